Source: an optimization exercise on an open RTL-to-GDS flow (aim: small area). Production flows keep margins and buffers that such runs may drop. Where RTL was checked, it was by simulation tests only, not by an equivalence proof against the original. The runs stand in the order in which they began. Some may have run side by side, so a run need not build on the results above it, and the first need not be the original design. Some runs may be left out. An edit can pass the tests and still lose a function that they never use. No functional check of the RTL was part of run 1. Power is estimated from default activity; no workload was simulated.

## design/flow/design.v

```verilog
`timescale 1ns / 1ps
module clockdivider #(parameter n=5000)(rst,inputclk,outputclk,tick);
input inputclk,rst;
output reg outputclk;
output tick;
assign tick=(count==n-1)&&(outputclk==1'b0);
reg[31:0] count;
always @(posedge(inputclk),posedge(rst)) begin
if(rst==1'b1)
count<=32'b0;
else if(count==n-1)
count<=32'b0;
else
count<=count+1;
end
always @(posedge(inputclk),posedge(rst))begin
if(rst==1'b1)
outputclk<=1'b0;
else if(count==n-1)
outputclk<=~outputclk;
else
outputclk<=outputclk;
end
endmodule
`timescale 1ns / 1ps
module count_refresh(input clk, input rst, input en, output reg [1:0] refresh_counter);
always @(posedge clk, posedge rst)
if(rst)
refresh_counter<=2'b00;
else if(en)
refresh_counter<=refresh_counter+1;
endmodule
`timescale 1ns / 1ps
module counter(input clk, en, reset,in, output reg [3:0]count);
reg pushing, pushing_sync, pushing_fn;
wire pushing_edge;
always @(posedge clk) if(en) begin
pushing<=in;
pushing_sync<=pushing;
end
always @(posedge clk) begin
    if(reset) begin
    pushing_fn<=1'b0;
    end 
    else if(en) begin
    pushing_fn<=pushing_sync;
    end
end
assign pushing_edge=pushing_sync&~pushing_fn;
always @(posedge clk, posedge reset) begin
 if (reset)
 count <= 4'b0000;  
 else if(en) begin
 if(pushing_edge) begin
 if(in) begin
 count <= count + 1;  
 end
 if(count>=4'b1001) begin
 count<=4'b0000;
 end
 end
end
end
endmodule
`timescale 1ns / 1ps
module anode_control(input [1:0]LED_activating_counter,  output reg [3:0] Anode_Activate);
always @(LED_activating_counter)
begin
    case(LED_activating_counter)
    2'b00: begin
        Anode_Activate = 4'b0111; 
         end
    2'b01: begin
        Anode_Activate = 4'b1011; 
            end
    2'b10: begin
        Anode_Activate = 4'b1101; 
          end
      2'b11: begin
        Anode_Activate = 4'b1110; 
        end
    endcase
end
endmodule
`timescale 1ns / 1ps
module adjust(input [3:0] a,input [3:0] b,input [3:0] c,input [3:0] d,output[7:0] num1,num2);
wire [7:0] temp1,temp2;
assign temp1=a*10;
assign num1=temp1+b;
assign temp2=c*10;
assign num2=temp2+d;
endmodule
`timescale 1ns / 1ps
module addition(input [3:0] a,input [3:0] b,input [3:0] c,input [3:0] d,output[13:0] result);
wire [7:0] num1,num2;
adjust adj (a,b,c,d,num1,num2);
assign result=num1+num2;
endmodule
`timescale 1ns / 1ps
module multiply(input [3:0] a,input [3:0] b,input [3:0] c,input [3:0] d,output[13:0] result);
wire [7:0] num1,num2;
adjust adj (a,b,c,d,num1,num2);
assign result=num1*num2;
endmodule
`timescale 1ns / 1ps
module divide(input[3:0] D1,D2,D3,D4, output reg [13:0]res);
wire[7:0] num1,num2;
reg r;
adjust adj (D1,D2,D3,D4,num1,num2);
 always @(*) begin
  if(num2==8'd0) begin
   r = 1'b0;
   res = 14'd0;
  end
  else begin
 r = num1%num2;
 res = num1/num2;
  if(r*2 >= num2)begin
     res = res+1;
  end
  end
  end
endmodule
`timescale 1ns / 1ps
module subtractor(input[3:0] i1,i2,i3,i4, output reg[3:0]D1,D2,D3,D4, output reg isNegative);
wire [7:0] num1,num2;
reg signed [13:0] res;
	adjust adj (i1,i2,i3,i4,num1,num2);
	always@(*) begin 
	   if(num2 > num1)begin
	       res = num2 - num1;
	       isNegative = 1;
	   end
	   else begin
	       res =  num1 - num2;
	        isNegative = 0;
       end
        if (res<0) begin
          D1 = 4'b1111;
            res = -1*res;
            D4 = res%10;
            res = res/10;
            D3 = res%10;
            res = res/10;
            D2 = res%10;
        end
      else begin
        D4 = res%10;
        res = res/10;
        D3 = res%10;
        res = res/10;
        D2 = res%10;
        res = res/10;
        D1 = res%10;
      end
    end 
endmodule
`timescale 1ns / 1ps
module converter(input[13:0] result_temp, output  [3:0]out0, out1, out2, out3);
    assign out0=result_temp / 1000;
    assign out1=((result_temp % 1000)/100);
   assign out2=(result_temp % 100)/10;
   assign out3=result_temp % 10;
endmodule
`timescale 1ns / 1ps
module bcd_control(input [1:0] refreshcounter, input [3:0] out0,out1,out2,out3, output reg [3:0]digit,output reg second);
always@(*)
begin
case(refreshcounter)
2'd0:begin
digit=out0;
second=0;
end
2'd1:begin
digit=out1;
second=1;
end
2'd2:begin
digit=out2;
second=0;
end
2'd3:begin
digit=out3;
second=0;
end
endcase
end
endmodule
`timescale 1ns / 1ps
module sdcc (operations,second,x, enable , y);
input [3:0] x;
input operations,second;
input enable ;
output reg [7:0] y;
 always @(*) begin
 if( enable )begin
 if(second==1&&operations==0) begin
 case (x)
4'b0000 : y = 8'b00000_001 ;
4'b0001 : y = 8'b01001_111 ;
4'b0010 : y = 8'b00010_010 ;
4'b0011 : y = 8'b00000_110 ;
4'b0100 : y = 8'b01001_100 ;
4'b0101 : y = 8'b00100_100 ;
4'b0110 : y = 8'b00100_000 ;
4'b0111 : y = 8'b00001_111 ;
4'b1000 : y = 8'b00000_000 ;
4'b1001 : y = 8'b00000_100 ;
4'b1111 : y=  8'b01111_110 ;
default : y=  8'b01111_111 ;
endcase
end
else begin
 case (x)
4'b0000 : y = 8'b10000_001 ;
4'b0001 : y = 8'b11001_111 ;
4'b0010 : y = 8'b10010_010 ;
4'b0011 : y = 8'b10000_110 ;
4'b0100 : y = 8'b11001_100 ;
4'b0101 : y = 8'b10100_100 ;
4'b0110 : y = 8'b10100_000 ;
4'b0111 : y = 8'b10001_111 ;
4'b1000 : y = 8'b10000_000 ;
4'b1001 : y = 8'b10000_100 ;
4'b1111 : y=  8'b11111_110 ;
default : y=  8'b11111_111 ;
endcase
end
end
else
y = 8'b1111_1111 ;
end
endmodule
`timescale 1ns / 1ps
module countertest(input clk,original, input [3:0] in, input rstn, input[3:0] operations, output [7:0] y, output [3:0] Anode_Activate);
wire [3:0] out[3:0];
wire [3:0] out2[3:0];
wire [3:0] out3[3:0];
wire [3:0] out4[3:0];
wire [3:0] out5[3:0];
reg [3:0] temp[3:0];
wire clkout;
wire isNegative;
wire second_number;
wire [13:0]result, result2,result3,result4;
reg [6:0] y1,y2;
wire tick;
clockdivider #(5) div(rstn,clk,clkout,tick);
reg operation;
wire [1:0] refreshcounter;
wire [3:0] digit, digit1;
wire debout,debout2;
wire [3:0] temp1;
genvar j;
genvar i;
count_refresh dev(clk, rstn, tick, refreshcounter);
generate for (i = 0; i < 4; i = i + 1) begin: block1
        counter c(clk, tick, rstn, in[i], out[i]);
    end endgenerate
anode_control inst(refreshcounter, Anode_Activate);
addition inst2 (out[0],out[1],out[2],out[3],result);
multiply inst3 (out[0],out[1],out[2],out[3],result2);
divide inst4 (out[0],out[1],out[2],out[3],result3);
subtractor inst5(out[0],out[1],out[2],out[3],out5[0],out5[1],out5[2],out5[3], isNegative);
converter conv1 (result, out2[0], out2[1], out2[2], out2[3]);
 converter conv2 (result2, out3[0], out3[1], out3[2], out3[3]);
 converter conv3 (result3, out4[0], out4[1], out4[2], out4[3]);
 always @(posedge clk) if (tick) begin
temp[0]=out[0];
temp[1]=out[1];
temp[2]=out[2];
temp[3]=out[3];
if(operations==4'b0000)begin
operation=0;
end
    if (original ==1) begin 
    temp[0]=out[0];
    temp[1]=out[1];
    temp[2]=out[2];
    temp[3]=out[3];
   operation=0;
    end
    else begin
  if(operations[0]==1) begin
    temp[0]=out2[0];
    temp[1]=out2[1];
    temp[2]=out2[2];
    temp[3]=out2[3];
    operation=1;
end
else if(operations[1]==1) begin
    temp[0]=out3[0];
    temp[1]=out3[1];
    temp[2]=out3[2];
    temp[3]=out3[3];
    operation=1;
end
else
if(operations[2]==1) begin
    temp[0]=out4[0];
    temp[1]=out4[1];
    temp[2]=out4[2];
    temp[3]=out4[3];
    operation=1;
end
else
if(operations[3]==1) begin
    temp[0]=out5[0];
    temp[1]=out5[1];
    temp[2]=out5[2];
    temp[3]=out5[3];
    operation=1;
end
end
end
 bcd_control bcd (refreshcounter, (isNegative && operations[3]&&original==0)? 4'b1111 : temp[0], temp[1], temp[2], temp[3], digit,second_number);
 sdcc sd (operation,second_number,digit, 1'b1, y);
endmodule
```

## design/flow/constraint.sdc

```tcl
create_clock -name core_clock -period 250.0 [get_ports {clk}]
set_input_delay 50.0000 -clock core_clock [delete_from_list [all_inputs] [get_ports {clk}]]
set_output_delay 50.0000 -clock core_clock [all_outputs]
set_load 0.01 [all_outputs]
```

## design/flow/run.sh

```bash
#!/bin/bash
# synth_recipe.tcl (not shown) runs the flow's synth.tcl, then flattens the netlist and writes it again
# the make line also repeats each setting of config.mk as NAME=value (left out here)
make -C /OpenROAD-flow-scripts/flow DESIGN_CONFIG=/design/flow/config.mk WORK_HOME=/design/flow/orfs CLKGATE_MAP_FILE= SYNTH_SCRIPT=/design/flow/synth_recipe.tcl finish
```

## design/flow/config.mk

```make
export PLATFORM = sky130hd
export DESIGN_NAME = countertest
export DESIGN_NICKNAME = countertest
export VERILOG_FILES = /design/flow/design.v
export SDC_FILE = /design/flow/constraint.sdc
export NUM_CORES = 4
export LEC_CHECK = 0
export CAP_MARGIN = 20
export CORE_MARGIN = 2
export CORE_UTILIZATION = 40
export SLEW_MARGIN = 20
```

==> flow_metrics.py, run 1 <==
metrics = {
    "setup_path": {
        "cp_max_fo": 26,
        "rrSetupSlack_ns": 209.67,
        "r2r-start": "block1[2].c.count[3]",
        "startpoint_type": "primary input",
        "crit_arrival_ns": 53.20,
        "cp-end-kind": "primary output",
        "crit_start": "operations[3]",
        "crit_required_ns": 200.00,
        "path_class": "primary input to primary output",
    },
    "placed_design": {
        "dp_hpwl_mm": 91.5,
        "io_buffers": 22,
        "gp_congestion": 0.951,
    },
    "global_route": {
        "grt_use_total": 0.232,
        "grt_max_degree": 57,
        "grt_pass1_wl_mm": 187,
        "grt_antenna_before_repair": 3,
        "overflow": 0,
        "grt_pass1_vias": 35400,
    },
    "cts": {
        "cts-root-buf": "clkbuf_16",
        "cts_hold_buf": 0,
        "cts_tree": "yes",
        "clock_sinks": 80,
        "cts_buffers": 9,
        "cts_max_level": 3,
        "path_clk_slew_ns": 0.06,
        "post_cts_resized": 0,
        "cts_setup_buffers": 0,
        "cts_max_path_buffers": 2,
        "clk_latency_ns": 0.36,
    },
    "sta": {
        "fmax_mhz": 9.69,
        "setup_viol": 0,
        "hold_viol_final": 0,
        "maxSlewViolCount": 0,
        "period_share": 0.413,
        "fin_crit_ns": 103.21,
        "rsz0062_at_grt": "no",
        "clock_skew_ns": 0.0148,
        "relSlewSlack": 0.239,
        "tns_ns": 0,
        "worst_pin_slew_ns": 1.13,
    },
    "route": {
        "ant_nets": 0,
        "wire_per_inst_um": 17.8,
        "wl_mm": 117,
        "vias": 40200,
        "drc": 0,
        "drtIter0Drc": 4084,
        "detail_route.vias_per_cell": 6.15,
        "drtPass1Iterations": 9,
    },
    "synthesis": {
        "ys_seq_elements": 80,
        "synthMuxAreaShare": 0.0429,
        "synth_compound_area_frac": 0.335,
        "yosysSeqAreaShare": 0.0565,
        "synth_simple_gate_area_frac": 0.273,
        "async_flop_share": 0.638,
        "synth_top_family_by_area": "compound AO/OA/AOI/OAI gates",
        "yosysUniqueCellTypes": 160,
        "netlist_area_sq_um": 37300,
        "syn_inst": 5407,
        "synthFlopType": "dfrtp_1",
        "synthAdderAreaFrac": 0.122,
        "avgSynthCellArea_sq_um": 6.89,
        "yosys_warnings": 11,
        "synth-edff-count": 25,
        "synth-xor-area-share": 0.113,
    },
    "floorplanning": {
        "io-pin-count": 23,
        "core_sq_um": 92100,
        "dieWidth_um": 309,
        "die_area_sq_um": 95700,
        "die_height_um": 309,
        "rows": 111,
        "start_util": 0.405,
    },
    "run": {
        "maxCapViolCount": 0,
    },
    "cells_and_area": {
        "area_growth_pct": 4.27,
        "final_common_cell": "nor2_1",
        "multiInputGateArea_sq_um": 33100,
        "final_util": 0.422,
        "final_net_count": 5607,
        "final_cell_mix": "nor2_1, nand2_1, a21oi_1",
        "seq_area_sq_um": 2110,
        "drive_gt1_frac": 0.0721,
        "diodes": 0,
        "fillers": 9664,
    },
    "worst_hold_path": {
        "hp-class": "register to register",
        "hp-start": "block1[2].c.pushing",
    },
    "status": {
        "outcome": "finished clean",
    },
}
==> Yosys cell counts, types with 26 or more instances <==
master | number | area [sq um]
nor2_1 | 564 | 2120
nand2_1 | 523 | 1960
a21oi_1 | 401 | 2010
xnor2_1 | 373 | 3270
o21ai_0 | 357 | 1790
ha_1 | 258 | 3230
inv_1 | 220 | 826
nor3_1 | 192 | 961
nand3_1 | 187 | 936
clkbuf_1 | 140 | 526
xor2_1 | 103 | 902
mux2i_1 | 94 | 941
a211oi_1 | 86 | 646
a31oi_1 | 82 | 513
and3_1 | 81 | 507
o21a_1 | 81 | 608
nand2b_1 | 78 | 488
and2_1 | 72 | 450
o211ai_1 | 69 | 518
o31ai_1 | 62 | 465
nor2b_1 | 58 | 363
mux2_2 | 52 | 586
dfrtp_1 | 51 | 1280
o22ai_1 | 51 | 319
nor4_1 | 48 | 300
a21o_1 | 47 | 353
or2_2 | 47 | 294
or3_1 | 47 | 294
maj3_1 | 44 | 440
nand4_1 | 43 | 269
fa_1 | 42 | 841
a211o_1 | 39 | 342
buf_2 | 33 | 165
o21ai_1 | 31 | 155
buf_6 | 26 | 293
o21bai_1 | 26 | 195
==> area by class of cell <==
| type | instances | share of cell area |
|---|---|---|
| multi-input cells | 4859 | 0.853 |
| flip-flops and latches | 80 | 0.0542 |
| well taps | 1243 | 0.0400 |
| repair buffers | 112 | 0.0230 |
| inverters | 234 | 0.0227 |
| clock buffers | 10 | 0.00589 |
| clock inverters | 6 | 0.00151 |
==> worst paths after layout <==
kind | end | cells after the start
max | y[1] | 10
min | block1[2].c.pushing_sync | 0
max reg2reg | temp[2][0] | 167
min reg2reg | block1[2].c.pushing_sync | 0
max in group asynchronous | div.count[1] | 3
min in group asynchronous | block1[0].c.count[1] | 2
==> registers in the layout, summed over array words and instances (netlist names) <==
register               flops
block1.c.count            16
block1.c.pushing           4
block1.c.pushing_fn        4
block1.c.pushing_sync      4
dev.refresh_counter        2
div.count                 32
div.outputclk              1
operation                  1
temp                      16
==> critical path: stages <==
cell and delay (ns):
clkdlybuf4s50_1 0.46, buf_4 0.28, inv_1 0.17, o31ai_1 0.63
o21ai_0 0.39, inv_1 0.23, ha_1 0.20, o21ai_0 0.10
a21oi_1 0.18, clkdlybuf4s50_1 0.55
==> kinds of logic after synthesis <==
logic type	after synthesis
simple gates	2082
compound gates	1795
xor+xnor	479
buf+inv	473
fa+ha+maj	347
mux	150
flops	80
other cells	1
==> per-stage QoR <==
step	hold WS [ns]	instance area [sq um]	std cells	worst slack (ns)
CTS	0.425	38800	6544	146.91
finish	0.423	38900	6544	146.80
global route	0.428	38900	6544	146.62
detailed placement	0.405	38600	6528	146.93
global placement	0.402	38600	6528	147.00
floorplan	0.400	37300	5412	148.52
==> routing by layer <==
| layer | track usage | share of wire |
|---|---|---|
| met1 | 0.346 | 0.49 |
| met2 | 0.368 | 0.43 |
| met3 | 0.0180 | 0.063 |
| met4 | 0.0392 | 0.015 |
| met5 | 0 | 0.00023 |
Power of run 1 is left out: the tool's default activity adds up to more than one toggle a clock period on the data nets, which glitch-free logic cannot reach.
==> run 2, diff against run 1 <==
==> design/flow/design.v (replaced) <==
module countertest(input clk, original, input [3:0] in, input rstn,
                   input [3:0] operations, output [7:0] y,
                   output [3:0] Anode_Activate);
  reg [3:0] cnt;                        
  wire tick = (cnt == 4'd9);
  always @(posedge clk or posedge rstn)
    if (rstn) cnt <= 4'd5;
    else      cnt <= tick ? 4'd0 : cnt + 4'd1;
  reg [1:0] rc;
  always @(posedge clk or posedge rstn)
    if (rstn) rc <= 2'd0;
    else if (tick) rc <= rc + 2'd1;
  reg [3:0] p1, ps, pf;
  reg [3:0] D0, D1, D2, D3;
  always @(posedge clk) if (tick) begin
    p1 <= in;
    ps <= p1;
    pf <= ps;
  end
  wire [3:0] pe = ps & ~pf;
  function [3:0] step(input [3:0] d, input e, input i);
    step = !e ? d : (d >= 4'd9) ? 4'd0 : i ? d + 4'd1 : d;
  endfunction
  always @(posedge clk or posedge rstn)
    if (rstn) begin
      D0 <= 4'd0; D1 <= 4'd0; D2 <= 4'd0; D3 <= 4'd0;
    end else if (tick) begin
      D0 <= step(D0, pe[0], in[0]);
      D1 <= step(D1, pe[1], in[1]);
      D2 <= step(D2, pe[2], in[2]);
      D3 <= step(D3, pe[3], in[3]);
    end
  wire [3:0] a = D0, b = D1, c = D2, d = D3;
  wire [1:0] k = rc + 2'd1;             
  wire [4:0] s0 = b + d;
  wire       c0 = s0 >= 5'd10;
  wire [3:0] add1 = c0 ? s0 - 5'd10 : s0;
  wire [4:0] s1 = a + c + c0;
  wire       c1 = s1 >= 5'd10;
  wire [3:0] add10 = c1 ? s1 - 5'd10 : s1;
  wire neg = {c, d} > {a, b};
  wire [3:0] x1 = neg ? c : a, x0 = neg ? d : b;
  wire [3:0] y1 = neg ? a : c, y0 = neg ? b : d;
  wire       bw = x0 < y0;
  wire [3:0] sub1 = bw ? x0 + 4'd10 - y0 : x0 - y0;
  wire [3:0] sub10 = x1 - y1 - bw;
  reg  [7:0] S;
  wire [4:0] S10 = S / 10;
  reg  [1:0] asel;                      
  reg        xsel;                      
  reg  [1:0] ysel;                      
  always @* begin
    asel = 2'd1; xsel = 1'b0; ysel = 2'd0;
    case (cnt)
      4'd0: begin asel = 2'd0; xsel = 1'b0; ysel = 2'd1; end
      4'd1: if (k != 2'd3) begin asel = 2'd2; xsel = 1'b1; ysel = 2'd1; end
      4'd2: if (k != 2'd3) begin asel = 2'd1; xsel = 1'b0; ysel = 2'd2; end
      4'd3: if (k[1] == 1'b0) begin asel = 2'd2; xsel = 1'b1; ysel = 2'd2; end
      4'd4: if (k == 2'd0) begin asel = 2'd2; ysel = 2'd0; end
      default: ;
    endcase
  end
  wire [3:0] mx = xsel ? a : b;
  wire [3:0] my = ysel == 2'd1 ? d : ysel == 2'd2 ? c : 4'd0;
  wire [7:0] mA = asel == 2'd0 ? 8'd0 : asel == 2'd1 ? S : {3'd0, S10};
  always @(posedge clk) S <= mA + mx * my;
  wire [3:0] mulD = S % 10;
  wire [6:0] n1 = a * 4'd10 + b;
  wire [6:0] n2 = c * 4'd10 + d;
  wire       two = (c == 4'd0) && (d == 4'd2);
  wire [6:0] N  = n1 + two;             
  reg  [6:0] R;
  reg  [7:0] Q;
  wire       first = (cnt == 4'd0);
  wire       run = (cnt <= 4'd6);
  wire [7:0] Tr = {first ? 7'd0 : R, N[3'd6 - cnt[2:0]]};
  wire       ge = Tr >= {1'b0, n2};
  wire [7:0] Rn = ge ? Tr - {1'b0, n2} : Tr;
  wire [7:0] Qo = first ? 8'd0 : Q;
  wire [3:0] qh = Qo[7:4] >= 4'd5 ? Qo[7:4] + 4'd3 : Qo[7:4];
  wire [3:0] ql = Qo[3:0] >= 4'd5 ? Qo[3:0] + 4'd3 : Qo[3:0];
  always @(posedge clk) if (run) begin
    R <= Rn[6:0];
    Q <= {qh[2:0], ql, ge};
  end
  wire dz = (c == 4'd0) && (d == 4'd0);
  wire [3:0] divD = dz ? 4'd0 : k == 2'd2 ? Q[7:4] : Q[3:0];
  reg [3:0] T;
  reg       op;
  reg [3:0] nd;
  reg       nop;
  wire zero = ~|{a, b, c, d};
  always @* begin
    nop = 1'b1;
    if (original || operations == 4'd0) begin
      nop = 1'b0;
      case (k) 2'd0: nd = a; 2'd1: nd = b; 2'd2: nd = c; default: nd = d; endcase
    end else if (operations[0])
      nd = k == 2'd0 ? 4'd0 : k == 2'd1 ? {3'd0, c1} : k == 2'd2 ? add10 : add1;
    else if (operations[1])
      nd = zero ? 4'd0 : mulD;
    else if (operations[2])
      nd = k[1] ? divD : 4'd0;
    else
      nd = k[1] ? (k[0] ? sub1 : sub10) : 4'd0;
  end
  always @(posedge clk) if (tick) begin
    T  <= nd;
    op <= nop;
  end
  assign Anode_Activate = ~(4'b1000 >> rc);
  wire [3:0] dig = (rc == 2'd0 && neg && operations[3] && !original) ? 4'hf : T;
  reg  [6:0] seg;
  always @* case (dig)
    4'd0: seg = 7'b0000001;  4'd1: seg = 7'b1001111;
    4'd2: seg = 7'b0010010;  4'd3: seg = 7'b0000110;
    4'd4: seg = 7'b1001100;  4'd5: seg = 7'b0100100;
    4'd6: seg = 7'b0100000;  4'd7: seg = 7'b0001111;
    4'd8: seg = 7'b0000000;  4'd9: seg = 7'b0000100;
    4'd15: seg = 7'b1111110;
    default: seg = 7'b1111111;
  endcase
  assign y = {~(rc == 2'd1 && !op), seg};
endmodule
--- a/design/flow/config.mk
+++ b/design/flow/config.mk
@@ -7,2 +7,3 @@
 export LEC_CHECK = 0
+export ABC_AREA = 1
 export CAP_MARGIN = 20
==> flow_metrics.py, run 2 <==
metrics = {
    "status": {
        "outcome": "finished clean",
    },
    "setup_path": {
        "cp_max_fo": 6,
        "r2r-start": "cnt[3]",
        "crit_start": "original",
        "cp-end-kind": "primary output",
        "crit_end": "y[0]",
        "crit_arrival_ns": 51.97,
        "crit_required_ns": 200.00,
        "reg2reg_to": "S[7]",
        "critPathSlowestCell": "clkdlybuf4s50_1",
        "startpoint_type": "primary input",
        "crit_chain": "clkdlybuf4s50_1 > inv_1 > nand3_1 > nand2_1 > o21ai_0 > a21oi_1 > o21bai_1 > clkdlybuf4s50_1",
        "rrSetupSlack_ns": 244.45,
        "crit_path_frequent_cell": "clkdlybuf4s50_1",
        "path_class": "primary input to primary output",
        "rr_worst_depth": 20,
        "max_stage_delay_ns": 0.48,
    },
    "sta": {
        "tns_ns": 0,
        "setup_viol": 0,
        "hold_viol_final": 0,
        "fin_crit_ns": 101.97,
        "hold_slack_ns": 0.420,
        "period_share": 0.408,
        "relSlewSlack": 0.362,
        "fmax_mhz": 9.81,
        "rsz0062_at_grt": "no",
        "maxSlewViolCount": 0,
        "clock_skew_ns": 0.00677,
        "worst_pin_slew_ns": 0.945,
    },
    "route": {
        "ant_nets": 0,
        "drtPass1Iterations": 4,
        "wl_mm": 16.2,
        "detail_route.vias_per_cell": 5.07,
        "drtIter0Drc": 281,
        "wire_per_inst_um": 13.8,
        "vias": 5946,
        "drc": 0,
    },
    "cts": {
        "post_cts_resized": 0,
        "cts_tree": "yes",
        "cts_buffers": 9,
        "path_clk_slew_ns": 0.05,
        "clock_sinks": 62,
        "cts_setup_buffers": 0,
        "cts_max_level": 3,
        "cts_hold_buf": 0,
        "clk_latency_ns": 0.35,
        "cts-root-buf": "clkbuf_16",
        "cts_max_path_buffers": 2,
    },
    "synthesis": {
        "yosys.area.top_type_share": 0.172,
        "yosysUniqueCellTypes": 57,
        "synth_most_common_cell": "nand2_1",
        "netlist_area_sq_um": 6910,
        "synthTopCellsByCount": "nand2_1, inv_1, ha_1",
        "ys_seq_elements": 62,
        "avgSynthCellArea_sq_um": 7.51,
        "yosysSeqAreaShare": 0.242,
        "syn_inst": 920,
        "yosys_warnings": 1,
        "async_flop_share": 0.355,
        "yosys-top-cells-area": "ha_1, edfxtp_1, nand2_1",
        "yosys.area.top_type": "ha_1",
        "synthFlopType": "edfxtp_1",
        "synth-edff-count": 32,
    },
    "placed_design": {
        "dp.cells": 1157,
        "gp_congestion": 0.889,
        "io_buffers": 22,
        "placed_cell_area_sq_um": 7380,
        "dp_hpwl_mm": 12.9,
    },
    "global_route": {
        "grt_max_degree": 24,
        "overflow": 0,
        "grt_use_total": 0.187,
        "grt_pass1_vias": 5543,
        "grt_antenna_before_repair": 0,
        "grt_pass1_wl_mm": 27.1,
    },
    "cells_and_area": {
        "stdcell_area_sq_um": 7720,
        "drive_gt1_frac": 0.0696,
        "final_common_cell": "nand2_1",
        "final_net_count": 1069,
        "final_cell_mix": "nand2_1, inv_1, ha_1",
        "area_growth_pct": 11.7,
        "seq_area_sq_um": 1670,
        "multiInputGateArea_sq_um": 4540,
        "diodes": 0,
        "final_cells": 1173,
        "fillers": 1763,
    },
    "floorplanning": {
        "die_height_um": 135,
        "dieWidth_um": 135,
        "core_sq_um": 17100,
        "io-pin-count": 23,
        "rows": 48,
        "die_area_sq_um": 18300,
        "start_util": 0.404,
    },
    "pwr": {
        "leakagePower_nw": 3.86,
        "ir_drop_mv": 0.00334,
        "powerDensity_nw_per_um2": 5.00,
    },
    "worst_hold_path": {
        "hp-class": "register to register",
    },
    "run": {
        "maxCapViolCount": 0,
    },
}
## run 2: cell types whose count changed after synthesis, moves of 185 or more
cell,delta
a21oi_1,-351
xnor2_1,-363
nor2_1,-501
o21ai_0,-278
nand2_1,-351
nor3_1,-185
## run 2: where the power goes
group / total (mW) / internal (mW) / switching, mW
logic: 0.0124 / 0.00457 / 0.00778
registers: 0.0116 / 0.0111 / 0.000486
clock network: 0.0146 / 0.00973 / 0.00491
## run 2: routing by layer
layer | up-vias | GRT usage | part of all wire
met5 | - | 0 | 0
met4 | 0 | 0.0694 | 0.018
met3 | 20 | 0.0269 | 0.041
met2 | 116 | 0.294 | 0.44
met1 | 2729 | 0.262 | 0.50
li1 | 3081 | - | -
## run 2: how the worst min path moves through the flow
stage               slack [ns]  start    end  depth (start not counted)
floorplan                 0.40  p1[0]  ps[0]                          0
global placement          0.40  p1[3]  ps[3]                          0
detailed placement        0.41  p1[3]  ps[3]                          0
CTS                       0.42  p1[2]  ps[2]                          0
global route              0.43  p1[2]  ps[2]                          0
finish                    0.42  p1[3]  ps[3]                          0
## run 2: critical path, delay by kind of cell
| family | cells | cell delay, ns |
|---|---|---|
| compound gates | 3 | 0.70 |
| simple gates | 2 | 0.30 |
| buf+inv | 3 | 0.98 |
## run 2: layout make-up
type	instances	area share
multi-input combinational	673	0.588
sequential	62	0.217
inverter	173	0.0844
tap	225	0.0365
timing repair buffer	24	0.0305
clock buffer	10	0.0297
clock inverter	6	0.0141
## run 2: logic make-up after synthesis
kind of cell    after synthesis  share of synthesized area
simple gates                342                      0.231
buf+inv                     185                      0.102
compound gates              180                      0.150
fa+ha+maj                   115                      0.230
flops                        62                      0.242
xor+xnor                     36                     0.0456
## run 2: stage by stage
stage                util  total power, mW  worst slack, ns
finish              0.451           0.0386           148.03
global route        0.451           0.0413           147.74
CTS                 0.451           0.0389           148.01
detailed placement  0.431           0.0242           148.02
global placement    0.431           0.0241           148.04
floorplan               -           0.0220           148.99
==> run 3, diff against run 2 <==
==> design/flow/design.v (replaced) <==
module radd #(parameter W = 4) (input [W-1:0] a, b, input ci,
                                output [W-1:0] s, output co);
  wire [W:0] c;
  assign c[0] = ci;
  genvar i;
  generate for (i = 0; i < W; i = i + 1) begin : g
    assign s[i] = a[i] ^ b[i] ^ c[i];
    assign c[i+1] = (a[i] & b[i]) | (c[i] & (a[i] ^ b[i]));
  end endgenerate
  assign co = c[W];
endmodule
module bcdadd (input [3:0] x, y, input ci, output [3:0] r, output dc);
  wire [3:0] s;
  wire s4;
  radd #(4) u (x, y, ci, s, s4);
  assign dc = s4 | (s[3] & (s[2] | s[1]));
  assign r = {s[3] ^ (dc & (s[2] | s[1])), s[2] ^ (dc & ~s[1]), s[1] ^ dc, s[0]};
endmodule
module countertest(input clk, original, input [3:0] in, input rstn,
                   input [3:0] operations, output [7:0] y,
                   output [3:0] Anode_Activate);
  function [3:0] nc(input [3:0] v);
    nc = {~(v[3] | v[2] | v[1]), v[2] ^ v[1], v[1], ~v[0]};
  endfunction
  function [3:0] add3(input [3:0] v);
    add3 = (v[3] | (v[2] & (v[1] | v[0]))) ? v + 4'd3 : v;
  endfunction
  reg [3:0] cnt;                        
  wire tick = cnt[3] & cnt[0];
  always @(posedge clk or posedge rstn)
    if (rstn) cnt <= 4'd5;
    else      cnt <= tick ? 4'd0 : cnt + 4'd1;
  reg [1:0] rc;
  always @(posedge clk or posedge rstn)
    if (rstn) rc <= 2'd0;
    else if (tick) rc <= rc + 2'd1;
  reg [3:0] p1, ps, pf;
  reg [3:0] D0, D1, D2, D3;
  always @(posedge clk) if (tick) begin
    p1 <= in;
    ps <= p1;
    pf <= ps;
  end
  wire [3:0] pe = ps & ~pf;
  function [3:0] step(input [3:0] d, input e, input i);
    step = !e ? d : (d[3] & d[0]) ? 4'd0 :
           i ? {d[3] | (d[2] & d[1] & d[0]), d[2] ^ (d[1] & d[0]), d[1] ^ d[0], ~d[0]} : d;
  endfunction
  always @(posedge clk or posedge rstn)
    if (rstn) begin
      D0 <= 4'd0; D1 <= 4'd0; D2 <= 4'd0; D3 <= 4'd0;
    end else if (tick) begin
      D0 <= step(D0, pe[0], in[0]);
      D1 <= step(D1, pe[1], in[1]);
      D2 <= step(D2, pe[2], in[2]);
      D3 <= step(D3, pe[3], in[3]);
    end
  wire [3:0] a = D0, b = D1, c = D2, d = D3;
  wire [1:0] k = rc + 2'd1;             
  wire two = ~|c & (d == 4'd2);         
  wire dz  = ~|c & ~|d;                 
  wire [3:0] u1s; wire u1c;
  radd #(4) ad1 (a, {1'b0, b[3:1]}, 1'b0, u1s, u1c);               
  wire [5:0] m1 = {u1c, u1s, b[0]};                                 
  wire [5:0] m1p; wire m1c;
  radd #(6) ad1c (m1, 6'd0, two, m1p, m1c);
  wire [3:0] N63; wire Nc;
  radd #(4) ad1d (a, {1'b0, m1p[5:3]}, 1'b0, N63, Nc);
  wire [6:0] N = {N63, m1p[2:0]};
  wire [3:0] v1s; wire v1c;
  radd #(4) ad2 (c, {1'b0, d[3:1]}, 1'b0, v1s, v1c);
  wire [5:0] m2 = {v1c, v1s, d[0]};
  wire [3:0] n263; wire n2c;
  radd #(4) ad2d (c, {1'b0, m2[5:3]}, 1'b0, n263, n2c);
  wire [6:0] n2 = {n263, m2[2:0]};
  reg nb, mb;
  always @* case (cnt)
    4'd2: begin nb = N[6]; mb = n2[6]; end
    4'd3: begin nb = N[5]; mb = n2[5]; end
    4'd4: begin nb = N[4]; mb = n2[4]; end
    4'd5: begin nb = N[3]; mb = n2[3]; end
    4'd6: begin nb = N[2]; mb = n2[2]; end
    4'd7: begin nb = N[1]; mb = n2[1]; end
    default: begin nb = N[0]; mb = n2[0]; end
  endcase
  wire first = (cnt == 4'd2);
  reg [3:0] P0, P1, P2, P3;
  wire [3:0] z0 = P0 & {4{~first}}, z1 = P1 & {4{~first}};
  wire [3:0] z2 = P2 & {4{~first}}, z3 = P3 & {4{~first}};
  wire [3:0] h0 = add3(z0), h1 = add3(z1), h2 = add3(z2);
  wire [3:0] d0 = {h0[2:0], 1'b0};
  wire [3:0] d1 = {h1[2:0], h0[3]};
  wire [3:0] d2 = {h2[2:0], h1[3]};
  wire [3:0] d3 = {z3[2:0], h2[3]};
  wire sub = ~operations[0];
  wire neg = {c, d} > {a, b};
  wire [3:0] A0 = tick ? (sub ? nc(d) : d) : d0;
  wire [3:0] A1 = tick ? (sub ? nc(c) : c) : d1;
  wire g = tick | mb;
  wire [3:0] r0, r1;
  wire c1, c2;
  bcdadd ua0 (A0, b & {4{g}}, tick & sub & ~neg, r0, c1);
  bcdadd ua1 (A1, a & {4{g}}, c1, r1, c2);
  wire c3 = c2 & d2[3] & d2[0];
  wire [3:0] r2 = c3 ? 4'd0 : d2 + c2;
  wire [3:0] r3 = d3 + c3;
  always @(posedge clk) begin
    P0 <= r0; P1 <= r1; P2 <= r2; P3 <= r3;
  end
  wire [3:0] s0 = (sub & neg) ? nc(r0) : r0;
  wire [3:0] s1 = (sub & neg) ? nc(r1) : r1;
  reg  [6:0] R;
  reg  [7:0] Q;
  wire [7:0] Tr = {R & {7{~first}}, nb};
  wire [7:0] df;
  wire ge;
  radd #(8) sb (Tr, ~{1'b0, n2}, 1'b1, df, ge);
  wire [7:0] Qo = Q & {8{~first}};
  wire [3:0] qh = add3(Qo[7:4]), ql = add3(Qo[3:0]);
  always @(posedge clk) begin
    R <= ge ? df[6:0] : Tr[6:0];
    Q <= {qh[2:0], ql, ge};
  end
  reg [3:0] T;
  reg       op;
  reg [3:0] nd;
  reg       nop;
  always @* begin
    nop = 1'b1;
    if (original || operations == 4'd0) begin
      nop = 1'b0;
      case (k) 2'd0: nd = a; 2'd1: nd = b; 2'd2: nd = c; default: nd = d; endcase
    end else if (operations[0])
      nd = k == 2'd0 ? 4'd0 : k == 2'd1 ? {3'd0, c2} : k == 2'd2 ? r1 : r0;
    else if (operations[1]) begin
      if (dz) nd = 4'd0;
      else case (k) 2'd0: nd = P3; 2'd1: nd = P2; 2'd2: nd = P1; default: nd = P0; endcase
    end else if (operations[2])
      nd = (dz | ~k[1]) ? 4'd0 : k[0] ? Q[3:0] : Q[7:4];
    else
      nd = k[1] ? (k[0] ? s0 : s1) : 4'd0;
  end
  always @(posedge clk) if (tick) begin
    T  <= nd;
    op <= nop;
  end
  assign Anode_Activate = ~(4'b1000 >> rc);
  wire [3:0] dig = (rc == 2'd0 && neg && operations[3] && !original) ? 4'hf : T;
  reg  [6:0] seg;
  always @* case (dig)
    4'd0: seg = 7'b0000001;  4'd1: seg = 7'b1001111;
    4'd2: seg = 7'b0010010;  4'd3: seg = 7'b0000110;
    4'd4: seg = 7'b1001100;  4'd5: seg = 7'b0100100;
    4'd6: seg = 7'b0100000;  4'd7: seg = 7'b0001111;
    4'd8: seg = 7'b0000000;  4'd9: seg = 7'b0000100;
    4'd15: seg = 7'b1111110;
    default: seg = 7'b1111111;
  endcase
  assign y = {~(rc == 2'd1 && !op), seg};
endmodule
==> flow_metrics.py, run 3 <==
metrics = {
    "synthesis": {
        "synth_simple_gate_area_frac": 0.210,
        "avgSynthCellArea_sq_um": 7.89,
        "synth-xor-area-share": 0.0368,
        "yosys-top-cells-area": "ha_1, dfxtp_1, nand2_1",
        "netlist_area_sq_um": 5480,
        "yosysUniqueCellTypes": 50,
        "yosysSeqAreaShare": 0.307,
        "synthTopCellsByCount": "nand2_1, inv_1, ha_1",
        "synth_top_family_by_area": "adder cells",
        "yosys.area.top_type_share": 0.137,
        "yosys_warnings": 1,
        "synth-edff-count": 17,
        "synthMuxAreaShare": 0,
        "synthFlopType": "dfxtp_1",
        "yosys.area.top_type": "ha_1",
        "syn_inst": 695,
        "synthAdderAreaFrac": 0.221,
        "ys_seq_elements": 70,
        "async_flop_share": 0.314,
        "synth_most_common_cell": "nand2_1",
        "synth_compound_area_frac": 0.123,
    },
    "floorplanning": {
        "rows": 42,
        "die_area_sq_um": 14700,
        "die_height_um": 121,
        "start_util": 0.412,
        "io-pin-count": 23,
        "core_sq_um": 13300,
        "dieWidth_um": 121,
    },
    "global_route": {
        "grt_max_degree": 28,
        "grt_pass1_wl_mm": 22.5,
        "grt_use_total": 0.200,
        "grt_antenna_before_repair": 0,
        "grt_pass1_vias": 4611,
        "overflow": 0,
    },
    "cells_and_area": {
        "largest_reg_flops": 8,
        "drive_gt1_frac": 0.0676,
        "diodes": 0,
        "final_net_count": 814,
        "area_growth_pct": 12.8,
        "final_common_cell": "nand2_1",
        "final_cell_mix": "nand2_1, inv_1, ha_1",
        "largest-register": "Q",
    },
    "pwr": {
        "pwr-share-comb": 0.392,
        "leakagePower_nw": 3.03,
        "ir_drop_mv": 0.00452,
        "intPower_mw": 0.0293,
        "powerDensity_nw_per_um2": 7.57,
        "clockPowerShare": 0.276,
        "p_sw_frac": 0.374,
        "pwr-share-seq": 0.332,
        "switchingPower_mw": 0.0175,
    },
    "cts": {
        "post_cts_resized": 0,
        "path_clk_slew_ns": 0.06,
        "clock_sinks": 70,
        "cts_max_level": 3,
        "cts_setup_buffers": 0,
        "cts-root-buf": "clkbuf_16",
        "cts_hold_buf": 0,
        "cts_buffers": 9,
        "cts_tree": "yes",
        "clk_latency_ns": 0.34,
        "cts_max_path_buffers": 2,
    },
    "route": {
        "detail_route.vias_per_cell": 5.08,
        "wire_per_inst_um": 15.2,
        "drtIter0Drc": 389,
        "drtPass1Iterations": 6,
        "vias": 4577,
        "wl_mm": 13.7,
        "ant_nets": 0,
        "drc": 0,
    },
    "setup_path": {
        "rrSetupSlack_ns": 241.44,
        "cp_max_fo": 4,
        "crit_chain": "clkdlybuf4s50_1 > nor2_1 > nand4_2 > nand2_1 > inv_1 > ha_1 > nor2_1 > o21ai_0 > clkdlybuf4s50_1",
        "path_class": "primary input to primary output",
        "max_stage_delay_ns": 0.56,
        "cp_top_family": "buffers and inverters",
        "cp-end-kind": "primary output",
        "startpoint_type": "primary input",
        "crit_required_ns": 200.00,
        "crit_arrival_ns": 52.16,
        "critPathSlowestCell": "clkdlybuf4s50_1",
        "path_buf_inv": 3,
    },
    "sta": {
        "clock_skew_ns": 0.00642,
        "rsz0062_at_grt": "no",
        "setup_viol": 0,
        "tns_ns": 0,
        "hold_viol_final": 0,
        "maxSlewViolCount": 0,
        "hold_slack_ns": 0.425,
        "fmax_mhz": 9.79,
        "period_share": 0.409,
        "worst_pin_slew_ns": 0.970,
        "relSlewSlack": 0.353,
        "fin_crit_ns": 102.16,
    },
    "run": {
        "maxCapViolCount": 0,
    },
    "placed_design": {
        "io_buffers": 22,
        "gp_congestion": 0.881,
        "dp_hpwl_mm": 10.7,
    },
    "worst_hold_path": {
        "hp-class": "register to register",
    },
    "status": {
        "outcome": "finished clean",
    },
}
-- run 3: cell count changes after synthesis, sizes merged, moves of 5 or more --
cell,before,now
a31oi,7,2
xor2,26,17
nand4,19,7
inv,173,134
o21ai,82,49
nor2,68,62
a21oi,54,39
nand2,183,150
ha,95,60
o211ai,10,3
nand3,50,23
edfxtp,32,17
dfxtp,8,31
-- run 3: layout make-up --
class,instances,area [sq um]
clock buffers,10,239
clock inverters,6,61.3
fillers,1308,7110
inverters,135,509
multi-input cells,480,3230
flip-flops and latches,70,1680
well taps,176,220
repair buffers,24,235
-- run 3: logic make-up (layout without fill, tap and decap cells) --
family,after synthesis,count (layout)
buf+inv,145,175
simple gates,259,259
xor+xnor,23,23
flops,70,70
fa+ha+maj,83,83
compound gates,115,115
-- run 3: per-stage QoR --
step | std cells | setup slack [ns] | instance area (sq um) | power (mW) | util
2_1_floorplan | 695 | 148.91 | 5480 | 0.0298 | -
3_3_place_gp | 885 | 147.90 | 5880 | 0.0333 | 0.443
3_5_place_dp | 885 | 147.84 | 5880 | 0.0342 | 0.443
4_1_cts | 901 | 147.82 | 6180 | 0.0474 | 0.465
5_1_grt | 901 | 147.66 | 6180 | 0.0510 | 0.465
6_report | 901 | 147.84 | 6180 | 0.0468 | 0.465
-- run 3: path summary, 6_finish.rpt --
path,start,end,depth (start not counted)
setup / recovery,original,y[3],9
hold / removal,p1[2],ps[2],0
setup reg to reg,D2[1],T[3],38
hold reg to reg,p1[2],ps[2],0
max in group asynchronous,rstn,D1[0],2
min in group asynchronous,rstn,D0[1],2
-- run 3: power groups by stage --
stage               Combinational, mW  Clock (mW)  Sequential [mW]
floorplan                      0.0145           0           0.0153
global placement               0.0176           0           0.0157
detailed placement             0.0184           0           0.0158
CTS                            0.0185      0.0133           0.0156
global route                   0.0214      0.0138           0.0158
finish                         0.0184      0.0129           0.0155
-- run 3: layer usage --
layer / vias to the layer above / routed length (um) / track usage
met5: - / 0 / 0
met4: 0 / 290 / 0.0727
met3: 21 / 695 / 0.0404
met2: 116 / 6720 / 0.345
met1: 2159 / 5980 / 0.246
li1: 2281 / - / -
==> run 4, diff against run 3 <==
--- a/design/flow/config.mk
+++ b/design/flow/config.mk
@@ -11,2 +11,5 @@
 export CORE_UTILIZATION = 40
+export CTS_BUF_LIST = sky130_fd_sc_hd__clkbuf_4
+export CTS_CLUSTER_DIAMETER = 100
+export CTS_CLUSTER_SIZE = 30
 export SLEW_MARGIN = 20
==> flow_metrics.py, run 4 <==
metrics = {
    "global_route": {
        "grt_pass1_wl_mm": 22.4,
        "grt_pass1_vias": 4595,
        "grt_use_total": 0.199,
        "grt_max_degree": 28,
        "grt_antenna_before_repair": 1,
        "overflow": 0,
    },
    "cts": {
        "cts_max_level": 3,
        "cts-root-buf": "clkbuf_4",
        "clk_latency_ns": 0.46,
        "post_cts_resized": 0,
        "cts_max_path_buffers": 2,
        "cts_buffers": 9,
        "clock_sinks": 70,
        "cts_tree": "yes",
        "path_clk_slew_ns": 0.12,
        "cts_setup_buffers": 0,
        "cts_hold_buf": 0,
    },
    "synthesis": {
        "avgSynthCellArea_sq_um": 7.89,
        "yosys-top-cells-area": "ha_1, dfxtp_1, nand2_1",
        "yosys_warnings": 1,
        "yosys.area.top_type": "ha_1",
        "synth_most_common_cell": "nand2_1",
        "yosysSeqAreaShare": 0.307,
        "yosysUniqueCellTypes": 50,
        "synthTopCellsByCount": "nand2_1, inv_1, ha_1",
        "ys_seq_elements": 70,
        "yosys.area.top_type_share": 0.137,
        "syn_inst": 695,
        "netlist_area_sq_um": 5480,
        "synthFlopType": "dfxtp_1",
        "async_flop_share": 0.314,
        "synth-edff-count": 17,
    },
    "pwr": {
        "powerDensity_nw_per_um2": 6.84,
        "ir_drop_mv": 0.00282,
        "p_sw_frac": 0.410,
        "leakagePower_nw": 2.95,
        "clockPowerShare": 0.178,
        "intPower_mw": 0.0243,
        "finalPower_mw": 0.0412,
        "pwr-share-seq": 0.376,
        "pwr-share-comb": 0.446,
        "switchingPower_mw": 0.0169,
    },
    "setup_path": {
        "crit_required_ns": 200.00,
        "cp_max_fo": 4,
        "path_class": "primary input to primary output",
        "reg2reg_to": "T[3]",
        "r2r-start": "D2[1]",
        "crit_arrival_ns": 52.17,
        "cp-end-kind": "primary output",
        "rr_worst_depth": 38,
        "rrSetupSlack_ns": 241.42,
        "crit_start": "original",
        "crit_end": "y[3]",
        "startpoint_type": "primary input",
    },
    "floorplanning": {
        "rows": 42,
        "dieWidth_um": 121,
        "core_sq_um": 13300,
        "io-pin-count": 23,
        "die_area_sq_um": 14700,
        "die_height_um": 121,
        "start_util": 0.412,
    },
    "placed_design": {
        "io_buffers": 22,
        "gp_congestion": 0.881,
        "placed_cell_area_sq_um": 5880,
        "dp_hpwl_mm": 10.7,
    },
    "sta": {
        "rsz0062_at_grt": "no",
        "maxSlewViolCount": 0,
        "relSlewSlack": 0.364,
        "clock_skew_ns": 0.0194,
        "fin_crit_ns": 102.17,
        "fmax_mhz": 9.79,
        "tns_ns": 0,
        "period_share": 0.409,
        "hold_viol_final": 0,
        "setup_viol": 0,
        "worst_pin_slew_ns": 0.953,
    },
    "route": {
        "wl_mm": 13.6,
        "route.top_layer_used": "met4",
        "routed-wl-met2_mm": 6.74,
        "wl_met3_um": 722,
        "drtIter0Drc": 352,
        "vias": 4574,
        "drtPass1Iterations": 7,
        "ant_nets": 0,
        "detail_route.vias_per_cell": 5.07,
        "drc": 0,
        "routedLengthMet1_mm": 5.93,
        "wire_per_inst_um": 15.0,
    },
    "cells_and_area": {
        "final_net_count": 814,
        "final_cell_mix": "nand2_1, inv_1, ha_1",
        "final_common_cell": "nand2_1",
        "stdcell_area_sq_um": 6020,
        "area_growth_pct": 9.82,
        "drive_gt1_frac": 0.0662,
        "largest_reg_flops": 8,
        "largest-register": "Q",
    },
    "run": {
        "maxCapViolCount": 0,
    },
    "status": {
        "outcome": "finished clean",
    },
    "worst_hold_path": {
        "hp-start": "p1[2]",
        "hp-class": "register to register",
    },
}
[run 4: cell types whose count changed in the layout (fill, tap and decap cells not counted), sizes merged]
cell / before / now
diode: 0 / 1
clkbuf: 10 / 9
clkinv: 4 / 5
[run 4: cells by family after synthesis]
group           after synthesis  synth area share
compound gates              115             0.123
buf+inv                     145             0.103
simple gates                259             0.210
xor+xnor                     23            0.0368
flops                        70             0.307
fa+ha+maj                    83             0.221
[run 4: area by class of cell]
cell class,count,area [sq um]
diodes,1,2.50
clock buffers,9,67.6
clock inverters,7,65.1
flip-flops and latches,70,1680
multi-input cells,480,3230
inverters,135,509
well taps,176,220
fillers,1320,7280
repair buffers,24,235
[run 4: worst max-delay path, stage by stage]
cell,delay (ns)
clkdlybuf4s50_1,0.44
nor2_1,0.14
nand4_2,0.18
nand2_1,0.20
inv_1,0.12
ha_1,0.32
nor2_1,0.05
o21ai_0,0.16
clkdlybuf4s50_1,0.56
[run 4: per-stage QoR]
stage          std cells  hold slack [ns]  setup WS, ns  utilization
2_1_floorplan        695            0.400        148.91            -
3_3_place_gp         885            0.403        147.90        0.443
3_5_place_dp         885            0.406        147.84        0.443
4_1_cts              901            0.441        147.82        0.452
5_1_grt              902            0.449        147.66        0.453
6_report             902            0.441        147.83        0.453
[run 4: worst min-delay path by stage]
stage | end | slack (ns) | depth (start not counted)
floorplan | ps[0] | 0.40 | 0
detailed placement | ps[1] | 0.41 | 0
CTS | ps[2] | 0.44 | 0
finish | ps[2] | 0.44 | 0
global placement | ps[1] | 0.40 | 0
global route | ps[2] | 0.45 | 0
[run 4: power groups by stage]
| stage | clock network (mW) | logic (mW) | registers [mW] |
|---|---|---|---|
| 2_1_floorplan | 0 | 0.0145 | 0.0153 |
| 3_3_place_gp | 0 | 0.0176 | 0.0157 |
| 3_5_place_dp | 0 | 0.0184 | 0.0158 |
| 4_1_cts | 0.00763 | 0.0185 | 0.0155 |
| 5_1_grt | 0.00815 | 0.0214 | 0.0158 |
| 6_report | 0.00733 | 0.0184 | 0.0155 |
[run 4: routing by layer]
| layer | GRT usage | vias to the layer above |
|---|---|---|
| met1 | 0.246 | 2181 |
| li1 | - | 2283 |
| met4 | 0.0531 | 0 |
| met2 | 0.344 | 96 |
| met5 | 0 | - |
| met3 | 0.0517 | 14 |
==> run 5, diff against run 4 <==
==> design/flow/flow/run.sh (new file) <==
#!/bin/bash
# Layout flow: the standard ORFS flow (standard.sh) with these changes,
# all made through ORFS variables and a copy of ORFS's synth.tcl:
#  - synthesis maps the combinational logic with flow/area.abc instead of the
#    ORFS ABC script, and leaves adders to ABC (no extract_fa adder cells, no
#    Kogge-Stone carry lookahead); flip-flops are mapped by the same
#    dfflibmap step, so the registers are those of the standard synthesis;
#  - every port still gets a buffer, a buf_1 cell;
#  - CTS builds the clock tree from small clock buffers, without dummy loads.
# Each tool's output goes to a log file in this folder (flow_*.log) and to
# ORFS's own logs under orfs/logs.
set -uo pipefail
W=$(pwd)
F=$W/flow
sed -e "s|^\(\s*\)log_cmd abc {\*}\$abc_args|\1set abc_args [lreplace \$abc_args 1 1 $F/area.abc]; log_cmd abc {*}\$abc_args|" \
    -e 's|"-extra-map $::env(FLOW_HOME)/platforms/common/lcu_kogge_stone.v"|""|' \
    "$FLOW_HOME/scripts/synth.tcl" > "$W/own_orfs_synth.tcl"
grep -q "area.abc" "$W/own_orfs_synth.tcl" || { echo "synth.tcl patch failed"; exit 1; }
sed -e "s|source \$::env(SCRIPTS_DIR)/synth.tcl|source $W/own_orfs_synth.tcl|" \
    "$W/synth_recipe.tcl" > "$W/own_synth.tcl"
grep -q "own_orfs_synth" "$W/own_synth.tcl" || { echo "synth_recipe.tcl patch failed"; exit 1; }
CTS="-sink_clustering_enable -repair_clock_nets -dont_use_dummy_load -root_buf sky130_fd_sc_hd__clkbuf_8 -buf_list sky130_fd_sc_hd__clkbuf_4"
sed -e "s|SYNTH_SCRIPT=[^ ]*|SYNTH_SCRIPT=$W/own_synth.tcl ADDER_MAP_FILE= 'BUFFER_PORTS_ARGS=-buffer_cell sky130_fd_sc_hd__buf_1' 'CTS_ARGS=$CTS'|" \
    "$W/standard.sh" > "$W/own_standard.sh"
grep -q "own_synth.tcl" "$W/own_standard.sh" || { echo "standard.sh patch failed"; exit 1; }
bash "$W/own_standard.sh" finish > "$W/flow_make.log" 2>&1
rc=$?
tail -n 30 "$W/flow_make.log"
exit $rc
==> design/flow/flow/area.abc (new file) <==
strash
&get -n
&deepsyn -T 20
&dch -f
&nf -a
&put
topo
==> design/flow/standard.sh (new file) <==
#!/bin/bash
# synth_recipe.tcl (not shown) runs the flow's synth.tcl, then flattens the netlist and writes it again
# the make line also repeats each setting of config.mk as NAME=value (left out here)
make -C /OpenROAD-flow-scripts/flow DESIGN_CONFIG=/design/flow/config.mk WORK_HOME=/design/flow/orfs CLKGATE_MAP_FILE= SYNTH_SCRIPT=/design/flow/synth_recipe.tcl "${@:-finish}"
--- a/design/flow/config.mk
+++ b/design/flow/config.mk
@@ -7,3 +7,2 @@
 export LEC_CHECK = 0
-export ABC_AREA = 1
 export CAP_MARGIN = 20
@@ -11,5 +10,2 @@
 export CORE_UTILIZATION = 40
-export CTS_BUF_LIST = sky130_fd_sc_hd__clkbuf_4
-export CTS_CLUSTER_DIAMETER = 100
-export CTS_CLUSTER_SIZE = 30
 export SLEW_MARGIN = 20
removed: design/flow/run.sh
==> flow_metrics.py, run 5 <==
metrics = {
    "worst_hold_path": {
        "hp-class": "register to register",
        "min_path_cells": 0,
        "hp-start": "p1[2]",
    },
    "cts": {
        "cts_hold_buf": 0,
        "cts_max_level": 3,
        "cts_tree": "yes",
        "post_cts_resized": 0,
        "path_clk_slew_ns": 0.06,
        "cts_buffers": 9,
        "clock_sinks": 70,
        "cts-root-buf": "clkbuf_8",
        "cts_setup_buffers": 0,
        "clk_latency_ns": 0.35,
        "cts_max_path_buffers": 2,
    },
    "global_route": {
        "grt_pass1_vias": 4127,
        "grt_max_degree": 23,
        "grt_pass1_wl_mm": 20.8,
        "overflow": 0,
        "grt_antenna_before_repair": 0,
        "grt_use_total": 0.210,
    },
    "synthesis": {
        "synth_most_common_cell": "nand2_1",
        "yosys.area.top_type": "dfxtp_1",
        "avgSynthCellArea_sq_um": 8.22,
        "netlist_area_sq_um": 4550,
        "async_flop_share": 0.314,
        "yosysUniqueCellTypes": 59,
        "synth-edff-count": 17,
        "yosys.area.top_type_share": 0.136,
        "yosys-top-cells-area": "dfxtp_1, edfxtp_1, dfrtp_1",
        "synthTopCellsByCount": "nand2_1, nor2_1, a21oi_1",
        "syn_inst": 554,
        "yosysSeqAreaShare": 0.370,
        "yosys_warnings": 1,
        "ys_seq_elements": 70,
        "synthFlopType": "dfxtp_1",
    },
    "floorplanning": {
        "dieWidth_um": 111,
        "die_area_sq_um": 12300,
        "start_util": 0.415,
        "rows": 38,
        "core_sq_um": 11000,
        "io-pin-count": 23,
        "die_height_um": 111,
    },
    "placed_design": {
        "dp.cells": 718,
        "dp_slack_ns": 148.67,
        "io_buffers": 22,
        "dp_hpwl_mm": 9.30,
        "gp_congestion": 0.919,
    },
    "sta": {
        "tns_ns": 0,
        "setup_slack_ns": 148.63,
        "fmax_mhz": 9.87,
        "setup_viol": 0,
        "hold_viol_final": 0,
        "maxSlewViolCount": 0,
        "clock_skew_ns": 0.0134,
        "hold_slack_ns": 0.429,
        "rsz0062_at_grt": "no",
        "period_share": 0.405,
        "fin_crit_ns": 101.37,
        "relSlewSlack": 0.445,
        "worst_pin_slew_ns": 0.827,
    },
    "setup_path": {
        "startpoint_type": "primary input",
        "crit_chain": "buf_1 > clkinv_1 > and4_1 > nor3_1 > a22oi_1 > or2_0 > buf_1",
        "path_buf_inv": 3,
        "path_depth": 7,
        "cp_max_fo": 4,
        "crit_required_ns": 200.00,
        "critPathSlowestCell": "nor3_1",
        "path_class": "primary input to primary output",
        "cp-end-kind": "primary output",
        "crit_start": "original",
        "cp_top_family": "simple AND/OR/NAND/NOR gates",
        "r2r-start": "D3[0]",
        "rr_worst_depth": 21,
        "crit_arrival_ns": 51.37,
        "crit_path_frequent_cell": "buf_1",
        "max_stage_delay_ns": 0.40,
    },
    "route": {
        "wl_mm": 12.5,
        "ant_nets": 0,
        "drtIter0Drc": 320,
        "wire_per_inst_um": 17.2,
        "vias": 4321,
        "drc": 0,
        "detail_route.vias_per_cell": 5.94,
        "drtPass1Iterations": 7,
    },
    "status": {
        "outcome": "finished clean",
    },
    "cells_and_area": {
        "largest-register": "Q",
        "area_growth_pct": 8.71,
        "drive_gt1_frac": 0.0221,
        "final_cells": 727,
        "final_net_count": 600,
        "final_cell_mix": "nand2_1, nor2_1, a21oi_1",
        "diodes": 0,
        "final_common_cell": "nand2_1",
        "largest_reg_flops": 8,
    },
    "pwr": {
        "leakagePower_nw": 1.90,
        "powerDensity_nw_per_um2": 6.23,
        "ir_drop_mv": 0.00376,
    },
    "run": {
        "maxCapViolCount": 0,
    },
}
-- run 5: path summary, 6_finish.rpt --
check	endpoint	slack, ns
worst min register to register	ps[2]	0.43
min in group asynchronous	D1[0]	49.68
worst min-delay path	ps[2]	0.43
worst max register to register	T[2]	243.45
max in group asynchronous	D2[3]	199.91
worst max-delay path	y[2]	148.63
-- run 5: cell type report --
cell class / count / area (sq um)
sequential: 70 / 1680
clock buffer: 9 / 124
multi-input combinational: 448 / 2740
fill: 1091 / 6030
tap: 140 / 175
inverter: 36 / 135
timing repair buffer: 24 / 97.6
-- run 5: metrics by stage --
step / total power, mW / util / area, sq um
2_1_floorplan: 0.0217 / - / 4550
3_3_place_gp: 0.0234 / 0.440 / 4830
3_5_place_dp: 0.0238 / 0.440 / 4830
4_1_cts: 0.0310 / 0.451 / 4950
5_1_grt: 0.0329 / 0.451 / 4950
6_report: 0.0308 / 0.451 / 4950
-- run 5: report_power, final --
| group | switching [mW] | total [mW] | internal, mW |
|---|---|---|---|
| Sequential | 0.00216 | 0.0159 | 0.0137 |
| Combinational | 0.00450 | 0.00784 | 0.00334 |
| Clock | 0.00393 | 0.00714 | 0.00321 |
-- run 5: cell families after synthesis --
| group | share of synthesized area |
|---|---|
| flip-flops | 0.370 |
| XOR/XNOR | 0.103 |
| AND/OR/NAND/NOR | 0.236 |
| multiplexers | 0.00494 |
| adder cells (fa/ha/maj) | 0.0154 |
| AO/OA/AOI/OAI | 0.241 |
| buffers and inverters | 0.0297 |
-- run 5: metal layers --
metal | wire length [um] | vias up | part of all wire | global-route usage
li1 | - | 2097 | - | -
met1 | 5660 | 2045 | 0.45 | 0.272
met2 | 5620 | 142 | 0.45 | 0.338
met3 | 611 | 37 | 0.049 | 0.0295
met4 | 579 | 0 | 0.046 | 0.113
met5 | 0 | - | 0 | 0
==> run 6, diff against run 5 <==
--- a/design/flow/design.v
+++ b/design/flow/design.v
@@ -96,8 +96,11 @@
   wire neg = {c, d} > {a, b};
-  wire [3:0] A0 = tick ? (sub ? nc(d) : d) : d0;
-  wire [3:0] A1 = tick ? (sub ? nc(c) : c) : d1;
-  wire g = tick | mb;
+  wire dm = original | ~|operations;
+  wire az = dm & ~k[1];                 
+  wire bz = dm & k[1];                  
+  wire [3:0] A0 = tick ? ((sub & ~dm ? nc(d) : d) & {4{~az}}) : d0;
+  wire [3:0] A1 = tick ? ((sub & ~dm ? nc(c) : c) & {4{~az}}) : d1;
+  wire g = tick ? ~bz : mb;
   wire [3:0] r0, r1;
   wire c1, c2;
-  bcdadd ua0 (A0, b & {4{g}}, tick & sub & ~neg, r0, c1);
+  bcdadd ua0 (A0, b & {4{g}}, tick & sub & ~dm & ~neg, r0, c1);
   bcdadd ua1 (A1, a & {4{g}}, c1, r1, c2);
@@ -109,4 +112,5 @@
   end
-  wire [3:0] s0 = (sub & neg) ? nc(r0) : r0;
-  wire [3:0] s1 = (sub & neg) ? nc(r1) : r1;
+  wire cn = sub & ~dm & neg;            
+  wire [3:0] s0 = cn ? nc(r0) : r0;
+  wire [3:0] s1 = cn ? nc(r1) : r1;
   reg  [6:0] R;
@@ -129,7 +133,6 @@
     nop = 1'b1;
-    if (original || operations == 4'd0) begin
-      nop = 1'b0;
-      case (k) 2'd0: nd = a; 2'd1: nd = b; 2'd2: nd = c; default: nd = d; endcase
-    end else if (operations[0])
-      nd = k == 2'd0 ? 4'd0 : k == 2'd1 ? {3'd0, c2} : k == 2'd2 ? r1 : r0;
+    if (dm | operations[0] | ~(operations[1] | operations[2])) begin
+      nop = ~dm;
+      nd = (dm | k[1]) ? (k[0] ? s0 : s1) : {3'd0, k[0] & c2 & ~sub};
+    end
     else if (operations[1]) begin
@@ -137,6 +140,4 @@
       else case (k) 2'd0: nd = P3; 2'd1: nd = P2; 2'd2: nd = P1; default: nd = P0; endcase
-    end else if (operations[2])
+    end else
       nd = (dz | ~k[1]) ? 4'd0 : k[0] ? Q[3:0] : Q[7:4];
-    else
-      nd = k[1] ? (k[0] ? s0 : s1) : 4'd0;
   end
--- a/design/flow/flow/run.sh
+++ b/design/flow/flow/run.sh
@@ -21,3 +21,3 @@
 grep -q "own_orfs_synth" "$W/own_synth.tcl" || { echo "synth_recipe.tcl patch failed"; exit 1; }
-CTS="-sink_clustering_enable -repair_clock_nets -dont_use_dummy_load -root_buf sky130_fd_sc_hd__clkbuf_8 -buf_list sky130_fd_sc_hd__clkbuf_4"
+CTS="-repair_clock_nets -dont_use_dummy_load -root_buf sky130_fd_sc_hd__clkbuf_16 -buf_list sky130_fd_sc_hd__clkbuf_16"
 sed -e "s|SYNTH_SCRIPT=[^ ]*|SYNTH_SCRIPT=$W/own_synth.tcl ADDER_MAP_FILE= 'BUFFER_PORTS_ARGS=-buffer_cell sky130_fd_sc_hd__buf_1' 'CTS_ARGS=$CTS'|" \
==> flow_metrics.py, run 6 <==
metrics = {
    "synthesis": {
        "yosys-top-cells-area": "dfxtp_1, edfxtp_1, dfrtp_1",
        "yosysSeqAreaShare": 0.385,
        "async_flop_share": 0.314,
        "syn_inst": 521,
        "netlist_area_sq_um": 4380,
        "ys_seq_elements": 70,
        "yosys.area.top_type_share": 0.142,
        "avgSynthCellArea_sq_um": 8.41,
        "synthFlopType": "dfxtp_1",
        "yosys_warnings": 1,
        "synth-edff-count": 17,
        "synthTopCellsByCount": "nand2_1, nor2_1, a21oi_1",
        "yosys.area.top_type": "dfxtp_1",
        "synth_most_common_cell": "nand2_1",
        "yosysUniqueCellTypes": 60,
    },
    "sta": {
        "fmax_mhz": 9.89,
        "rsz0062_at_grt": "no",
        "setup_slack_ns": 148.90,
        "period_share": 0.404,
        "setup_viol": 0,
        "maxSlewViolCount": 0,
        "clock_skew_ns": 0.0111,
        "tns_ns": 0,
        "worst_pin_slew_ns": 0.878,
        "relSlewSlack": 0.411,
        "fin_crit_ns": 101.10,
        "hold_viol_final": 0,
    },
    "route": {
        "drtPass1Iterations": 4,
        "ant_nets": 0,
        "wire_per_inst_um": 16.1,
        "vias": 4031,
        "drc": 0,
        "detail_route.vias_per_cell": 5.81,
        "drtIter0Drc": 275,
        "wl_mm": 11.2,
    },
    "placed_design": {
        "placed_cell_area_sq_um": 4650,
        "gp_congestion": 0.878,
        "dp_hpwl_mm": 8.38,
        "io_buffers": 22,
        "dp_slack_ns": 148.92,
    },
    "cts": {
        "cts_buffers": 9,
        "post_cts_resized": 0,
        "cts_max_level": 3,
        "clock_sinks": 70,
        "cts_tree": "yes",
        "cts_setup_buffers": 0,
        "cts_hold_buf": 0,
        "cts-root-buf": "clkbuf_16",
        "cts_max_path_buffers": 2,
        "clk_latency_ns": 0.34,
        "path_clk_slew_ns": 0.05,
    },
    "cells_and_area": {
        "largest_reg_flops": 8,
        "final_cell_mix": "nand2_1, nor2_1, a21oi_1",
        "area_growth_pct": 11.4,
        "diodes": 0,
        "drive_gt1_frac": 0.0271,
        "fillers": 1097,
        "final_common_cell": "nand2_1",
        "stdcell_area_sq_um": 4880,
        "final_net_count": 567,
        "largest-register": "Q",
    },
    "floorplanning": {
        "rows": 38,
        "die_area_sq_um": 11800,
        "die_height_um": 109,
        "core_sq_um": 10700,
        "start_util": 0.408,
        "io-pin-count": 23,
        "dieWidth_um": 109,
    },
    "setup_path": {
        "cp_max_fo": 7,
        "crit_required_ns": 200.00,
        "crit_arrival_ns": 51.10,
        "startpoint_type": "primary input",
        "path_class": "primary input to primary output",
        "cp-end-kind": "primary output",
    },
    "global_route": {
        "grt_pass1_wl_mm": 18.4,
        "grt_pass1_vias": 3744,
        "grt_antenna_before_repair": 0,
        "grt_use_total": 0.204,
        "overflow": 0,
        "grt_max_degree": 27,
    },
    "status": {
        "outcome": "finished clean",
    },
    "pwr": {
        "leakagePower_nw": 1.86,
        "powerDensity_nw_per_um2": 7.69,
        "finalPower_mw": 0.0375,
        "ir_drop_mv": 0.00539,
    },
    "worst_hold_path": {
        "hp-class": "register to register",
    },
    "run": {
        "maxCapViolCount": 0,
    },
}
-- run 6: cell types whose count changed after synthesis, sizes merged, moves of 4 or more --
cell,previous run,this run
a222oi,7,2
a211oi,9,3
or2,5,10
xor2,19,13
nor3,21,17
clkinv,36,24
and3,11,7
nand2,66,73
nor2,64,51
-- run 6: metal layers --
layer | global-route usage | vias to the layer above | part of all wire
met3 | 0.0538 | 13 | 0.047
met4 | 0.0705 | 0 | 0.015
li1 | - | 1986 | -
met1 | 0.254 | 1920 | 0.46
met2 | 0.344 | 112 | 0.48
met5 | 0 | - | 0
-- run 6: area by class of cell --
type,count,area [sq um],share of cell area
inverters,24,90.1,0.0185
repair buffers,24,97.6,0.0200
multi-input cells,427,2610,0.534
clock buffers,9,225,0.0462
well taps,140,175,0.0359
flip-flops and latches,70,1680,0.345
-- run 6: kinds of logic (layout without fill, tap and decap cells) --
logic type | count (synthesis) | after routing | share of synthesized area
simple gates | 219 | 219 | 0.239
xor+xnor | 38 | 38 | 0.0857
flops | 70 | 70 | 0.385
compound gates | 157 | 157 | 0.235
fa+ha+maj | 8 | 8 | 0.0183
buf+inv | 24 | 57 | 0.0206
mux | 5 | 5 | 0.0171
-- run 6: worst max-delay path, stage by stage --
cell,delay [ns]
buf_1,0.23
nor3_1,0.12
a21oi_1,0.32
o31ai_1,0.14
nand2b_1,0.16
buf_1,0.12
-- run 6: worst paths after layout --
check,start,end,slack (ns),depth (start not counted)
setup / recovery,original,y[3],148.90,6
hold / removal,p1[3],ps[3],0.41,0
setup reg to reg,D3[1],P3[3],242.96,21
hold reg to reg,p1[3],ps[3],0.41,0
max in group asynchronous,rstn,D2[3],199.87,2
min in group asynchronous,rstn,D0[3],49.71,2
-- run 6: power by group --
group / switching, mW / internal, mW
Combinational: 0.00579 / 0.00466
Clock: 0.00423 / 0.00629
Sequential: 0.00259 / 0.0140
Total: 0.0126 / 0.0249
-- run 6: stage by stage --
| step | std cells | hold WS (ns) | utilization |
|---|---|---|---|
| floorplan | 521 | 0.400 | - |
| global placement | 685 | 0.401 | 0.433 |
| detailed placement | 685 | 0.407 | 0.433 |
| CTS | 694 | 0.413 | 0.454 |
| global route | 694 | 0.414 | 0.454 |
| finish | 694 | 0.412 | 0.454 |
==> run 7, diff against run 6 <==
--- a/design/flow/flow/run.sh
+++ b/design/flow/flow/run.sh
@@ -21,3 +21,3 @@
 grep -q "own_orfs_synth" "$W/own_synth.tcl" || { echo "synth_recipe.tcl patch failed"; exit 1; }
-CTS="-repair_clock_nets -dont_use_dummy_load -root_buf sky130_fd_sc_hd__clkbuf_16 -buf_list sky130_fd_sc_hd__clkbuf_16"
+CTS="-sink_clustering_enable -sink_clustering_size 40 -sink_clustering_max_diameter 200 -repair_clock_nets -dont_use_dummy_load -root_buf sky130_fd_sc_hd__clkbuf_8 -buf_list sky130_fd_sc_hd__clkbuf_8"
 sed -e "s|SYNTH_SCRIPT=[^ ]*|SYNTH_SCRIPT=$W/own_synth.tcl ADDER_MAP_FILE= 'BUFFER_PORTS_ARGS=-buffer_cell sky130_fd_sc_hd__buf_1' 'CTS_ARGS=$CTS'|" \
==> flow_metrics.py, run 7 <==
metrics = {
    "status": {
        "outcome": "finished clean",
    },
    "synthesis": {
        "yosysUniqueCellTypes": 60,
        "synth-edff-count": 17,
        "yosys.area.top_type": "dfxtp_1",
        "syn_inst": 521,
        "yosys.area.top_type_share": 0.142,
        "netlist_area_sq_um": 4380,
        "synth_most_common_cell": "nand2_1",
        "yosys_warnings": 1,
        "yosysSeqAreaShare": 0.385,
        "synthFlopType": "dfxtp_1",
        "yosys-top-cells-area": "dfxtp_1, edfxtp_1, dfrtp_1",
        "avgSynthCellArea_sq_um": 8.41,
        "ys_seq_elements": 70,
        "synthTopCellsByCount": "nand2_1, nor2_1, a21oi_1",
        "async_flop_share": 0.314,
    },
    "floorplanning": {
        "dieWidth_um": 109,
        "io-pin-count": 23,
        "rows": 38,
        "core_sq_um": 10700,
        "die_height_um": 109,
        "die_area_sq_um": 11800,
        "start_util": 0.408,
    },
    "sta": {
        "fmax_mhz": 9.89,
        "hold_viol_final": 0,
        "period_share": 0.404,
        "maxSlewViolCount": 0,
        "hold_slack_ns": 0.412,
        "fin_crit_ns": 101.08,
        "relSlewSlack": 0.406,
        "setup_viol": 0,
        "worst_pin_slew_ns": 0.885,
        "rsz0062_at_grt": "no",
        "clock_skew_ns": 0.0181,
        "tns_ns": 0,
    },
    "route": {
        "wire_per_inst_um": 16.1,
        "wl_mm": 11.2,
        "drtIter0Drc": 290,
        "detail_route.vias_per_cell": 5.82,
        "vias": 4038,
        "ant_nets": 0,
        "drc": 0,
        "drtPass1Iterations": 6,
    },
    "cells_and_area": {
        "largest_reg_flops": 8,
        "final_cells": 694,
        "fillers": 1104,
        "seq_area_sq_um": 1680,
        "largest-register": "Q",
        "stdcell_area_sq_um": 4780,
        "final_cell_mix": "nand2_1, nor2_1, a21oi_1",
        "final_net_count": 567,
        "diodes": 0,
        "multiInputGateArea_sq_um": 2610,
        "final_common_cell": "nand2_1",
        "drive_gt1_frac": 0.0271,
        "area_growth_pct": 9.06,
    },
    "pwr": {
        "intPower_mw": 0.0218,
        "leakagePower_nw": 1.81,
        "finalPower_mw": 0.0340,
        "pwr-share-comb": 0.308,
        "switchingPower_mw": 0.0122,
        "clockPowerShare": 0.205,
        "ir_drop_mv": 0.00478,
        "p_sw_frac": 0.359,
        "pwr-share-seq": 0.487,
        "powerDensity_nw_per_um2": 7.12,
    },
    "cts": {
        "cts_tree": "yes",
        "cts_buffers": 9,
        "cts_max_path_buffers": 2,
        "post_cts_resized": 0,
        "cts_hold_buf": 0,
        "cts_setup_buffers": 0,
        "clock_sinks": 70,
        "cts_max_level": 3,
        "cts-root-buf": "clkbuf_8",
        "clk_latency_ns": 0.36,
        "path_clk_slew_ns": 0.07,
    },
    "setup_path": {
        "max_stage_delay_ns": 0.32,
        "crit_path_frequent_cell": "buf_1",
        "crit_arrival_ns": 51.08,
        "cp_max_fo": 7,
        "critPathSlowestCell": "a21oi_1",
        "cp-end-kind": "primary output",
        "path_class": "primary input to primary output",
        "crit_chain": "buf_1 > nor3_1 > a21oi_1 > o31ai_1 > nand2b_1 > buf_1",
        "path_buf_inv": 2,
        "rrSetupSlack_ns": 242.99,
        "crit_required_ns": 200.00,
        "cp_top_family": "compound AO/OA/AOI/OAI gates",
        "startpoint_type": "primary input",
    },
    "placed_design": {
        "io_buffers": 22,
        "dp_hpwl_mm": 8.38,
        "gp_congestion": 0.878,
        "dp.cells": 685,
        "placed_cell_area_sq_um": 4650,
    },
    "global_route": {
        "grt_pass1_wl_mm": 18.4,
        "grt_pass1_vias": 3751,
        "grt_max_degree": 27,
        "grt_antenna_before_repair": 0,
        "grt_use_total": 0.204,
        "overflow": 0,
    },
    "run": {
        "maxCapViolCount": 0,
    },
    "worst_hold_path": {
        "hp-class": "register to register",
    },
}
[run 7: cell counts after synthesis]
Identical to the previous run, type by type.
[run 7: cells by family (layout without fill, tap and decap cells)]
logic type / after synthesis / in the layout / share of synthesized area
and+or+nand+nor: 219 / 219 / 0.239
AOI/OAI and AO/OA: 157 / 157 / 0.235
DFF: 70 / 70 / 0.385
xor gates and xnor gates: 38 / 38 / 0.0857
buffers and inverters: 24 / 57 / 0.0206
adders and majority gates: 8 / 8 / 0.0183
muxes: 5 / 5 / 0.0171
[run 7: power by group through the flow]
| stage | Combinational [mW] | Clock [mW] | Sequential (mW) |
|---|---|---|---|
| floorplan | 0.00850 | 0 | 0.0158 |
| global placement | 0.00993 | 0 | 0.0167 |
| detailed placement | 0.0103 | 0 | 0.0167 |
| CTS | 0.0104 | 0.00727 | 0.0165 |
| global route | 0.0118 | 0.00766 | 0.0169 |
| finish | 0.0105 | 0.00698 | 0.0165 |
[run 7: layer usage]
layer | up-vias | wire (um) | track usage
li1 | 1987 | - | -
met1 | 1903 | 5130 | 0.255
met2 | 129 | 5310 | 0.344
met3 | 19 | 542 | 0.0556
met4 | 0 | 184 | 0.0595
met5 | - | 0 | 0
[run 7: layout make-up]
class,count,area share
Clock buffer,9,0.0259
Inverter,24,0.0189
Multi-Input combinational cell,427,0.545
Sequential cell,70,0.353
Tap cell,140,0.0367
Timing Repair Buffer,24,0.0204
[run 7: stage by stage]
step / setup WS, ns / util
floorplan: 149.24 / -
detailed placement: 148.92 / 0.433
global route: 148.76 / 0.444
global placement: 149.01 / 0.433
finish: 148.92 / 0.444
CTS: 148.92 / 0.444
[run 7: final timing paths]
check	start	end	cells after the start
min reg2reg	p1[3]	ps[3]	0
max	original	y[3]	6
min	p1[3]	ps[3]	0
max in group asynchronous	rstn	D2[3]	2
min in group asynchronous	rstn	rc[0]	2
max reg2reg	D3[1]	P3[3]	21
==> run 8, diff against run 7 <==
--- a/design/flow/flow/run.sh
+++ b/design/flow/flow/run.sh
@@ -21,3 +21,3 @@
 grep -q "own_orfs_synth" "$W/own_synth.tcl" || { echo "synth_recipe.tcl patch failed"; exit 1; }
-CTS="-sink_clustering_enable -sink_clustering_size 40 -sink_clustering_max_diameter 200 -repair_clock_nets -dont_use_dummy_load -root_buf sky130_fd_sc_hd__clkbuf_8 -buf_list sky130_fd_sc_hd__clkbuf_8"
+CTS="-sink_clustering_enable -repair_clock_nets -dont_use_dummy_load -root_buf sky130_fd_sc_hd__clkbuf_4 -buf_list sky130_fd_sc_hd__clkbuf_4"
 sed -e "s|SYNTH_SCRIPT=[^ ]*|SYNTH_SCRIPT=$W/own_synth.tcl ADDER_MAP_FILE= 'BUFFER_PORTS_ARGS=-buffer_cell sky130_fd_sc_hd__buf_1' 'CTS_ARGS=$CTS'|" \
==> flow_metrics.py, run 8 <==
metrics = {
    "status": {
        "outcome": "finished clean",
    },
    "route": {
        "wire_per_inst_um": 16.1,
        "drc": 0,
        "detail_route.vias_per_cell": 5.78,
        "drtPass1Iterations": 5,
        "vias": 4014,
        "ant_nets": 0,
        "wl_mm": 11.1,
        "drtIter0Drc": 277,
    },
    "synthesis": {
        "yosys-top-cells-area": "dfxtp_1, edfxtp_1, dfrtp_1",
        "synth_most_common_cell": "nand2_1",
        "synth-edff-count": 17,
        "yosys.area.top_type": "dfxtp_1",
        "netlist_area_sq_um": 4380,
        "yosys_warnings": 1,
        "avgSynthCellArea_sq_um": 8.41,
        "async_flop_share": 0.314,
        "yosysSeqAreaShare": 0.385,
        "syn_inst": 521,
        "synthTopCellsByCount": "nand2_1, nor2_1, a21oi_1",
        "yosys.area.top_type_share": 0.142,
        "ys_seq_elements": 70,
        "synthFlopType": "dfxtp_1",
        "yosysUniqueCellTypes": 60,
    },
    "sta": {
        "tns_ns": 0,
        "setup_viol": 0,
        "maxSlewViolCount": 0,
        "fmax_mhz": 9.89,
        "setup_slack_ns": 148.90,
        "hold_viol_final": 0,
        "fin_crit_ns": 101.10,
        "relSlewSlack": 0.401,
        "rsz0062_at_grt": "no",
        "worst_pin_slew_ns": 0.893,
        "hold_slack_ns": 0.413,
        "period_share": 0.404,
        "clock_skew_ns": 0.0269,
    },
    "cells_and_area": {
        "drive_gt1_frac": 0.0271,
        "stdcell_area_sq_um": 4720,
        "final_util": 0.439,
        "area_growth_pct": 7.77,
        "final_net_count": 567,
        "final_common_cell": "nand2_1",
        "largest_reg_flops": 8,
        "diodes": 0,
        "final_cells": 694,
        "largest-register": "Q",
        "final_cell_mix": "nand2_1, nor2_1, a21oi_1",
    },
    "placed_design": {
        "dp.cells": 685,
        "io_buffers": 22,
        "gp_congestion": 0.878,
        "dp_hpwl_mm": 8.38,
        "dp_slack_ns": 148.92,
        "placed_cell_area_sq_um": 4650,
    },
    "pwr": {
        "intPower_mw": 0.0203,
        "pwr-share-comb": 0.325,
        "finalPower_mw": 0.0322,
        "ir_drop_mv": 0.00438,
        "switchingPower_mw": 0.0119,
        "pwr-share-seq": 0.514,
        "leakagePower_nw": 1.79,
        "p_sw_frac": 0.371,
        "clockPowerShare": 0.161,
        "powerDensity_nw_per_um2": 6.82,
    },
    "floorplanning": {
        "rows": 38,
        "die_height_um": 109,
        "io-pin-count": 23,
        "core_sq_um": 10700,
        "dieWidth_um": 109,
        "start_util": 0.408,
        "die_area_sq_um": 11800,
    },
    "setup_path": {
        "rr_worst_depth": 21,
        "crit_arrival_ns": 51.10,
        "cp-end-kind": "primary output",
        "crit_required_ns": 200.00,
        "cp_max_fo": 7,
        "startpoint_type": "primary input",
        "path_class": "primary input to primary output",
    },
    "global_route": {
        "grt_use_total": 0.203,
        "grt_pass1_wl_mm": 18.4,
        "grt_pass1_vias": 3766,
        "grt_antenna_before_repair": 0,
        "overflow": 0,
        "grt_max_degree": 27,
    },
    "cts": {
        "cts_buffers": 9,
        "cts_tree": "yes",
        "clock_sinks": 70,
        "post_cts_resized": 0,
        "cts-root-buf": "clkbuf_4",
        "path_clk_slew_ns": 0.10,
        "cts_setup_buffers": 0,
        "cts_hold_buf": 0,
        "cts_max_path_buffers": 2,
        "cts_max_level": 3,
        "clk_latency_ns": 0.43,
    },
    "worst_hold_path": {
        "hp-class": "register to register",
        "min_path_cells": 0,
    },
    "run": {
        "maxCapViolCount": 0,
    },
}
-- run 8: path summary, 6_finish.rpt --
path                                from     to  slack (ns)
worst min-delay path               p1[3]  ps[3]        0.41
worst max register to register     D3[1]  P3[3]      242.99
worst min register to register     p1[3]  ps[3]        0.41
min in group asynchronous           rstn  rc[0]       49.61
worst max-delay path            original   y[3]      148.90
max in group asynchronous           rstn  D2[3]      199.95
-- run 8: kinds of logic (layout without fill, tap and decap cells) --
logic type | count (synthesis) | after routing | share of synthesized area
flops | 70 | 70 | 0.385
simple gates | 219 | 219 | 0.239
mux | 5 | 5 | 0.0171
compound gates | 157 | 157 | 0.235
xor+xnor | 38 | 38 | 0.0857
fa+ha+maj | 8 | 8 | 0.0183
buf+inv | 24 | 57 | 0.0206
-- run 8: layout make-up --
| type | instances | area (sq um) |
|---|---|---|
| Sequential cell | 70 | 1680 |
| Inverter | 24 | 90.1 |
| Clock buffer | 9 | 67.6 |
| Fill cell | 1112 | 6030 |
| Tap cell | 140 | 175 |
| Multi-Input combinational cell | 427 | 2610 |
| Timing Repair Buffer | 24 | 97.6 |
-- run 8: power by group through the flow --
stage	combinational [mW]	sequential [mW]	clock, mW
after floorplan	0.00850	0.0158	0
after global placement	0.00993	0.0167	0
after detailed placement	0.0103	0.0167	0
after CTS	0.0104	0.0165	0.00551
after global routing	0.0119	0.0169	0.00584
final	0.0105	0.0165	0.00517
-- run 8: routing by layer --
layer	track usage	vias to the layer above	wire length, um
met5	0	-	0
met4	0.0595	0	167
met3	0.0514	21	479
met2	0.343	96	5310
met1	0.256	1910	5190
li1	-	1987	-
-- run 8: critical path, cell delays in order --
cell	delay [ns]
buf_1	0.23
nor3_1	0.12
a21oi_1	0.32
o31ai_1	0.14
nand2b_1	0.16
buf_1	0.12
==> run 9, diff against run 8 <==
--- a/design/flow/config.mk
+++ b/design/flow/config.mk
@@ -9,3 +9,4 @@
 export CORE_MARGIN = 2
-export CORE_UTILIZATION = 40
+export CORE_UTILIZATION = 70
+export GPL_TIMING_DRIVEN = 0
 export SLEW_MARGIN = 20
==> flow_metrics.py, run 9 <==
metrics = {
    "status": {
        "outcome": "finished clean",
    },
    "pwr": {
        "leakagePower_nw": 1.78,
        "pwr-share-seq": 0.511,
        "clockPowerShare": 0.162,
        "switchingPower_mw": 0.0118,
        "ir_drop_mv": 0.00683,
        "finalPower_mw": 0.0320,
        "powerDensity_nw_per_um2": 6.93,
        "pwr-share-comb": 0.328,
        "p_sw_frac": 0.368,
        "intPower_mw": 0.0203,
    },
    "synthesis": {
        "syn_inst": 521,
        "netlist_area_sq_um": 4380,
        "synthFlopType": "dfxtp_1",
        "synth-edff-count": 17,
        "yosys.area.top_type": "dfxtp_1",
        "synth_most_common_cell": "nand2_1",
        "yosys_warnings": 1,
        "async_flop_share": 0.314,
        "yosysSeqAreaShare": 0.385,
        "avgSynthCellArea_sq_um": 8.41,
        "yosysUniqueCellTypes": 60,
        "yosys.area.top_type_share": 0.142,
        "synthTopCellsByCount": "nand2_1, nor2_1, a21oi_1",
        "ys_seq_elements": 70,
        "yosys-top-cells-area": "dfxtp_1, edfxtp_1, dfrtp_1",
    },
    "placed_design": {
        "io_buffers": 22,
        "gp_congestion": 1.01,
        "dp_hpwl_mm": 7.83,
    },
    "global_route": {
        "grt_antenna_before_repair": 0,
        "met1_usage": 0.397,
        "grt_pass1_vias": 3933,
        "grt_use_total": 0.317,
        "use_met3": 0.0567,
        "grtUsageMet2": 0.529,
        "grt_pass1_wl_mm": 17.8,
        "grt_busiest_layer": "met2",
        "grt_max_degree": 28,
        "overflow": 0,
    },
    "cts": {
        "cts_max_path_buffers": 2,
        "cts_setup_buffers": 0,
        "clock_sinks": 70,
        "post_cts_resized": 0,
        "cts_max_level": 3,
        "cts_buffers": 9,
        "cts_tree": "yes",
        "clk_latency_ns": 0.43,
        "cts_hold_buf": 0,
        "path_clk_slew_ns": 0.10,
        "cts-root-buf": "clkbuf_4",
    },
    "setup_path": {
        "reg2reg_to": "P3[3]",
        "crit_chain": "buf_1 > nor3_1 > a21oi_1 > o31ai_1 > nand2b_1 > buf_1",
        "crit_path_frequent_cell": "buf_1",
        "r2r-start": "D3[1]",
        "cp_top_family": "compound AO/OA/AOI/OAI gates",
        "path_class": "primary input to primary output",
        "cp-end-kind": "primary output",
        "startpoint_type": "primary input",
        "crit_required_ns": 200.00,
        "path_buf_inv": 2,
        "cp_max_fo": 7,
        "crit_arrival_ns": 51.12,
        "max_stage_delay_ns": 0.32,
        "critPathSlowestCell": "a21oi_1",
        "rr_worst_depth": 21,
        "rrSetupSlack_ns": 243.12,
    },
    "sta": {
        "period_share": 0.404,
        "rsz0062_at_grt": "no",
        "hold_slack_ns": 0.430,
        "maxSlewViolCount": 0,
        "tns_ns": 0,
        "relSlewSlack": 0.333,
        "fmax_mhz": 9.89,
        "setup_viol": 0,
        "worst_pin_slew_ns": 0.995,
        "hold_viol_final": 0,
        "fin_crit_ns": 101.12,
        "clock_skew_ns": 0.0257,
    },
    "floorplanning": {
        "start_util": 0.731,
        "rows": 28,
        "die_height_um": 83.1,
        "io-pin-count": 23,
        "dieWidth_um": 83.1,
        "die_area_sq_um": 6900,
        "core_sq_um": 5990,
    },
    "run": {
        "maxCapViolCount": 0,
    },
    "cells_and_area": {
        "fillers": 440,
        "final_net_count": 565,
        "diodes": 0,
        "drive_gt1_frac": 0.0236,
        "final_common_cell": "nand2_1",
        "final_cell_mix": "nand2_1, nor2_1, a21oi_1",
        "largest-register": "Q",
        "largest_reg_flops": 8,
        "area_growth_pct": 5.57,
    },
    "route": {
        "wl_mm": 10.6,
        "detail_route.vias_per_cell": 6.57,
        "ant_nets": 0,
        "vias": 4119,
        "drc": 0,
        "drtPass1Iterations": 7,
        "drtIter0Drc": 328,
        "wire_per_inst_um": 16.9,
    },
    "worst_hold_path": {
        "hp-class": "register to register",
        "holdPathEnd": "ps[0]",
        "min_path_cells": 0,
        "hp-start": "p1[0]",
    },
}
==> run 9: layer usage <==
| metal | vias up | share of wire |
|---|---|---|
| met3 | 32 | 0.071 |
| met5 | - | 0 |
| met1 | 1914 | 0.42 |
| li1 | 1989 | - |
| met4 | 0 | 0.032 |
| met2 | 184 | 0.48 |
==> run 9: worst register-to-register path: stages (launching register included) <==
cell and delay, ns:
dfrtp_1 0.68, clkinv_1 0.24, a211oi_1 0.38, nand2_1 0.16, o211a_1 0.19, or2_0 0.28
a221oi_1 0.30, o21ai_0 0.26, a31oi_1 0.27, o21ai_0 0.17, maj3_1 0.40, maj3_1 0.39
o21a_1 0.24, o21ai_0 0.33, maj3_1 0.28, maj3_1 0.21, xor3_1 0.49, a21oi_1 0.26
o22ai_1 0.26, nor4b_1 0.59, nand4_1 0.20, xor2_1 0.19
==> run 9: final cells by class <==
type | count | area, sq um | share of cell area
well taps | 75 | 93.8 | 0.0203
multi-input cells | 427 | 2610 | 0.563
inverters | 24 | 90.1 | 0.0195
repair buffers | 22 | 82.6 | 0.0179
flip-flops and latches | 70 | 1680 | 0.364
clock buffers | 9 | 67.6 | 0.0146
==> run 9: power groups by stage <==
| stage | Combinational (mW) | Clock [mW] | Sequential [mW] |
|---|---|---|---|
| 6_report | 0.0105 | 0.00518 | 0.0164 |
| 2_1_floorplan | 0.00850 | 0 | 0.0158 |
| 4_1_cts | 0.0103 | 0.00517 | 0.0163 |
| 3_5_place_dp | 0.0102 | 0 | 0.0166 |
| 3_3_place_gp | 0.00977 | 0 | 0.0164 |
| 5_1_grt | 0.0119 | 0.00569 | 0.0167 |
==> run 9: worst max path at each step <==
stage	from	endpoint	slack [ns]	depth (start not counted)
floorplan	operations[3]	y[3]	149.24	5
global placement	original	y[3]	148.98	6
detailed placement	original	y[3]	148.87	6
CTS	original	y[3]	148.87	6
global route	original	y[3]	148.73	6
finish	original	y[3]	148.88	6
==> run 9: through the flow <==
step / util / cell area [sq um] / cells / setup slack, ns
finish: 0.772 / 4620 / 627 / 148.88
global route: 0.772 / 4620 / 627 / 148.73
global placement: 0.760 / 4560 / 618 / 148.98
floorplan: - / 4380 / 521 / 149.24
CTS: 0.772 / 4620 / 627 / 148.87
detailed placement: 0.760 / 4560 / 618 / 148.87
==> run 9: logic make-up (layout without fill, tap and decap cells) <==
family	Yosys count	count (layout)	synth area share
buffers and inverters	24	55	0.0206
and+or+nand+nor	219	219	0.239
adders and majority gates	8	8	0.0183
DFF	70	70	0.385
AOI/OAI and AO/OA	157	157	0.235
muxes	5	5	0.0171
xor gates and xnor gates	38	38	0.0857
==> run 10, diff against run 9 <==
--- a/design/flow/flow/run.sh
+++ b/design/flow/flow/run.sh
@@ -8,3 +8,5 @@
 #  - every port still gets a buffer, a buf_1 cell;
-#  - CTS builds the clock tree from small clock buffers, without dummy loads.
+#  - CTS builds the clock tree from clkbuf_4 cells without dummy loads; if a
+#    flip-flop clock pin of the finished layout then has a slew above
+#    110 ps, CTS and the later steps are run again with clkbuf_8 cells.
 # Each tool's output goes to a log file in this folder (flow_*.log) and to
@@ -21,9 +23,31 @@
 grep -q "own_orfs_synth" "$W/own_synth.tcl" || { echo "synth_recipe.tcl patch failed"; exit 1; }
-CTS="-sink_clustering_enable -repair_clock_nets -dont_use_dummy_load -root_buf sky130_fd_sc_hd__clkbuf_4 -buf_list sky130_fd_sc_hd__clkbuf_4"
-sed -e "s|SYNTH_SCRIPT=[^ ]*|SYNTH_SCRIPT=$W/own_synth.tcl ADDER_MAP_FILE= 'BUFFER_PORTS_ARGS=-buffer_cell sky130_fd_sc_hd__buf_1' 'CTS_ARGS=$CTS'|" \
-    "$W/standard.sh" > "$W/own_standard.sh"
-grep -q "own_synth.tcl" "$W/own_standard.sh" || { echo "standard.sh patch failed"; exit 1; }
+
+mkscript () {   # $1: clock buffer cell, $2: script name
+  local cts="-sink_clustering_enable -repair_clock_nets -dont_use_dummy_load -root_buf $1 -buf_list $1"
+  sed -e "s|SYNTH_SCRIPT=[^ ]*|SYNTH_SCRIPT=$W/own_synth.tcl ADDER_MAP_FILE= 'BUFFER_PORTS_ARGS=-buffer_cell sky130_fd_sc_hd__buf_1' 'CTS_ARGS=$cts'|" \
+      "$W/standard.sh" > "$W/$2"
+  grep -q "own_synth.tcl" "$W/$2" || { echo "standard.sh patch failed"; exit 1; }
+}
+mkscript sky130_fd_sc_hd__clkbuf_4 own_standard.sh
+mkscript sky130_fd_sc_hd__clkbuf_8 own_standard8.sh
+
 bash "$W/own_standard.sh" finish > "$W/flow_make.log" 2>&1
 rc=$?
-tail -n 30 "$W/flow_make.log"
-exit $rc
+tail -n 20 "$W/flow_make.log"
+[ $rc -eq 0 ] || exit $rc
+
+RES=$(ls -d "$W"/orfs/results/*/countertest/base)
+LIB_FILE=$(ls "$FLOW_HOME"/platforms/sky130hd/lib/sky130_fd_sc_hd__tt_025C_1v80.lib) RES=$RES \
+  openroad -no_init -exit "$F/clkslew.tcl" > "$W/flow_slew.log" 2>&1
+slew=$(sed -n 's/^MAXCLKSLEW //p' "$W/flow_slew.log")
+echo "clock pin slew with clkbuf_4: ${slew:-unknown} ns"
+if [ -z "$slew" ] || python3 -c "import sys; sys.exit(0 if float('$slew') > 0.110 else 1)"; then
+  echo "rebuilding the clock tree with clkbuf_8"
+  rm -f "$W/out/final.def"
+  bash "$W/own_standard8.sh" clean_cts clean_route clean_finish > "$W/flow_clean.log" 2>&1
+  bash "$W/own_standard8.sh" finish > "$W/flow_make8.log" 2>&1
+  rc=$?
+  tail -n 20 "$W/flow_make8.log"
+  exit $rc
+fi
+exit 0
==> design/flow/flow/clkslew.tcl (new file) <==
# Largest slew at a flip-flop clock pin of the final layout, with its
# extracted parasitics. Prints "MAXCLKSLEW <ns>".
read_liberty $::env(LIB_FILE)
read_db $::env(RES)/6_final.odb
read_sdc $::env(RES)/6_final.sdc
read_spef $::env(RES)/6_final.spef
set mx 0
foreach p [get_pins -hierarchical */CLK] {
  foreach prop {slew_max_rise slew_max_fall} {
    set s [get_property $p $prop]
    if {$s > $mx} { set mx $s }
  }
}
puts "MAXCLKSLEW $mx"
==> flow_metrics.py, run 10 <==
metrics = {
    "setup_path": {
        "crit_required_ns": 200.00,
        "crit_path_frequent_cell": "buf_1",
        "path_buf_inv": 2,
        "max_stage_delay_ns": 0.32,
        "path_class": "primary input to primary output",
        "crit_chain": "buf_1 > nor3_1 > a21oi_1 > o31ai_1 > nand2b_1 > buf_1",
        "crit_arrival_ns": 51.12,
        "cp_top_family": "compound AO/OA/AOI/OAI gates",
        "startpoint_type": "primary input",
        "cp-end-kind": "primary output",
        "cp_max_fo": 7,
        "critPathSlowestCell": "a21oi_1",
    },
    "sta": {
        "fmax_mhz": 9.89,
        "fin_crit_ns": 101.12,
        "clock_skew_ns": 0.0170,
        "maxSlewViolCount": 0,
        "rsz0062_at_grt": "no",
        "period_share": 0.404,
        "setup_viol": 0,
        "relSlewSlack": 0.335,
        "tns_ns": 0,
        "worst_pin_slew_ns": 0.992,
        "hold_viol_final": 0,
    },
    "cells_and_area": {
        "largest-register": "Q",
        "final_util": 0.781,
        "diodes": 0,
        "drive_gt1_frac": 0.0236,
        "area_growth_pct": 6.86,
        "final_cell_mix": "nand2_1, nor2_1, a21oi_1",
        "final_common_cell": "nand2_1",
        "final_net_count": 565,
        "largest_reg_flops": 8,
    },
    "status": {
        "outcome": "finished clean",
    },
    "pwr": {
        "leakagePower_nw": 1.80,
        "ir_drop_mv": 0.00756,
        "finalPower_mw": 0.0338,
        "powerDensity_nw_per_um2": 7.23,
    },
    "cts": {
        "cts_buffers": 9,
        "cts_max_level": 3,
        "cts-root-buf": "clkbuf_8",
        "cts_hold_buf": 0,
        "post_cts_resized": 0,
        "clk_latency_ns": 0.36,
        "path_clk_slew_ns": 0.07,
        "cts_setup_buffers": 0,
        "cts_max_path_buffers": 2,
        "cts_tree": "yes",
        "clock_sinks": 70,
    },
    "synthesis": {
        "avgSynthCellArea_sq_um": 8.41,
        "synth_most_common_cell": "nand2_1",
        "yosys.area.top_type_share": 0.142,
        "netlist_area_sq_um": 4380,
        "yosys-top-cells-area": "dfxtp_1, edfxtp_1, dfrtp_1",
        "synthFlopType": "dfxtp_1",
        "yosys.area.top_type": "dfxtp_1",
        "yosysUniqueCellTypes": 60,
        "yosys_warnings": 1,
        "ys_seq_elements": 70,
        "synthTopCellsByCount": "nand2_1, nor2_1, a21oi_1",
        "syn_inst": 521,
        "synth-edff-count": 17,
        "yosysSeqAreaShare": 0.385,
        "async_flop_share": 0.314,
    },
    "global_route": {
        "overflow": 0,
        "grt_pass1_vias": 3922,
        "grt_pass1_wl_mm": 17.8,
        "grt_use_total": 0.316,
        "grt_max_degree": 28,
        "grt_antenna_before_repair": 0,
    },
    "worst_hold_path": {
        "hp-class": "register to register",
    },
    "floorplanning": {
        "die_area_sq_um": 6900,
        "rows": 28,
        "die_height_um": 83.1,
        "dieWidth_um": 83.1,
        "io-pin-count": 23,
        "start_util": 0.731,
        "core_sq_um": 5990,
    },
    "route": {
        "drc": 0,
        "detail_route.vias_per_cell": 6.66,
        "wl_mm": 10.6,
        "vias": 4174,
        "ant_nets": 0,
        "wire_per_inst_um": 16.9,
        "drtIter0Drc": 307,
        "drtPass1Iterations": 6,
    },
    "run": {
        "maxCapViolCount": 0,
    },
    "placed_design": {
        "io_buffers": 22,
        "gp_congestion": 1.01,
        "dp_hpwl_mm": 7.83,
    },
}
[run 10: path summary, 6_finish.rpt]
kind                           from  endpoint  slack [ns]  depth (start not counted)
hold / removal                p1[0]     ps[0]        0.42                          0
setup reg to reg              D3[1]     P3[3]      243.13                         21
hold reg to reg               p1[0]     ps[0]        0.42                          0
max in group asynchronous      rstn     D3[0]      199.91                          2
setup / recovery           original      y[3]      148.88                          6
min in group asynchronous      rstn     D1[1]       49.69                          2
[run 10: cell families (layout without fill, tap and decap cells)]
logic type | Yosys count | in the layout | share of synthesized area
AOI/OAI and AO/OA | 157 | 157 | 0.235
xor gates and xnor gates | 38 | 38 | 0.0857
adders and majority gates | 8 | 8 | 0.0183
buffers and inverters | 24 | 55 | 0.0206
DFF | 70 | 70 | 0.385
muxes | 5 | 5 | 0.0171
and+or+nand+nor | 219 | 219 | 0.239
[run 10: where the power goes]
group	total [mW]	switching [mW]	internal [mW]
clock	0.00692	0.00372	0.00320
sequential	0.0164	0.00243	0.0139
combinational	0.0105	0.00588	0.00466
total	0.0338	0.0120	0.0218
[run 10: layer usage]
metal,up-vias,GRT usage,wire length (um),share of wire
met2,190,0.523,5000,0.47
met3,43,0.0606,748,0.071
met5,-,0,0,0
met4,0,0.151,386,0.036
met1,1942,0.400,4470,0.42
li1,1999,-,-,-
[run 10: metrics by stage]
step           worst slack, ns  std cells  hold slack [ns]  instance area [sq um]
2_1_floorplan           149.24        521            0.400                   4380
3_3_place_gp            148.98        618            0.404                   4560
3_5_place_dp            148.87        618            0.415                   4560
4_1_cts                 148.87        627            0.424                   4680
5_1_grt                 148.73        627            0.444                   4680
6_report                148.88        627            0.422                   4680
[run 10: cell type report]
class | instances | area [sq um]
Sequential cell | 70 | 1680
Fill cell | 429 | 1310
Tap cell | 75 | 93.8
Multi-Input combinational cell | 427 | 2610
Timing Repair Buffer | 22 | 82.6
Inverter | 24 | 90.1
Clock buffer | 9 | 124
==> run 11, diff against run 10 <==
--- a/design/flow/flow/run.sh
+++ b/design/flow/flow/run.sh
@@ -43,3 +43,3 @@
 echo "clock pin slew with clkbuf_4: ${slew:-unknown} ns"
-if [ -z "$slew" ] || python3 -c "import sys; sys.exit(0 if float('$slew') > 0.110 else 1)"; then
+if [ -z "$slew" ] || python3 -c "import sys; sys.exit(0 if float('$slew') > 0.050 else 1)"; then
   echo "rebuilding the clock tree with clkbuf_8"
==> flow_metrics.py, run 11 <==
metrics = {
    "synthesis": {
        "async_flop_share": 0.314,
        "ys_seq_elements": 70,
        "synthTopCellsByCount": "nand2_1, nor2_1, a21oi_1",
        "yosys.area.top_type_share": 0.142,
        "avgSynthCellArea_sq_um": 8.41,
        "yosysUniqueCellTypes": 60,
        "synth_top_family_by_area": "simple AND/OR/NAND/NOR gates",
        "synthFlopType": "dfxtp_1",
        "yosys-top-cells-area": "dfxtp_1, edfxtp_1, dfrtp_1",
        "synth-xor-area-share": 0.0857,
        "netlist_area_sq_um": 4380,
        "synth_simple_gate_area_frac": 0.239,
        "synth_most_common_cell": "nand2_1",
        "synthAdderAreaFrac": 0.0183,
        "yosysSeqAreaShare": 0.385,
        "yosys_warnings": 1,
        "synthMuxAreaShare": 0.0171,
        "synth-edff-count": 17,
        "yosys.area.top_type": "dfxtp_1",
        "synth_compound_area_frac": 0.235,
        "syn_inst": 521,
    },
    "route": {
        "drtPass1Iterations": 6,
        "vias": 4174,
        "routed-wl-met2_mm": 5.00,
        "wl_met3_um": 748,
        "wire_per_inst_um": 16.9,
        "routedLengthMet1_mm": 4.47,
        "detail_route.vias_per_cell": 6.66,
        "ant_nets": 0,
        "route.top_layer_used": "met4",
        "drc": 0,
        "wl_mm": 10.6,
        "drtIter0Drc": 307,
    },
    "cells_and_area": {
        "seq_area_sq_um": 1680,
        "fillers": 429,
        "largest_reg_flops": 8,
        "final_cells": 627,
        "largest-register": "Q",
        "area_growth_pct": 6.86,
        "final_net_count": 565,
        "final_cell_mix": "nand2_1, nor2_1, a21oi_1",
        "multiInputGateArea_sq_um": 2610,
        "final_common_cell": "nand2_1",
        "diodes": 0,
        "drive_gt1_frac": 0.0236,
    },
    "sta": {
        "period_share": 0.404,
        "clock_skew_ns": 0.0170,
        "worst_pin_slew_ns": 0.992,
        "setup_viol": 0,
        "fmax_mhz": 9.89,
        "hold_viol_final": 0,
        "tns_ns": 0,
        "relSlewSlack": 0.335,
        "maxSlewViolCount": 0,
        "rsz0062_at_grt": "no",
        "fin_crit_ns": 101.12,
        "setup_slack_ns": 148.88,
    },
    "setup_path": {
        "crit_arrival_ns": 51.12,
        "r2r-start": "D3[1]",
        "crit_required_ns": 200.00,
        "path_class": "primary input to primary output",
        "cp-end-kind": "primary output",
        "rrSetupSlack_ns": 243.13,
        "reg2reg_to": "P3[3]",
        "rr_worst_depth": 21,
        "startpoint_type": "primary input",
        "cp_max_fo": 7,
    },
    "floorplanning": {
        "start_util": 0.731,
        "io-pin-count": 23,
        "die_height_um": 83.1,
        "rows": 28,
        "die_area_sq_um": 6900,
        "core_sq_um": 5990,
        "dieWidth_um": 83.1,
    },
    "cts": {
        "post_cts_resized": 0,
        "cts_max_path_buffers": 2,
        "cts_buffers": 9,
        "path_clk_slew_ns": 0.07,
        "cts-root-buf": "clkbuf_8",
        "cts_max_level": 3,
        "cts_setup_buffers": 0,
        "clk_latency_ns": 0.36,
        "cts_tree": "yes",
        "clock_sinks": 70,
        "cts_hold_buf": 0,
    },
    "global_route": {
        "grt_antenna_before_repair": 0,
        "grt_pass1_wl_mm": 17.8,
        "grt_max_degree": 28,
        "grt_use_total": 0.316,
        "overflow": 0,
        "grt_pass1_vias": 3922,
    },
    "status": {
        "outcome": "finished clean",
    },
    "pwr": {
        "finalPower_mw": 0.0338,
        "leakagePower_nw": 1.80,
        "powerDensity_nw_per_um2": 7.23,
        "ir_drop_mv": 0.00756,
    },
    "placed_design": {
        "gp_congestion": 1.01,
        "dp_slack_ns": 148.87,
        "io_buffers": 22,
        "dp_hpwl_mm": 7.83,
        "dp.cells": 618,
    },
    "worst_hold_path": {
        "min_path_cells": 0,
        "holdPathEnd": "ps[0]",
        "hp-class": "register to register",
        "hp-start": "p1[0]",
    },
    "run": {
        "maxCapViolCount": 0,
    },
}
[run 11: how the worst max path moves through the flow]
stage                     slack [ns]    to           from
after floorplan               149.24  y[3]  operations[3]
after global placement        148.98  y[3]       original
after detailed placement      148.87  y[3]       original
after CTS                     148.87  y[3]       original
after global routing          148.73  y[3]       original
final                         148.88  y[3]       original
[run 11: cells by family (layout without fill, tap and decap cells)]
logic type,after synthesis,after routing
xor gates and xnor gates,38,38
AOI/OAI and AO/OA,157,157
buffers and inverters,24,55
DFF,70,70
muxes,5,5
adders and majority gates,8,8
and+or+nand+nor,219,219
[run 11: power by group]
group | internal [mW] | switching, mW | total [mW]
Sequential | 0.0139 | 0.00243 | 0.0164
Combinational | 0.00466 | 0.00588 | 0.0105
Clock | 0.00320 | 0.00372 | 0.00692
Total | 0.0218 | 0.0120 | 0.0338
[run 11: layout make-up]
| type | instances | area share |
|---|---|---|
| inverter | 24 | 0.0193 |
| tap | 75 | 0.0201 |
| clock buffer | 9 | 0.0265 |
| timing repair buffer | 22 | 0.0176 |
| sequential | 70 | 0.360 |
| multi-input combinational | 427 | 0.557 |
[run 11: per-stage QoR]
step                      hold slack (ns)   util  instance area [sq um]
after floorplan                     0.400      -                   4380
after global routing                0.444  0.781                   4680
after global placement              0.404  0.760                   4560
after CTS                           0.424  0.781                   4680
after detailed placement            0.415  0.760                   4560
final                               0.422  0.781                   4680
[run 11: critical path: stages]
cell,delay [ns]
buf_1,0.23
nor3_1,0.13
a21oi_1,0.32
o31ai_1,0.16
nand2b_1,0.16
buf_1,0.12
[run 11: per-layer routing]
| metal | up-vias | global-route usage |
|---|---|---|
| met5 | - | 0 |
| met4 | 0 | 0.151 |
| met3 | 43 | 0.0606 |
| met2 | 190 | 0.523 |
| met1 | 1942 | 0.400 |
| li1 | 1999 | - |
==> run 12, diff against run 11 <==
--- a/design/flow/flow/run.sh
+++ b/design/flow/flow/run.sh
@@ -4,5 +4,7 @@
 #  - synthesis maps the combinational logic with flow/area.abc instead of the
-#    ORFS ABC script, and leaves adders to ABC (no extract_fa adder cells, no
-#    Kogge-Stone carry lookahead); flip-flops are mapped by the same
-#    dfflibmap step, so the registers are those of the standard synthesis;
+#    ORFS ABC script, run with six &deepsyn seeds, keeping the smallest
+#    result (flow/abc_multi.tcl), and leaves adders to ABC (no extract_fa
+#    adder cells, no Kogge-Stone carry lookahead); flip-flops are mapped by
+#    the same dfflibmap step, so the registers are those of the standard
+#    synthesis;
 #  - every port still gets a buffer, a buf_1 cell;
@@ -10,3 +12,3 @@
 #    flip-flop clock pin of the finished layout then has a slew above
-#    110 ps, CTS and the later steps are run again with clkbuf_8 cells.
+#    118 ps, CTS and the later steps are run again with clkbuf_8 cells.
 # Each tool's output goes to a log file in this folder (flow_*.log) and to
@@ -16,6 +18,13 @@
 F=$W/flow
-sed -e "s|^\(\s*\)log_cmd abc {\*}\$abc_args|\1set abc_args [lreplace \$abc_args 1 1 $F/area.abc]; log_cmd abc {*}\$abc_args|" \
+# one ABC script per &deepsyn seed; abc_multi.tcl keeps the smallest result
+scripts=""
+for sd in 0 1 2 3 4 5; do
+  sed "s/&deepsyn -T 20/\&deepsyn -T 20 -S $sd/" "$F/area.abc" > "$W/own_area_$sd.abc"
+  scripts="$scripts $W/own_area_$sd.abc"
+done
+{ echo "set own_abc_scripts {$scripts}"; cat "$F/abc_multi.tcl"; } > "$W/own_abc_multi.tcl"
+sed -e "s|^\(\s*\)log_cmd abc {\*}\$abc_args|\1source $W/own_abc_multi.tcl|" \
     -e 's|"-extra-map $::env(FLOW_HOME)/platforms/common/lcu_kogge_stone.v"|""|' \
     "$FLOW_HOME/scripts/synth.tcl" > "$W/own_orfs_synth.tcl"
-grep -q "area.abc" "$W/own_orfs_synth.tcl" || { echo "synth.tcl patch failed"; exit 1; }
+grep -q "own_abc_multi.tcl" "$W/own_orfs_synth.tcl" || { echo "synth.tcl patch failed"; exit 1; }
 sed -e "s|source \$::env(SCRIPTS_DIR)/synth.tcl|source $W/own_orfs_synth.tcl|" \
@@ -43,3 +52,3 @@
 echo "clock pin slew with clkbuf_4: ${slew:-unknown} ns"
-if [ -z "$slew" ] || python3 -c "import sys; sys.exit(0 if float('$slew') > 0.050 else 1)"; then
+if [ -z "$slew" ] || python3 -c "import sys; sys.exit(0 if float('$slew') > 0.118 else 1)"; then
   echo "rebuilding the clock tree with clkbuf_8"
==> design/flow/flow/abc_multi.tcl (new file) <==
# Included in place of synth.tcl's ABC call. Maps the logic with ABC once per
# script in own_abc_scripts (the same script with different &deepsyn seeds)
# and keeps the result with the smallest standard-cell area.
design -save own_pre_abc
set own_best -1
foreach own_script $own_abc_scripts {
  design -load own_pre_abc
  log_cmd abc {*}[lreplace $abc_args 1 1 $own_script]
  set own_txt [tee -q -s result.string stat {*}$lib_args]
  set own_area -1
  regexp {Chip area for module[^:]*:\s*([0-9.]+)} $own_txt -> own_area
  puts "own flow: ABC script $own_script gives area $own_area"
  if { $own_area > 0 && ($own_best < 0 || $own_area < $own_best) } {
    set own_best $own_area
    design -save own_best_abc
  }
}
design -load own_best_abc
puts "own flow: kept area $own_best"
==> flow_metrics.py, run 12 <==
metrics = {
    "pwr": {
        "leakagePower_nw": 1.68,
        "ir_drop_mv": 0.00646,
        "pwr-share-comb": 0.286,
        "intPower_mw": 0.0189,
        "clockPowerShare": 0.179,
        "pwr-share-seq": 0.534,
        "powerDensity_nw_per_um2": 6.39,
        "switchingPower_mw": 0.0104,
        "finalPower_mw": 0.0293,
        "p_sw_frac": 0.354,
    },
    "synthesis": {
        "yosysSeqAreaShare": 0.389,
        "yosys_warnings": 1,
        "netlist_area_sq_um": 4330,
        "yosys.area.top_type": "dfxtp_1",
        "synth_simple_gate_area_frac": 0.252,
        "avgSynthCellArea_sq_um": 8.32,
        "synthMuxAreaShare": 0.00521,
        "synthTopCellsByCount": "nand2_1, nor2_1, o21ai_0",
        "synthAdderAreaFrac": 0.0162,
        "syn_inst": 520,
        "synth_most_common_cell": "nand2_1",
        "yosys-top-cells-area": "dfxtp_1, edfxtp_1, dfrtp_1",
        "yosysUniqueCellTypes": 52,
        "ys_seq_elements": 70,
        "synthFlopType": "dfxtp_1",
        "synth-edff-count": 17,
        "yosys.area.top_type_share": 0.143,
        "synth_compound_area_frac": 0.232,
        "synth-xor-area-share": 0.0911,
        "synth_top_family_by_area": "simple AND/OR/NAND/NOR gates",
        "async_flop_share": 0.314,
    },
    "setup_path": {
        "cp_max_fo": 4,
        "cp-end-kind": "primary output",
        "crit_arrival_ns": 51.02,
        "startpoint_type": "primary input",
        "path_class": "primary input to primary output",
        "crit_required_ns": 200.00,
    },
    "placed_design": {
        "placed_cell_area_sq_um": 4510,
        "io_buffers": 22,
        "dp_hpwl_mm": 8.02,
        "gp_congestion": 0.920,
        "dp.cells": 618,
    },
    "cts": {
        "cts-root-buf": "clkbuf_4",
        "cts_tree": "yes",
        "post_cts_resized": 0,
        "cts_buffers": 9,
        "clock_sinks": 70,
        "cts_hold_buf": 0,
        "cts_max_path_buffers": 2,
        "path_clk_slew_ns": 0.10,
        "cts_max_level": 3,
        "clk_latency_ns": 0.43,
        "cts_setup_buffers": 0,
    },
    "cells_and_area": {
        "drive_gt1_frac": 0.0254,
        "diodes": 0,
        "final_common_cell": "nand2_1",
        "area_growth_pct": 6.05,
        "final_net_count": 565,
        "largest_reg_flops": 8,
        "final_cells": 627,
        "largest-register": "Q",
        "stdcell_area_sq_um": 4590,
        "final_cell_mix": "nand2_1, nor2_1, o21ai_0",
    },
    "floorplanning": {
        "dieWidth_um": 82.6,
        "start_util": 0.726,
        "io-pin-count": 23,
        "core_sq_um": 5960,
        "die_height_um": 82.6,
        "rows": 28,
        "die_area_sq_um": 6820,
    },
    "sta": {
        "maxSlewViolCount": 0,
        "tns_ns": 0,
        "fmax_mhz": 9.90,
        "clock_skew_ns": 0.0361,
        "hold_slack_ns": 0.435,
        "setup_viol": 0,
        "fin_crit_ns": 101.02,
        "worst_pin_slew_ns": 0.990,
        "period_share": 0.404,
        "hold_viol_final": 0,
        "rsz0062_at_grt": "no",
        "relSlewSlack": 0.323,
    },
    "status": {
        "outcome": "finished clean",
    },
    "route": {
        "wl_mm": 11.0,
        "ant_nets": 0,
        "drtIter0Drc": 381,
        "detail_route.vias_per_cell": 6.73,
        "drtPass1Iterations": 5,
        "drc": 0,
        "vias": 4218,
        "wire_per_inst_um": 17.5,
    },
    "global_route": {
        "grt_max_degree": 23,
        "grt_pass1_vias": 3936,
        "grt_antenna_before_repair": 0,
        "overflow": 0,
        "grt_use_total": 0.337,
        "grt_pass1_wl_mm": 17.4,
    },
    "worst_hold_path": {
        "hp-class": "register to register",
    },
    "run": {
        "maxCapViolCount": 0,
    },
}
## run 12: changes by cell type after synthesis, moves of 7 or more
cell      previous run  this run
nand2_1             73        64
xor2_1              13        22
a21oi_1             39        31
clkinv_1            24        17
nor3_1              17        24
or3_1                3        10
## run 12: through the flow
stage / util / setup slack, ns
after global placement: 0.756 / 149.03
final: 0.770 / 148.98
after global routing: 0.770 / 148.82
after CTS: 0.769 / 148.99
after detailed placement: 0.758 / 149.00
after floorplan: - / 149.25
## run 12: cells by family (layout without fill, tap and decap cells)
kind of cell / Yosys count / in the layout
simple gates: 227 / 227
compound gates: 152 / 152
flops: 70 / 70
xor+xnor: 45 / 45
buf+inv: 17 / 49
fa+ha+maj: 7 / 7
mux: 2 / 2
## run 12: power groups by stage
| stage | clock network [mW] | logic [mW] | registers [mW] |
|---|---|---|---|
| after floorplan | 0 | 0.00687 | 0.0152 |
| after global placement | 0 | 0.00776 | 0.0157 |
| after detailed placement | 0 | 0.00820 | 0.0158 |
| after CTS | 0.00528 | 0.00826 | 0.0156 |
| after global routing | 0.00561 | 0.00942 | 0.0159 |
| final | 0.00526 | 0.00839 | 0.0157 |
## run 12: routing by layer
| layer | wire length (um) | vias to the layer above | track usage | share of wire |
|---|---|---|---|---|
| met5 | 0 | - | 0 | 0 |
| met2 | 5300 | 207 | 0.577 | 0.48 |
| li1 | - | 1998 | - | - |
| met1 | 4490 | 1970 | 0.388 | 0.41 |
| met3 | 804 | 43 | 0.0685 | 0.073 |
| met4 | 365 | 0 | 0.202 | 0.033 |
## run 12: path summary, 6_finish.rpt
path / startpoint / endpoint / slack, ns / depth (start not counted)
setup / recovery: original / y[3] / 148.98 / 8
hold / removal: p1[3] / ps[3] / 0.43 / 0
setup reg to reg: D3[2] / T[2] / 242.15 / 24
hold reg to reg: p1[3] / ps[3] / 0.43 / 0
max in group asynchronous: rstn / D2[1] / 199.92 / 2
min in group asynchronous: rstn / D2[0] / 49.63 / 2
## run 12: final cells by class
cell class	instances	area (sq um)
multi-input combinational	433	2590
fill	415	1370
clock buffer	9	67.6
tap	75	93.8
timing repair buffer	23	90.1
inverter	17	63.8
sequential	70	1680
## run 12: worst max-delay path, stage by stage
cell	delay [ns]
buf_1	0.14
nor2_1	0.10
nand3_1	0.13
nand2_1	0.10
a21oi_1	0.18
o31ai_1	0.11
nand2b_1	0.14
buf_1	0.12
==> run 13, diff against run 12 <==
--- a/design/flow/design.v
+++ b/design/flow/design.v
@@ -32,6 +32,6 @@
     else      cnt <= tick ? 4'd0 : cnt + 4'd1;
-  reg [1:0] rc;
+  reg [1:0] k;
   always @(posedge clk or posedge rstn)
-    if (rstn) rc <= 2'd0;
-    else if (tick) rc <= rc + 2'd1;
+    if (rstn) k <= 2'd1;
+    else if (tick) k <= k + 2'd1;
   reg [3:0] p1, ps, pf;
@@ -58,13 +58,4 @@
   wire [3:0] a = D0, b = D1, c = D2, d = D3;
-  wire [1:0] k = rc + 2'd1;             
   wire two = ~|c & (d == 4'd2);         
   wire dz  = ~|c & ~|d;                 
-  wire [3:0] u1s; wire u1c;
-  radd #(4) ad1 (a, {1'b0, b[3:1]}, 1'b0, u1s, u1c);               
-  wire [5:0] m1 = {u1c, u1s, b[0]};                                 
-  wire [5:0] m1p; wire m1c;
-  radd #(6) ad1c (m1, 6'd0, two, m1p, m1c);
-  wire [3:0] N63; wire Nc;
-  radd #(4) ad1d (a, {1'b0, m1p[5:3]}, 1'b0, N63, Nc);
-  wire [6:0] N = {N63, m1p[2:0]};
   wire [3:0] v1s; wire v1c;
@@ -75,11 +66,11 @@
   wire [6:0] n2 = {n263, m2[2:0]};
-  reg nb, mb;
+  reg mb;
   always @* case (cnt)
-    4'd2: begin nb = N[6]; mb = n2[6]; end
-    4'd3: begin nb = N[5]; mb = n2[5]; end
-    4'd4: begin nb = N[4]; mb = n2[4]; end
-    4'd5: begin nb = N[3]; mb = n2[3]; end
-    4'd6: begin nb = N[2]; mb = n2[2]; end
-    4'd7: begin nb = N[1]; mb = n2[1]; end
-    default: begin nb = N[0]; mb = n2[0]; end
+    4'd2: mb = n2[6];
+    4'd3: mb = n2[5];
+    4'd4: mb = n2[4];
+    4'd5: mb = n2[3];
+    4'd6: mb = n2[2];
+    4'd7: mb = n2[1];
+    default: mb = n2[0];
   endcase
@@ -115,5 +106,18 @@
   wire [3:0] s1 = cn ? nc(r1) : r1;
+  wire b9 = b[3] & b[0];
+  wire [3:0] a1 = a + (two & b9);                    
+  wire [3:0] b1 = (two & b9) ? 4'd0 : b + two;       
   reg  [6:0] R;
-  reg  [7:0] Q;
-  wire [7:0] Tr = {R & {7{~first}}, nb};
+  reg  [3:0] X;
+  wire [3:0] w1s; wire w1c;
+  radd #(4) ad3 (R[3:0], {1'b0, b1[3:1]}, 1'b0, w1s, w1c);
+  wire [5:0] m3 = {w1c, w1s, b1[0]};
+  wire [3:0] x263; wire x2c;
+  radd #(4) ad3d (R[3:0], {1'b0, m3[5:3]}, 1'b0, x263, x2c);
+  wire [6:0] X2 = {x263, m3[2:0]};
+  wire p1f = k[0] ? (cnt == 4'd1) : (cnt == 4'd5);   
+  wire p2f = k[0] & (cnt == 4'd5);                   
+  wire [6:0] Ri = p1f ? 7'd0 : p2f ? {4'd0, X2[6:4]} : R;
+  wire [3:0] Xi = p1f ? a1 : p2f ? X2[3:0] : X;
+  wire [7:0] Tr = {Ri, Xi[3]};
   wire [7:0] df;
@@ -121,7 +125,5 @@
   radd #(8) sb (Tr, ~{1'b0, n2}, 1'b1, df, ge);
-  wire [7:0] Qo = Q & {8{~first}};
-  wire [3:0] qh = add3(Qo[7:4]), ql = add3(Qo[3:0]);
   always @(posedge clk) begin
     R <= ge ? df[6:0] : Tr[6:0];
-    Q <= {qh[2:0], ql, ge};
+    X <= {Xi[2:0], ge};
   end
@@ -141,3 +143,3 @@
     end else
-      nd = (dz | ~k[1]) ? 4'd0 : k[0] ? Q[3:0] : Q[7:4];
+      nd = (dz | ~k[1]) ? 4'd0 : X;
   end
@@ -147,4 +149,4 @@
   end
-  assign Anode_Activate = ~(4'b1000 >> rc);
-  wire [3:0] dig = (rc == 2'd0 && neg && operations[3] && !original) ? 4'hf : T;
+  assign Anode_Activate = ~{k == 2'd1, k == 2'd2, k == 2'd3, k == 2'd0};
+  wire [3:0] dig = (k == 2'd1 && neg && operations[3] && !original) ? 4'hf : T;
   reg  [6:0] seg;
@@ -159,3 +161,3 @@
   endcase
-  assign y = {~(rc == 2'd1 && !op), seg};
+  assign y = {~(k == 2'd2 && !op), seg};
 endmodule
==> flow_metrics.py, run 13 <==
metrics = {
    "sta": {
        "tns_ns": 0,
        "relSlewSlack": 0.291,
        "worst_pin_slew_ns": 1.06,
        "fin_crit_ns": 101.69,
        "setup_slack_ns": 148.31,
        "hold_viol_final": 0,
        "fmax_mhz": 9.83,
        "hold_slack_ns": 0.419,
        "rsz0062_at_grt": "no",
        "setup_viol": 0,
        "clock_skew_ns": 0.0231,
        "period_share": 0.407,
        "maxSlewViolCount": 0,
    },
    "route": {
        "wire_per_inst_um": 15.2,
        "drtPass1Iterations": 8,
        "detail_route.vias_per_cell": 6.26,
        "vias": 4023,
        "ant_nets": 0,
        "drc": 0,
        "wl_mm": 9.76,
        "drtIter0Drc": 462,
    },
    "synthesis": {
        "syn_inst": 537,
        "yosys-top-cells-area": "dfxtp_1, edfxtp_1, dfrtp_1",
        "async_flop_share": 0.333,
        "yosys_warnings": 1,
        "yosysUniqueCellTypes": 45,
        "synth-edff-count": 17,
        "synth_most_common_cell": "nand2_1",
        "netlist_area_sq_um": 4250,
        "yosys.area.top_type": "dfxtp_1",
        "yosys.area.top_type_share": 0.127,
        "synthFlopType": "dfxtp_1",
        "avgSynthCellArea_sq_um": 7.92,
        "synthTopCellsByCount": "nand2_1, a21oi_1, o21ai_0",
        "yosysSeqAreaShare": 0.378,
        "ys_seq_elements": 66,
    },
    "pwr": {
        "leakagePower_nw": 1.80,
        "ir_drop_mv": 0.00534,
        "powerDensity_nw_per_um2": 7.07,
    },
    "placed_design": {
        "dp_hpwl_mm": 7.17,
        "gp_congestion": 0.989,
        "io_buffers": 22,
        "dp_slack_ns": 147.98,
    },
    "run": {
        "maxCapViolCount": 0,
    },
    "setup_path": {
        "cp-end-kind": "primary output",
        "path_class": "primary input to primary output",
        "cp_max_fo": 7,
        "crit_required_ns": 200.00,
        "crit_arrival_ns": 51.69,
        "startpoint_type": "primary input",
    },
    "global_route": {
        "grt_use_total": 0.310,
        "overflow": 0,
        "grt_pass1_vias": 3463,
        "grt_antenna_before_repair": 0,
        "grt_pass1_wl_mm": 15.8,
        "grt_max_degree": 27,
    },
    "cts": {
        "cts_max_path_buffers": 2,
        "cts_max_level": 3,
        "cts_hold_buf": 0,
        "cts_buffers": 9,
        "post_cts_resized": 0,
        "clk_latency_ns": 0.35,
        "clock_sinks": 66,
        "cts-root-buf": "clkbuf_8",
        "cts_setup_buffers": 0,
        "cts_tree": "yes",
        "path_clk_slew_ns": 0.08,
    },
    "cells_and_area": {
        "seq_area_sq_um": 1610,
        "multiInputGateArea_sq_um": 2570,
        "drive_gt1_frac": 0.0246,
        "largest-register": "R",
        "fillers": 457,
        "final_cell_mix": "nand2_1, a21oi_1, o21ai_0",
        "area_growth_pct": 7.33,
        "diodes": 0,
        "final_common_cell": "nand2_1",
        "largest_reg_flops": 7,
        "final_net_count": 581,
    },
    "floorplanning": {
        "dieWidth_um": 81.9,
        "die_height_um": 81.9,
        "io-pin-count": 23,
        "die_area_sq_um": 6710,
        "start_util": 0.722,
        "rows": 28,
        "core_sq_um": 5890,
    },
    "status": {
        "outcome": "finished clean",
    },
    "worst_hold_path": {
        "hp-class": "register to register",
    },
}
## run 13: cell count changes in the layout (fill, tap and decap cells not counted), moves of 7 or more
cell / previous run / this run
a21oi_1: 31 / 56
nand2_1: 64 / 87
nand3_1: 16 / 31
nor2_1: 56 / 42
nor3_1: 22 / 11
o21ai_0: 34 / 44
clkbuf_4: 9 / 0
clkbuf_8: 0 / 9
xnor2_1: 23 / 31
a221oi_1: 7 / 0
## run 13: worst paths after layout
kind                       cells past startpoint  slack, ns      from     end
max                                            7     148.31  original    y[2]
min                                            0       0.42     p1[3]   ps[3]
max reg2reg                                   24     242.89     D2[1]    T[3]
min reg2reg                                    0       0.42     p1[3]   ps[3]
max in group asynchronous                      2     199.92      rstn  cnt[1]
min in group asynchronous                      2      49.67      rstn   D3[3]
## run 13: power breakdown
part,switching [mW],internal (mW)
clock,0.00351,0.00320
sequential,0.00184,0.0129
combinational,0.00608,0.00471
## run 13: kinds of logic (layout without fill, tap and decap cells)
group / count (synthesis) / after routing / synth area share
AND/OR/NAND/NOR: 221 / 221 / 0.241
AO/OA/AOI/OAI: 165 / 165 / 0.231
flip-flops: 66 / 66 / 0.378
XOR/XNOR: 54 / 54 / 0.111
buffers and inverters: 23 / 54 / 0.0203
adder cells (fa/ha/maj): 6 / 6 / 0.0141
multiplexers: 2 / 2 / 0.00471
## run 13: area by class of cell
cell class                 count  area share
multi-input combinational    448       0.563
sequential                    66       0.352
clock buffer                   9      0.0271
tap                           75      0.0206
inverter                      23      0.0189
timing repair buffer          22      0.0181
## run 13: metrics by stage
stage               power (mW)  utilization  instances  area, sq um
floorplan               0.0234            -        537         4250
finish                  0.0322        0.775        643         4560
global route            0.0344        0.775        643         4560
global placement        0.0250        0.752        634         4430
detailed placement      0.0255        0.753        634         4430
CTS                     0.0322        0.774        643         4560
## run 13: per-layer routing
metal	up-vias	share of wire	GRT usage
met5	-	0	0
met4	0	0.0085	0.108
met3	7	0.082	0.0670
met2	181	0.47	0.499
met1	1848	0.44	0.414
li1	1987	-	-
## run 13: critical path, stage by stage
cell and delay, ns:
buf_1 0.14, nor4b_2 0.63, nor3_1 0.12, nand2b_1 0.19
xor2_1 0.16, or3_1 0.31, buf_1 0.13
==> run 14, diff against run 13 <==
--- a/design/flow/design.v
+++ b/design/flow/design.v
@@ -78,5 +78,3 @@
   reg [3:0] P0, P1, P2, P3;
-  wire [3:0] z0 = P0 & {4{~first}}, z1 = P1 & {4{~first}};
-  wire [3:0] z2 = P2 & {4{~first}}, z3 = P3 & {4{~first}};
-  wire [3:0] h0 = add3(z0), h1 = add3(z1), h2 = add3(z2);
+  wire [3:0] h0 = add3(P0), h1 = add3(P1), h2 = add3(P2);
   wire [3:0] d0 = {h0[2:0], 1'b0};
@@ -84,3 +82,3 @@
   wire [3:0] d2 = {h2[2:0], h1[3]};
-  wire [3:0] d3 = {z3[2:0], h2[3]};
+  wire [3:0] d3 = {P3[2:0], h2[3]};
   wire sub = ~operations[0];
@@ -90,4 +88,4 @@
   wire bz = dm & k[1];                  
-  wire [3:0] A0 = tick ? ((sub & ~dm ? nc(d) : d) & {4{~az}}) : d0;
-  wire [3:0] A1 = tick ? ((sub & ~dm ? nc(c) : c) & {4{~az}}) : d1;
+  wire [3:0] A0 = tick ? ((sub & ~dm ? nc(d) : d) & {4{~az}}) : d0 & {4{~first}};
+  wire [3:0] A1 = tick ? ((sub & ~dm ? nc(c) : c) & {4{~az}}) : d1 & {4{~first}};
   wire g = tick ? ~bz : mb;
@@ -98,4 +96,4 @@
   wire c3 = c2 & d2[3] & d2[0];
-  wire [3:0] r2 = c3 ? 4'd0 : d2 + c2;
-  wire [3:0] r3 = d3 + c3;
+  wire [3:0] r2 = (c3 | first) ? 4'd0 : d2 + c2;
+  wire [3:0] r3 = first ? 4'd0 : d3 + c3;
   always @(posedge clk) begin
==> flow_metrics.py, run 14 <==
metrics = {
    "cells_and_area": {
        "stdcell_area_sq_um": 4470,
        "diodes": 0,
        "final_common_cell": "nand2_1",
        "final_net_count": 569,
        "largest-register": "R",
        "final_cell_mix": "nand2_1, nor2_1, a21oi_1",
        "area_growth_pct": 5.96,
        "largest_reg_flops": 7,
        "drive_gt1_frac": 0.0252,
    },
    "synthesis": {
        "syn_inst": 524,
        "yosys.area.top_type_share": 0.128,
        "yosysUniqueCellTypes": 43,
        "yosys-top-cells-area": "dfxtp_1, edfxtp_1, dfrtp_1",
        "synth-edff-count": 17,
        "yosys.area.top_type": "dfxtp_1",
        "avgSynthCellArea_sq_um": 8.06,
        "synth_most_common_cell": "nand2_1",
        "yosys_warnings": 1,
        "synthFlopType": "dfxtp_1",
        "synthTopCellsByCount": "nand2_1, nor2_1, a21oi_1",
        "ys_seq_elements": 66,
        "async_flop_share": 0.333,
        "netlist_area_sq_um": 4220,
        "yosysSeqAreaShare": 0.380,
    },
    "worst_hold_path": {
        "hp-start": "p1[0]",
        "hp-class": "register to register",
        "min_path_cells": 0,
        "holdPathEnd": "ps[0]",
    },
    "global_route": {
        "grt_antenna_before_repair": 0,
        "grt_use_total": 0.313,
        "grt_pass1_vias": 3442,
        "grt_pass1_wl_mm": 15.8,
        "overflow": 0,
        "grt_max_degree": 26,
    },
    "setup_path": {
        "rr_worst_depth": 24,
        "max_stage_delay_ns": 0.31,
        "path_class": "primary input to primary output",
        "cp_max_fo": 7,
        "critPathSlowestCell": "o21ai_0",
        "crit_chain": "buf_1 > nor2_1 > and3_1 > or2_0 > o21ai_0 > xnor2_1 > clkinv_1 > or3_1 > buf_1",
        "startpoint_type": "primary input",
        "crit_path_frequent_cell": "buf_1",
        "crit_required_ns": 200.00,
        "r2r-start": "D2[1]",
        "rrSetupSlack_ns": 243.20,
        "reg2reg_to": "T[2]",
        "cp-end-kind": "primary output",
        "crit_arrival_ns": 51.77,
    },
    "cts": {
        "post_cts_resized": 0,
        "cts_setup_buffers": 0,
        "clock_sinks": 66,
        "cts_buffers": 9,
        "cts_tree": "yes",
        "path_clk_slew_ns": 0.09,
        "cts_max_level": 3,
        "cts-root-buf": "clkbuf_4",
        "cts_hold_buf": 0,
        "cts_max_path_buffers": 2,
        "clk_latency_ns": 0.42,
    },
    "sta": {
        "period_share": 0.407,
        "relSlewSlack": 0.347,
        "rsz0062_at_grt": "no",
        "maxSlewViolCount": 0,
        "fmax_mhz": 9.83,
        "worst_pin_slew_ns": 0.969,
        "hold_viol_final": 0,
        "setup_viol": 0,
        "clock_skew_ns": 0.0183,
        "tns_ns": 0,
        "fin_crit_ns": 101.78,
    },
    "pwr": {
        "leakagePower_nw": 1.71,
        "powerDensity_nw_per_um2": 7.04,
        "ir_drop_mv": 0.00574,
    },
    "floorplanning": {
        "die_height_um": 81.7,
        "start_util": 0.717,
        "io-pin-count": 23,
        "rows": 28,
        "die_area_sq_um": 6670,
        "core_sq_um": 5890,
        "dieWidth_um": 81.7,
    },
    "route": {
        "ant_nets": 0,
        "drc": 0,
        "wl_mm": 9.98,
        "detail_route.vias_per_cell": 6.19,
        "wire_per_inst_um": 15.8,
        "drtIter0Drc": 281,
        "drtPass1Iterations": 5,
        "vias": 3903,
    },
    "placed_design": {
        "dp_hpwl_mm": 7.56,
        "gp_congestion": 0.906,
        "io_buffers": 22,
        "placed_cell_area_sq_um": 4410,
    },
    "status": {
        "outcome": "finished clean",
    },
    "run": {
        "maxCapViolCount": 0,
    },
}
## run 14: cell types whose count changed after synthesis, moves of 5 or more
| cell | before | now |
|---|---|---|
| and3_1 | 3 | 9 |
| xnor2_1 | 31 | 36 |
| nand2_1 | 87 | 63 |
| a31oi_1 | 13 | 5 |
| clkinv_1 | 23 | 31 |
| nor2_1 | 42 | 54 |
| nand2b_1 | 13 | 6 |
| maj3_1 | 6 | 12 |
| nand3_1 | 31 | 16 |
| o21ai_0 | 44 | 49 |
## run 14: cells by family after synthesis
| logic type | Yosys count | synth area share |
|---|---|---|
| multiplexers | 2 | 0.00770 |
| AO/OA/AOI/OAI | 161 | 0.225 |
| flip-flops | 66 | 0.380 |
| buffers and inverters | 31 | 0.0276 |
| adder cells (fa/ha/maj) | 12 | 0.0284 |
| AND/OR/NAND/NOR | 195 | 0.213 |
| XOR/XNOR | 57 | 0.118 |
## run 14: routing by layer
layer / up-vias / track usage / part of all wire
li1: 1924 / - / -
met1: 1806 / 0.400 / 0.45
met2: 149 / 0.521 / 0.47
met3: 24 / 0.0527 / 0.056
met4: 0 / 0.138 / 0.023
met5: - / 0 / 0
## run 14: worst max-delay path, delay by kind of cell
family                    cells  cell delay, ns
AOI/OAI and AO/OA             1            0.31
buffers and inverters         3            0.36
xor gates and xnor gates      1            0.19
and+or+nand+nor               4            0.91
## run 14: how the worst max path moves through the flow
stage / startpoint / endpoint / slack [ns] / cells after the start
floorplan: original / y[2] / 148.58 / 7
global placement: original / y[2] / 148.35 / 9
detailed placement: original / y[2] / 148.26 / 9
CTS: original / y[2] / 148.25 / 9
global route: original / y[2] / 148.05 / 9
finish: original / y[2] / 148.23 / 9
## run 14: power by group
group / total, mW / internal (mW) / switching, mW
sequential: 0.0150 / 0.0130 / 0.00206
clock: 0.00504 / 0.00167 / 0.00337
combinational: 0.0114 / 0.00520 / 0.00620
## run 14: final cells by class
class / count / area, sq um
Tap cell: 75 / 93.8
Timing Repair Buffer: 23 / 90.1
Inverter: 31 / 116
Fill cell: 471 / 1410
Clock buffer: 9 / 67.6
Multi-Input combinational cell: 427 / 2500
Sequential cell: 66 / 1610
## run 14: through the flow
stage                     hold WS [ns]  total power [mW]  setup slack [ns]  std cells   util
after floorplan                  0.400            0.0239            148.58        524      -
after global placement           0.418            0.0257            148.35        621  0.747
after detailed placement         0.408            0.0264            148.26        622  0.749
after CTS                        0.438            0.0313            148.25        631  0.760
after global routing             0.448            0.0334            148.05        631  0.760
final                            0.435            0.0315            148.23        631  0.760
==> run 15, diff against run 14 <==
--- a/design/flow/flow/run.sh
+++ b/design/flow/flow/run.sh
@@ -10,3 +10,3 @@
 #  - every port still gets a buffer, a buf_1 cell;
-#  - CTS builds the clock tree from clkbuf_4 cells without dummy loads; if a
+#  - CTS builds the clock tree from buf_6 cells without dummy loads; if a
 #    flip-flop clock pin of the finished layout then has a slew above
@@ -39,3 +39,3 @@
 }
-mkscript sky130_fd_sc_hd__clkbuf_4 own_standard.sh
+mkscript sky130_fd_sc_hd__buf_6 own_standard.sh
 mkscript sky130_fd_sc_hd__clkbuf_8 own_standard8.sh
@@ -51,3 +51,3 @@
 slew=$(sed -n 's/^MAXCLKSLEW //p' "$W/flow_slew.log")
-echo "clock pin slew with clkbuf_4: ${slew:-unknown} ns"
+echo "clock pin slew with buf_6: ${slew:-unknown} ns"
 if [ -z "$slew" ] || python3 -c "import sys; sys.exit(0 if float('$slew') > 0.118 else 1)"; then
==> flow_metrics.py, run 15 <==
metrics = {
    "cts": {
        "post_cts_resized": 0,
        "clk_latency_ns": 0.31,
        "clock_sinks": 66,
        "cts_buffers": 9,
        "path_clk_slew_ns": 0.07,
        "cts_hold_buf": 0,
        "cts-root-buf": "buf_6",
        "cts_setup_buffers": 0,
        "cts_max_path_buffers": 2,
        "cts_max_level": 3,
        "cts_tree": "yes",
    },
    "global_route": {
        "grtUsageMet2": 0.524,
        "grt_pass1_vias": 3468,
        "overflow": 0,
        "use_met3": 0.0549,
        "grt_use_total": 0.314,
        "grt_busiest_layer": "met2",
        "met1_usage": 0.400,
        "grt_max_degree": 26,
        "grt_antenna_before_repair": 0,
        "grt_pass1_wl_mm": 15.9,
    },
    "floorplanning": {
        "dieWidth_um": 81.7,
        "rows": 28,
        "die_area_sq_um": 6670,
        "core_sq_um": 5890,
        "start_util": 0.717,
        "io-pin-count": 23,
        "die_height_um": 81.7,
    },
    "synthesis": {
        "yosys_warnings": 1,
        "yosysUniqueCellTypes": 43,
        "yosys-top-cells-area": "dfxtp_1, edfxtp_1, dfrtp_1",
        "async_flop_share": 0.333,
        "yosys.area.top_type_share": 0.128,
        "yosysSeqAreaShare": 0.380,
        "ys_seq_elements": 66,
        "syn_inst": 524,
        "avgSynthCellArea_sq_um": 8.06,
        "yosys.area.top_type": "dfxtp_1",
        "synth-edff-count": 17,
        "synthFlopType": "dfxtp_1",
        "synth_most_common_cell": "nand2_1",
        "netlist_area_sq_um": 4220,
        "synthTopCellsByCount": "nand2_1, nor2_1, a21oi_1",
    },
    "placed_design": {
        "io_buffers": 22,
        "dp_hpwl_mm": 7.56,
        "dp.cells": 622,
        "gp_congestion": 0.906,
    },
    "sta": {
        "setup_viol": 0,
        "hold_viol_final": 0,
        "rsz0062_at_grt": "no",
        "fin_crit_ns": 101.77,
        "hold_slack_ns": 0.430,
        "maxSlewViolCount": 0,
        "period_share": 0.407,
        "relSlewSlack": 0.342,
        "clock_skew_ns": 0.0117,
        "worst_pin_slew_ns": 0.976,
        "fmax_mhz": 9.83,
        "tns_ns": 0,
    },
    "cells_and_area": {
        "drive_gt1_frac": 0.0252,
        "largest_reg_flops": 7,
        "area_growth_pct": 6.76,
        "final_net_count": 569,
        "diodes": 0,
        "largest-register": "R",
        "final_common_cell": "nand2_1",
        "final_cell_mix": "nand2_1, nor2_1, a21oi_1",
        "final_cells": 631,
    },
    "worst_hold_path": {
        "holdPathEnd": "ps[3]",
        "hp-class": "register to register",
        "min_path_cells": 0,
        "hp-start": "p1[3]",
    },
    "pwr": {
        "powerDensity_nw_per_um2": 7.30,
        "ir_drop_mv": 0.00623,
        "leakagePower_nw": 1.73,
    },
    "setup_path": {
        "reg2reg_to": "T[2]",
        "path_class": "primary input to primary output",
        "r2r-start": "D2[1]",
        "startpoint_type": "primary input",
        "crit_arrival_ns": 51.77,
        "cp-end-kind": "primary output",
        "crit_required_ns": 200.00,
        "rr_worst_depth": 24,
        "cp_max_fo": 7,
        "rrSetupSlack_ns": 243.21,
    },
    "status": {
        "outcome": "finished clean",
    },
    "route": {
        "drtIter0Drc": 311,
        "wl_mm": 9.95,
        "detail_route.vias_per_cell": 6.20,
        "wire_per_inst_um": 15.8,
        "drtPass1Iterations": 6,
        "ant_nets": 0,
        "drc": 0,
        "vias": 3915,
    },
    "run": {
        "maxCapViolCount": 0,
    },
}
[run 15: changes by cell type in the layout (fill, tap and decap cells not counted)]
cell      change
buf_6         +9
clkbuf_4      -9
[run 15: how the worst max path moves through the flow]
stage | from | to | depth (start not counted)
after floorplan | original | y[2] | 7
after global placement | original | y[2] | 9
after detailed placement | original | y[2] | 9
after CTS | original | y[2] | 9
after global routing | original | y[2] | 9
final | original | y[2] | 9
[run 15: critical path, stage by stage]
cell      delay (ns)
buf_1           0.12
nor2_1          0.06
and3_1          0.25
or2_0           0.30
o21ai_0         0.31
xnor2_1         0.19
clkinv_1        0.10
or3_1           0.31
buf_1           0.13
[run 15: kinds of logic after synthesis]
family / after synthesis / synth area share
and+or+nand+nor: 195 / 0.213
AOI/OAI and AO/OA: 161 / 0.225
DFF: 66 / 0.380
xor gates and xnor gates: 57 / 0.118
buffers and inverters: 31 / 0.0276
adders and majority gates: 12 / 0.0284
muxes: 2 / 0.00770
[run 15: area by class of cell]
class | instances | area (sq um)
well taps | 75 | 93.8
fillers | 456 | 1380
repair buffers | 23 | 90.1
multi-input cells | 427 | 2500
flip-flops and latches | 66 | 1610
clock buffers | 9 | 101
inverters | 31 | 116
[run 15: through the flow]
step	utilization	cell area, sq um	total power, mW	worst slack (ns)
after floorplan	-	4220	0.0239	148.58
after global placement	0.747	4400	0.0257	148.35
after detailed placement	0.749	4410	0.0264	148.26
after CTS	0.766	4510	0.0327	148.25
after global routing	0.766	4510	0.0349	148.05
final	0.766	4510	0.0329	148.23
[run 15: layer usage]
layer | part of all wire | vias up
li1 | - | 1930
met1 | 0.44 | 1827
met2 | 0.47 | 133
met3 | 0.060 | 25
met4 | 0.026 | 0
met5 | 0 | -
[run 15: where the power goes]
part | switching, mW | leakage [nW] | internal [mW]
clock network | 0.00364 | 0.0545 | 0.00276
registers | 0.00204 | 0.681 | 0.0130
logic | 0.00624 | 0.992 | 0.00520
==> run 16, diff against run 15 <==
--- a/design/flow/design.v
+++ b/design/flow/design.v
@@ -77,3 +77,6 @@
   wire first = (cnt == 4'd2);
-  reg [3:0] P0, P1, P2, P3;
+  reg [3:0] P0, P1;
+  reg [7:0] S;
+  wire [3:0] P2 = S[3:0], P3 = S[7:4];
+  wire [6:0] Rn;                        
   wire [3:0] h0 = add3(P0), h1 = add3(P1), h2 = add3(P2);
@@ -99,3 +102,4 @@
   always @(posedge clk) begin
-    P0 <= r0; P1 <= r1; P2 <= r2; P3 <= r3;
+    P0 <= r0;
+    P1 <= (k == 2'd3) ? {1'b0, Rn[6:4]} : r1;
   end
@@ -107,4 +111,4 @@
   wire [3:0] b1 = (two & b9) ? 4'd0 : b + two;       
-  reg  [6:0] R;
-  reg  [3:0] X;
+  wire [6:0] R = {P1[2:0] & {3{k[0]}}, S[3:0]};    
+  wire [3:0] X = S[7:4];
   wire [3:0] w1s; wire w1c;
@@ -123,6 +127,5 @@
   radd #(8) sb (Tr, ~{1'b0, n2}, 1'b1, df, ge);
-  always @(posedge clk) begin
-    R <= ge ? df[6:0] : Tr[6:0];
-    X <= {Xi[2:0], ge};
-  end
+  assign Rn = ge ? df[6:0] : Tr[6:0];
+  always @(posedge clk)
+    S <= k[1] ? {Xi[2:0], ge, Rn[3:0]} : {r3, r2};
   reg [3:0] T;
--- a/design/flow/flow/run.sh
+++ b/design/flow/flow/run.sh
@@ -10,5 +10,6 @@
 #  - every port still gets a buffer, a buf_1 cell;
-#  - CTS builds the clock tree from buf_6 cells without dummy loads; if a
+#  - CTS builds the clock tree from clkbuf_4 cells without dummy loads; if a
 #    flip-flop clock pin of the finished layout then has a slew above
-#    118 ps, CTS and the later steps are run again with clkbuf_8 cells.
+#    118 ps, CTS and the later steps are run again with buf_6 cells, and
+#    then with clkbuf_8 cells.
 # Each tool's output goes to a log file in this folder (flow_*.log) and to
@@ -39,24 +40,31 @@
 }
-mkscript sky130_fd_sc_hd__buf_6 own_standard.sh
-mkscript sky130_fd_sc_hd__clkbuf_8 own_standard8.sh
 
-bash "$W/own_standard.sh" finish > "$W/flow_make.log" 2>&1
-rc=$?
-tail -n 20 "$W/flow_make.log"
-[ $rc -eq 0 ] || exit $rc
-
-RES=$(ls -d "$W"/orfs/results/*/countertest/base)
-LIB_FILE=$(ls "$FLOW_HOME"/platforms/sky130hd/lib/sky130_fd_sc_hd__tt_025C_1v80.lib) RES=$RES \
-  openroad -no_init -exit "$F/clkslew.tcl" > "$W/flow_slew.log" 2>&1
-slew=$(sed -n 's/^MAXCLKSLEW //p' "$W/flow_slew.log")
-echo "clock pin slew with buf_6: ${slew:-unknown} ns"
-if [ -z "$slew" ] || python3 -c "import sys; sys.exit(0 if float('$slew') > 0.118 else 1)"; then
-  echo "rebuilding the clock tree with clkbuf_8"
-  rm -f "$W/out/final.def"
-  bash "$W/own_standard8.sh" clean_cts clean_route clean_finish > "$W/flow_clean.log" 2>&1
-  bash "$W/own_standard8.sh" finish > "$W/flow_make8.log" 2>&1
+# clock buffer cells to try, smallest first; the last one is kept regardless
+cells="clkbuf_4 buf_6 clkbuf_8"
+last=clkbuf_8
+first=1
+for cell in $cells; do
+  mkscript sky130_fd_sc_hd__$cell own_standard_$cell.sh
+  if [ $first -eq 1 ]; then
+    bash "$W/own_standard_$cell.sh" finish > "$W/flow_make_$cell.log" 2>&1
+  else
+    rm -f "$W/out/final.def"
+    bash "$W/own_standard_$cell.sh" clean_cts clean_route clean_finish > "$W/flow_clean_$cell.log" 2>&1
+    bash "$W/own_standard_$cell.sh" finish > "$W/flow_make_$cell.log" 2>&1
+  fi
   rc=$?
-  tail -n 20 "$W/flow_make8.log"
-  exit $rc
-fi
+  first=0
+  tail -n 20 "$W/flow_make_$cell.log"
+  [ $rc -eq 0 ] || exit $rc
+  [ "$cell" = "$last" ] && exit 0
+  RES=$(ls -d "$W"/orfs/results/*/countertest/base)
+  LIB_FILE=$(ls "$FLOW_HOME"/platforms/sky130hd/lib/sky130_fd_sc_hd__tt_025C_1v80.lib) RES=$RES \
+    openroad -no_init -exit "$F/clkslew.tcl" > "$W/flow_slew_$cell.log" 2>&1
+  slew=$(sed -n 's/^MAXCLKSLEW //p' "$W/flow_slew_$cell.log")
+  echo "clock pin slew with $cell: ${slew:-unknown} ns"
+  if [ -n "$slew" ] && python3 -c "import sys; sys.exit(0 if float('$slew') <= 0.118 else 1)"; then
+    exit 0
+  fi
+  echo "rebuilding the clock tree with larger buffers"
+done
 exit 0
==> flow_metrics.py, run 16 <==
metrics = {
    "status": {
        "outcome": "finished clean",
    },
    "cells_and_area": {
        "seq_area_sq_um": 1390,
        "final_util": 0.776,
        "largest-register": "S",
        "final_net_count": 566,
        "final_common_cell": "nor2_1",
        "largest_reg_flops": 8,
        "diodes": 0,
        "fillers": 438,
        "multiInputGateArea_sq_um": 2650,
        "final_cell_mix": "nor2_1, nand2_1, a21oi_1",
        "drive_gt1_frac": 0.0145,
        "area_growth_pct": 5.59,
    },
    "pwr": {
        "ir_drop_mv": 0.00409,
        "powerDensity_nw_per_um2": 5.74,
        "finalPower_mw": 0.0248,
        "leakagePower_nw": 1.68,
    },
    "sta": {
        "setup_slack_ns": 149.11,
        "clock_skew_ns": 0.0297,
        "period_share": 0.404,
        "maxSlewViolCount": 0,
        "hold_slack_ns": 0.433,
        "fin_crit_ns": 100.89,
        "tns_ns": 0,
        "hold_viol_final": 0,
        "fmax_mhz": 9.91,
        "setup_viol": 0,
        "rsz0062_at_grt": "no",
        "relSlewSlack": 0.325,
        "worst_pin_slew_ns": 1.01,
    },
    "global_route": {
        "grt_pass1_wl_mm": 18.2,
        "grt_antenna_before_repair": 0,
        "grt_max_degree": 30,
        "grt_pass1_vias": 3923,
        "grt_use_total": 0.364,
        "overflow": 0,
    },
    "setup_path": {
        "critPathSlowestCell": "nand3b_1",
        "crit_arrival_ns": 50.89,
        "crit_chain": "buf_1 > nor2_1 > nand3b_1 > nand2_1 > or2_0 > buf_1",
        "r2r-start": "cnt[3]",
        "cp_max_fo": 6,
        "path_buf_inv": 2,
        "crit_path_frequent_cell": "buf_1",
        "cp_top_family": "simple AND/OR/NAND/NOR gates",
        "startpoint_type": "primary input",
        "crit_required_ns": 200.00,
        "rr_worst_depth": 18,
        "cp-end-kind": "primary output",
        "max_stage_delay_ns": 0.22,
        "rrSetupSlack_ns": 242.38,
        "path_class": "primary input to primary output",
        "reg2reg_to": "T[3]",
    },
    "route": {
        "vias": 4294,
        "wire_per_inst_um": 17.8,
        "drc": 0,
        "ant_nets": 0,
        "drtPass1Iterations": 6,
        "detail_route.vias_per_cell": 6.87,
        "wl_mm": 11.1,
        "drtIter0Drc": 555,
    },
    "cts": {
        "cts_tree": "yes",
        "clock_sinks": 55,
        "cts_hold_buf": 0,
        "path_clk_slew_ns": 0.10,
        "cts-root-buf": "buf_6",
        "cts_max_path_buffers": 2,
        "cts_setup_buffers": 0,
        "clk_latency_ns": 0.28,
        "cts_buffers": 5,
        "cts_max_level": 2,
        "post_cts_resized": 0,
    },
    "synthesis": {
        "async_flop_share": 0.400,
        "ys_seq_elements": 55,
        "yosys_warnings": 1,
        "synthFlopType": "dfrtp_1",
        "synth_most_common_cell": "nor2_1",
        "yosys.area.top_type": "edfxtp_1",
        "synthTopCellsByCount": "nor2_1, nand2_1, a21oi_1",
        "netlist_area_sq_um": 4100,
        "avgSynthCellArea_sq_um": 7.79,
        "synth-edff-count": 17,
        "yosys-top-cells-area": "edfxtp_1, dfrtp_1, dfxtp_1",
        "syn_inst": 526,
        "yosysUniqueCellTypes": 59,
        "yosysSeqAreaShare": 0.338,
        "yosys.area.top_type_share": 0.125,
    },
    "worst_hold_path": {
        "holdPathEnd": "ps[3]",
        "min_path_cells": 0,
        "hp-start": "p1[3]",
        "hp-class": "register to register",
    },
    "floorplanning": {
        "dieWidth_um": 80.5,
        "die_area_sq_um": 6480,
        "core_sq_um": 5570,
        "rows": 27,
        "die_height_um": 80.5,
        "start_util": 0.735,
        "io-pin-count": 23,
    },
    "placed_design": {
        "gp_congestion": 0.969,
        "io_buffers": 22,
        "dp_slack_ns": 149.13,
        "dp_hpwl_mm": 8.24,
    },
    "run": {
        "maxCapViolCount": 0,
    },
}
## run 16: per-stage QoR
step | area (sq um) | cells
after floorplan | 4100 | 526
after global placement | 4270 | 620
after detailed placement | 4270 | 620
after CTS | 4330 | 625
after global routing | 4330 | 625
final | 4330 | 625
## run 16: cell type report
type                       instances  share of cell area
inverter                          18              0.0156
multi-input combinational        453               0.611
timing repair buffer              22              0.0191
sequential                        55               0.320
clock buffer                       5              0.0130
tap                               72              0.0208
## run 16: cells by family after synthesis
| group | share of synthesized area |
|---|---|
| AOI/OAI and AO/OA | 0.262 |
| xor gates and xnor gates | 0.0849 |
| adders and majority gates | 0.0147 |
| buffers and inverters | 0.0165 |
| DFF | 0.338 |
| muxes | 0.0104 |
| and+or+nand+nor | 0.274 |
## run 16: worst max-delay path by stage
stage | from | end | slack, ns | cells after the start
2_1_floorplan | original | y[2] | 149.40 | 4
5_1_grt | original | y[2] | 149.02 | 6
3_3_place_gp | original | y[2] | 149.17 | 6
6_report | original | y[2] | 149.11 | 6
4_1_cts | original | y[2] | 149.13 | 6
3_5_place_dp | original | y[2] | 149.13 | 6
## run 16: routing by layer
layer  vias up  track usage  wire (um)
met2       259        0.593       5120
li1       2012            -          -
met4         0        0.175        470
met1      1965        0.470       4540
met3        58       0.0640       1010
met5         -            0          0
## run 16: report_power, final
group	switching, mW	internal (mW)	leakage [nW]
registers	0.00216	0.0103	0.590
logic	0.00452	0.00352	1.06
clock network	0.00280	0.00157	0.0303
==> run 17, diff against run 16 <==
--- a/design/flow/flow/run.sh
+++ b/design/flow/flow/run.sh
@@ -10,6 +10,3 @@
 #  - every port still gets a buffer, a buf_1 cell;
-#  - CTS builds the clock tree from clkbuf_4 cells without dummy loads; if a
-#    flip-flop clock pin of the finished layout then has a slew above
-#    118 ps, CTS and the later steps are run again with buf_6 cells, and
-#    then with clkbuf_8 cells.
+#  - CTS builds the clock tree from clkbuf_8 cells without dummy loads.
 # Each tool's output goes to a log file in this folder (flow_*.log) and to
@@ -42,3 +39,3 @@
 # clock buffer cells to try, smallest first; the last one is kept regardless
-cells="clkbuf_4 buf_6 clkbuf_8"
+cells="clkbuf_8"
 last=clkbuf_8
==> flow_metrics.py, run 17 <==
metrics = {
    "global_route": {
        "grt_use_total": 0.363,
        "grt_pass1_wl_mm": 18.3,
        "grt_antenna_before_repair": 0,
        "overflow": 0,
        "grt_max_degree": 30,
        "grt_pass1_vias": 3945,
    },
    "run": {
        "maxCapViolCount": 0,
    },
    "cells_and_area": {
        "drive_gt1_frac": 0.0145,
        "fillers": 436,
        "seq_area_sq_um": 1390,
        "multiInputGateArea_sq_um": 2650,
        "largest-register": "S",
        "final_cell_mix": "nor2_1, nand2_1, a21oi_1",
        "final_net_count": 566,
        "stdcell_area_sq_um": 4340,
        "diodes": 0,
        "final_common_cell": "nor2_1",
        "area_growth_pct": 5.89,
        "largest_reg_flops": 8,
    },
    "route": {
        "ant_nets": 0,
        "wl_mm": 11.0,
        "drtPass1Iterations": 6,
        "drtIter0Drc": 530,
        "wire_per_inst_um": 17.7,
        "drc": 0,
        "vias": 4245,
        "detail_route.vias_per_cell": 6.79,
    },
    "cts": {
        "cts-root-buf": "clkbuf_8",
        "clock_sinks": 55,
        "cts_buffers": 5,
        "path_clk_slew_ns": 0.10,
        "cts_max_path_buffers": 2,
        "clk_latency_ns": 0.32,
        "cts_tree": "yes",
        "cts_max_level": 2,
        "cts_hold_buf": 0,
        "post_cts_resized": 0,
        "cts_setup_buffers": 0,
    },
    "floorplanning": {
        "rows": 27,
        "start_util": 0.735,
        "io-pin-count": 23,
        "die_area_sq_um": 6480,
        "core_sq_um": 5570,
        "dieWidth_um": 80.5,
        "die_height_um": 80.5,
    },
    "setup_path": {
        "cp_top_family": "simple AND/OR/NAND/NOR gates",
        "startpoint_type": "primary input",
        "crit_path_frequent_cell": "buf_1",
        "crit_chain": "buf_1 > nor2_1 > nand3b_1 > nand2_1 > or2_0 > buf_1",
        "crit_arrival_ns": 50.93,
        "path_class": "primary input to primary output",
        "critPathSlowestCell": "nand3b_1",
        "crit_required_ns": 200.00,
        "path_buf_inv": 2,
        "max_stage_delay_ns": 0.24,
        "cp_max_fo": 6,
        "cp-end-kind": "primary output",
    },
    "synthesis": {
        "yosys_warnings": 1,
        "yosys-top-cells-area": "edfxtp_1, dfrtp_1, dfxtp_1",
        "synthFlopType": "dfrtp_1",
        "yosys.area.top_type": "edfxtp_1",
        "async_flop_share": 0.400,
        "synthAdderAreaFrac": 0.0147,
        "synth-xor-area-share": 0.0849,
        "synth_top_family_by_area": "simple AND/OR/NAND/NOR gates",
        "yosys.area.top_type_share": 0.125,
        "synthTopCellsByCount": "nor2_1, nand2_1, a21oi_1",
        "synth_most_common_cell": "nor2_1",
        "yosysUniqueCellTypes": 59,
        "netlist_area_sq_um": 4100,
        "syn_inst": 526,
        "synth_compound_area_frac": 0.262,
        "yosysSeqAreaShare": 0.338,
        "synthMuxAreaShare": 0.0104,
        "synth_simple_gate_area_frac": 0.274,
        "synth-edff-count": 17,
        "ys_seq_elements": 55,
        "avgSynthCellArea_sq_um": 7.79,
    },
    "sta": {
        "hold_viol_final": 0,
        "clock_skew_ns": 0.0157,
        "fmax_mhz": 9.91,
        "period_share": 0.404,
        "tns_ns": 0,
        "fin_crit_ns": 100.93,
        "setup_viol": 0,
        "rsz0062_at_grt": "no",
        "worst_pin_slew_ns": 1.02,
        "maxSlewViolCount": 0,
        "relSlewSlack": 0.319,
    },
    "pwr": {
        "powerDensity_nw_per_um2": 5.82,
        "ir_drop_mv": 0.00505,
        "leakagePower_nw": 1.68,
    },
    "placed_design": {
        "gp_congestion": 0.926,
        "placed_cell_area_sq_um": 4270,
        "io_buffers": 22,
        "dp_hpwl_mm": 8.17,
    },
    "status": {
        "outcome": "finished clean",
    },
    "worst_hold_path": {
        "hp-class": "register to register",
    },
}
[run 17: cell counts after synthesis]
No cell type changed its count.
[run 17: per-stage QoR]
stage	setup slack [ns]	utilization	cells	total power [mW]	hold WS, ns
floorplan	149.40	-	526	0.0182	0.400
CTS	149.11	0.779	625	0.0248	0.432
global placement	149.15	0.766	620	0.0200	0.403
global route	148.98	0.779	625	0.0266	0.439
detailed placement	149.11	0.766	620	0.0204	0.408
finish	149.07	0.779	625	0.0253	0.430
[run 17: final timing paths]
kind	start	cells after the start	slack [ns]	end
max	original	6	149.07	y[2]
min	p1[3]	0	0.43	ps[3]
max reg2reg	D2[1]	22	242.55	T[3]
min reg2reg	p1[3]	0	0.43	ps[3]
max in group asynchronous	rstn	2	199.95	k[0]
min in group asynchronous	rstn	2	49.68	D3[1]
[run 17: layer usage]
metal / up-vias / routed length, um / GRT usage
li1: 2008 / - / -
met1: 1973 / 4650 / 0.475
met2: 224 / 5160 / 0.590
met3: 40 / 904 / 0.0652
met4: 0 / 320 / 0.153
met5: - / 0 / 0
[run 17: area by class of cell]
| cell class | instances | area share |
|---|---|---|
| timing repair buffer | 22 | 0.0190 |
| tap | 72 | 0.0208 |
| inverter | 18 | 0.0156 |
| clock buffer | 5 | 0.0159 |
| sequential | 55 | 0.319 |
| multi-input combinational | 453 | 0.610 |
[run 17: report_power, final]
part	total [mW]	switching [mW]	internal, mW
sequential	0.0125	0.00227	0.0103
clock	0.00465	0.00283	0.00182
combinational	0.00809	0.00456	0.00352
total	0.0253	0.00967	0.0156
[run 17: cells by family (layout without fill, tap and decap cells)]
logic type / after synthesis / in the layout
AOI/OAI and AO/OA: 170 / 170
xor gates and xnor gates: 38 / 38
adders and majority gates: 6 / 6
buffers and inverters: 18 / 45
DFF: 55 / 55
muxes: 4 / 4
and+or+nand+nor: 235 / 235
==> run 18, diff against run 17 <==
--- a/design/flow/design.v
+++ b/design/flow/design.v
@@ -41,4 +41,6 @@
     ps <= p1;
-    pf <= ps;
   end
+  always @(posedge clk)
+    if (rstn) pf <= 4'd0;
+    else if (tick) pf <= ps;
   wire [3:0] pe = ps & ~pf;
==> flow_metrics.py, run 18 <==
metrics = {
    "status": {
        "outcome": "finished clean",
    },
    "cts": {
        "cts_buffers": 5,
        "cts-root-buf": "clkbuf_8",
        "clock_sinks": 55,
        "cts_setup_buffers": 0,
        "clk_latency_ns": 0.33,
        "path_clk_slew_ns": 0.09,
        "cts_tree": "yes",
        "cts_max_level": 2,
        "cts_max_path_buffers": 2,
        "post_cts_resized": 0,
        "cts_hold_buf": 0,
    },
    "cells_and_area": {
        "final_common_cell": "nand2_1",
        "stdcell_area_sq_um": 4360,
        "area_growth_pct": 5.87,
        "final_cell_mix": "nand2_1, nor2_1, o21ai_0, a21oi_1, clkinv_1",
        "drive_gt1_frac": 0.0137,
        "largest_reg_flops": 8,
        "diodes": 0,
        "fillers": 428,
        "final_cells": 654,
        "seq_area_sq_um": 1350,
        "largest-register": "S",
        "multiInputGateArea_sq_um": 2670,
        "final_net_count": 595,
    },
    "route": {
        "detail_route.vias_per_cell": 6.58,
        "drtIter0Drc": 524,
        "drc": 0,
        "drtPass1Iterations": 5,
        "wl_mm": 11.3,
        "ant_nets": 0,
        "wire_per_inst_um": 17.3,
        "vias": 4305,
    },
    "setup_path": {
        "cp_max_fo": 6,
        "cp-end-kind": "primary output",
        "crit_arrival_ns": 50.81,
        "path_class": "primary input to primary output",
        "startpoint_type": "primary input",
        "crit_required_ns": 200.00,
    },
    "sta": {
        "relSlewSlack": 0.401,
        "hold_viol_final": 0,
        "fmax_mhz": 9.92,
        "fin_crit_ns": 100.81,
        "rsz0062_at_grt": "no",
        "setup_viol": 0,
        "worst_pin_slew_ns": 0.893,
        "maxSlewViolCount": 0,
        "period_share": 0.403,
        "setup_slack_ns": 149.19,
        "clock_skew_ns": 0.0335,
        "tns_ns": 0,
    },
    "placed_design": {
        "io_buffers": 22,
        "placed_cell_area_sq_um": 4290,
        "dp_hpwl_mm": 8.45,
        "gp_congestion": 0.945,
        "dp.cells": 649,
        "dp_slack_ns": 149.17,
    },
    "global_route": {
        "overflow": 0,
        "grt_antenna_before_repair": 0,
        "grt_max_degree": 26,
        "grt_pass1_wl_mm": 18.4,
        "grt_pass1_vias": 3953,
        "grt_use_total": 0.368,
    },
    "synthesis": {
        "synth_most_common_cell": "nand2_1",
        "syn_inst": 555,
        "avgSynthCellArea_sq_um": 7.42,
        "yosys-top-cells-area": "dfrtp_1, dfxtp_1, edfxtp_1",
        "async_flop_share": 0.400,
        "yosysSeqAreaShare": 0.327,
        "ys_seq_elements": 55,
        "synth-edff-count": 13,
        "netlist_area_sq_um": 4120,
        "synthFlopType": "dfxtp_1",
        "synthTopCellsByCount": "nand2_1, nor2_1, o21ai_0",
        "yosysUniqueCellTypes": 52,
        "yosys_warnings": 1,
        "yosys.area.top_type": "dfrtp_1",
        "yosys.area.top_type_share": 0.116,
    },
    "pwr": {
        "leakagePower_nw": 1.63,
        "ir_drop_mv": 0.00623,
        "finalPower_mw": 0.0300,
        "powerDensity_nw_per_um2": 6.87,
    },
    "floorplanning": {
        "die_height_um": 80.7,
        "core_sq_um": 5610,
        "start_util": 0.734,
        "dieWidth_um": 80.7,
        "die_area_sq_um": 6510,
        "io-pin-count": 23,
        "rows": 27,
    },
    "worst_hold_path": {
        "hp-class": "register to register",
    },
    "run": {
        "maxCapViolCount": 0,
    },
}
-- run 18: cell count changes after synthesis, moves of 6 or more --
cell	change
clkinv_1	+10
o21ai_0	+14
o31ai_1	+9
o22ai_1	-10
a21oi_1	+6
a22oi_1	+8
and3_1	-7
nand3_1	+8
nor3_1	-19
nand2_1	+17
-- run 18: final timing paths --
check | startpoint | end | slack (ns) | cells after the start
worst max-delay path | original | y[2] | 149.19 | 6
min in group asynchronous | rstn | D0[1] | 49.84 | 2
max in group asynchronous | rstn | D2[1] | 199.76 | 2
worst max register to register | D2[1] | T[2] | 242.50 | 24
worst min register to register | p1[2] | ps[2] | 0.43 | 0
worst min-delay path | p1[2] | ps[2] | 0.43 | 0
-- run 18: kinds of logic after synthesis --
| kind of cell | synth area share |
|---|---|
| fa+ha+maj | 0.00730 |
| mux | 0.00274 |
| flops | 0.327 |
| xor+xnor | 0.0723 |
| buf+inv | 0.0255 |
| simple gates | 0.275 |
| compound gates | 0.290 |
-- run 18: per-stage QoR --
stage | hold slack, ns | util
final | 0.428 | 0.777
after global routing | 0.440 | 0.777
after floorplan | 0.400 | -
after detailed placement | 0.408 | 0.765
after CTS | 0.429 | 0.777
after global placement | 0.401 | 0.765
-- run 18: layout make-up --
class / instances / share of cell area
sequential: 55 / 0.309
inverter: 28 / 0.0241
clock buffer: 5 / 0.0158
multi-input combinational: 472 / 0.612
tap: 72 / 0.0207
timing repair buffer: 22 / 0.0189
-- run 18: power by group --
group	internal, mW	leakage [nW]	switching [mW]
Sequential	0.0104	0.569	0.00293
Clock	0.00182	0.0359	0.00276
Combinational	0.00504	1.03	0.00698
Total	0.0173	1.63	0.0127
-- run 18: critical path, cell delays in order --
cell,delay [ns]
buf_1,0.08
nor2_1,0.13
nand3_1,0.20
nand2_1,0.14
or2_0,0.11
buf_1,0.16
-- run 18: layer usage --
layer  global-route usage  vias up  share of wire  wire (um)
li1                     -     2083              -          -
met2                0.608      199           0.46       5250
met5                    0        -              0          0
met4                0.151        0          0.034        389
met3               0.0697       41          0.079        900
met1                0.472     1982           0.42       4790
==> run 19, diff against run 18 <==
--- a/design/flow/design.v
+++ b/design/flow/design.v
@@ -41,6 +41,4 @@
     ps <= p1;
+    pf <= ps;
   end
-  always @(posedge clk)
-    if (rstn) pf <= 4'd0;
-    else if (tick) pf <= ps;
   wire [3:0] pe = ps & ~pf;
--- a/design/flow/flow/run.sh
+++ b/design/flow/flow/run.sh
@@ -5,8 +5,10 @@
 #    ORFS ABC script, run with six &deepsyn seeds, keeping the smallest
-#    result (flow/abc_multi.tcl), and leaves adders to ABC (no extract_fa
-#    adder cells, no Kogge-Stone carry lookahead); flip-flops are mapped by
-#    the same dfflibmap step, so the registers are those of the standard
-#    synthesis;
+#    result (flow/abc_multi.tcl); Yosys's extract_fa maps only full adders
+#    to adder cells (half adders are left to ABC), and there is no
+#    Kogge-Stone carry lookahead; flip-flops are mapped by the same
+#    dfflibmap step, so the registers are those of the standard synthesis;
 #  - every port still gets a buffer, a buf_1 cell;
-#  - CTS builds the clock tree from clkbuf_8 cells without dummy loads.
+#  - CTS builds the clock tree from buf_6 cells without dummy loads; if a
+#    flip-flop clock pin of the finished layout then has a slew above
+#    118 ps, CTS and the later steps are run again with clkbuf_8 cells.
 # Each tool's output goes to a log file in this folder (flow_*.log) and to
@@ -25,4 +27,6 @@
     -e 's|"-extra-map $::env(FLOW_HOME)/platforms/common/lcu_kogge_stone.v"|""|' \
+    -e 's|extract_fa {\*}\[dont_use_extract_fa_args\]|extract_fa -fa|' \
     "$FLOW_HOME/scripts/synth.tcl" > "$W/own_orfs_synth.tcl"
 grep -q "own_abc_multi.tcl" "$W/own_orfs_synth.tcl" || { echo "synth.tcl patch failed"; exit 1; }
+grep -q "extract_fa -fa" "$W/own_orfs_synth.tcl" || { echo "synth.tcl patch failed"; exit 1; }
 sed -e "s|source \$::env(SCRIPTS_DIR)/synth.tcl|source $W/own_orfs_synth.tcl|" \
@@ -33,3 +37,3 @@
   local cts="-sink_clustering_enable -repair_clock_nets -dont_use_dummy_load -root_buf $1 -buf_list $1"
-  sed -e "s|SYNTH_SCRIPT=[^ ]*|SYNTH_SCRIPT=$W/own_synth.tcl ADDER_MAP_FILE= 'BUFFER_PORTS_ARGS=-buffer_cell sky130_fd_sc_hd__buf_1' 'CTS_ARGS=$cts'|" \
+  sed -e "s|SYNTH_SCRIPT=[^ ]*|SYNTH_SCRIPT=$W/own_synth.tcl 'BUFFER_PORTS_ARGS=-buffer_cell sky130_fd_sc_hd__buf_1' 'CTS_ARGS=$cts'|" \
       "$W/standard.sh" > "$W/$2"
@@ -39,3 +43,3 @@
 # clock buffer cells to try, smallest first; the last one is kept regardless
-cells="clkbuf_8"
+cells="buf_6 clkbuf_8"
 last=clkbuf_8
==> flow_metrics.py, run 19 <==
metrics = {
    "cts": {
        "cts_tree": "yes",
        "cts_max_path_buffers": 2,
        "cts_hold_buf": 0,
        "cts_buffers": 5,
        "cts-root-buf": "buf_6",
        "cts_max_level": 2,
        "clock_sinks": 55,
        "post_cts_resized": 0,
        "cts_setup_buffers": 0,
        "path_clk_slew_ns": 0.10,
        "clk_latency_ns": 0.27,
    },
    "cells_and_area": {
        "final_util": 0.757,
        "final_cells": 555,
        "largest_reg_flops": 8,
        "drive_gt1_frac": 0.0166,
        "fillers": 428,
        "final_net_count": 518,
        "final_cell_mix": "nor2_1, nand2_1, a21oi_1",
        "final_common_cell": "nor2_1",
        "largest-register": "S",
        "area_growth_pct": 5.89,
        "diodes": 0,
    },
    "sta": {
        "fmax_mhz": 9.89,
        "tns_ns": 0,
        "clock_skew_ns": 0.0141,
        "setup_viol": 0,
        "worst_pin_slew_ns": 0.888,
        "rsz0062_at_grt": "no",
        "hold_viol_final": 0,
        "period_share": 0.405,
        "fin_crit_ns": 101.13,
        "relSlewSlack": 0.405,
        "maxSlewViolCount": 0,
    },
    "setup_path": {
        "crit_chain": "buf_1 > nor2_1 > o211a_1 > a211o_1 > o32ai_1 > clkinv_1 > buf_1",
        "crit_end": "y[6]",
        "reg2reg_to": "T[2]",
        "crit_required_ns": 200.00,
        "crit_path_frequent_cell": "buf_1",
        "startpoint_type": "primary input",
        "crit_arrival_ns": 51.13,
        "r2r-start": "D2[1]",
        "crit_start": "original",
        "rrSetupSlack_ns": 240.99,
        "path_class": "primary input to primary output",
        "cp-end-kind": "primary output",
        "rr_worst_depth": 30,
        "critPathSlowestCell": "a211o_1",
        "max_stage_delay_ns": 0.30,
        "cp_max_fo": 5,
    },
    "synthesis": {
        "yosys_warnings": 1,
        "avgSynthCellArea_sq_um": 8.53,
        "yosys-top-cells-area": "edfxtp_1, dfrtp_1, fa_1",
        "syn_inst": 456,
        "yosys.area.top_type_share": 0.131,
        "yosysUniqueCellTypes": 49,
        "yosysSeqAreaShare": 0.356,
        "yosys.area.top_type": "edfxtp_1",
        "synthTopCellsByCount": "nor2_1, nand2_1, a21oi_1",
        "synth-edff-count": 17,
        "netlist_area_sq_um": 3890,
        "synthFlopType": "dfrtp_1",
        "ys_seq_elements": 55,
        "async_flop_share": 0.400,
        "synth_most_common_cell": "nor2_1",
    },
    "placed_design": {
        "gp_congestion": 0.988,
        "dp.cells": 550,
        "dp_hpwl_mm": 7.43,
        "io_buffers": 22,
    },
    "pwr": {
        "ir_drop_mv": 0.00699,
        "leakagePower_nw": 1.58,
        "powerDensity_nw_per_um2": 5.79,
    },
    "worst_hold_path": {
        "hp-class": "register to register",
        "min_path_cells": 0,
    },
    "global_route": {
        "grt_max_degree": 26,
        "overflow": 0,
        "grt_antenna_before_repair": 0,
        "grt_use_total": 0.339,
        "grt_pass1_vias": 3376,
        "grt_pass1_wl_mm": 16.3,
    },
    "route": {
        "drtPass1Iterations": 5,
        "route.top_layer_used": "met4",
        "drtIter0Drc": 470,
        "ant_nets": 0,
        "detail_route.vias_per_cell": 6.70,
        "routed-wl-met2_mm": 4.82,
        "vias": 3720,
        "drc": 0,
        "wire_per_inst_um": 18.0,
        "wl_mm": 9.99,
        "routedLengthMet1_mm": 4.22,
        "wl_met3_um": 703,
    },
    "floorplanning": {
        "die_area_sq_um": 6170,
        "io-pin-count": 23,
        "die_height_um": 78.5,
        "start_util": 0.715,
        "core_sq_um": 5440,
        "rows": 27,
        "dieWidth_um": 78.5,
    },
    "status": {
        "outcome": "finished clean",
    },
    "run": {
        "maxCapViolCount": 0,
    },
}
==> run 19: changes by cell type after synthesis, moves of 8 or more <==
cell,delta
o21ai_0,-20
xnor2_1,-13
nand3_1,-10
o31ai_1,-8
nand2_1,-26
a21o_1,-8
a21oi_1,-9
fa_1,+22
==> run 19: logic make-up (layout without fill, tap and decap cells) <==
| kind of cell | after synthesis | count (layout) | synth area share |
|---|---|---|---|
| compound gates | 146 | 146 | 0.238 |
| xor+xnor | 16 | 16 | 0.0360 |
| fa+ha+maj | 22 | 22 | 0.113 |
| buf+inv | 30 | 57 | 0.0290 |
| flops | 55 | 55 | 0.356 |
| mux | 1 | 1 | 0.00257 |
| simple gates | 186 | 186 | 0.225 |
==> run 19: critical path: cells and delay by family <==
family                 cells  cell delay [ns]
AOI/OAI and AO/OA          3             0.71
buffers and inverters      3             0.35
and+or+nand+nor            1             0.06
==> run 19: layout make-up <==
class	count	area (sq um)	area share
Inverter	30	113	0.0273
Multi-Input combinational cell	371	2390	0.581
Tap cell	72	90.1	0.0219
Sequential cell	55	1390	0.336
Timing Repair Buffer	22	82.6	0.0201
Clock buffer	5	56.3	0.0137
==> run 19: metrics by stage <==
stage / hold WS, ns / power (mW) / area (sq um) / setup slack, ns
2_1_floorplan: 0.400 / 0.0174 / 3890 / 149.10
3_3_place_gp: 0.401 / 0.0191 / 4060 / 148.92
3_5_place_dp: 0.411 / 0.0195 / 4060 / 148.88
4_1_cts: 0.434 / 0.0237 / 4120 / 148.87
5_1_grt: 0.448 / 0.0254 / 4120 / 148.77
6_report: 0.431 / 0.0239 / 4120 / 148.87
==> run 19: power breakdown <==
group | switching [mW] | total [mW] | internal (mW)
clock network | 0.00273 | 0.00430 | 0.00157
registers | 0.00200 | 0.0122 | 0.0102
logic | 0.00415 | 0.00735 | 0.00320
==> run 19: worst min-delay path by stage <==
stage               start  endpoint  slack (ns)
floorplan           p1[0]     ps[0]        0.40
global placement    p1[1]     ps[1]        0.40
detailed placement  p1[2]     ps[2]        0.41
CTS                 p1[0]     ps[0]        0.43
global route        p1[1]     ps[1]        0.45
finish              p1[0]     ps[0]        0.43
==> run 19: layer usage <==
layer,track usage,vias to the layer above
met5,0,-
met4,0.121,0
met3,0.0425,32
met2,0.537,192
met1,0.482,1791
li1,-,1705

## port drivers added, routing unchanged
The flow's constraints put no driver on any port. The routed layouts listed below were extracted and timed again, unchanged, in two steps.
Step 1 (the two cells are an assumption about what drives the block):
set clk [get_ports {clk}]
set_driving_cell -lib_cell sky130_fd_sc_hd__clkbuf_16 $clk
set_driving_cell -lib_cell sky130_fd_sc_hd__buf_2 [delete_from_list [all_inputs] $clk]
Step 2 moves the port delays by t, midway between the first and last clock arrival at a register: inputs arrive t later, outputs are due t later. That takes back most of the time a late clock gives input paths.
Three values: ideal ports, drivers, drivers and shift; two values: the first two.
| run | t (ns) | setup slack, ns | latest minus earliest clock arrival (ns) | slew at the worst register clock pin (ns) | worst data-port slew with drivers (ns) |
|---|---|---|---|---|---|
| run 1 | 0.398 | 146.795 / 146.770 / 146.770 | 0.015 / 0.015 | 0.07 / 0.07 | 0.07 |
| run 2 | 0.388 | 148.027 / 147.994 / 147.994 | 0.008 / 0.007 | 0.06 / 0.06 | 0.04 |
| run 3 | 0.379 | 147.835 / 147.805 / 147.805 | 0.006 / 0.007 | 0.06 / 0.06 | 0.04 |
| run 4 | 0.485 | 147.833 / 147.804 / 147.804 | 0.019 / 0.019 | 0.13 / 0.13 | 0.04 |
| run 5 | 0.380 | 148.634 / 148.607 / 148.607 | 0.016 / 0.016 | 0.08 / 0.08 | 0.03 |
| run 6 | 0.373 | 148.896 / 148.872 / 148.872 | 0.012 / 0.012 | 0.06 / 0.06 | 0.03 |
| run 7 | 0.381 | 148.918 / 148.894 / 148.894 | 0.019 / 0.019 | 0.08 / 0.08 | 0.03 |
| run 8 | 0.449 | 148.900 / 148.876 / 148.876 | 0.027 / 0.028 | 0.11 / 0.11 | 0.03 |
| run 9 | 0.448 | 148.884 / 148.863 / 148.863 | 0.025 / 0.025 | 0.11 / 0.11 | 0.03 |
| run 10 | 0.381 | 148.881 / 148.860 / 148.860 | 0.017 / 0.017 | 0.07 / 0.07 | 0.03 |
| run 11 | 0.381 | 148.881 / 148.860 / 148.860 | 0.017 / 0.017 | 0.07 / 0.07 | 0.03 |
| run 12 | 0.440 | 148.981 / 148.955 / 148.955 | 0.036 / 0.037 | 0.11 / 0.11 | 0.03 |
| run 13 | 0.370 | 148.312 / 148.289 / 148.289 | 0.023 / 0.024 | 0.08 / 0.08 | 0.03 |
| run 14 | 0.441 | 148.225 / 148.197 / 148.197 | 0.018 / 0.018 | 0.10 / 0.10 | 0.03 |
| run 15 | 0.335 | 148.226 / 148.198 / 148.198 | 0.012 / 0.012 | 0.07 / 0.07 | 0.03 |
| run 16 | 0.299 | 149.106 / 149.084 / 149.084 | 0.030 / 0.031 | 0.12 / 0.12 | 0.03 |
| run 17 | 0.340 | 149.069 / 149.043 / 149.043 | 0.015 / 0.016 | 0.10 / 0.10 | 0.03 |
| run 18 | 0.339 | 149.188 / 149.166 / 149.166 | 0.034 / 0.033 | 0.12 / 0.12 | 0.03 |
| run 19 | 0.293 | 148.870 / 148.844 / 148.844 | 0.014 / 0.014 | 0.10 / 0.10 | 0.03 |
After both steps setup and hold are still met in every run listed. For run 2, which loses most, drivers alone change the setup slack by -0.033 ns; drivers and shift together by -0.033 ns.
